Source: an optimization exercise on an open RTL-to-GDS flow (aim: small area). Production flows keep margins and buffers that such runs may drop. Where RTL was checked, it was by simulation tests only, not by an equivalence proof against the original. Runs are listed by start time; runs that overlapped did not see each other's results, and the first one shown may already differ from the original design. Some runs may be left out. An edit can pass the tests and still lose a function that they never use. No functional check of the RTL was part of runs 2, 3, 8, 11, 12 and 14. The clock cells of runs 6 to 18 come from the design's own scripts or RTL, not from TritonCTS. No driver is modelled on the clock port, so clock power and skew are understated where the tree is cut down; a real chip needs a root buffer or a tree. Power is estimated from default activity; no workload was simulated.

==> design/flow/constraint.sdc <==
create_clock -name core_clock -period 8.0 [get_ports {clk}]
set_input_delay 1.6000 -clock core_clock [delete_from_list [all_inputs] [get_ports {clk}]]
set_output_delay 1.6000 -clock core_clock [all_outputs]
set_load 0.01 [all_outputs]
==> design/flow/config.mk <==
export PLATFORM = sky130hd
export DESIGN_NAME = mac_row
export DESIGN_NICKNAME = mac_row
export VERILOG_FILES = /design/flow/design.v
export SDC_FILE = /design/flow/constraint.sdc
export NUM_CORES = 4
export LEC_CHECK = 0
export CAP_MARGIN = 20
export CORE_MARGIN = 2
export CORE_UTILIZATION = 40
export SLEW_MARGIN = 20
==> design/flow/design.v <==
module mac_tile_wrapper (
    clk,
    reset,
    execute,
    a_select,
    in_activation_flat,
    in_weight_flat,
    a_index_flat,
    w_index_flat,
    out_psum,
    w_index_out
);
    parameter bw = 4;
    parameter psum_bw = 16;
    parameter depth = 4;
    input clk;
    input reset;
    input execute;
    input a_select;
    input [2*bw-1:0] in_activation_flat;    
    input [depth*bw-1:0] in_weight_flat;    
    input [2*2-1:0] a_index_flat;            
    input [depth*2-1:0] w_index_flat;        
    output reg [psum_bw-1:0] out_psum;
    output [1:0] w_index_out;
    reg [bw-1:0] in_activation [0:1];
    reg [bw-1:0] in_weight [0:depth-1];
    reg [1:0] a_index [0:1];
    reg [1:0] w_index [0:depth-1];
    reg [bw-1:0] act_select, act_select_q;
    reg [1:0] act_select_index, act_select_index_q;
    reg [bw-1:0] select_w, select_w_q;
    reg [1:0] select_w_index, select_w_index_q;
    reg [1:0] out_w_index;
    wire [psum_bw-1:0] product;
    integer i;
    always @(*) begin
        for (i = 0; i < 2; i = i + 1) begin
            in_activation[i] = in_activation_flat[bw*i +: bw];
            a_index[i] = a_index_flat[2*i +: 2];
        end
        for (i = 0; i < depth; i = i + 1) begin
            in_weight[i] = in_weight_flat[bw*i +: bw];
            w_index[i] = w_index_flat[2*i +: 2];
        end
    end
    always @(*) begin
        if (a_select) begin
            act_select = in_activation[1];
            act_select_index = a_index[1];
        end else begin
            act_select = in_activation[0];
            act_select_index = a_index[0];
        end
        select_w = in_weight[act_select_index];
        select_w_index = w_index[act_select_index];
    end
    assign product = act_select_q * select_w_q;
    assign w_index_out = out_w_index;
    always @(posedge clk) begin
        if (reset) begin
            out_psum <= 0;
            out_w_index <= 0;
            act_select_q <= 0;
            act_select_index_q <= 0;
            select_w_q <= 0;
            select_w_index_q <= 0;
        end else begin
            act_select_q <= act_select;
            act_select_index_q <= act_select_index;
            select_w_q <= select_w;
            select_w_index_q <= select_w_index;
            if (execute) begin
                out_psum <= product;
                out_w_index <= select_w_index_q;
            end
        end
    end
endmodule
module mac_row (
    clk, reset, execute, load, a_select,
    nzero_weights_flat, w_indexes_flat,
    in_activation_flat, in_psum_flat, act_index_flat,
    final_psum_flat, load_out
);
    parameter nz = 8;
    parameter bw = 4;
    parameter psum_bw = 20;
    parameter ncol = 2;
    parameter col = 4;
    input clk, reset, execute, load, a_select;
    input [nz*bw-1:0] nzero_weights_flat;    
    input [nz*2-1:0] w_indexes_flat;         
    input [2*bw-1:0] in_activation_flat;     
    input [col*psum_bw-1:0] in_psum_flat;    
    input [2*2-1:0] act_index_flat;          
    output [col*psum_bw-1:0] final_psum_flat;
    output load_out;
    reg [psum_bw-1:0] int_psum [0:col-1];
    reg [psum_bw-1:0] final_psum [0:col-1];
    reg [psum_bw-1:0] temp_psum [0:col-1];
    wire [psum_bw-1:0] in_psum [0:col-1];
    wire [psum_bw-1:0] out_psum_wire [0:ncol-1];
    wire [1:0]         w_index_out_wire [0:ncol-1];
    reg load_q, execute_q;
    assign load_out = load_q;
    integer i;
    generate
        genvar idx;
        for (idx = 0; idx < col; idx = idx + 1) begin : UNPACK_PSUM
            assign in_psum[idx] = in_psum_flat[psum_bw*idx +: psum_bw];
            assign final_psum_flat[psum_bw*idx +: psum_bw] = final_psum[idx];
        end
    endgenerate
    always @(*) begin
        for (i = 0; i < col; i = i + 1)
            temp_psum[i] = int_psum[i];
        for (i = 0; i < ncol; i = i + 1)
            temp_psum[w_index_out_wire[i]] = temp_psum[w_index_out_wire[i]] + out_psum_wire[i];
    end       
  always @(*) begin
    for (i = 0; i < col; i = i + 1)
        final_psum[i] = int_psum[i];
    end
    always @(posedge clk) begin
        execute_q <= execute;
        load_q <= load;
        if (reset) begin
            for (i = 0; i < col; i = i + 1) begin
                int_psum[i] <= 0;
            end
        end else if (execute_q) begin
            if (load_q) begin
                for (i = 0; i < col; i = i + 1)
                    int_psum[i] <= in_psum[i];
            end else begin
                for (i = 0; i < col; i = i + 1)
                    int_psum[i] <= temp_psum[i];
            end
        end
    end                 
    generate
        genvar tile;
        for (tile = 0; tile < ncol; tile = tile + 1) begin : col_num
            localparam integer slice_start = tile * col;
            wire [bw*col-1:0] in_weight_slice;
            wire [2*col-1:0]  w_index_slice;
            assign in_weight_slice = nzero_weights_flat[(slice_start*bw) +: (col*bw)];
            assign w_index_slice   = w_indexes_flat[(slice_start*2) +: (col*2)];
            mac_tile_wrapper #(
                .bw(bw),
                .psum_bw(psum_bw),
                .depth(col)
            ) mac_tile_instance (
                .clk(clk),
                .reset(reset),
                .execute(execute_q),
                .a_select(a_select),
                .in_activation_flat(in_activation_flat),
                .in_weight_flat(in_weight_slice),
                .a_index_flat(act_index_flat),
                .w_index_flat(w_index_slice),
                .out_psum(out_psum_wire[tile]),         
                .w_index_out(w_index_out_wire[tile])    
            );
        end
    endgenerate
endmodule
==> design/flow/run.sh <==
#!/bin/bash
# synth_recipe.tcl (not shown) runs the flow's synth.tcl, then flattens the netlist and writes it again
# the make line also repeats each setting of config.mk as NAME=value (left out here)
make -C /OpenROAD-flow-scripts/flow DESIGN_CONFIG=/design/flow/config.mk WORK_HOME=/design/flow/orfs CLKGATE_MAP_FILE= SYNTH_SCRIPT=/design/flow/synth_recipe.tcl finish
==> results of run 1 <==
-- state kept, by name, indices dropped and copies added, names as in the netlist --
register                                    flops
col_num.mac_tile_instance.select_w_q            8
col_num.mac_tile_instance.out_psum             16
col_num.mac_tile_instance.select_w_index_q      4
execute_q                                       1
col_num.mac_tile_instance.out_w_index           4
col_num.mac_tile_instance.act_select_q          4
int_psum                                       80
load_q                                          1
-- stage by stage --
| stage | instance area, µm² | util | setup WS, ns |
|---|---|---|---|
| after floorplan | 9960 | - | 2.65 |
| after global placement | 12400 | 0.509 | 2.35 |
| after detailed placement | 12400 | 0.509 | 2.27 |
| after CTS | 13000 | 0.534 | 2.21 |
| after global routing | 13000 | 0.534 | 1.61 |
| final | 13000 | 0.534 | 2.16 |
-- layout by cell type, fill, tap and decap left out, types with 26 or more instances in the layout --
| cell type | instances |
|---|---|
| nor2_1 | 189 |
| and2_1 | 26 |
| nor2b_1 | 34 |
| clkdlybuf4s50_1 | 224 |
| xor2_1 | 27 |
| a21oi_1 | 68 |
| mux4_2 | 35 |
| o21ai_0 | 72 |
| ha_1 | 41 |
| nand2_1 | 113 |
| xnor2_1 | 41 |
| mux2i_1 | 46 |
| a211oi_1 | 38 |
| o211ai_1 | 34 |
| dfxtp_1 | 115 |
-- cells in the mapped netlist, types with 22 or more instances --
cell      number
a21oi_1       68
nor3_1        22
nor2b_1       34
xor2_1        27
nand2_1      113
xnor2_1       41
o21ai_0       72
dfxtp_1      118
nor2_1       189
mux4_2        35
o211ai_1      34
ha_1          41
mux2i_1       47
a211oi_1      38
and2_1        26
clkbuf_1      73
-- cell families (layout without fill, tap and decap cells) --
family	count (synthesis)	in the layout	synth area share
AOI/OAI and AO/OA	347	347	0.236
muxes	84	84	0.129
buffers and inverters	119	301	0.0476
and+or+nand+nor	461	461	0.219
xor gates and xnor gates	68	68	0.0598
DFF	118	118	0.237
adders and majority gates	51	51	0.0716
-- layout make-up --
class                      count  area share
timing repair buffer         249       0.187
clock buffer                  18      0.0330
clock inverter                14      0.0136
tap                          324      0.0311
inverter                      20     0.00577
sequential                   118       0.182
multi-input combinational   1011       0.548
-- where the power goes --
group | switching, µW | total [µW] | internal [µW]
registers | 69.6 | 699 | 630
clock network | 315 | 809 | 494
logic | 313 | 605 | 292
total | 697 | 2110 | 1420
-- how the worst max path moves through the flow --
stage / startpoint / end / slack (ns)
after detailed placement: col_num[0].mac_tile_instance.out_w_index[1]$_SDFFE_PP0P_ / int_psum[3][10]$_SDFFE_PP0P_ / 2.27
after global routing: col_num[0].mac_tile_instance.out_w_index[1]$_SDFFE_PP0P_ / int_psum[2][15]$_SDFFE_PP0P_ / 1.61
final: col_num[0].mac_tile_instance.out_w_index[1]$_SDFFE_PP0P_ / int_psum[3][10]$_SDFFE_PP0P_ / 2.16
after floorplan: col_num[0].mac_tile_instance.out_w_index[1]$_SDFFE_PP0P_ / int_psum[2][16]$_SDFFE_PP0P_ / 2.65
after CTS: col_num[0].mac_tile_instance.out_w_index[1]$_SDFFE_PP0P_ / int_psum[3][10]$_SDFFE_PP0P_ / 2.21
after global placement: col_num[0].mac_tile_instance.out_w_index[1]$_SDFFE_PP0P_ / int_psum[3][10]$_SDFFE_PP0P_ / 2.35
-- layer usage --
layer  vias to the layer above  track usage  wire length [µm]
met2                       475        0.441             16300
li1                       4873            -                 -
met4                         0       0.0949              1090
met3                        70       0.0488              2900
met1                      4804        0.388             16400
met5                         -            0                 0
-- worst min-delay path, stage by stage (launching register included) --
cell and delay [ns]:
dfxtp_1 0.30, mux2i_1 0.06, nor2_1 0.08
==> results.cfg, run 1 <==
[outcome]
status = no timing/DRC/antenna violations

[grt]
grt_max_degree = 81
antenna_found_initial = 0
grt_overflow = 0
track_usage = 0.280
grt_pass1_wl_mm = 57.4
grt_pass1_vias = 9945

[synthesis]
synth_top_area_share = 0.237
synth_edf_count = 0
synthDistinctLibCells = 76
synth_area_leader_cell = dfxtp_1
synthCells = 1248
synth.avg_cell_area_um2 = 7.98
synth_top_flop_cell = dfxtp_1
synth_area_um2 = 9960
ys.warnings.count = 12
ys_ff_latch = 118
seq_area_frac_synth = 0.237
synthArstFlopShare = 0
ys_top_cells_by_area = dfxtp_1 (24%), mux4_2 (7.9%), nor2_1 (7.1%), ha_1 (5.1%), mux2i_1 (4.7%)
synth_nets = 1444

[worst_setup_path]
timing.rr.end = int_psum[3][10]$_SDFFE_PP0P_
cp_common_cell = nor2_1
cpPeakStageDelay_ns = 0.68
required_ns = 8.33
worstSetupPathDepth = 20
r2r-start = col_num[0].mac_tile_instance.out_w_index[1]$_SDFFE_PP0P_
ff2ff_path_depth = 20
arrival_ns = 6.18
crit_family = compound AO/OA/AOI/OAI gates
critPathCaptureType = flop
start_kind = flop
crit_buf_inv = 2
crit_chain = buf_4 -> mux4_2 -> ha_1 -> inv_1 -> fa_1 -> xor2_1 -> o21ai_0 -> mux4_2 -> ha_1 -> a21oi_1 -> nor2_1 -> nor2_1 -> o21bai_1 -> a21o_1 -> a31oi_1 -> nor2_1 -> xnor2_1 -> nor2_1 -> o311a_1 -> nor3_1
reg2reg_slack_ns = 2.16
cp_max_fo = 19
worst_path_max_delay_cell = dfxtp_2
path_class = flop to flop

[timing]
tightest_slew_ns = 1.11
period_share = 0.731
finalCriticalPeriod_ns = 5.84
setup_viol = 0
slew_headroom = 0.258
tns_ns = 0
slew_viol_final = 0
holdWs_ns = 0.468
skew_ns = 0.0137
rsz0062_at_grt = false
max_freq_mhz = 171
hold_viol_final = 0

[pwr]
ir_drop_mv = 0.127
leakage_uw = 0.00493
power.density_nw_per_um2 = 162
total_power_uw = 2110

[floorplanning]
num_rows = 57
initial_core_util = 0.408
fp.dieH_um = 162
ioPinCount = 226
dieWidth_um = 162
core_area_um2 = 24400
die_area_um2 = 26200

[routing]
dr_total_vias = 10200
routed_wl_mm = 36.7
wire_per_inst_um = 20.9
drt_first_pass_iters = 5
via_per_inst = 5.83
drcViolationCount = 0
postRouteAntennaNets = 0
drt_iter0_drc = 956

[worst_hold_path]
hold_depth = 2
hold_path_end = col_num[1].mac_tile_instance.out_w_index[1]$_SDFFE_PP0P_
hp-start = col_num[1].mac_tile_instance.select_w_index_q[1]$_SDFF_PP0_
hp-class = flop to flop

[cts]
clockRootBuffer = clkbuf_16
htreeDepth = 4
cts_tree = built
clkTransAtPathRegs_ns = 0.06
cts.sinks = 118
cts_buffers = 17
clk-insertion-delay-late_ns = 0.43
cts_setup_buffers = 0
cts_max_path_buffers = 2
cts-resized-gates = 0
postCtsHoldBufs = 0

[final_layout]
nets = 1613
diodes = 0
seqCellArea_um2 = 2370
fin_cells = 1754
multi_input_area_um2 = 7130
fillers = 2297
syn2layout_area_growth_pct = 30.7
final_layout_size_suffix_gt1_frac = 0.0804

[placement]
dp.cells = 1722
hpwl_mm = 27.1
routabilityCongestion = 0.966
portBuffers = 225

[flow_run]
drv_cap = 0
==> inputs of run 2 (changes only) <==
==> design/flow/design.v (replaced) <==
module mac_tile_wrapper (
    clk, en, index, in_weight_flat, w_index_flat, weight_out, w_index_out
);
    input clk;
    input en;                    
    input [1:0] index;           
    input [15:0] in_weight_flat;
    input [7:0] w_index_flat;
    output reg [3:0] weight_out;
    output reg [1:0] w_index_out;
    reg [3:0] w1;
    reg [1:0] c1;
    always @(posedge clk) begin
        w1 <= in_weight_flat[4*index +: 4];
        c1 <= w_index_flat[2*index +: 2];
        if (en) begin
            weight_out <= w1;
            w_index_out <= c1;
        end
    end
endmodule
module mac_row (
    clk, reset, execute, load, a_select,
    nzero_weights_flat, w_indexes_flat,
    in_activation_flat, in_psum_flat, act_index_flat,
    final_psum_flat, load_out
);
    input clk, reset, execute, load, a_select;
    input [31:0] nzero_weights_flat;
    input [15:0] w_indexes_flat;
    input [7:0] in_activation_flat;
    input [79:0] in_psum_flat;
    input [3:0] act_index_flat;
    output [79:0] final_psum_flat;
    output load_out;
    reg load_q, execute_q;
    reg [3:0] a1, a2;
    reg [19:0] psum [0:3];
    wire [1:0] idx = a_select ? act_index_flat[3:2] : act_index_flat[1:0];
    wire [3:0] act = a_select ? in_activation_flat[7:4] : in_activation_flat[3:0];
    wire [3:0] w0, w1;
    wire [1:0] c0, c1;
    mac_tile_wrapper t0 (.clk(clk), .en(execute_q), .index(idx),
        .in_weight_flat(nzero_weights_flat[15:0]), .w_index_flat(w_indexes_flat[7:0]),
        .weight_out(w0), .w_index_out(c0));
    mac_tile_wrapper t1 (.clk(clk), .en(execute_q), .index(idx),
        .in_weight_flat(nzero_weights_flat[31:16]), .w_index_flat(w_indexes_flat[15:8]),
        .weight_out(w1), .w_index_out(c1));
    always @(posedge clk) begin
        execute_q <= execute;
        load_q <= load;
        a1 <= reset ? 4'd0 : act;
        if (reset) a2 <= 4'd0;
        else if (execute_q) a2 <= a1;
    end
    wire [7:0] p0, p1;
    mul4x4 m0 (.a(a2), .b(w0), .p(p0));
    mul4x4 m1 (.a(a2), .b(w1), .p(p1));
    wire [8:0] p01;
    wire [8:0] pc;
    assign pc[0] = 1'b0;
    genvar j;
    generate
        for (j = 0; j < 8; j = j + 1) begin : P01
            assign p01[j] = p0[j] ^ p1[j] ^ pc[j];
            assign pc[j+1] = (p0[j] & p1[j]) | (pc[j] & (p0[j] ^ p1[j]));
        end
    endgenerate
    assign p01[8] = pc[8];
    assign load_out = load_q;
    genvar c;
    generate
        for (c = 0; c < 4; c = c + 1) begin : COL
            wire s0 = execute_q && (c0 == c);
            wire s1 = execute_q && (c1 == c);
            wire [8:0] addend = (s0 && s1) ? p01 : s0 ? {1'b0, p0} : s1 ? {1'b0, p1} : 9'd0;
            wire [19:0] b = {11'd0, addend};
            wire [19:0] sum;
            wire [20:0] cy;
            assign cy[0] = 1'b0;
            for (j = 0; j < 9; j = j + 1) begin : ADD
                assign sum[j] = psum[c][j] ^ b[j] ^ cy[j];
                assign cy[j+1] = (psum[c][j] & b[j]) | (cy[j] & (psum[c][j] ^ b[j]));
            end
            for (j = 9; j < 20; j = j + 1) begin : INC
                wire ci = (j == 15) ? (cy[9] & (&psum[c][14:9])) : cy[j];
                assign sum[j] = psum[c][j] ^ ci;
                assign cy[j+1] = psum[c][j] & ci;
            end
            always @(posedge clk) begin
                if (reset) psum[c] <= 20'd0;
                else if (execute_q && load_q) psum[c] <= in_psum_flat[20*c +: 20];
                else psum[c] <= sum;
            end
            assign final_psum_flat[20*c +: 20] = psum[c];
        end
    endgenerate
endmodule
module mul4x4 (a, b, p);
    input [3:0] a, b;
    output [7:0] p;
    wire [3:0] pp0 = a & {4{b[0]}};
    wire [3:0] pp1 = a & {4{b[1]}};
    wire [3:0] pp2 = a & {4{b[2]}};
    wire [3:0] pp3 = a & {4{b[3]}};
    wire [4:0] r1; wire [4:0] k1;
    assign k1[0] = 1'b0;
    genvar i;
    generate
        for (i = 0; i < 4; i = i + 1) begin : R1
            wire x = (i < 3) ? pp0[i+1] : 1'b0;
            assign r1[i] = x ^ pp1[i] ^ k1[i];
            assign k1[i+1] = (x & pp1[i]) | (k1[i] & (x ^ pp1[i]));
        end
    endgenerate
    assign r1[4] = k1[4];
    wire [4:0] r2; wire [4:0] k2;
    assign k2[0] = 1'b0;
    generate
        for (i = 0; i < 4; i = i + 1) begin : R2
            assign r2[i] = r1[i+1] ^ pp2[i] ^ k2[i];
            assign k2[i+1] = (r1[i+1] & pp2[i]) | (k2[i] & (r1[i+1] ^ pp2[i]));
        end
    endgenerate
    assign r2[4] = k2[4];
    wire [4:0] r3; wire [4:0] k3;
    assign k3[0] = 1'b0;
    generate
        for (i = 0; i < 4; i = i + 1) begin : R3
            assign r3[i] = r2[i+1] ^ pp3[i] ^ k3[i];
            assign k3[i+1] = (r2[i+1] & pp3[i]) | (k3[i] & (r2[i+1] ^ pp3[i]));
        end
    endgenerate
    assign r3[4] = k3[4];
    assign p = {r3, r2[0], r1[0], pp0[0]};
endmodule
--- a/design/flow/config.mk
+++ b/design/flow/config.mk
@@ -7,5 +7,7 @@
 export LEC_CHECK = 0
 export CAP_MARGIN = 20
 export CORE_MARGIN = 2
-export CORE_UTILIZATION = 40
+export CORE_UTILIZATION = 60
+export CTS_BUF_LIST = sky130_fd_sc_hd__clkbuf_4 sky130_fd_sc_hd__clkbuf_8
+export CTS_CLUSTER_SIZE = 30
 export SLEW_MARGIN = 20
==> results.cfg, run 2 <==
[outcome]
status = no timing/DRC/antenna violations

[routing]
postRouteAntennaNets = 0
via_per_inst = 5.63
drt_first_pass_iters = 6
dr_total_vias = 5985
drt_iter0_drc = 482
wire_per_inst_um = 19.1
drcViolationCount = 0
routed_wl_mm = 20.3

[timing]
tns_ns = 0
rsz0062_at_grt = false
max_freq_mhz = 130
slew_headroom = 0.361
setup_viol = 0
skew_ns = 0.0165
slew_viol_final = 0
period_share = 0.958
hold_viol_final = 0
finalCriticalPeriod_ns = 7.67
tightest_slew_ns = 0.959

[grt]
grt_max_degree = 121
grt_pass1_wl_mm = 32.1
antenna_found_initial = 0
track_usage = 0.330
grt_pass1_vias = 6405
grt_overflow = 0

[synthesis]
ys.warnings.count = 3
synthArstFlopShare = 0
synth.avg_cell_area_um2 = 10.1
yosys-top-cells-count = dfxtp_1 (102), nand2_1 (96), inv_1 (71)
seq_area_frac_synth = 0.341
synth_edf_count = 12
synthCells = 701
synth_top_flop_cell = dfxtp_1
ys_ff_latch = 114
yosysMostFrequentCell = dfxtp_1
synth_nets = 950
synth_top_area_share = 0.290
synth_area_leader_cell = dfxtp_1
ys_top_cells_by_area = dfxtp_1 (29%), fa_1 (16%), ha_1 (8.7%), edfxtp_1 (5.1%), nand2_1 (5.1%)
synth_area_um2 = 7050
synthDistinctLibCells = 38

[final_layout]
nets = 1157
top_register = psum
fin_util = 0.848
final_cell_mix = clkdlybuf4s50_1 (224), dfxtp_1 (100), nand2_1 (95)
syn2layout_area_growth_pct = 37.9
layout_commonest_cell = clkdlybuf4s50_1
largest_reg_flops = 80
diodes = 0
final_layout_size_suffix_gt1_frac = 0.0858

[worst_hold_path]
hp-class = flop to flop

[pwr]
power.density_nw_per_um2 = 158
ir_drop_mv = 0.154
leakage_uw = 0.00390

[cts]
clk-insertion-delay-late_ns = 0.46
cts_tree = built
cts_setup_buffers = 0
cts_max_path_buffers = 2
postCtsHoldBufs = 0
clkTransAtPathRegs_ns = 0.08
cts_buffers = 17
htreeDepth = 4
clockRootBuffer = clkbuf_8
cts.sinks = 114

[placement]
routabilityCongestion = 0.882
portBuffers = 225
hpwl_mm = 15.4

[worst_setup_path]
arrival_ns = 7.97
required_ns = 8.30
critPathCaptureType = flop
path_class = flop to flop
cp_max_fo = 5
start_kind = flop

[floorplanning]
ioPinCount = 226
dieWidth_um = 112
die_area_um2 = 12600
core_area_um2 = 11500
fp.dieH_um = 112
initial_core_util = 0.615
num_rows = 39

[flow_run]
drv_cap = 0
-- run 2: cell types whose count changed in the layout (fill, tap and decap cells not counted), moves of 27 or more --
cell,before,now
fa_1,10,52
o21ai_0,72,0
nor2b_1,34,0
nor2_1,189,51
a21oi_1,68,40
inv_1,19,71
xnor2_1,41,8
xor2_1,27,0
o211ai_1,34,0
-- run 2: area by class of cell --
cell class | count | area (µm²)
repair buffers | 230 | 2280
multi-input cells | 474 | 4190
well taps | 143 | 179
clock inverters | 9 | 106
fillers | 597 | 1740
flip-flops and latches | 114 | 2400
clock buffers | 23 | 298
inverters | 71 | 267
-- run 2: kinds of logic after synthesis --
kind of cell,count (synthesis),synth area share
and+or+nand+nor,196,0.125
muxes,54,0.104
buffers and inverters,113,0.0699
adders and majority gates,104,0.243
xor gates and xnor gates,8,0.00993
AOI/OAI and AO/OA,112,0.108
DFF,114,0.341
-- run 2: through the flow --
| step | hold WS [ns] | std cells | power, µW | area [µm²] | worst slack (ns) |
|---|---|---|---|---|---|
| after floorplan | 0.386 | 701 | 827 | 7050 | 1.02 |
| after global placement | 0.387 | 1032 | 979 | 9300 | 0.670 |
| after detailed placement | 0.389 | 1032 | 994 | 9300 | 0.252 |
| after CTS | 0.390 | 1064 | 1540 | 9700 | 0.153 |
| after global routing | 0.399 | 1064 | 1600 | 9730 | 0.00978 |
| final | 0.389 | 1064 | 1540 | 9730 | 0.334 |
-- run 2: path summary, 6_finish.rpt --
kind	start	end	slack (ns)	cells past startpoint
setup / recovery	t1.weight_out[1]$_DFFE_PP_	psum[0][19]$_SDFF_PP0_	0.33	25
hold / removal	t1.w1[1]$_DFF_P_	t1.weight_out[1]$_DFFE_PP_	0.39	0
hold reg to reg	t1.w1[1]$_DFF_P_	t1.weight_out[1]$_DFFE_PP_	0.39	0
setup reg to reg	t1.weight_out[1]$_DFFE_PP_	psum[0][19]$_SDFF_PP0_	0.33	25
-- run 2: metal layers --
layer	wire (µm)	track usage
met1	7650	0.381
met2	10600	0.595
met3	1340	0.0670
met4	704	0.141
met5	0	0
-- run 2: worst max-delay path: stages, from the launching register on --
cell	delay (ns)
edfxtp_1	0.42
and2_1	0.19
ha_1	0.22
fa_1	0.48
ha_1	0.21
fa_1	0.46
fa_1	0.59
fa_2	0.49
fa_1	0.44
fa_1	0.47
fa_1	0.47
fa_1	0.54
inv_1	0.06
mux2i_1	0.14
a22oi_1	0.12
fa_2	0.41
fa_1	0.40
inv_1	0.10
nand4_1	0.10
nor2_1	0.16
ha_1	0.17
ha_1	0.14
ha_1	0.17
ha_1	0.23
xnor2_1	0.21
a211oi_2	0.12
-- run 2: timing repair --
action | in CTS | in global routing
setup endpoints to repair | 0 | 2
hold endpoints to repair | 0 | 0
gates resized for setup | 0 | 7
-- run 2: report_power, final --
| part | internal [µW] | switching, µW |
|---|---|---|
| clock | 311 | 242 |
| sequential | 625 | 32.8 |
| combinational | 182 | 148 |
==> inputs of run 3 (changes only) <==
==> design/flow/config.mk (replaced) <==
export PLATFORM = sky130hd
export DESIGN_NAME = mac_row
export DESIGN_NICKNAME = mac_row
export VERILOG_FILES = /design/flow/design.v
export SDC_FILE = /design/flow/constraint.sdc
export NUM_CORES = 4
export LEC_CHECK = 0
export CAP_MARGIN = 20
export CORE_MARGIN = 2
export CORE_UTILIZATION = 40
export SLEW_MARGIN = 20
==> results.cfg, run 3 <==
[outcome]
status = no timing/DRC/antenna violations

[flow_run]
drv_cap = 0

[grt]
grt_pass1_vias = 5911
antenna_found_initial = 0
track_usage = 0.210
grt_overflow = 0
grt_max_degree = 121
grt_pass1_wl_mm = 30.1

[synthesis]
synth_area_leader_cell = dfxtp_1
seq_area_frac_synth = 0.341
synth_edf_count = 12
synth_area_um2 = 7050
yosysMostFrequentCell = dfxtp_1
ys_top_cells_by_area = dfxtp_1 (29%), fa_1 (16%), ha_1 (8.7%), edfxtp_1 (5.1%), nand2_1 (5.1%)
yosys-top-cells-count = dfxtp_1 (102), nand2_1 (96), inv_1 (71)
synth_top_area_share = 0.290
ys_ff_latch = 114
synth_nets = 950
synth.avg_cell_area_um2 = 10.1
synthCells = 701
ys.warnings.count = 3
synth_top_flop_cell = dfxtp_1
synthDistinctLibCells = 38
synthArstFlopShare = 0

[worst_setup_path]
cp_max_fo = 5
arrival_ns = 7.87
start_kind = flop
worstSetupPathDepth = 27
crit_family = adder cells
ff2ff_path_depth = 27
critPathCaptureType = flop
cpPeakStageDelay_ns = 0.57
path_class = flop to flop
worst_path_max_delay_cell = fa_1
crit_buf_inv = 5
required_ns = 8.32
cp_common_cell = fa_1

[timing]
hold_viol_final = 0
holdWs_ns = 0.398
max_freq_mhz = 132
period_share = 0.944
rsz0062_at_grt = false
tns_ns = 0
finalCriticalPeriod_ns = 7.55
slew_viol_final = 0
skew_ns = 0.0104
tightest_slew_ns = 0.975
setup_viol = 0
slew_headroom = 0.337

[pwr]
leakage_uw = 0.00400
ir_drop_mv = 0.136
power.density_nw_per_um2 = 178

[cts]
cts_setup_buffers = 0
clockRootBuffer = clkbuf_16
clkTransAtPathRegs_ns = 0.06
clk-insertion-delay-late_ns = 0.42
cts_buffers = 17
cts_max_path_buffers = 2
htreeDepth = 4
cts-resized-gates = 0
cts.sinks = 114
cts_tree = built
postCtsHoldBufs = 0

[routing]
routed_wl_mm = 19.0
postRouteAntennaNets = 0
wire_per_inst_um = 16.6
drt_first_pass_iters = 4
dr_total_vias = 5706
drt_iter0_drc = 232
via_per_inst = 4.98
drcViolationCount = 0

[floorplanning]
initial_core_util = 0.408
die_area_um2 = 18700
core_area_um2 = 17300
num_rows = 48
dieWidth_um = 137
fp.dieH_um = 137
ioPinCount = 226

[final_layout]
final_cell_mix = clkdlybuf4s50_1 (224), dfxtp_1 (100), nand2_1 (95)
layout_commonest_cell = clkdlybuf4s50_1
largest_reg_flops = 80
top_register = psum
final_layout_size_suffix_gt1_frac = 0.0803
nets = 1157
diodes = 0
syn2layout_area_growth_pct = 42.4

[placement]
portBuffers = 225
routabilityCongestion = 0.879
hpwl_mm = 14.6

[worst_hold_path]
hp-class = flop to flop
hold_depth = 0
run 3: cell count changes in the layout (fill, tap and decap cells not counted), sizes merged:
cell,before,now
bufinv,2,3
inv,71,75
clkbuf,23,19
clkinv,7,4
clkinvlp,0,2
run 3: cells by family (layout without fill, tap and decap cells):
| logic type | after synthesis | count (layout) | share of synthesized area |
|---|---|---|---|
| AND/OR/NAND/NOR | 196 | 196 | 0.125 |
| flip-flops | 114 | 114 | 0.341 |
| buffers and inverters | 113 | 333 | 0.0699 |
| AO/OA/AOI/OAI | 112 | 112 | 0.108 |
| adder cells (fa/ha/maj) | 104 | 104 | 0.243 |
| multiplexers | 54 | 54 | 0.104 |
| XOR/XNOR | 8 | 8 | 0.00993 |
run 3: per-layer routing:
metal | vias to the layer above | global-route usage | share of wire
met5 | - | 0 | 0
met2 | 188 | 0.338 | 0.47
met4 | 0 | 0.0727 | 0.022
met3 | 25 | 0.0574 | 0.068
li1 | 2786 | - | -
met1 | 2707 | 0.274 | 0.44
run 3: area by class of cell:
cell class	instances	area, µm²
timing repair buffer	230	2280
sequential	114	2400
tap	225	282
inverter	71	267
multi-input combinational	474	4170
clock inverter	13	170
clock buffer	19	464
fill	1497	7250
run 3: path summary, 6_finish.rpt:
path	startpoint	end	slack, ns
worst min register to register	t1.w1[0]$_DFF_P_	t1.weight_out[0]$_DFFE_PP_	0.40
worst max-delay path	t0.weight_out[1]$_DFFE_PP_	psum[2][19]$_SDFF_PP0_	0.45
worst min-delay path	t1.w1[0]$_DFF_P_	t1.weight_out[0]$_DFFE_PP_	0.40
worst max register to register	t0.weight_out[1]$_DFFE_PP_	psum[2][19]$_SDFF_PP0_	0.45
run 3: report_power, final:
part / internal, µW / switching, µW
clock: 520 / 284
combinational: 181 / 144
sequential: 625 / 31.6
total: 1330 / 460
run 3: per-stage QoR:
stage	setup WS, ns	total power [µW]	util	std cells	cell area (µm²)
after CTS	0.401	1810	0.581	1146	10000
after detailed placement	0.421	995	0.544	1114	9410
final	0.451	1790	0.581	1146	10000
after floorplan	1.02	827	-	701	7050
after global placement	0.576	988	0.543	1114	9400
after global routing	0.00540	1870	0.581	1146	10000
==> inputs of run 4 (changes only) <==
==> design/flow/design.v (replaced) <==
module mac_fa (a, b, c, s, co);
    input a, b, c;
    output s, co;
    assign s = a ^ b ^ c;
    assign co = (a & b) | (c & (a ^ b));
endmodule
module mac_ha (a, b, s, co);
    input a, b;
    output s, co;
    assign s = a ^ b;
    assign co = a & b;
endmodule
module mac_sel (ld, ad, d, s, q);
    input ld, ad, d, s;
    output q;
    assign q = (ld & d) | (ad & s);
endmodule
module mac_mul4 (a, b, p);
    input [3:0] a, b;
    output [7:0] p;
    wire [3:0] pp0 = a & {4{b[0]}};
    wire [3:0] pp1 = a & {4{b[1]}};
    wire [3:0] pp2 = a & {4{b[2]}};
    wire [3:0] pp3 = a & {4{b[3]}};
    wire s3a, c3a, s4a, c4a;
    mac_ha h3 (.a(pp0[3]), .b(pp1[2]), .s(s3a), .co(c3a));
    mac_ha h4 (.a(pp1[3]), .b(pp2[2]), .s(s4a), .co(c4a));
    wire s2b, c2b, s3b, c3b, s4b, c4b, s5b, c5b;
    mac_fa f2 (.a(pp0[2]), .b(pp1[1]), .c(pp2[0]), .s(s2b), .co(c2b));
    mac_fa f3 (.a(s3a), .b(pp2[1]), .c(pp3[0]), .s(s3b), .co(c3b));
    mac_fa f4 (.a(s4a), .b(pp3[1]), .c(c3a), .s(s4b), .co(c4b));
    mac_fa f5 (.a(pp2[3]), .b(pp3[2]), .c(c4a), .s(s5b), .co(c5b));
    wire k2, k3, k4, k5, k6;
    assign p[0] = pp0[0];
    mac_ha r1 (.a(pp0[1]), .b(pp1[0]), .s(p[1]), .co(k2));
    mac_ha r2 (.a(s2b), .b(k2), .s(p[2]), .co(k3));
    mac_fa r3 (.a(s3b), .b(c2b), .c(k3), .s(p[3]), .co(k4));
    mac_fa r4 (.a(s4b), .b(c3b), .c(k4), .s(p[4]), .co(k5));
    mac_fa r5 (.a(s5b), .b(c4b), .c(k5), .s(p[5]), .co(k6));
    mac_fa r6 (.a(pp3[3]), .b(c5b), .c(k6), .s(p[6]), .co(p[7]));
endmodule
module mac_row (
    clk, reset, execute, load, a_select,
    nzero_weights_flat, w_indexes_flat,
    in_activation_flat, in_psum_flat, act_index_flat,
    final_psum_flat, load_out
);
    input clk, reset, execute, load, a_select;
    input [31:0] nzero_weights_flat;
    input [15:0] w_indexes_flat;
    input [7:0] in_activation_flat;
    input [79:0] in_psum_flat;
    input [3:0] act_index_flat;
    output [79:0] final_psum_flat;
    output load_out;
    reg execute_q, load_q;
    reg [3:0] a1, a2, w1_0, w1_1, w2_0, w2_1;
    reg [1:0] c1_0, c1_1, c2_0, c2_1;
    reg [19:0] psum0, psum1, psum2, psum3;
    wire [1:0] idx = a_select ? act_index_flat[3:2] : act_index_flat[1:0];
    wire [3:0] act = a_select ? in_activation_flat[7:4] : in_activation_flat[3:0];
    always @(posedge clk) begin
        execute_q <= execute;
        load_q <= load;
        a1 <= reset ? 4'd0 : act;
        w1_0 <= nzero_weights_flat[4*idx +: 4];
        w1_1 <= nzero_weights_flat[16 + 4*idx +: 4];
        c1_0 <= w_indexes_flat[2*idx +: 2];
        c1_1 <= w_indexes_flat[8 + 2*idx +: 2];
        if (reset) a2 <= 4'd0;
        else if (execute_q) a2 <= a1;
        if (execute_q) begin
            w2_0 <= w1_0;
            w2_1 <= w1_1;
            c2_0 <= c1_0;
            c2_1 <= c1_1;
        end
    end
    assign load_out = load_q;
    wire [7:0] p0, p1;
    mac_mul4 m0 (.a(a2), .b(w2_0), .p(p0));
    mac_mul4 m1 (.a(a2), .b(w2_1), .p(p1));
    wire eq = (c2_0 == c2_1);
    wire [7:0] p1e = p1 & {8{eq}};
    wire [8:0] q0;
    wire [8:0] qk;
    assign q0[0] = p0[0] ^ p1e[0];
    assign qk[1] = p0[0] & p1e[0];
    genvar j;
    generate
        for (j = 1; j < 8; j = j + 1) begin : Q0
            mac_fa u (.a(p0[j]), .b(p1e[j]), .c(qk[j]), .s(q0[j]), .co(qk[j+1]));
        end
    endgenerate
    assign q0[8] = qk[8];
    wire ld = execute_q & load_q;
    wire ldv = ld & ~reset;           
    wire adv = ~ld & ~reset;          
    wire e0 = execute_q;
    wire e1 = execute_q & ~eq;
    wire g0_0 = e0 & (c2_0 == 2'd0);
    wire g1_0 = e1 & (c2_1 == 2'd0);
    wire [8:0] ad0 = ({9{g0_0}} & q0) | ({9{g1_0}} & {1'b0, p1});
    wire [19:0] sum0;
    wire [20:0] cy0;
    mac_ha a0_0 (.a(psum0[0]), .b(ad0[0]), .s(sum0[0]), .co(cy0[1]));
    generate
        for (j = 1; j < 9; j = j + 1) begin : ADD0
            mac_fa u (.a(psum0[j]), .b(ad0[j]), .c(cy0[j]), .s(sum0[j]), .co(cy0[j+1]));
        end
    endgenerate
    assign cy0[15] = cy0[9] & (&psum0[14:9]);
    generate
        for (j = 9; j < 19; j = j + 1) begin : INC0
            if (j != 14) begin : h
                mac_ha u (.a(psum0[j]), .b(cy0[j]), .s(sum0[j]), .co(cy0[j+1]));
            end else begin : x
                assign sum0[j] = psum0[j] ^ cy0[j];
            end
        end
    endgenerate
    assign sum0[19] = psum0[19] ^ cy0[19];
    wire [19:0] nx0;
    generate
        for (j = 0; j < 20; j = j + 1) begin : SEL0
            mac_sel u (.ld(ldv), .ad(adv), .d(in_psum_flat[20*0 + j]), .s(sum0[j]), .q(nx0[j]));
        end
    endgenerate
    always @(posedge clk) psum0 <= nx0;
    assign final_psum_flat[20*0 +: 20] = psum0;
    wire g0_1 = e0 & (c2_0 == 2'd1);
    wire g1_1 = e1 & (c2_1 == 2'd1);
    wire [8:0] ad1 = ({9{g0_1}} & q0) | ({9{g1_1}} & {1'b0, p1});
    wire [19:0] sum1;
    wire [20:0] cy1;
    mac_ha a1_0 (.a(psum1[0]), .b(ad1[0]), .s(sum1[0]), .co(cy1[1]));
    generate
        for (j = 1; j < 9; j = j + 1) begin : ADD1
            mac_fa u (.a(psum1[j]), .b(ad1[j]), .c(cy1[j]), .s(sum1[j]), .co(cy1[j+1]));
        end
    endgenerate
    assign cy1[15] = cy1[9] & (&psum1[14:9]);
    generate
        for (j = 9; j < 19; j = j + 1) begin : INC1
            if (j != 14) begin : h
                mac_ha u (.a(psum1[j]), .b(cy1[j]), .s(sum1[j]), .co(cy1[j+1]));
            end else begin : x
                assign sum1[j] = psum1[j] ^ cy1[j];
            end
        end
    endgenerate
    assign sum1[19] = psum1[19] ^ cy1[19];
    wire [19:0] nx1;
    generate
        for (j = 0; j < 20; j = j + 1) begin : SEL1
            mac_sel u (.ld(ldv), .ad(adv), .d(in_psum_flat[20*1 + j]), .s(sum1[j]), .q(nx1[j]));
        end
    endgenerate
    always @(posedge clk) psum1 <= nx1;
    assign final_psum_flat[20*1 +: 20] = psum1;
    wire g0_2 = e0 & (c2_0 == 2'd2);
    wire g1_2 = e1 & (c2_1 == 2'd2);
    wire [8:0] ad2 = ({9{g0_2}} & q0) | ({9{g1_2}} & {1'b0, p1});
    wire [19:0] sum2;
    wire [20:0] cy2;
    mac_ha a2_0 (.a(psum2[0]), .b(ad2[0]), .s(sum2[0]), .co(cy2[1]));
    generate
        for (j = 1; j < 9; j = j + 1) begin : ADD2
            mac_fa u (.a(psum2[j]), .b(ad2[j]), .c(cy2[j]), .s(sum2[j]), .co(cy2[j+1]));
        end
    endgenerate
    assign cy2[15] = cy2[9] & (&psum2[14:9]);
    generate
        for (j = 9; j < 19; j = j + 1) begin : INC2
            if (j != 14) begin : h
                mac_ha u (.a(psum2[j]), .b(cy2[j]), .s(sum2[j]), .co(cy2[j+1]));
            end else begin : x
                assign sum2[j] = psum2[j] ^ cy2[j];
            end
        end
    endgenerate
    assign sum2[19] = psum2[19] ^ cy2[19];
    wire [19:0] nx2;
    generate
        for (j = 0; j < 20; j = j + 1) begin : SEL2
            mac_sel u (.ld(ldv), .ad(adv), .d(in_psum_flat[20*2 + j]), .s(sum2[j]), .q(nx2[j]));
        end
    endgenerate
    always @(posedge clk) psum2 <= nx2;
    assign final_psum_flat[20*2 +: 20] = psum2;
    wire g0_3 = e0 & (c2_0 == 2'd3);
    wire g1_3 = e1 & (c2_1 == 2'd3);
    wire [8:0] ad3 = ({9{g0_3}} & q0) | ({9{g1_3}} & {1'b0, p1});
    wire [19:0] sum3;
    wire [20:0] cy3;
    mac_ha a3_0 (.a(psum3[0]), .b(ad3[0]), .s(sum3[0]), .co(cy3[1]));
    generate
        for (j = 1; j < 9; j = j + 1) begin : ADD3
            mac_fa u (.a(psum3[j]), .b(ad3[j]), .c(cy3[j]), .s(sum3[j]), .co(cy3[j+1]));
        end
    endgenerate
    assign cy3[15] = cy3[9] & (&psum3[14:9]);
    generate
        for (j = 9; j < 19; j = j + 1) begin : INC3
            if (j != 14) begin : h
                mac_ha u (.a(psum3[j]), .b(cy3[j]), .s(sum3[j]), .co(cy3[j+1]));
            end else begin : x
                assign sum3[j] = psum3[j] ^ cy3[j];
            end
        end
    endgenerate
    assign sum3[19] = psum3[19] ^ cy3[19];
    wire [19:0] nx3;
    generate
        for (j = 0; j < 20; j = j + 1) begin : SEL3
            mac_sel u (.ld(ldv), .ad(adv), .d(in_psum_flat[20*3 + j]), .s(sum3[j]), .q(nx3[j]));
        end
    endgenerate
    always @(posedge clk) psum3 <= nx3;
    assign final_psum_flat[20*3 +: 20] = psum3;
endmodule
==> design/flow/flow/run.sh (new file) <==
#!/bin/bash
# Layout flow: the standard flow, with port buffers of the smallest buffer.
cd "$(dirname "$0")/.."
export BUFFER_PORTS_ARGS="-buffer_cell sky130_fd_sc_hd__buf_1"
bash standard.sh > standard.log 2>&1
==> design/flow/standard.sh (new file) <==
#!/bin/bash
# synth_recipe.tcl (not shown) runs the flow's synth.tcl, then flattens the netlist and writes it again
# the make line also repeats each setting of config.mk as NAME=value (left out here)
make -C /OpenROAD-flow-scripts/flow DESIGN_CONFIG=/design/flow/config.mk WORK_HOME=/design/flow/orfs CLKGATE_MAP_FILE= SYNTH_SCRIPT=/design/flow/synth_recipe.tcl "${@:-finish}"
--- a/design/flow/config.mk
+++ b/design/flow/config.mk
@@ -9,3 +9,4 @@
 export CORE_MARGIN = 2
 export CORE_UTILIZATION = 40
 export SLEW_MARGIN = 20
+export SYNTH_HIERARCHICAL = 1
removed: design/flow/run.sh
==> results.cfg, run 4 <==
[cts]
cts-resized-gates = 0
cts_tree = built
cts_setup_buffers = 0
cts.sinks = 114
clkTransAtPathRegs_ns = 0.06
cts_max_path_buffers = 2
clk-insertion-delay-late_ns = 0.42
postCtsHoldBufs = 0
htreeDepth = 4
clockRootBuffer = clkbuf_16
cts_buffers = 17

[floorplanning]
ioPinCount = 226
core_area_um2 = 15100
dieWidth_um = 128
fp.dieH_um = 128
die_area_um2 = 16400
initial_core_util = 0.407
num_rows = 45

[synthesis]
synth_nets = 721
synth_top_family_by_area = adder cells
synthAdderAreaFrac = 0.278
synth-compound-area-share = 0.160
synth.avg_cell_area_um2 = 13.1
synthMuxAreaShare = 0.0640
synthXorXnorAreaFrac = 0.0142
synth_area_leader_cell = dfxtp_1
seq_area_frac_synth = 0.390
yosysMostFrequentCell = dfxtp_1
synthArstFlopShare = 0
synth_area_um2 = 6160
yosys-top-cells-count = dfxtp_1 (102), a22o_1 (80), fa_1 (55)
ys_ff_latch = 114
ys_top_cells_by_area = dfxtp_1 (33%), fa_1 (18%), a22o_1 (11%), ha_1 (10%), edfxtp_1 (5.9%)
yosys.area_share.simple = 0.0703
synthCells = 472
synth_top_flop_cell = dfxtp_1
synth_top_area_share = 0.332
synth_edf_count = 12
ys.warnings.count = 7
synthDistinctLibCells = 28

[final_layout]
layout_commonest_cell = buf_1
syn2layout_area_growth_pct = 26.0
final_cell_mix = buf_1 (225), dfxtp_1 (102), a22o_1 (80)
final_layout_size_suffix_gt1_frac = 0.0641
diodes = 0
nets = 954
fin_cells = 906

[routing]
postRouteAntennaNets = 0
drt_iter0_drc = 261
routed_wl_mm = 15.4
wire_per_inst_um = 17.0
dr_total_vias = 4832
drcViolationCount = 0
via_per_inst = 5.33
drt_first_pass_iters = 4

[worst_hold_path]
hp-start = c1_1[0]$_DFF_P_
hold_depth = 0
hp-class = flop to flop
hold_path_end = c2_1[0]$_DFFE_PP_

[placement]
routabilityCongestion = 0.854
dp.cells = 874
hpwl_mm = 11.9
portBuffers = 225

[grt]
grt_pass1_wl_mm = 24.9
grt_overflow = 0
antenna_found_initial = 0
grt_pass1_vias = 5083
grt_max_degree = 81
track_usage = 0.197

[pwr]
ir_drop_mv = 0.142
p_seq_frac = 0.420
p_comb_frac = 0.129
internal_power_uw = 1150
power.density_nw_per_um2 = 202
p_sw_uw = 421
leakage_uw = 0.00337
power_frac_clock = 0.452
swShare = 0.269

[worst_setup_path]
timing.rr.end = psum3[14]$_DFF_P_
critPathCaptureType = flop
crit_path_start = w2_1[0]$_DFFE_PP_
start_kind = flop
cp_max_fo = 5
arrival_ns = 7.23
path_class = flop to flop
required_ns = 8.31
r2r-start = w2_1[0]$_DFFE_PP_
reg2reg_slack_ns = 1.08
ff2ff_path_depth = 22

[timing]
rsz0062_at_grt = false
slew_headroom = 0.415
tightest_slew_ns = 0.877
max_freq_mhz = 144
setup_viol = 0
period_share = 0.866
finalCriticalPeriod_ns = 6.92
slew_viol_final = 0
hold_viol_final = 0
tns_ns = 0
skew_ns = 0.0124

[outcome]
status = no timing/DRC/antenna violations

[flow_run]
drv_cap = 0
-- run 4: cell count changes after synthesis, sizes merged, moves of 36 or more --
cell    previous run  this run
a211oi            40         0
a22o               1        80
nor2              54        18
inv               71        17
nand2             96         1
a21oi             40         1
-- run 4: layout make-up --
class / instances / area [µm²]
Clock inverter: 11 / 106
Tap cell: 188 / 235
Inverter: 17 / 63.8
Multi-Input combinational cell: 327 / 3640
Clock buffer: 21 / 450
Sequential cell: 114 / 2400
Timing Repair Buffer: 228 / 867
Fill cell: 1400 / 7380
-- run 4: modules after synthesis (local to each module, per instance) --
module | area (µm²) | cells | flip-flops and latches | times used
mac_row | 3540 | 255 | 114 | 1
mac_sel | 8.76 | 1 | 0 | 80
mac_fa | 20.0 | 1 | 0 | 55
mac_mul4 | 108 | 17 | 0 | 2
mac_ha | 12.5 | 1 | 0 | 48
-- run 4: worst max path at each step --
stage	endpoint	slack (ns)	depth (start not counted)
global route	psum3[19]$_DFF_P_	0.76	23
finish	psum3[14]$_DFF_P_	1.08	22
global placement	psum3[14]$_DFF_P_	1.19	22
CTS	psum3[14]$_DFF_P_	1.04	22
floorplan	psum1[14]$_DFF_P_	1.56	22
detailed placement	psum3[14]$_DFF_P_	1.08	22
-- run 4: kinds of logic after synthesis --
| family | after synthesis |
|---|---|
| xor gates and xnor gates | 10 |
| DFF | 114 |
| adders and majority gates | 104 |
| and+or+nand+nor | 78 |
| buffers and inverters | 31 |
| AOI/OAI and AO/OA | 113 |
| muxes | 22 |
-- run 4: power by group through the flow --
stage	Sequential [µW]	Clock, µW	Combinational, µW
final	658	708	202
after floorplan	670	0	117
after global placement	668	0	196
after global routing	664	755	226
after CTS	658	728	204
after detailed placement	670	0	202
-- run 4: worst max-delay path: stages (launching register included) --
cell,delay [ns]
edfxtp_1,0.44
and2_1,0.17
ha_1,0.31
fa_1,0.51
fa_1,0.55
inv_1,0.09
nor3_1,0.29
fa_1,0.47
inv_1,0.13
o32ai_1,0.13
fa_1,0.44
fa_1,0.39
fa_1,0.45
fa_1,0.40
fa_1,0.39
fa_1,0.40
ha_1,0.20
ha_1,0.18
ha_1,0.18
ha_1,0.19
ha_1,0.19
xor2_1,0.14
a22o_1,0.17
-- run 4: metal layers --
metal	vias to the layer above	GRT usage	part of all wire
met5	-	0	0
met2	184	0.319	0.48
met3	23	0.0672	0.074
met4	0	0.0814	0.023
li1	2268	-	-
met1	2357	0.240	0.42
-- run 4: stage by stage --
| stage | setup WS, ns | cell area (µm²) | power, µW | utilization | hold WS, ns |
|---|---|---|---|---|---|
| 3_5_place_dp | 1.08 | 7200 | 872 | 0.476 | 0.392 |
| 4_1_cts | 1.04 | 7760 | 1590 | 0.512 | 0.405 |
| 2_1_floorplan | 1.56 | 6160 | 787 | - | 0.386 |
| 5_1_grt | 0.757 | 7760 | 1650 | 0.513 | 0.416 |
| 6_report | 1.08 | 7760 | 1570 | 0.513 | 0.405 |
| 3_3_place_gp | 1.19 | 7200 | 864 | 0.476 | 0.389 |
==> inputs of run 5 (changes only) <==
==> design/flow/flow/run.sh (replaced) <==
#!/bin/bash
# Layout flow: the standard ORFS flow (standard.sh) with two changes:
#  - port buffers use the smallest buffer cell (buffer_ports -buffer_cell)
#  - the clock tree is built by flow/cts_tree.tcl instead of TritonCTS
set -euo pipefail
cd "$(dirname "$0")/.."
export BUFFER_PORTS_ARGS="-buffer_cell sky130_fd_sc_hd__buf_1"
export PRE_CTS_TCL="$PWD/flow/cts_tree.tcl"
export CLK_LEAVES=${CLK_LEAVES:-8}
export CLK_BUF=${CLK_BUF:-sky130_fd_sc_hd__clkbuf_8}
export CLK_ROOT_BUF=${CLK_ROOT_BUF:-sky130_fd_sc_hd__clkbuf_8}
bash standard.sh > standard.log 2>&1
==> design/flow/flow/cts_tree.tcl (new file) <==
# Hook sourced by ORFS's cts.tcl before clock_tree_synthesis (PRE_CTS_TCL).
# It replaces TritonCTS with a small balanced tree built by hand: the clock
# port drives one root buffer (CLK_ROOT_BUF), which drives CLK_LEAVES leaf
# buffers (CLK_BUF). The registers are split into CLK_LEAVES groups of equal
# size by recursive bisection of their placement, and each leaf buffer sits at
# the centre of its group.
proc mk_clock_tree {args} {
  set db [ord::get_db]
  set block [ord::get_db_block]
  set k $::env(CLK_LEAVES)
  set master [$db findMaster $::env(CLK_BUF)]
  set bt [$block findBTerm clk]
  set net [$bt getNet]
  set sinks [list]
  set xs [list]
  set ys [list]
  foreach it [$net getITerms] {
    set bb [[$it getInst] getBBox]
    lappend sinks $it
    lappend xs [expr {([$bb xMin] + [$bb xMax]) / 2}]
    lappend ys [expr {([$bb yMin] + [$bb yMax]) / 2}]
  }
  set n [llength $sinks]
  # split the registers into k groups of equal size by recursive bisection
  # along the longer side of each group's bounding box
  set groups [list [list 0 $k [lsearch -all -integer -not $xs -999999999]]]
  set asg [lrepeat $n 0]
  while {[llength $groups] > 0} {
    set g [lindex $groups 0]
    set groups [lrange $groups 1 end]
    lassign $g c0 kk idx
    if {$kk == 1} {
      foreach i $idx { lset asg $i $c0 }
      continue
    }
    set minx 1e18; set maxx -1e18; set miny 1e18; set maxy -1e18
    foreach i $idx {
      set x [lindex $xs $i]; set y [lindex $ys $i]
      if {$x < $minx} {set minx $x}; if {$x > $maxx} {set maxx $x}
      if {$y < $miny} {set miny $y}; if {$y > $maxy} {set maxy $y}
    }
    set keys [list]
    foreach i $idx {
      if {$maxx - $minx >= $maxy - $miny} { lappend keys [list $i [lindex $xs $i]] } else { lappend keys [list $i [lindex $ys $i]] }
    }
    set keys [lsort -real -index 1 $keys]
    set k1 [expr {$kk / 2}]
    set n1 [expr {int(round(double([llength $idx]) * $k1 / $kk))}]
    set a [list]; set b [list]
    set j 0
    foreach e $keys { if {$j < $n1} { lappend a [lindex $e 0] } else { lappend b [lindex $e 0] }; incr j }
    lappend groups [list $c0 $k1 $a] [list [expr {$c0 + $k1}] [expr {$kk - $k1}] $b]
  }
  for {set c 0} {$c < $k} {incr c} { set sx($c) 0; set sy($c) 0; set cnt($c) 0 }
  for {set i 0} {$i < $n} {incr i} {
    set c [lindex $asg $i]
    set sx($c) [expr {$sx($c) + [lindex $xs $i]}]
    set sy($c) [expr {$sy($c) + [lindex $ys $i]}]
    incr cnt($c)
  }
  set cx [list]; set cy [list]
  for {set c 0} {$c < $k} {incr c} {
    lappend cx [expr {$sx($c) / max(1, $cnt($c))}]; lappend cy [expr {$sy($c) / max(1, $cnt($c))}]
  }
  # optional root buffer between the port and the leaf buffers
  set src $net
  if {[info exists ::env(CLK_ROOT_BUF)] && $::env(CLK_ROOT_BUF) ne ""} {
    set r [odb::dbInst_create $block [$db findMaster $::env(CLK_ROOT_BUF)] "clkbuf_root"]
    set rn [odb::dbNet_create $block "clknet_root"]
    $rn setSigType CLOCK
    set mx 0; set my 0
    for {set c 0} {$c < $k} {incr c} { set mx [expr {$mx + [lindex $cx $c] / $k}]; set my [expr {$my + [lindex $cy $c] / $k}] }
    [$r findITerm A] connect $net
    [$r findITerm X] connect $rn
    $r setLocation [expr {int($mx)}] [expr {int($my)}]
    $r setPlacementStatus PLACED
    set src $rn
  }
  for {set c 0} {$c < $k} {incr c} {
    set b [odb::dbInst_create $block $master "clkbuf_leaf_$c"]
    set ln [odb::dbNet_create $block "clknet_leaf_$c"]
    $ln setSigType CLOCK
    [$b findITerm A] connect $src
    [$b findITerm X] connect $ln
    $b setLocation [expr {int([lindex $cx $c])}] [expr {int([lindex $cy $c])}]
    $b setPlacementStatus PLACED
    set leafnet($c) $ln
    puts "clock leaf $c: $cnt($c) registers"
  }
  for {set i 0} {$i < $n} {incr i} {
    set it [lindex $sinks $i]
    $it disconnect
    $it connect $leafnet([lindex $asg $i])
  }
  global_connect
}

rename clock_tree_synthesis triton_clock_tree_synthesis
proc clock_tree_synthesis {args} {
  puts "manual clock tree instead of: clock_tree_synthesis $args"
  mk_clock_tree
}
--- a/design/flow/config.mk
+++ b/design/flow/config.mk
@@ -7,6 +7,6 @@
 export LEC_CHECK = 0
 export CAP_MARGIN = 20
 export CORE_MARGIN = 2
-export CORE_UTILIZATION = 40
+export CORE_UTILIZATION = 80
 export SLEW_MARGIN = 20
 export SYNTH_HIERARCHICAL = 1
==> results.cfg, run 5 <==
[outcome]
status = stopped before the end
stop_stage = clock tree synthesis (4_1_cts)
firstError = [ERROR DPL-0033] detailed placement checks failed during check placement.

[placement]
portBuffers = 225
routabilityCongestion = 0.931
hpwl_mm = 16.2

[floorplanning]
fp.dieH_um = 91.7
dieWidth_um = 91.7
initial_core_util = 0.836
ioPinCount = 226
num_rows = 31

[synthesis]
seq_area_frac_synth = 0.390
synth_top_area_share = 0.332
yosys-top-cells-count = dfxtp_1 (102), a22o_1 (80), fa_1 (55)
ys.warnings.count = 7
synth_top_flop_cell = dfxtp_1
yosysMostFrequentCell = dfxtp_1
synth_nets = 721
synthArstFlopShare = 0
synthDistinctLibCells = 28
ys_top_cells_by_area = dfxtp_1 (33%), fa_1 (18%), a22o_1 (11%), ha_1 (10%), edfxtp_1 (5.9%)
synth_area_leader_cell = dfxtp_1
synthCells = 472
synth_area_um2 = 6160
synth.avg_cell_area_um2 = 13.1
ys_ff_latch = 114
synth_edf_count = 12

[cts]
cts_setup_buffers = 0
cts-resized-gates = 0
postCtsHoldBufs = 0
[run 5: cell counts after synthesis]
Identical to the previous run, type by type.
[run 5: cell families after synthesis]
logic type / after synthesis / share of synthesized area
muxes: 22 / 0.0640
adders and majority gates: 104 / 0.278
buffers and inverters: 31 / 0.0232
xor gates and xnor gates: 10 / 0.0142
and+or+nand+nor: 78 / 0.0703
AOI/OAI and AO/OA: 113 / 0.160
DFF: 114 / 0.390
[run 5: power by group through the flow]
stage / registers (µW) / clock network [µW] / logic (µW)
detailed placement: 674 / 0 / 212
global placement: 667 / 0 / 188
floorplan: 670 / 0 / 117
[run 5: how the worst min path moves through the flow]
stage,from,depth (start not counted),endpoint
after floorplan,c1_0[0]$_DFF_P_,0,c2_0[0]$_DFFE_PP_
after global placement,w1_0[2]$_DFF_P_,0,w2_0[2]$_DFFE_PP_
after detailed placement,w1_1[0]$_DFF_P_,0,w2_1[0]$_DFFE_PP_
[run 5: per-module statistics from Yosys, one instance, submodules excluded]
module / flip-flops and latches / cells inside / area [µm²]
mac_ha: 0 / 1 / 12.5
mac_sel: 0 / 1 / 8.76
mac_row: 114 / 255 / 3540
mac_mul4: 0 / 17 / 108
mac_fa: 0 / 1 / 20.0
[run 5: through the flow]
stage                     setup slack, ns  instances  hold slack (ns)  total power, µW  area, µm²
after detailed placement            0.879        785            0.389              886       7090
after floorplan                      1.56        472            0.386              787       6160
after global placement               1.28        785            0.388              855       7090
==> inputs of run 6 (changes only) <==
--- a/design/flow/config.mk
+++ b/design/flow/config.mk
@@ -7,6 +7,6 @@
 export LEC_CHECK = 0
 export CAP_MARGIN = 20
 export CORE_MARGIN = 2
-export CORE_UTILIZATION = 80
+export CORE_UTILIZATION = 60
 export SLEW_MARGIN = 20
 export SYNTH_HIERARCHICAL = 1
==> results.cfg, run 6 <==
[grt]
antenna_found_initial = 0
grt_pass1_vias = 4948
grt_max_degree = 81
track_usage = 0.255
grt_pass1_wl_mm = 23.1
grt_overflow = 0

[floorplanning]
core_area_um2 = 9860
initial_core_util = 0.624
die_area_um2 = 11100
dieWidth_um = 105
num_rows = 36
ioPinCount = 226
fp.dieH_um = 105

[worst_setup_path]
worst_path_max_delay_cell = fa_1
cpPeakStageDelay_ns = 0.54
cp_max_fo = 5
arrival_ns = 7.20
path_class = flop to flop
cp_common_cell = fa_1
start_kind = flop
crit_family = adder cells
crit_buf_inv = 2
crit_chain = and2_1 -> ha_1 -> fa_1 -> fa_1 -> inv_1 -> nor3_1 -> fa_1 -> inv_1 -> o32ai_1 -> fa_1 -> fa_1 -> fa_1 -> fa_1 -> fa_1 -> fa_1 -> ha_1 -> ha_1 -> ha_1 -> ha_1 -> ha_1 -> xor2_1 -> a22o_1
required_ns = 8.29
critPathCaptureType = flop

[final_layout]
nets = 946
final_cell_mix = buf_1 (225), dfxtp_1 (101), a22o_1 (80)
final_layout_size_suffix_gt1_frac = 0.0374
final_cell_area_um2 = 7260
syn2layout_area_growth_pct = 17.8
layout_commonest_cell = buf_1
fin_util = 0.736
diodes = 0

[synthesis]
yosys-top-cells-count = dfxtp_1 (102), a22o_1 (80), fa_1 (55)
synthArstFlopShare = 0
synthDistinctLibCells = 28
ys_ff_latch = 114
ys.warnings.count = 7
synth_area_um2 = 6160
seq_area_frac_synth = 0.390
synth_area_leader_cell = dfxtp_1
yosysMostFrequentCell = dfxtp_1
synth_top_area_share = 0.332
synth_nets = 721
synth.avg_cell_area_um2 = 13.1
synth_top_flop_cell = dfxtp_1
synth_edf_count = 12
ys_top_cells_by_area = dfxtp_1 (33%), fa_1 (18%), a22o_1 (11%), ha_1 (10%), edfxtp_1 (5.9%)
synthCells = 472

[timing]
setup_viol = 0
skew_ns = 0.0174
hold_viol_final = 0
slew_headroom = 0.434
holdWs_ns = 0.409
period_share = 0.864
max_freq_mhz = 145
finalCriticalPeriod_ns = 6.91
tns_ns = 0
tightest_slew_ns = 0.849
slew_viol_final = 0
rsz0062_at_grt = false

[routing]
drcViolationCount = 0
drt_iter0_drc = 262
postRouteAntennaNets = 0
via_per_inst = 5.80
dr_total_vias = 4805
wire_per_inst_um = 17.6
drt_first_pass_iters = 5
routed_wl_mm = 14.5

[pwr]
total_power_uw = 1130
power.density_nw_per_um2 = 156
ir_drop_mv = 0.133
leakage_uw = 0.00317

[cts]
postCtsHoldBufs = 0
cts-resized-gates = 0
clkTransAtPathRegs_ns = 0.10
clk-insertion-delay-late_ns = 0.39
cts_setup_buffers = 0

[outcome]
status = no timing/DRC/antenna violations

[placement]
hpwl_mm = 11.7
place_area_um2 = 7130
routabilityCongestion = 0.861
portBuffers = 225

[flow_run]
drv_cap = 0

[worst_hold_path]
hp-class = flop to flop
-- run 6: worst paths after layout --
check                         start                end  slack, ns  cells after the start
hold reg to reg     c1_0[1]$_DFF_P_  c2_0[1]$_DFFE_PP_       0.41                      0
hold / removal      c1_0[1]$_DFF_P_  c2_0[1]$_DFFE_PP_       0.41                      0
setup / recovery  w2_1[1]$_DFFE_PP_  psum3[14]$_DFF_P_       1.09                     22
setup reg to reg  w2_1[1]$_DFFE_PP_  psum3[14]$_DFF_P_       1.09                     22
-- run 6: routing by layer --
layer	part of all wire	routed length, µm	global-route usage	vias up
met5	0	0	0	-
met4	0.029	415	0.0657	0
met3	0.086	1250	0.0507	34
met2	0.51	7420	0.460	212
met1	0.37	5450	0.310	2319
li1	-	-	-	2240
-- run 6: worst register-to-register path, delay by kind of cell (launching register included) --
family,cells,cell delay [ns]
fa+ha+maj,15,5.24
simple gates,2,0.48
flops,1,0.45
compound gates,2,0.29
buf+inv,2,0.21
xor+xnor,1,0.14
-- run 6: metrics by stage --
step / std cells / worst slack (ns)
floorplan: 472 / 1.56
global placement: 819 / 1.22
detailed placement: 819 / 1.05
CTS: 828 / 1.07
global route: 828 / 0.783
finish: 828 / 1.09
-- run 6: per-module statistics from Yosys (local to each module, per instance) --
module	cell area, µm²	cells	copies in the design	flip-flops and latches
mac_fa	20.0	1	55	0
mac_ha	12.5	1	48	0
mac_mul4	108	17	2	0
mac_row	3540	255	1	114
mac_sel	8.76	1	80	0
-- run 6: report_power, final --
| part | internal [µW] | switching [µW] |
|---|---|---|
| Sequential | 622 | 35.6 |
| Clock | 101 | 172 |
| Combinational | 87.3 | 112 |
-- run 6: layout make-up --
type	instances	area (µm²)
well taps	133	166
flip-flops and latches	114	2400
repair buffers	228	867
multi-input cells	327	3630
plain buffers	9	124
inverters	17	63.8
fillers	746	2610
-- run 6: logic make-up (layout without fill, tap and decap cells) --
group,Yosys count,after routing,synth area share
DFF,114,114,0.390
AOI/OAI and AO/OA,113,113,0.160
adders and majority gates,104,104,0.278
and+or+nand+nor,78,78,0.0703
buffers and inverters,31,254,0.0232
muxes,22,22,0.0640
xor gates and xnor gates,10,10,0.0142
==> inputs of run 7 (changes only) <==
--- a/design/flow/design.v
+++ b/design/flow/design.v
@@ -9,6 +9,11 @@
     output s, co;
     assign s = a ^ b;
     assign co = a & b;
+endmodule
+module mac_pick (s, d, y);
+    input [3:0] s, d;
+    output y;
+    assign y = |(s & d);
 endmodule
 module mac_sel (ld, ad, d, s, q);
     input ld, ad, d, s;
@@ -59,14 +64,28 @@
     reg [19:0] psum0, psum1, psum2, psum3;
     wire [1:0] idx = a_select ? act_index_flat[3:2] : act_index_flat[1:0];
     wire [3:0] act = a_select ? in_activation_flat[7:4] : in_activation_flat[3:0];
+    wire [3:0] oh = {idx == 2'd3, idx == 2'd2, idx == 2'd1, idx == 2'd0};
+    wire [3:0] sw0, sw1;
+    wire [1:0] sc0, sc1;
+    genvar b;
+    generate
+        for (b = 0; b < 4; b = b + 1) begin : PW
+            mac_pick u0 (.s(oh), .d({nzero_weights_flat[12+b], nzero_weights_flat[8+b], nzero_weights_flat[4+b], nzero_weights_flat[b]}), .y(sw0[b]));
+            mac_pick u1 (.s(oh), .d({nzero_weights_flat[28+b], nzero_weights_flat[24+b], nzero_weights_flat[20+b], nzero_weights_flat[16+b]}), .y(sw1[b]));
+        end
+        for (b = 0; b < 2; b = b + 1) begin : PC
+            mac_pick u0 (.s(oh), .d({w_indexes_flat[6+b], w_indexes_flat[4+b], w_indexes_flat[2+b], w_indexes_flat[b]}), .y(sc0[b]));
+            mac_pick u1 (.s(oh), .d({w_indexes_flat[14+b], w_indexes_flat[12+b], w_indexes_flat[10+b], w_indexes_flat[8+b]}), .y(sc1[b]));
+        end
+    endgenerate
     always @(posedge clk) begin
         execute_q <= execute;
         load_q <= load;
         a1 <= reset ? 4'd0 : act;
-        w1_0 <= nzero_weights_flat[4*idx +: 4];
-        w1_1 <= nzero_weights_flat[16 + 4*idx +: 4];
-        c1_0 <= w_indexes_flat[2*idx +: 2];
-        c1_1 <= w_indexes_flat[8 + 2*idx +: 2];
+        w1_0 <= sw0;
+        w1_1 <= sw1;
+        c1_0 <= sc0;
+        c1_1 <= sc1;
         if (reset) a2 <= 4'd0;
         else if (execute_q) a2 <= a1;
         if (execute_q) begin
@@ -100,7 +119,13 @@
     wire e1 = execute_q & ~eq;
     wire g0_0 = e0 & (c2_0 == 2'd0);
     wire g1_0 = e1 & (c2_1 == 2'd0);
-    wire [8:0] ad0 = ({9{g0_0}} & q0) | ({9{g1_0}} & {1'b0, p1});
+    wire [8:0] ad0;
+    generate
+        for (j = 0; j < 8; j = j + 1) begin : AD0
+            mac_sel u (.ld(g0_0), .ad(g1_0), .d(q0[j]), .s(p1[j]), .q(ad0[j]));
+        end
+    endgenerate
+    assign ad0[8] = g0_0 & q0[8];
     wire [19:0] sum0;
     wire [20:0] cy0;
     mac_ha a0_0 (.a(psum0[0]), .b(ad0[0]), .s(sum0[0]), .co(cy0[1]));
@@ -130,7 +155,13 @@
     assign final_psum_flat[20*0 +: 20] = psum0;
     wire g0_1 = e0 & (c2_0 == 2'd1);
     wire g1_1 = e1 & (c2_1 == 2'd1);
-    wire [8:0] ad1 = ({9{g0_1}} & q0) | ({9{g1_1}} & {1'b0, p1});
+    wire [8:0] ad1;
+    generate
+        for (j = 0; j < 8; j = j + 1) begin : AD1
+            mac_sel u (.ld(g0_1), .ad(g1_1), .d(q0[j]), .s(p1[j]), .q(ad1[j]));
+        end
+    endgenerate
+    assign ad1[8] = g0_1 & q0[8];
     wire [19:0] sum1;
     wire [20:0] cy1;
     mac_ha a1_0 (.a(psum1[0]), .b(ad1[0]), .s(sum1[0]), .co(cy1[1]));
@@ -160,7 +191,13 @@
     assign final_psum_flat[20*1 +: 20] = psum1;
     wire g0_2 = e0 & (c2_0 == 2'd2);
     wire g1_2 = e1 & (c2_1 == 2'd2);
-    wire [8:0] ad2 = ({9{g0_2}} & q0) | ({9{g1_2}} & {1'b0, p1});
+    wire [8:0] ad2;
+    generate
+        for (j = 0; j < 8; j = j + 1) begin : AD2
+            mac_sel u (.ld(g0_2), .ad(g1_2), .d(q0[j]), .s(p1[j]), .q(ad2[j]));
+        end
+    endgenerate
+    assign ad2[8] = g0_2 & q0[8];
     wire [19:0] sum2;
     wire [20:0] cy2;
     mac_ha a2_0 (.a(psum2[0]), .b(ad2[0]), .s(sum2[0]), .co(cy2[1]));
@@ -190,7 +227,13 @@
     assign final_psum_flat[20*2 +: 20] = psum2;
     wire g0_3 = e0 & (c2_0 == 2'd3);
     wire g1_3 = e1 & (c2_1 == 2'd3);
-    wire [8:0] ad3 = ({9{g0_3}} & q0) | ({9{g1_3}} & {1'b0, p1});
+    wire [8:0] ad3;
+    generate
+        for (j = 0; j < 8; j = j + 1) begin : AD3
+            mac_sel u (.ld(g0_3), .ad(g1_3), .d(q0[j]), .s(p1[j]), .q(ad3[j]));
+        end
+    endgenerate
+    assign ad3[8] = g0_3 & q0[8];
     wire [19:0] sum3;
     wire [20:0] cy3;
     mac_ha a3_0 (.a(psum3[0]), .b(ad3[0]), .s(sum3[0]), .co(cy3[1]));
--- a/design/flow/flow/run.sh
+++ b/design/flow/flow/run.sh
@@ -6,7 +6,7 @@
 cd "$(dirname "$0")/.."
 export BUFFER_PORTS_ARGS="-buffer_cell sky130_fd_sc_hd__buf_1"
 export PRE_CTS_TCL="$PWD/flow/cts_tree.tcl"
-export CLK_LEAVES=${CLK_LEAVES:-8}
+export CLK_LEAVES=${CLK_LEAVES:-7}
 export CLK_BUF=${CLK_BUF:-sky130_fd_sc_hd__clkbuf_8}
 export CLK_ROOT_BUF=${CLK_ROOT_BUF:-sky130_fd_sc_hd__clkbuf_8}
 bash standard.sh > standard.log 2>&1
--- a/design/flow/config.mk
+++ b/design/flow/config.mk
@@ -7,6 +7,6 @@
 export LEC_CHECK = 0
 export CAP_MARGIN = 20
 export CORE_MARGIN = 2
-export CORE_UTILIZATION = 60
+export CORE_UTILIZATION = 70
 export SLEW_MARGIN = 20
 export SYNTH_HIERARCHICAL = 1
==> results.cfg, run 7 <==
[outcome]
status = no timing/DRC/antenna violations

[routing]
dr_total_vias = 4895
postRouteAntennaNets = 0
drt_first_pass_iters = 4
via_per_inst = 5.95
drcViolationCount = 0
drt_iter0_drc = 220
routed_wl_mm = 14.2
wire_per_inst_um = 17.3

[worst_setup_path]
start_kind = flop
required_ns = 8.29
arrival_ns = 7.32
critPathCaptureType = flop
cp_common_cell = fa_1
crit_chain = and2_1 -> ha_1 -> fa_1 -> fa_1 -> fa_1 -> nor3b_1 -> fa_1 -> a22o_1 -> fa_1 -> fa_1 -> fa_1 -> fa_1 -> fa_1 -> ha_1 -> ha_1 -> ha_1 -> ha_1 -> ha_1 -> xor2_1 -> a22o_1
cp_max_fo = 9
crit_family = adder cells
path_class = flop to flop
worst_path_max_delay_cell = fa_1
cpPeakStageDelay_ns = 0.58
crit_buf_inv = 0

[timing]
tns_ns = 0
hold_viol_final = 0
slew_headroom = 0.338
tightest_slew_ns = 0.991
slew_viol_final = 0
skew_ns = 0.0152
period_share = 0.878
rsz0062_at_grt = false
setup_viol = 0
max_freq_mhz = 142
finalCriticalPeriod_ns = 7.03

[floorplanning]
num_rows = 34
fp.dieH_um = 97.2
core_area_um2 = 8550
ioPinCount = 226
die_area_um2 = 9450
initial_core_util = 0.711
dieWidth_um = 97.2

[grt]
grt_pass1_vias = 4956
antenna_found_initial = 0
grt_pass1_wl_mm = 23.0
track_usage = 0.292
grt_overflow = 0
grt_max_degree = 81

[synthesis]
synth_edf_count = 12
synthCells = 481
synthDistinctLibCells = 27
ys_top_cells_by_area = dfxtp_1 (34%), fa_1 (18%), a22o_1 (16%), ha_1 (10%), edfxtp_1 (5.9%)
seq_area_frac_synth = 0.395
yosysMostFrequentCell = a22o_1
yosys-top-cells-count = a22o_1 (112), dfxtp_1 (102), fa_1 (55)
synth_top_flop_cell = dfxtp_1
synth_area_leader_cell = dfxtp_1
ys_ff_latch = 114
synthArstFlopShare = 0
synth.avg_cell_area_um2 = 12.6
synth_nets = 730
ys.warnings.count = 7
synth_area_um2 = 6080
synth_top_area_share = 0.336

[cts]
clkTransAtPathRegs_ns = 0.11
clk-insertion-delay-late_ns = 0.39
cts-resized-gates = 0
cts_setup_buffers = 0
postCtsHoldBufs = 0

[pwr]
p_comb_frac = 0.178
p_sw_uw = 314
ir_drop_mv = 0.121
power_frac_clock = 0.233
p_seq_frac = 0.590
swShare = 0.282
internal_power_uw = 798
power.density_nw_per_um2 = 154
leakage_uw = 0.00329

[final_layout]
final_layout_size_suffix_gt1_frac = 0.0280
diodes = 0
syn2layout_area_growth_pct = 18.4
layout_commonest_cell = buf_1
nets = 965
fin_util = 0.842
final_cell_mix = buf_1 (225), a22o_1 (112), dfxtp_1 (102)

[placement]
routabilityCongestion = 0.870
portBuffers = 225
hpwl_mm = 11.1

[worst_hold_path]
hp-class = flop to flop

[flow_run]
drv_cap = 0
==> run 7: changes by cell type in the layout (fill, tap and decap cells not counted), moves of 4 or more <==
| cell | change |
|---|---|
| a22o_1 | +32 |
| a22oi_1 | +24 |
| inv_1 | -12 |
| mux4_2 | -9 |
| nand2_1 | +15 |
| nand2b_1 | +4 |
| nand3b_1 | -4 |
| nor3_1 | -8 |
| nor3b_1 | +8 |
| o32ai_1 | -30 |
==> run 7: worst reg2reg max path, cell delays in order (launching register included) <==
cell	delay, ns
dfxtp_1	0.48
and2_1	0.18
ha_1	0.25
fa_1	0.51
fa_1	0.45
fa_1	0.58
nor3b_1	0.31
fa_1	0.53
a22o_1	0.27
fa_1	0.43
fa_1	0.41
fa_1	0.41
fa_1	0.41
fa_1	0.43
ha_1	0.22
ha_1	0.18
ha_1	0.19
ha_1	0.19
ha_1	0.19
xor2_1	0.14
a22o_1	0.19
==> run 7: cell families after synthesis <==
kind of cell	share of synthesized area
AO/OA/AOI/OAI	0.207
flip-flops	0.395
adder cells (fa/ha/maj)	0.282
buffers and inverters	0.00843
multiplexers	0.0132
XOR/XNOR	0.0169
AND/OR/NAND/NOR	0.0772
==> run 7: per-module statistics from Yosys (local to each module, per instance) <==
module	cells inside	copies in the design	cell area, µm²	flops+latches
mac_ha	1	48	12.5	0
mac_row	196	1	2960	114
mac_sel	1	112	8.76	0
mac_mul4	17	2	108	0
mac_pick	3	12	18.8	0
mac_fa	1	55	20.0	0
==> run 7: per-stage QoR <==
stage	hold slack [ns]	area, µm²	setup slack [ns]	cells	total power, µW
2_1_floorplan	0.386	6080	1.45	481	781
3_3_place_gp	0.387	7090	1.18	814	853
3_5_place_dp	0.389	7090	0.994	814	865
4_1_cts	0.389	7200	0.984	822	1060
5_1_grt	0.421	7200	0.699	822	1160
6_report	0.414	7200	0.973	822	1110
==> run 7: routing by layer <==
layer,routed length [µm],vias to the layer above,track usage,share of wire
met5,0,-,0,0
met4,499,0,0.0910,0.035
met3,944,39,0.0345,0.066
met2,7110,227,0.513,0.50
li1,-,2290,-,-
met1,5670,2339,0.381,0.40
==> run 7: layout make-up <==
class	instances	area (µm²)
tap	108	135
timing repair buffer	230	882
inverter	6	22.5
sequential	114	2400
buffer	8	110
multi-input combinational	356	3650
fill	521	1350
==> run 7: power by group through the flow <==
stage	Sequential (µW)	Clock [µW]	Combinational (µW)
after floorplan	673	0	108
after detailed placement	669	0	196
after CTS	669	189	198
final	655	259	198
after global placement	666	0	187
after global routing	661	279	220
==> run 7: worst paths after layout <==
| kind | depth (start not counted) | start | slack (ns) | to |
|---|---|---|---|---|
| setup reg to reg | 20 | a2[3]$_SDFFE_PP0P_ | 0.97 | psum2[14]$_DFF_P_ |
| hold / removal | 0 | w1_0[1]$_DFF_P_ | 0.41 | w2_0[1]$_DFFE_PP_ |
| hold reg to reg | 0 | w1_0[1]$_DFF_P_ | 0.41 | w2_0[1]$_DFFE_PP_ |
| setup / recovery | 20 | a2[3]$_SDFFE_PP0P_ | 0.97 | psum2[14]$_DFF_P_ |
==> inputs of run 8 (changes only) <==
--- a/design/flow/design.v
+++ b/design/flow/design.v
@@ -9,6 +9,17 @@
     output s, co;
     assign s = a ^ b;
     assign co = a & b;
+endmodule
+module mac_dec (i, o);
+    input [1:0] i;
+    output [3:0] o;
+    assign o = {i == 2'd3, i == 2'd2, i == 2'd1, i == 2'd0};
+endmodule
+module mac_ctl (e, l, r, ldv, adv);
+    input e, l, r;
+    output ldv, adv;
+    assign ldv = e & l & ~r;
+    assign adv = ~(e & l) & ~r;
 endmodule
 module mac_pick (s, d, y);
     input [3:0] s, d;
@@ -64,18 +75,20 @@
     reg [19:0] psum0, psum1, psum2, psum3;
     wire [1:0] idx = a_select ? act_index_flat[3:2] : act_index_flat[1:0];
     wire [3:0] act = a_select ? in_activation_flat[7:4] : in_activation_flat[3:0];
-    wire [3:0] oh = {idx == 2'd3, idx == 2'd2, idx == 2'd1, idx == 2'd0};
+    wire [3:0] oh, oh1;
+    mac_dec d0 (.i(idx), .o(oh));
+    mac_dec d1 (.i(idx), .o(oh1));
     wire [3:0] sw0, sw1;
     wire [1:0] sc0, sc1;
     genvar b;
     generate
         for (b = 0; b < 4; b = b + 1) begin : PW
             mac_pick u0 (.s(oh), .d({nzero_weights_flat[12+b], nzero_weights_flat[8+b], nzero_weights_flat[4+b], nzero_weights_flat[b]}), .y(sw0[b]));
-            mac_pick u1 (.s(oh), .d({nzero_weights_flat[28+b], nzero_weights_flat[24+b], nzero_weights_flat[20+b], nzero_weights_flat[16+b]}), .y(sw1[b]));
+            mac_pick u1 (.s(oh1), .d({nzero_weights_flat[28+b], nzero_weights_flat[24+b], nzero_weights_flat[20+b], nzero_weights_flat[16+b]}), .y(sw1[b]));
         end
         for (b = 0; b < 2; b = b + 1) begin : PC
             mac_pick u0 (.s(oh), .d({w_indexes_flat[6+b], w_indexes_flat[4+b], w_indexes_flat[2+b], w_indexes_flat[b]}), .y(sc0[b]));
-            mac_pick u1 (.s(oh), .d({w_indexes_flat[14+b], w_indexes_flat[12+b], w_indexes_flat[10+b], w_indexes_flat[8+b]}), .y(sc1[b]));
+            mac_pick u1 (.s(oh1), .d({w_indexes_flat[14+b], w_indexes_flat[12+b], w_indexes_flat[10+b], w_indexes_flat[8+b]}), .y(sc1[b]));
         end
     endgenerate
     always @(posedge clk) begin
@@ -112,9 +125,6 @@
         end
     endgenerate
     assign q0[8] = qk[8];
-    wire ld = execute_q & load_q;
-    wire ldv = ld & ~reset;           
-    wire adv = ~ld & ~reset;          
     wire e0 = execute_q;
     wire e1 = execute_q & ~eq;
     wire g0_0 = e0 & (c2_0 == 2'd0);
@@ -145,10 +155,12 @@
         end
     endgenerate
     assign sum0[19] = psum0[19] ^ cy0[19];
+    wire ldv_0, adv_0;
+    mac_ctl k0 (.e(execute_q), .l(load_q), .r(reset), .ldv(ldv_0), .adv(adv_0));
     wire [19:0] nx0;
     generate
         for (j = 0; j < 20; j = j + 1) begin : SEL0
-            mac_sel u (.ld(ldv), .ad(adv), .d(in_psum_flat[20*0 + j]), .s(sum0[j]), .q(nx0[j]));
+            mac_sel u (.ld(ldv_0), .ad(adv_0), .d(in_psum_flat[20*0 + j]), .s(sum0[j]), .q(nx0[j]));
         end
     endgenerate
     always @(posedge clk) psum0 <= nx0;
@@ -181,10 +193,12 @@
         end
     endgenerate
     assign sum1[19] = psum1[19] ^ cy1[19];
+    wire ldv_1, adv_1;
+    mac_ctl k1 (.e(execute_q), .l(load_q), .r(reset), .ldv(ldv_1), .adv(adv_1));
     wire [19:0] nx1;
     generate
         for (j = 0; j < 20; j = j + 1) begin : SEL1
-            mac_sel u (.ld(ldv), .ad(adv), .d(in_psum_flat[20*1 + j]), .s(sum1[j]), .q(nx1[j]));
+            mac_sel u (.ld(ldv_1), .ad(adv_1), .d(in_psum_flat[20*1 + j]), .s(sum1[j]), .q(nx1[j]));
         end
     endgenerate
     always @(posedge clk) psum1 <= nx1;
@@ -217,10 +231,12 @@
         end
     endgenerate
     assign sum2[19] = psum2[19] ^ cy2[19];
+    wire ldv_2, adv_2;
+    mac_ctl k2 (.e(execute_q), .l(load_q), .r(reset), .ldv(ldv_2), .adv(adv_2));
     wire [19:0] nx2;
     generate
         for (j = 0; j < 20; j = j + 1) begin : SEL2
-            mac_sel u (.ld(ldv), .ad(adv), .d(in_psum_flat[20*2 + j]), .s(sum2[j]), .q(nx2[j]));
+            mac_sel u (.ld(ldv_2), .ad(adv_2), .d(in_psum_flat[20*2 + j]), .s(sum2[j]), .q(nx2[j]));
         end
     endgenerate
     always @(posedge clk) psum2 <= nx2;
@@ -253,10 +269,12 @@
         end
     endgenerate
     assign sum3[19] = psum3[19] ^ cy3[19];
+    wire ldv_3, adv_3;
+    mac_ctl k3 (.e(execute_q), .l(load_q), .r(reset), .ldv(ldv_3), .adv(adv_3));
     wire [19:0] nx3;
     generate
         for (j = 0; j < 20; j = j + 1) begin : SEL3
-            mac_sel u (.ld(ldv), .ad(adv), .d(in_psum_flat[20*3 + j]), .s(sum3[j]), .q(nx3[j]));
+            mac_sel u (.ld(ldv_3), .ad(adv_3), .d(in_psum_flat[20*3 + j]), .s(sum3[j]), .q(nx3[j]));
         end
     endgenerate
     always @(posedge clk) psum3 <= nx3;
--- a/design/flow/flow/run.sh
+++ b/design/flow/flow/run.sh
@@ -8,5 +8,5 @@
 export PRE_CTS_TCL="$PWD/flow/cts_tree.tcl"
 export CLK_LEAVES=${CLK_LEAVES:-7}
 export CLK_BUF=${CLK_BUF:-sky130_fd_sc_hd__clkbuf_8}
-export CLK_ROOT_BUF=${CLK_ROOT_BUF:-sky130_fd_sc_hd__clkbuf_8}
+export CLK_ROOT_BUF=${CLK_ROOT_BUF:-sky130_fd_sc_hd__clkbuf_4}
 bash standard.sh > standard.log 2>&1
==> results.cfg, run 8 <==
[synthesis]
synth_top_flop_cell = dfxtp_1
ys_top_cells_by_area = dfxtp_1 (33%), fa_1 (18%), a22o_1 (16%), ha_1 (10%), edfxtp_1 (5.9%)
synth_top_area_share = 0.332
synth_area_um2 = 6140
ys_ff_latch = 114
synth_nets = 736
synthArstFlopShare = 0
yosys-top-cells-count = a22o_1 (112), dfxtp_1 (102), fa_1 (55)
seq_area_frac_synth = 0.391
synth_area_leader_cell = dfxtp_1
synth.avg_cell_area_um2 = 12.6
synthCells = 487
ys.warnings.count = 7
synthDistinctLibCells = 31
synth_edf_count = 12
yosysMostFrequentCell = a22o_1

[pwr]
power_frac_clock = 0.225
p_comb_frac = 0.187
ir_drop_mv = 0.143
leakage_uw = 0.00332
power.density_nw_per_um2 = 154
swShare = 0.287
p_seq_frac = 0.588
p_sw_uw = 321
internal_power_uw = 797

[worst_setup_path]
path_class = flop to flop
cp_max_fo = 5
critPathCaptureType = flop
crit_path_start = w2_1[0]$_DFFE_PP_
r2r-start = w2_1[0]$_DFFE_PP_
crit_family = adder cells
crit_chain = and2_1 -> ha_1 -> fa_1 -> fa_1 -> nor3b_1 -> fa_1 -> a22o_1 -> fa_1 -> fa_1 -> fa_1 -> fa_1 -> fa_1 -> fa_1 -> nand4_1 -> nor2_1 -> ha_1 -> ha_1 -> ha_1 -> ha_1 -> xor2_1 -> a22o_1
worst_path_max_delay_cell = fa_1
required_ns = 8.35
crit_buf_inv = 0
start_kind = flop
cp_common_cell = fa_1
arrival_ns = 7.44
cpPeakStageDelay_ns = 0.70

[placement]
routabilityCongestion = 0.877
portBuffers = 225
dp_slack_ns = 0.933
hpwl_mm = 11.9

[final_layout]
syn2layout_area_growth_pct = 17.9
diodes = 0
fillers = 483
nets = 972
final_cell_mix = buf_1 (225), a22o_1 (112), dfxtp_1 (102)
final_layout_size_suffix_gt1_frac = 0.0347
layout_commonest_cell = buf_1

[timing]
finalCriticalPeriod_ns = 7.09
tightest_slew_ns = 0.775
period_share = 0.886
rsz0062_at_grt = false
holdWs_ns = 0.413
hold_viol_final = 0
setup_viol = 0
max_freq_mhz = 141
slew_headroom = 0.483
slew_viol_final = 0
skew_ns = 0.0160
tns_ns = 0
final.setup.worst_slack_ns = 0.913

[cts]
clk-insertion-delay-late_ns = 0.46
cts-resized-gates = 0
clkTransAtPathRegs_ns = 0.10
cts_setup_buffers = 0
postCtsHoldBufs = 0

[floorplanning]
initial_core_util = 0.712
core_area_um2 = 8640
die_area_um2 = 9540
fp.dieH_um = 97.7
ioPinCount = 226
num_rows = 34
dieWidth_um = 97.7

[routing]
drcViolationCount = 0
drt_first_pass_iters = 5
wire_per_inst_um = 18.2
postRouteAntennaNets = 0
via_per_inst = 6.03
drt_iter0_drc = 216
dr_total_vias = 4998
routed_wl_mm = 15.1

[outcome]
status = no timing/DRC/antenna violations

[flow_run]
drv_cap = 0

[grt]
antenna_found_initial = 0
grt_max_degree = 30
grt_pass1_wl_mm = 24.1
track_usage = 0.309
grt_pass1_vias = 5077
grt_overflow = 0

[worst_hold_path]
hp-start = w1_0[1]$_DFF_P_
hp-class = flop to flop
## run 8: power groups by stage
stage	combinational, µW	sequential (µW)	clock (µW)
detailed placement	207	671	0
global placement	196	667	0
floorplan	113	675	0
global route	231	663	270
finish	209	658	251
CTS	209	671	184
## run 8: logic make-up after synthesis
| family | Yosys count | synth area share |
|---|---|---|
| multiplexers | 10 | 0.0167 |
| adder cells (fa/ha/maj) | 104 | 0.279 |
| AND/OR/NAND/NOR | 96 | 0.0867 |
| buffers and inverters | 9 | 0.00712 |
| flip-flops | 114 | 0.391 |
| AO/OA/AOI/OAI | 144 | 0.203 |
| XOR/XNOR | 10 | 0.0167 |
## run 8: area by class of cell
| cell class | count | area, µm² | area share |
|---|---|---|---|
| Buffer | 8 | 104 | 0.0143 |
| Inverter | 4 | 15.0 | 0.00207 |
| Multi-Input combinational cell | 364 | 3700 | 0.511 |
| Sequential cell | 114 | 2400 | 0.332 |
| Tap cell | 108 | 135 | 0.0187 |
| Timing Repair Buffer | 231 | 890 | 0.123 |
## run 8: per-layer routing
metal / vias to the layer above / routed length (µm) / GRT usage
met1: 2413 / 5760 / 0.375
met2: 241 / 8010 / 0.595
li1: 2317 / - / -
met4: 0 / 310 / 0.0652
met5: - / 0 / 0
met3: 27 / 976 / 0.0281
## run 8: per-module statistics from Yosys, one instance, submodules excluded, excerpt
| module | copies in the design | flops+latches | cell area, µm² |
|---|---|---|---|
| mac_sel | 112 | 0 | 8.76 |
| mac_fa | 55 | 0 | 20.0 |
| mac_ctl | 4 | 0 | 13.8 |
| mac_dec | 2 | 0 | 26.3 |
| mac_pick | 12 | 0 | 18.8 |
| mac_ha | 48 | 0 | 12.5 |
## run 8: stage by stage
stage          total power [µW]  instances  instance area, µm²  utilization
3_3_place_gp                864        821                7140        0.827
2_1_floorplan               787        487                6140            -
5_1_grt                    1160        829                7240        0.839
6_report                   1120        829                7240        0.839
3_5_place_dp                878        821                7140        0.827
4_1_cts                    1060        829                7240        0.839
## run 8: worst paths after layout
path | endpoint | slack, ns | cells past startpoint
max | psum2[19]$_DFF_P_ | 0.91 | 21
min | w2_0[1]$_DFFE_PP_ | 0.41 | 0
max reg2reg | psum2[19]$_DFF_P_ | 0.91 | 21
min reg2reg | w2_0[1]$_DFFE_PP_ | 0.41 | 0
==> inputs of run 9 (changes only) <==
==> design/flow/design.v: back to that of run 7 <==
==> results.cfg, run 9 <==
[grt]
grt_pass1_wl_mm = 22.9
grt_max_degree = 81
grt_pass1_vias = 4959
track_usage = 0.291
antenna_found_initial = 0
grt_overflow = 0

[worst_setup_path]
path_class = flop to flop
ff2ff_path_depth = 20
critPathCaptureType = flop
crit_buf_inv = 0
cpPeakStageDelay_ns = 0.58
worst_path_max_delay_cell = fa_1
start_kind = flop
crit_family = adder cells
cp_max_fo = 9
worstSetupPathDepth = 20
required_ns = 8.37
arrival_ns = 7.39
crit_chain = and2_1 -> ha_1 -> fa_1 -> fa_1 -> fa_1 -> nor3b_1 -> fa_1 -> a22o_1 -> fa_1 -> fa_1 -> fa_1 -> fa_1 -> fa_1 -> ha_1 -> ha_1 -> ha_1 -> ha_1 -> ha_1 -> xor2_1 -> a22o_1
cp_common_cell = fa_1

[floorplanning]
dieWidth_um = 97.2
num_rows = 34
fp.dieH_um = 97.2
ioPinCount = 226
die_area_um2 = 9450
core_area_um2 = 8550
initial_core_util = 0.711

[synthesis]
ys.warnings.count = 7
synth_top_flop_cell = dfxtp_1
synthCells = 481
synth_area_leader_cell = dfxtp_1
synth.avg_cell_area_um2 = 12.6
synth_edf_count = 12
synth_nets = 730
ys_top_cells_by_area = dfxtp_1 (34%), fa_1 (18%), a22o_1 (16%), ha_1 (10%), edfxtp_1 (5.9%)
synthArstFlopShare = 0
yosysMostFrequentCell = a22o_1
yosys-top-cells-count = a22o_1 (112), dfxtp_1 (102), fa_1 (55)
seq_area_frac_synth = 0.395
synthDistinctLibCells = 27
synth_top_area_share = 0.336
synth_area_um2 = 6080
ys_ff_latch = 114

[routing]
wl_met2_mm = 7.06
dr_total_vias = 4887
drt_first_pass_iters = 4
via_per_inst = 5.95
wl_met1_mm = 5.64
wire_per_inst_um = 17.2
top_layer = met4
routed_wl_mm = 14.2
drcViolationCount = 0
drt_iter0_drc = 248
postRouteAntennaNets = 0
dr_wl_met3_um = 973

[outcome]
status = no timing/DRC/antenna violations

[placement]
hpwl_mm = 11.1
place_area_um2 = 7090
dp_slack_ns = 0.994
routabilityCongestion = 0.870
portBuffers = 225

[final_layout]
final_cell_area_um2 = 7190
final_cell_mix = buf_1 (225), a22o_1 (112), dfxtp_1 (102)
multi_input_area_um2 = 3650
layout_commonest_cell = buf_1
seqCellArea_um2 = 2400
diodes = 0
fillers = 522
final_layout_size_suffix_gt1_frac = 0.0280
nets = 965
syn2layout_area_growth_pct = 18.3

[worst_hold_path]
hold_depth = 0
hp-class = flop to flop

[pwr]
power.density_nw_per_um2 = 153
ir_drop_mv = 0.120
leakage_uw = 0.00328

[timing]
holdWs_ns = 0.414
max_freq_mhz = 142
tns_ns = 0
slew_headroom = 0.347
hold_viol_final = 0
setup_viol = 0
rsz0062_at_grt = false
slew_viol_final = 0
finalCriticalPeriod_ns = 7.02
tightest_slew_ns = 0.978
skew_ns = 0.0147
period_share = 0.878
final.setup.worst_slack_ns = 0.979

[cts]
clk-insertion-delay-late_ns = 0.47
clkTransAtPathRegs_ns = 0.11
postCtsHoldBufs = 0
cts_setup_buffers = 0
cts-resized-gates = 0

[flow_run]
drv_cap = 0
==> run 9: cell count changes after synthesis, sizes merged, moves of 2 or more <==
cell | before | now
o22ai | 0 | 2
nand2b | 2 | 4
inv | 3 | 6
a21oi | 4 | 1
and3b | 4 | 0
and2b | 2 | 0
o32ai | 0 | 2
and2 | 34 | 32
nor2b | 2 | 0
mux2 | 2 | 0
nand2 | 14 | 16
==> run 9: worst reg2reg max path: stages, from the launching register on <==
cell and delay, ns:
dfxtp_1 0.40, and2_1 0.19, ha_1 0.31, fa_1 0.51, fa_1 0.45, fa_1 0.58, nor3b_1 0.31, fa_1 0.53
a22o_1 0.27, fa_1 0.43, fa_1 0.41, fa_1 0.40, fa_1 0.41, fa_1 0.43, ha_1 0.22, ha_1 0.18
ha_1 0.19, ha_1 0.19, ha_1 0.19, xor2_1 0.14, a22o_1 0.19
==> run 9: per-module statistics from Yosys (local to each module, per instance) <==
module    flops+latches  times used  cell area (µm²)  cells
mac_fa                0          55             20.0      1
mac_ha                0          48             12.5      1
mac_mul4              0           2              108     17
mac_pick              0          12             18.8      3
mac_row             114           1             2960    196
mac_sel               0         112             8.76      1
==> run 9: power breakdown <==
part           switching [µW]  internal, µW
clock                     167          84.0
combinational             112          85.6
sequential               33.6           621
total                     313           791
==> run 9: layer usage <==
layer | global-route usage | vias up
li1 | - | 2293
met1 | 0.381 | 2317
met2 | 0.513 | 236
met3 | 0.0309 | 41
met4 | 0.0921 | 0
met5 | 0 | -
==> run 9: final cells by class <==
type	instances	area share
Buffer	8	0.0144
Inverter	6	0.00313
Timing Repair Buffer	230	0.123
Tap cell	108	0.0188
Sequential cell	114	0.334
Multi-Input combinational cell	356	0.507
==> run 9: worst paths after layout <==
path	from	end	slack, ns
setup reg to reg	a2[3]$_SDFFE_PP0P_	psum2[14]$_DFF_P_	0.98
hold reg to reg	w1_1[2]$_DFF_P_	w2_1[2]$_DFFE_PP_	0.41
hold / removal	w1_1[2]$_DFF_P_	w2_1[2]$_DFFE_PP_	0.41
setup / recovery	a2[3]$_SDFFE_PP0P_	psum2[14]$_DFF_P_	0.98
==> run 9: per-stage QoR <==
step	utilization	power [µW]	instances
finish	0.841	1100	822
global placement	0.829	853	814
CTS	0.841	1050	822
global route	0.841	1150	822
detailed placement	0.829	865	814
floorplan	-	781	481
==> run 9: logic make-up after synthesis <==
group / after synthesis / share of synthesized area
adder cells (fa/ha/maj): 104 / 0.282
AO/OA/AOI/OAI: 145 / 0.207
XOR/XNOR: 10 / 0.0169
flip-flops: 114 / 0.395
AND/OR/NAND/NOR: 89 / 0.0772
multiplexers: 8 / 0.0132
buffers and inverters: 11 / 0.00843
==> inputs of run 10 (changes only) <==
--- a/design/flow/design.v
+++ b/design/flow/design.v
@@ -43,6 +43,58 @@
     mac_fa r4 (.a(s4b), .b(c3b), .c(k4), .s(p[4]), .co(k5));
     mac_fa r5 (.a(s5b), .b(c4b), .c(k5), .s(p[5]), .co(k6));
     mac_fa r6 (.a(pp3[3]), .b(c5b), .c(k6), .s(p[6]), .co(p[7]));
+endmodule
+module mac_x3 (a, t);
+    input [3:0] a;
+    output [5:0] t;
+    wire k2, k3, k4;
+    assign t[0] = a[0];
+    mac_ha h1 (.a(a[1]), .b(a[0]), .s(t[1]), .co(k2));
+    mac_fa f2 (.a(a[2]), .b(a[1]), .c(k2), .s(t[2]), .co(k3));
+    mac_fa f3 (.a(a[3]), .b(a[2]), .c(k3), .s(t[3]), .co(k4));
+    mac_ha h4 (.a(a[3]), .b(k4), .s(t[4]), .co(t[5]));
+endmodule
+module mac_dig (a, t, d, y);
+    input [3:0] a;
+    input [5:0] t;
+    input [1:0] d;
+    output [5:0] y;
+    wire one, two, thr;
+    mac_dsel s (.d(d), .one(one), .two(two), .thr(thr));
+    assign y[0] = d[0] & a[0];
+    mac_ao3 b1 (.a(one), .b(a[1]), .c(two), .d(a[0]), .e(thr), .f(t[1]), .y(y[1]));
+    mac_ao3 b2 (.a(one), .b(a[2]), .c(two), .d(a[1]), .e(thr), .f(t[2]), .y(y[2]));
+    mac_ao3 b3 (.a(one), .b(a[3]), .c(two), .d(a[2]), .e(thr), .f(t[3]), .y(y[3]));
+    assign y[4] = (two & a[3]) | (thr & t[4]);
+    assign y[5] = thr & t[5];
+endmodule
+module mac_dsel (d, one, two, thr);
+    input [1:0] d;
+    output one, two, thr;
+    assign one = d[0] & ~d[1];
+    assign two = d[1] & ~d[0];
+    assign thr = d[1] & d[0];
+endmodule
+module mac_ao3 (a, b, c, d, e, f, y);
+    input a, b, c, d, e, f;
+    output y;
+    assign y = (a & b) | (c & d) | (e & f);
+endmodule
+module mac_mul4r (a, t, b, p);
+    input [3:0] a, b;
+    input [5:0] t;
+    output [7:0] p;
+    wire [5:0] d0, d1;
+    mac_dig g0 (.a(a), .t(t), .d(b[1:0]), .y(d0));
+    mac_dig g1 (.a(a), .t(t), .d(b[3:2]), .y(d1));
+    wire k3, k4, k5, k6, k7;
+    assign p[1:0] = d0[1:0];
+    mac_ha r2 (.a(d0[2]), .b(d1[0]), .s(p[2]), .co(k3));
+    mac_fa r3 (.a(d0[3]), .b(d1[1]), .c(k3), .s(p[3]), .co(k4));
+    mac_fa r4 (.a(d0[4]), .b(d1[2]), .c(k4), .s(p[4]), .co(k5));
+    mac_fa r5 (.a(d0[5]), .b(d1[3]), .c(k5), .s(p[5]), .co(k6));
+    mac_ha r6 (.a(d1[4]), .b(k6), .s(p[6]), .co(k7));
+    assign p[7] = d1[5] ^ k7;
 endmodule
 module mac_row (
     clk, reset, execute, load, a_select,
@@ -97,8 +149,10 @@
     end
     assign load_out = load_q;
     wire [7:0] p0, p1;
-    mac_mul4 m0 (.a(a2), .b(w2_0), .p(p0));
-    mac_mul4 m1 (.a(a2), .b(w2_1), .p(p1));
+    wire [5:0] a2x3;
+    mac_x3 x3 (.a(a2), .t(a2x3));
+    mac_mul4r m0 (.a(a2), .t(a2x3), .b(w2_0), .p(p0));
+    mac_mul4r m1 (.a(a2), .t(a2x3), .b(w2_1), .p(p1));
     wire eq = (c2_0 == c2_1);
     wire [7:0] p1e = p1 & {8{eq}};
     wire [8:0] q0;
==> results.cfg, run 10 <==
[final_layout]
diodes = 0
fillers = 409
final_cell_mix = buf_1 (225), a22o_1 (116), dfxtp_1 (102)
final_layout_size_suffix_gt1_frac = 0.0401
final_cell_area_um2 = 7170
nets = 964
layout_commonest_cell = buf_1
fin_util = 0.864
syn2layout_area_growth_pct = 18.7

[placement]
routabilityCongestion = 0.854
portBuffers = 225
place_area_um2 = 7060
hpwl_mm = 12.3

[grt]
grt_pass1_vias = 5375
globalRouteMet2Util = 0.575
antenna_found_initial = 0
grt.met3_usage = 0.0607
grt_overflow = 0
use_met1 = 0.389
grt_max_degree = 81
track_usage = 0.325
grt_pass1_wl_mm = 25.5
top_usage_layer = met2

[timing]
tightest_slew_ns = 0.904
slew_viol_final = 0
slew_headroom = 0.398
skew_ns = 0.0208
hold_viol_final = 0
rsz0062_at_grt = false
period_share = 0.964
max_freq_mhz = 130
finalCriticalPeriod_ns = 7.71
tns_ns = 0
setup_viol = 0

[worst_hold_path]
hp-start = c1_0[0]$_DFF_P_
hp-class = flop to flop

[synthesis]
synthCells = 487
ys.warnings.count = 7
synth_area_um2 = 6040
synth.avg_cell_area_um2 = 12.4
synth_nets = 726

[worst_setup_path]
critPathCaptureType = flop
r2r-start = a2[1]$_SDFFE_PP0P_
start_kind = flop
cp_common_cell = fa_1
arrival_ns = 8.08
required_ns = 8.37
crit_chain = ha_1 -> fa_1 -> fa_1 -> a222oi_1 -> inv_1 -> fa_1 -> nor3b_1 -> fa_1 -> a22o_1 -> fa_1 -> fa_1 -> fa_1 -> fa_1 -> fa_1 -> fa_1 -> ha_1 -> ha_1 -> ha_1 -> ha_1 -> ha_1 -> xor2_1 -> a22o_1
crit_path_start = a2[1]$_SDFFE_PP0P_
worst_path_max_delay_cell = fa_1
path_class = flop to flop
cp_max_fo = 11
cpPeakStageDelay_ns = 0.67

[routing]
drt_iter0_drc = 316
drt_first_pass_iters = 12
routed_wl_mm = 16.0
drcViolationCount = 0
dr_total_vias = 5223
wire_per_inst_um = 19.3
postRouteAntennaNets = 0
via_per_inst = 6.31

[pwr]
total_power_uw = 1130
power.density_nw_per_um2 = 158
internal_power_uw = 800
ir_drop_mv = 0.104
swShare = 0.295
p_comb_frac = 0.196
p_sw_uw = 334
power_frac_clock = 0.225
p_seq_frac = 0.579
leakage_uw = 0.00330

[floorplanning]
initial_core_util = 0.728
ioPinCount = 226
num_rows = 33
fp.dieH_um = 96.9
core_area_um2 = 8300
die_area_um2 = 9380
dieWidth_um = 96.9

[cts]
cts-resized-gates = 0
postCtsHoldBufs = 0
cts_setup_buffers = 0
clkTransAtPathRegs_ns = 0.11
clk-insertion-delay-late_ns = 0.47

[outcome]
status = no timing/DRC/antenna violations

[flow_run]
drv_cap = 0
## run 10: cell count changes in the layout (fill, tap and decap cells not counted)
| cell | delta |
|---|---|
| and2_1 | -24 |
| nor2b_1 | +4 |
| xor2_1 | +2 |
| buf_4 | +1 |
| and2b_2 | +4 |
| a22o_1 | +4 |
| inv_1 | +12 |
| ha_1 | -2 |
| fa_1 | -8 |
| a222oi_1 | +12 |
| and2_2 | +4 |
## run 10: path summary, 6_finish.rpt
kind | end | slack, ns | cells past startpoint
worst max-delay path | psum0[14]$_DFF_P_ | 0.29 | 22
worst max register to register | psum0[14]$_DFF_P_ | 0.29 | 22
worst min-delay path | c2_0[0]$_DFFE_PP_ | 0.41 | 0
worst min register to register | c2_0[0]$_DFFE_PP_ | 0.41 | 0
## run 10: cell type report
| class | instances | area, µm² | share of cell area |
|---|---|---|---|
| multi-input combinational | 352 | 3570 | 0.499 |
| buffer | 8 | 104 | 0.0145 |
| inverter | 18 | 67.6 | 0.00943 |
| tap | 105 | 131 | 0.0183 |
| timing repair buffer | 231 | 890 | 0.124 |
| sequential | 114 | 2400 | 0.335 |
## run 10: stage by stage
step | instances | worst slack, ns | hold WS [ns]
2_1_floorplan | 487 | 0.952 | 0.386
3_3_place_gp | 820 | 0.645 | 0.386
3_5_place_dp | 820 | 0.422 | 0.389
4_1_cts | 828 | 0.337 | 0.389
5_1_grt | 828 | 0.0227 | 0.421
6_report | 828 | 0.286 | 0.409
## run 10: metal layers
layer	share of wire	vias to the layer above	wire length, µm
met5	0	-	0
met4	0.042	0	678
met3	0.091	69	1450
met2	0.51	356	8100
met1	0.36	2440	5730
li1	-	2358	-
## run 10: power by group through the flow
stage	sequential, µW	clock [µW]	combinational, µW
2_1_floorplan	675	0	122
3_3_place_gp	666	0	204
3_5_place_dp	670	0	217
4_1_cts	670	184	220
5_1_grt	663	275	241
6_report	657	255	223
## run 10: critical path, delay by kind of cell (launching register included)
family,cells,cell delay (ns)
adders and majority gates,16,5.86
and+or+nand+nor,1,0.32
buffers and inverters,1,0.11
xor gates and xnor gates,1,0.14
AOI/OAI and AO/OA,3,0.76
DFF,1,0.43
==> inputs of run 11 (changes only) <==
--- a/design/flow/design.v
+++ b/design/flow/design.v
@@ -10,10 +10,11 @@
     assign s = a ^ b;
     assign co = a & b;
 endmodule
-module mac_pick (s, d, y);
+module mac_pick (s, d, h, q, y);
     input [3:0] s, d;
+    input h, q;
     output y;
-    assign y = |(s & d);
+    assign y = |(s & d) | (h & q);
 endmodule
 module mac_sel (ld, ad, d, s, q);
     input ld, ad, d, s;
@@ -116,36 +117,35 @@
     reg [19:0] psum0, psum1, psum2, psum3;
     wire [1:0] idx = a_select ? act_index_flat[3:2] : act_index_flat[1:0];
     wire [3:0] act = a_select ? in_activation_flat[7:4] : in_activation_flat[3:0];
-    wire [3:0] oh = {idx == 2'd3, idx == 2'd2, idx == 2'd1, idx == 2'd0};
+    wire [3:0] oh = {4{execute}} & {idx == 2'd3, idx == 2'd2, idx == 2'd1, idx == 2'd0};
+    wire hold = ~execute;
     wire [3:0] sw0, sw1;
     wire [1:0] sc0, sc1;
     genvar b;
     generate
         for (b = 0; b < 4; b = b + 1) begin : PW
-            mac_pick u0 (.s(oh), .d({nzero_weights_flat[12+b], nzero_weights_flat[8+b], nzero_weights_flat[4+b], nzero_weights_flat[b]}), .y(sw0[b]));
-            mac_pick u1 (.s(oh), .d({nzero_weights_flat[28+b], nzero_weights_flat[24+b], nzero_weights_flat[20+b], nzero_weights_flat[16+b]}), .y(sw1[b]));
+            mac_pick u0 (.s(oh), .d({nzero_weights_flat[12+b], nzero_weights_flat[8+b], nzero_weights_flat[4+b], nzero_weights_flat[b]}), .h(hold), .q(w1_0[b]), .y(sw0[b]));
+            mac_pick u1 (.s(oh), .d({nzero_weights_flat[28+b], nzero_weights_flat[24+b], nzero_weights_flat[20+b], nzero_weights_flat[16+b]}), .h(hold), .q(w1_1[b]), .y(sw1[b]));
         end
         for (b = 0; b < 2; b = b + 1) begin : PC
-            mac_pick u0 (.s(oh), .d({w_indexes_flat[6+b], w_indexes_flat[4+b], w_indexes_flat[2+b], w_indexes_flat[b]}), .y(sc0[b]));
-            mac_pick u1 (.s(oh), .d({w_indexes_flat[14+b], w_indexes_flat[12+b], w_indexes_flat[10+b], w_indexes_flat[8+b]}), .y(sc1[b]));
+            mac_pick u0 (.s(oh), .d({w_indexes_flat[6+b], w_indexes_flat[4+b], w_indexes_flat[2+b], w_indexes_flat[b]}), .h(hold), .q(c1_0[b]), .y(sc0[b]));
+            mac_pick u1 (.s(oh), .d({w_indexes_flat[14+b], w_indexes_flat[12+b], w_indexes_flat[10+b], w_indexes_flat[8+b]}), .h(hold), .q(c1_1[b]), .y(sc1[b]));
         end
     endgenerate
     always @(posedge clk) begin
         execute_q <= execute;
         load_q <= load;
-        a1 <= reset ? 4'd0 : act;
+        if (reset) a1 <= 4'd0;
+        else if (execute) a1 <= act;
         w1_0 <= sw0;
         w1_1 <= sw1;
         c1_0 <= sc0;
         c1_1 <= sc1;
-        if (reset) a2 <= 4'd0;
-        else if (execute_q) a2 <= a1;
-        if (execute_q) begin
-            w2_0 <= w1_0;
-            w2_1 <= w1_1;
-            c2_0 <= c1_0;
-            c2_1 <= c1_1;
-        end
+        a2 <= reset ? 4'd0 : a1;
+        w2_0 <= w1_0;
+        w2_1 <= w1_1;
+        c2_0 <= c1_0;
+        c2_1 <= c1_1;
     end
     assign load_out = load_q;
     wire [7:0] p0, p1;
==> results.cfg, run 11 <==
[floorplanning]
fp.dieH_um = 96.4
die_area_um2 = 9290
initial_core_util = 0.723
core_area_um2 = 8260
num_rows = 33
ioPinCount = 226
dieWidth_um = 96.4

[pwr]
ir_drop_mv = 0.114
leakage_uw = 0.00326
power.density_nw_per_um2 = 163

[worst_setup_path]
cp_common_cell = fa_1
crit_path_start = a2[1]$_SDFF_PP0_
cp_max_fo = 10
cpPeakStageDelay_ns = 0.59
critPathCaptureType = flop
required_ns = 8.36
crit_family = adder cells
worst_path_max_delay_cell = fa_1
arrival_ns = 8.17
path_class = flop to flop
start_kind = flop
crit_buf_inv = 1
crit_chain = ha_1 -> fa_1 -> fa_1 -> a222oi_1 -> inv_1 -> fa_1 -> fa_1 -> nor3b_2 -> fa_1 -> a22o_1 -> fa_1 -> fa_1 -> fa_1 -> fa_1 -> fa_1 -> nand4_1 -> nor2_1 -> ha_1 -> ha_1 -> ha_1 -> ha_1 -> xor2_1 -> a22o_1
r2r-start = a2[1]$_SDFF_PP0_

[timing]
finalCriticalPeriod_ns = 7.80
hold_viol_final = 0
setup_viol = 0
max_freq_mhz = 128
holdWs_ns = 0.358
slew_headroom = 0.330
final.setup.worst_slack_ns = 0.196
rsz0062_at_grt = false
skew_ns = 0.0108
tns_ns = 0
period_share = 0.976
slew_viol_final = 0
tightest_slew_ns = 1.00

[routing]
wire_per_inst_um = 19.1
dr_total_vias = 5382
routed_wl_mm = 15.8
via_per_inst = 6.50
drcViolationCount = 0
drt_iter0_drc = 462
postRouteAntennaNets = 0
drt_first_pass_iters = 6

[grt]
grt_max_degree = 81
grt_overflow = 0
grt_pass1_wl_mm = 24.0
grt_pass1_vias = 5101
antenna_found_initial = 0
track_usage = 0.326

[synthesis]
synth_area_um2 = 5970
synth_nets = 730
synth.avg_cell_area_um2 = 12.2
synthCells = 491
ys.warnings.count = 7

[final_layout]
final_layout_size_suffix_gt1_frac = 0.0387
layout_commonest_cell = buf_1
final_cell_mix = buf_1 (225), a22o_1 (116), dfxtp_1 (114)
diodes = 0
fillers = 408
syn2layout_area_growth_pct = 18.6
nets = 964

[outcome]
status = no timing/DRC/antenna violations

[placement]
routabilityCongestion = 0.876
dp_slack_ns = 0.327
portBuffers = 225
hpwl_mm = 12.1

[worst_hold_path]
hp-start = w1_1[2]$_DFF_P_
hp-class = flop to flop

[cts]
clkTransAtPathRegs_ns = 0.10
clk-insertion-delay-late_ns = 0.47

[flow_run]
drv_cap = 0
==> run 11: report_power, final <==
group          internal [µW]  switching [µW]  total (µW)
clock network           84.1             168         252
logic                    102             141         243
registers                615            42.9         658
total                    800             352        1150
==> run 11: layout make-up <==
type	instances	area, µm²	area share
Multi-Input combinational cell	357	3640	0.514
Sequential cell	114	2280	0.322
Timing Repair Buffer	227	860	0.121
Tap cell	105	131	0.0186
Buffer	8	104	0.0147
Inverter	17	63.8	0.00901
==> run 11: what timing repair did <==
item,4_1_cts,5_1_grt
endpoints found under the setup margin,0,8
setup buffers,0,0
gates resized for setup,0,3
hold buffers,0,0
hold endpoints to repair,0,0
==> run 11: final timing paths <==
| kind | endpoint | slack [ns] | depth (start not counted) |
|---|---|---|---|
| max reg2reg | psum0[19]$_DFF_P_ | 0.20 | 23 |
| max | psum0[19]$_DFF_P_ | 0.20 | 23 |
| min | w2_1[2]$_DFF_P_ | 0.36 | 0 |
| min reg2reg | w2_1[2]$_DFF_P_ | 0.36 | 0 |
==> run 11: per-stage QoR <==
stage / cells / area (µm²) / util / power (µW)
floorplan: 491 / 5970 / - / 808
global placement: 820 / 6960 / 0.843 / 884
detailed placement: 820 / 6960 / 0.843 / 903
CTS: 828 / 7070 / 0.856 / 1090
global route: 828 / 7080 / 0.857 / 1200
finish: 828 / 7080 / 0.857 / 1150
==> run 11: layer usage <==
metal / vias up / routed length, µm / global-route usage
li1: 2386 / - / -
met1: 2563 / 5700 / 0.385
met2: 357 / 7860 / 0.588
met3: 76 / 1440 / 0.0352
met4: 0 / 811 / 0.156
met5: - / 0 / 0
==> inputs of run 12 (changes only) <==
--- a/design/flow/config.mk
+++ b/design/flow/config.mk
@@ -8,5 +8,6 @@
 export CAP_MARGIN = 20
 export CORE_MARGIN = 2
 export CORE_UTILIZATION = 70
+export SETUP_SLACK_MARGIN = 0.3
 export SLEW_MARGIN = 20
 export SYNTH_HIERARCHICAL = 1
==> results.cfg, run 12 <==
[grt]
use_met1 = 0.388
grt_pass1_wl_mm = 23.9
grt_max_degree = 81
globalRouteMet2Util = 0.583
top_usage_layer = met2
grt_pass1_vias = 5117
track_usage = 0.326
grt_overflow = 0
antenna_found_initial = 0
grt.met3_usage = 0.0352

[timing]
slew_viol_final = 0
rsz0062_at_grt = false
hold_viol_final = 0
max_freq_mhz = 133
setup_viol = 0
tightest_slew_ns = 0.994
skew_ns = 0.00908
period_share = 0.943
finalCriticalPeriod_ns = 7.54
slew_headroom = 0.336
final.setup.worst_slack_ns = 0.457
tns_ns = 0

[routing]
drt_iter0_drc = 440
via_per_inst = 6.42
routed_wl_mm = 15.7
drcViolationCount = 0
dr_total_vias = 5313
drt_first_pass_iters = 8
postRouteAntennaNets = 0
wire_per_inst_um = 18.9

[cts]
postCtsHoldBufs = 0
clkTransAtPathRegs_ns = 0.10
cts_setup_buffers = 0
clk-insertion-delay-late_ns = 0.47

[worst_setup_path]
crit_buf_inv = 1
critPathCaptureType = flop
crit_chain = ha_1 -> fa_1 -> fa_1 -> a222oi_1 -> inv_1 -> fa_2 -> nor3b_2 -> fa_1 -> a22o_1 -> fa_1 -> fa_1 -> fa_1 -> fa_1 -> fa_1 -> fa_2 -> nand4_1 -> nor2_1 -> ha_1 -> ha_1 -> ha_1 -> ha_1 -> xor2_1 -> a22o_1
crit_family = adder cells
worst_path_max_delay_cell = fa_2
cpPeakStageDelay_ns = 0.60
path_class = flop to flop
cp_max_fo = 10
cp_common_cell = fa_1
start_kind = flop
required_ns = 8.37
arrival_ns = 7.91

[final_layout]
nets = 964
multi_input_area_um2 = 3660
final_cell_mix = buf_1 (225), a22o_1 (116), dfxtp_1 (112)
seqCellArea_um2 = 2280
syn2layout_area_growth_pct = 18.9
diodes = 0
fillers = 402
layout_commonest_cell = buf_1
final_layout_size_suffix_gt1_frac = 0.0470

[floorplanning]
fp.dieH_um = 96.4
die_area_um2 = 9290
ioPinCount = 226
core_area_um2 = 8260
initial_core_util = 0.723
num_rows = 33
dieWidth_um = 96.4

[placement]
portBuffers = 225
routabilityCongestion = 0.876
hpwl_mm = 12.1
dp_slack_ns = 0.327

[pwr]
ir_drop_mv = 0.114
power.density_nw_per_um2 = 162
leakage_uw = 0.00326

[synthesis]
synth_area_um2 = 5970
ys.warnings.count = 7
synth_nets = 730
synthCells = 491
synth.avg_cell_area_um2 = 12.2

[worst_hold_path]
hp-class = flop to flop

[outcome]
status = no timing/DRC/antenna violations

[flow_run]
drv_cap = 0
-- run 12: final timing paths --
| check | from | to | slack, ns | depth (start not counted) |
|---|---|---|---|---|
| max | a2[1]$_SDFF_PP0_ | psum0[19]$_DFF_P_ | 0.46 | 23 |
| max reg2reg | a2[1]$_SDFF_PP0_ | psum0[19]$_DFF_P_ | 0.46 | 23 |
| min reg2reg | w1_1[2]$_DFF_P_ | w2_1[2]$_DFF_P_ | 0.36 | 0 |
| min | w1_1[2]$_DFF_P_ | w2_1[2]$_DFF_P_ | 0.36 | 0 |
-- run 12: where the power goes --
group,internal (µW),total [µW],switching (µW)
registers,615,657,42.6
clock network,84.1,252,168
logic,102,244,142
total,801,1150,352
-- run 12: per-stage QoR --
step	power (µW)	hold WS, ns	cell area [µm²]	cells	util
after floorplan	808	0.331	5970	491	-
after global placement	884	0.342	6960	820	0.843
after detailed placement	903	0.343	6960	820	0.843
after CTS	1090	0.346	7080	828	0.857
after global routing	1200	0.371	7100	828	0.860
final	1150	0.358	7100	828	0.860
-- run 12: repair_timing --
item,in CTS,in global routing
pin swaps,1,4
resized for setup,3,7
gates cloned,0,0
endpoints found under the setup margin,2,19
-- run 12: final cells by class --
class                      instances  share of cell area
multi-input combinational        357               0.515
sequential                       114               0.322
timing repair buffer             227               0.121
tap                              105              0.0185
buffer                             8              0.0146
inverter                          17             0.00899
-- run 12: worst register-to-register path, stage by stage (launching register included) --
cell	delay (ns)
dfxtp_2	0.39
ha_1	0.23
fa_1	0.38
fa_1	0.50
a222oi_1	0.40
inv_1	0.14
fa_2	0.60
nor3b_2	0.21
fa_1	0.50
a22o_1	0.26
fa_1	0.42
fa_1	0.43
fa_1	0.43
fa_1	0.43
fa_1	0.42
fa_2	0.39
nand4_1	0.15
nor2_1	0.09
ha_1	0.19
ha_1	0.18
ha_1	0.18
ha_1	0.19
xor2_1	0.16
a22o_1	0.17
-- run 12: routing by layer --
layer	wire (µm)	up-vias	share of wire
li1	-	2387	-
met1	5670	2507	0.36
met2	7960	352	0.51
met3	1330	67	0.085
met4	707	0	0.045
met5	0	-	0
==> inputs of run 13 (changes only) <==
--- a/design/flow/design.v
+++ b/design/flow/design.v
@@ -44,58 +44,6 @@
     mac_fa r4 (.a(s4b), .b(c3b), .c(k4), .s(p[4]), .co(k5));
     mac_fa r5 (.a(s5b), .b(c4b), .c(k5), .s(p[5]), .co(k6));
     mac_fa r6 (.a(pp3[3]), .b(c5b), .c(k6), .s(p[6]), .co(p[7]));
-endmodule
-module mac_x3 (a, t);
-    input [3:0] a;
-    output [5:0] t;
-    wire k2, k3, k4;
-    assign t[0] = a[0];
-    mac_ha h1 (.a(a[1]), .b(a[0]), .s(t[1]), .co(k2));
-    mac_fa f2 (.a(a[2]), .b(a[1]), .c(k2), .s(t[2]), .co(k3));
-    mac_fa f3 (.a(a[3]), .b(a[2]), .c(k3), .s(t[3]), .co(k4));
-    mac_ha h4 (.a(a[3]), .b(k4), .s(t[4]), .co(t[5]));
-endmodule
-module mac_dig (a, t, d, y);
-    input [3:0] a;
-    input [5:0] t;
-    input [1:0] d;
-    output [5:0] y;
-    wire one, two, thr;
-    mac_dsel s (.d(d), .one(one), .two(two), .thr(thr));
-    assign y[0] = d[0] & a[0];
-    mac_ao3 b1 (.a(one), .b(a[1]), .c(two), .d(a[0]), .e(thr), .f(t[1]), .y(y[1]));
-    mac_ao3 b2 (.a(one), .b(a[2]), .c(two), .d(a[1]), .e(thr), .f(t[2]), .y(y[2]));
-    mac_ao3 b3 (.a(one), .b(a[3]), .c(two), .d(a[2]), .e(thr), .f(t[3]), .y(y[3]));
-    assign y[4] = (two & a[3]) | (thr & t[4]);
-    assign y[5] = thr & t[5];
-endmodule
-module mac_dsel (d, one, two, thr);
-    input [1:0] d;
-    output one, two, thr;
-    assign one = d[0] & ~d[1];
-    assign two = d[1] & ~d[0];
-    assign thr = d[1] & d[0];
-endmodule
-module mac_ao3 (a, b, c, d, e, f, y);
-    input a, b, c, d, e, f;
-    output y;
-    assign y = (a & b) | (c & d) | (e & f);
-endmodule
-module mac_mul4r (a, t, b, p);
-    input [3:0] a, b;
-    input [5:0] t;
-    output [7:0] p;
-    wire [5:0] d0, d1;
-    mac_dig g0 (.a(a), .t(t), .d(b[1:0]), .y(d0));
-    mac_dig g1 (.a(a), .t(t), .d(b[3:2]), .y(d1));
-    wire k3, k4, k5, k6, k7;
-    assign p[1:0] = d0[1:0];
-    mac_ha r2 (.a(d0[2]), .b(d1[0]), .s(p[2]), .co(k3));
-    mac_fa r3 (.a(d0[3]), .b(d1[1]), .c(k3), .s(p[3]), .co(k4));
-    mac_fa r4 (.a(d0[4]), .b(d1[2]), .c(k4), .s(p[4]), .co(k5));
-    mac_fa r5 (.a(d0[5]), .b(d1[3]), .c(k5), .s(p[5]), .co(k6));
-    mac_ha r6 (.a(d1[4]), .b(k6), .s(p[6]), .co(k7));
-    assign p[7] = d1[5] ^ k7;
 endmodule
 module mac_row (
     clk, reset, execute, load, a_select,
@@ -149,10 +97,8 @@
     end
     assign load_out = load_q;
     wire [7:0] p0, p1;
-    wire [5:0] a2x3;
-    mac_x3 x3 (.a(a2), .t(a2x3));
-    mac_mul4r m0 (.a(a2), .t(a2x3), .b(w2_0), .p(p0));
-    mac_mul4r m1 (.a(a2), .t(a2x3), .b(w2_1), .p(p1));
+    mac_mul4 m0 (.a(a2), .b(w2_0), .p(p0));
+    mac_mul4 m1 (.a(a2), .b(w2_1), .p(p1));
     wire eq = (c2_0 == c2_1);
     wire [7:0] p1e = p1 & {8{eq}};
     wire [8:0] q0;
--- a/design/flow/config.mk
+++ b/design/flow/config.mk
@@ -8,6 +8,5 @@
 export CAP_MARGIN = 20
 export CORE_MARGIN = 2
 export CORE_UTILIZATION = 70
-export SETUP_SLACK_MARGIN = 0.3
 export SLEW_MARGIN = 20
 export SYNTH_HIERARCHICAL = 1
==> results.cfg, run 13 <==
[outcome]
status = no timing/DRC/antenna violations

[flow_run]
drv_cap = 0

[final_layout]
final_layout_size_suffix_gt1_frac = 0.0238
nets = 966
diodes = 0
final_cell_area_um2 = 7090
final_cell_mix = buf_1 (225), dfxtp_1 (114), a22o_1 (112)
syn2layout_area_growth_pct = 17.9
layout_commonest_cell = buf_1

[routing]
drcViolationCount = 0
dr_total_vias = 5024
drt_iter0_drc = 286
wire_per_inst_um = 17.9
via_per_inst = 6.13
postRouteAntennaNets = 0
routed_wl_mm = 14.7
drt_first_pass_iters = 8

[synthesis]
ys.warnings.count = 7
ys_top_cells_by_area = dfxtp_1 (38%), fa_1 (18%), a22o_1 (16%), ha_1 (10%), and2_1 (3.3%)
yosys-top-cells-count = dfxtp_1 (114), a22o_1 (112), fa_1 (55)
synthDistinctLibCells = 30
synth_edf_count = 0
yosysMostFrequentCell = dfxtp_1
synthCells = 485
synth_nets = 734
ys_ff_latch = 114
synth.avg_cell_area_um2 = 12.4
synth_area_leader_cell = dfxtp_1
synth_area_um2 = 6010
synth_top_area_share = 0.379
seq_area_frac_synth = 0.379
synthArstFlopShare = 0
synth_top_flop_cell = dfxtp_1

[worst_setup_path]
start_kind = flop
crit_path_start = a2[3]$_SDFF_PP0_
r2r-start = a2[3]$_SDFF_PP0_
cp_common_cell = fa_1
cpPeakStageDelay_ns = 0.64
critPathCaptureType = flop
worst_path_max_delay_cell = fa_1
cp_max_fo = 8
required_ns = 8.36
path_class = flop to flop
crit_chain = and2_1 -> ha_1 -> fa_1 -> fa_1 -> nor3b_1 -> fa_1 -> a22o_1 -> fa_1 -> fa_1 -> fa_1 -> fa_1 -> fa_1 -> fa_1 -> ha_1 -> ha_1 -> ha_1 -> ha_1 -> ha_1 -> xor2_1 -> a22o_1
arrival_ns = 7.26

[grt]
track_usage = 0.305
antenna_found_initial = 0
grt_pass1_wl_mm = 24.1
grt_overflow = 0
grt_max_degree = 81
grt_pass1_vias = 5132

[pwr]
leakage_uw = 0.00324
total_power_uw = 1110
ir_drop_mv = 0.121
power.density_nw_per_um2 = 157

[floorplanning]
ioPinCount = 226
fp.dieH_um = 96.7
dieWidth_um = 96.7
core_area_um2 = 8260
die_area_um2 = 9350
num_rows = 33
initial_core_util = 0.728

[timing]
slew_headroom = 0.383
tns_ns = 0
finalCriticalPeriod_ns = 6.89
setup_viol = 0
hold_viol_final = 0
max_freq_mhz = 145
holdWs_ns = 0.359
slew_viol_final = 0
tightest_slew_ns = 0.924
skew_ns = 0.0154
period_share = 0.862
rsz0062_at_grt = false

[placement]
routabilityCongestion = 0.915
portBuffers = 225
hpwl_mm = 11.4
place_area_um2 = 6990

[cts]
clk-insertion-delay-late_ns = 0.47
postCtsHoldBufs = 0
clkTransAtPathRegs_ns = 0.09
cts-resized-gates = 0
cts_setup_buffers = 0

[worst_hold_path]
hp-class = flop to flop
hp-start = w1_0[0]$_DFF_P_
[run 13: cell type report]
cell class,instances,area (µm²)
Tap cell,105,131
Fill cell,473,1160
Inverter,5,18.8
Multi-Input combinational cell,361,3700
Buffer,8,104
Timing Repair Buffer,227,860
Sequential cell,114,2280
[run 13: where the power goes]
part	total [µW]	leakage, µW	internal [µW]	switching [µW]
Clock	249	0.0000549	84.0	165
Sequential	656	0.000939	614	41.9
Combinational	210	0.00225	90.7	119
[run 13: Yosys stat by module, one instance, submodules excluded]
module | cells | times used | flip-flops and latches
mac_row | 200 | 1 | 114
mac_mul4 | 17 | 2 | 0
mac_pick | 3 | 12 | 0
mac_fa | 1 | 55 | 0
mac_ha | 1 | 48 | 0
mac_sel | 1 | 112 | 0
[run 13: final timing paths]
check                       to  slack, ns  depth (start not counted)
max          psum3[14]$_DFF_P_       1.11                         20
min            w2_0[0]$_DFF_P_       0.36                          0
min reg2reg    w2_0[0]$_DFF_P_       0.36                          0
max reg2reg  psum3[14]$_DFF_P_       1.11                         20
[run 13: cells by family after synthesis]
family,count (synthesis),share of synthesized area
adder cells (fa/ha/maj),104,0.285
buffers and inverters,10,0.00894
AND/OR/NAND/NOR,94,0.0870
XOR/XNOR,10,0.0171
multiplexers,4,0.00666
flip-flops,114,0.379
AO/OA/AOI/OAI,149,0.216
[run 13: critical path: cells and delay by family (launching register included)]
| kind | cells | cell delay [ns] |
|---|---|---|
| adders and majority gates | 15 | 5.40 |
| and+or+nand+nor | 2 | 0.46 |
| AOI/OAI and AO/OA | 2 | 0.43 |
| DFF | 1 | 0.36 |
| xor gates and xnor gates | 1 | 0.14 |
[run 13: stage by stage]
stage / std cells / setup WS (ns) / utilization
2_1_floorplan: 485 / 1.50 / -
3_3_place_gp: 812 / 1.23 / 0.846
3_5_place_dp: 812 / 1.12 / 0.846
4_1_cts: 820 / 1.09 / 0.859
5_1_grt: 820 / 0.825 / 0.859
6_report: 820 / 1.11 / 0.859
[run 13: metal layers]
metal	up-vias	wire length [µm]	track usage
met5	-	0	0
met4	0	363	0.0748
met3	27	1030	0.0311
met2	255	7500	0.550
met1	2418	5770	0.396
li1	2324	-	-
==> inputs of run 14 (changes only) <==
--- a/design/flow/design.v
+++ b/design/flow/design.v
@@ -134,14 +134,9 @@
             mac_fa u (.a(psum0[j]), .b(ad0[j]), .c(cy0[j]), .s(sum0[j]), .co(cy0[j+1]));
         end
     endgenerate
-    assign cy0[15] = cy0[9] & (&psum0[14:9]);
     generate
         for (j = 9; j < 19; j = j + 1) begin : INC0
-            if (j != 14) begin : h
-                mac_ha u (.a(psum0[j]), .b(cy0[j]), .s(sum0[j]), .co(cy0[j+1]));
-            end else begin : x
-                assign sum0[j] = psum0[j] ^ cy0[j];
-            end
+            mac_ha u (.a(psum0[j]), .b(cy0[j]), .s(sum0[j]), .co(cy0[j+1]));
         end
     endgenerate
     assign sum0[19] = psum0[19] ^ cy0[19];
@@ -170,14 +165,9 @@
             mac_fa u (.a(psum1[j]), .b(ad1[j]), .c(cy1[j]), .s(sum1[j]), .co(cy1[j+1]));
         end
     endgenerate
-    assign cy1[15] = cy1[9] & (&psum1[14:9]);
     generate
         for (j = 9; j < 19; j = j + 1) begin : INC1
-            if (j != 14) begin : h
-                mac_ha u (.a(psum1[j]), .b(cy1[j]), .s(sum1[j]), .co(cy1[j+1]));
-            end else begin : x
-                assign sum1[j] = psum1[j] ^ cy1[j];
-            end
+            mac_ha u (.a(psum1[j]), .b(cy1[j]), .s(sum1[j]), .co(cy1[j+1]));
         end
     endgenerate
     assign sum1[19] = psum1[19] ^ cy1[19];
@@ -206,14 +196,9 @@
             mac_fa u (.a(psum2[j]), .b(ad2[j]), .c(cy2[j]), .s(sum2[j]), .co(cy2[j+1]));
         end
     endgenerate
-    assign cy2[15] = cy2[9] & (&psum2[14:9]);
     generate
         for (j = 9; j < 19; j = j + 1) begin : INC2
-            if (j != 14) begin : h
-                mac_ha u (.a(psum2[j]), .b(cy2[j]), .s(sum2[j]), .co(cy2[j+1]));
-            end else begin : x
-                assign sum2[j] = psum2[j] ^ cy2[j];
-            end
+            mac_ha u (.a(psum2[j]), .b(cy2[j]), .s(sum2[j]), .co(cy2[j+1]));
         end
     endgenerate
     assign sum2[19] = psum2[19] ^ cy2[19];
@@ -242,14 +227,9 @@
             mac_fa u (.a(psum3[j]), .b(ad3[j]), .c(cy3[j]), .s(sum3[j]), .co(cy3[j+1]));
         end
     endgenerate
-    assign cy3[15] = cy3[9] & (&psum3[14:9]);
     generate
         for (j = 9; j < 19; j = j + 1) begin : INC3
-            if (j != 14) begin : h
-                mac_ha u (.a(psum3[j]), .b(cy3[j]), .s(sum3[j]), .co(cy3[j+1]));
-            end else begin : x
-                assign sum3[j] = psum3[j] ^ cy3[j];
-            end
+            mac_ha u (.a(psum3[j]), .b(cy3[j]), .s(sum3[j]), .co(cy3[j+1]));
         end
     endgenerate
     assign sum3[19] = psum3[19] ^ cy3[19];
==> results.cfg, run 14 <==
[timing]
finalCriticalPeriod_ns = 7.70
tightest_slew_ns = 0.899
slew_headroom = 0.401
hold_viol_final = 0
setup_viol = 0
holdWs_ns = 0.359
skew_ns = 0.0140
tns_ns = 0
period_share = 0.963
max_freq_mhz = 130
slew_viol_final = 0

[floorplanning]
ioPinCount = 226
initial_core_util = 0.725
dieWidth_um = 96.3
die_area_um2 = 9270
core_area_um2 = 8220
fp.dieH_um = 96.3
num_rows = 33

[cts]
cts_setup_buffers = 0
clkTransAtPathRegs_ns = 0.10
cts-resized-gates = 0
clk-insertion-delay-late_ns = 0.47
postCtsHoldBufs = 0

[synthesis]
ys.warnings.count = 7
synthArstFlopShare = 0
synthCells = 476
ys_ff_latch = 114
synth_top_flop_cell = dfxtp_1
yosysMostFrequentCell = dfxtp_1
synth_area_leader_cell = dfxtp_1
synth_area_um2 = 5960
synth_top_area_share = 0.383
synth_edf_count = 0
synth_nets = 729
synth.avg_cell_area_um2 = 12.5
ys_top_cells_by_area = dfxtp_1 (38%), fa_1 (18%), a22o_1 (16%), ha_1 (11%), and2_1 (3.4%)
synthDistinctLibCells = 28
seq_area_frac_synth = 0.383
yosys-top-cells-count = dfxtp_1 (114), a22o_1 (112), fa_1 (55)

[outcome]
status = no timing/DRC/antenna violations

[pwr]
power.density_nw_per_um2 = 158
p_seq_frac = 0.583
ir_drop_mv = 0.148
leakage_uw = 0.00327
swShare = 0.293
p_comb_frac = 0.194
internal_power_uw = 794
power_frac_clock = 0.223
p_sw_uw = 328

[placement]
place_area_um2 = 6950
routabilityCongestion = 0.892
hpwl_mm = 11.1
portBuffers = 225

[grt]
grt_max_degree = 81
use_met1 = 0.356
grt_pass1_vias = 4665
top_usage_layer = met2
grt.met3_usage = 0.0415
grt_pass1_wl_mm = 21.4
grt_overflow = 0
antenna_found_initial = 0
track_usage = 0.290
globalRouteMet2Util = 0.527

[routing]
via_per_inst = 6.05
routed_wl_mm = 14.0
drt_first_pass_iters = 5
wire_per_inst_um = 17.2
dr_total_vias = 4918
drt_iter0_drc = 230
postRouteAntennaNets = 0
drcViolationCount = 0

[worst_setup_path]
arrival_ns = 8.07
cp-endpoint = psum3[19]$_DFF_P_
path_class = flop to flop
timing.rr.end = psum3[19]$_DFF_P_
required_ns = 8.37
r2r-start = a2[3]$_SDFF_PP0_
start_kind = flop
ff2ff_path_depth = 25
reg2reg_slack_ns = 0.30
crit_path_start = a2[3]$_SDFF_PP0_
cp_max_fo = 8
critPathCaptureType = flop

[final_layout]
diodes = 0
final_cell_mix = buf_1 (225), a22o_1 (112), dfxtp_1 (112)
final_layout_size_suffix_gt1_frac = 0.0367
final_cell_area_um2 = 7110
nets = 963
layout_commonest_cell = buf_1
syn2layout_area_growth_pct = 19.2

[worst_hold_path]
hp-class = flop to flop

[flow_run]
drv_cap = 0
==> run 14: stage by stage <==
| step | setup slack, ns | cells | util | total power (µW) |
|---|---|---|---|---|
| 2_1_floorplan | 0.646 | 476 | - | 786 |
| 3_3_place_gp | 0.380 | 805 | 0.846 | 862 |
| 3_5_place_dp | 0.193 | 805 | 0.846 | 876 |
| 4_1_cts | 0.191 | 813 | 0.859 | 1060 |
| 5_1_grt | -0.0190 | 813 | 0.865 | 1180 |
| 6_report | 0.297 | 813 | 0.865 | 1120 |
==> run 14: layer usage <==
metal	up-vias	routed length [µm]
met3	41	1200
met4	0	452
met2	264	6960
li1	2292	-
met1	2321	5390
met5	-	0
==> run 14: worst min path at each step <==
stage	startpoint	to	slack, ns	cells after the start
after floorplan	c1_0[0]$_DFF_P_	c2_0[0]$_DFF_P_	0.33	0
after global placement	c1_1[0]$_DFF_P_	c2_1[0]$_DFF_P_	0.34	0
after detailed placement	c1_1[0]$_DFF_P_	c2_1[0]$_DFF_P_	0.34	0
after CTS	c1_1[0]$_DFF_P_	c2_1[0]$_DFF_P_	0.34	0
after global routing	c1_1[0]$_DFF_P_	c2_1[0]$_DFF_P_	0.36	0
final	w1_0[2]$_DFF_P_	w2_0[2]$_DFF_P_	0.36	0
==> run 14: final cells by class <==
class	count	area (µm²)
Inverter	2	7.51
Multi-Input combinational cell	354	3700
Fill cell	442	1110
Buffer	8	104
Tap cell	105	131
Sequential cell	114	2280
Timing Repair Buffer	230	882
==> run 14: critical path, stage by stage (launching register included) <==
cell	delay [ns]
dfxtp_2	0.36
and2_1	0.16
ha_1	0.31
fa_1	0.51
fa_1	0.45
fa_2	0.61
nor3b_4	0.25
fa_2	0.51
a22o_1	0.24
fa_1	0.41
fa_1	0.40
fa_1	0.39
fa_1	0.39
fa_1	0.40
ha_1	0.20
ha_1	0.19
ha_1	0.20
ha_1	0.19
ha_1	0.19
ha_1	0.19
ha_1	0.19
ha_1	0.19
ha_1	0.18
ha_1	0.18
xor2_1	0.16
a22o_1	0.17
==> run 14: cell families after synthesis <==
group / count (synthesis) / synth area share
buffers and inverters: 8 / 0.00798
adder cells (fa/ha/maj): 108 / 0.296
multiplexers: 4 / 0.00672
AND/OR/NAND/NOR: 89 / 0.0844
flip-flops: 114 / 0.383
AO/OA/AOI/OAI: 147 / 0.211
XOR/XNOR: 6 / 0.0113
==> run 14: power by group through the flow <==
stage	Clock [µW]	Sequential, µW	Combinational [µW]
finish	250	654	218
global route	276	662	242
CTS	184	667	211
detailed placement	0	666	210
global placement	0	664	198
floorplan	0	667	120
==> run 14: modules after synthesis (local to each module, per instance) <==
| module | area, µm² | copies in the design | cells inside | flops+latches |
|---|---|---|---|---|
| mac_ha | 12.5 | 52 | 1 | 0 |
| mac_mul4 | 108 | 2 | 17 | 0 |
| mac_sel | 8.76 | 112 | 1 | 0 |
| mac_pick | 21.3 | 12 | 3 | 0 |
| mac_row | 2760 | 1 | 187 | 114 |
| mac_fa | 20.0 | 55 | 1 | 0 |
==> inputs of run 15 (changes only) <==
--- a/design/flow/design.v
+++ b/design/flow/design.v
@@ -45,6 +45,48 @@
     mac_fa r5 (.a(s5b), .b(c4b), .c(k5), .s(p[5]), .co(k6));
     mac_fa r6 (.a(pp3[3]), .b(c5b), .c(k6), .s(p[6]), .co(p[7]));
 endmodule
+module mac_mul45 (a, b, p);
+    input [3:0] a;
+    input [4:0] b;
+    output [8:0] p;
+    wire [3:0] pp0 = a & {4{b[0]}};
+    wire [3:0] pp1 = a & {4{b[1]}};
+    wire [3:0] pp2 = a & {4{b[2]}};
+    wire [3:0] pp3 = a & {4{b[3]}};
+    wire [3:0] pp4 = a & {4{b[4]}};
+    wire h1_s, h1_c;
+    mac_ha h1 (.a(pp0[3]), .b(pp1[2]), .s(h1_s), .co(h1_c));
+    wire f2_s, f2_c;
+    mac_fa f2 (.a(pp1[3]), .b(pp2[2]), .c(pp3[1]), .s(f2_s), .co(f2_c));
+    wire h3_s, h3_c;
+    mac_ha h3 (.a(pp2[3]), .b(pp3[2]), .s(h3_s), .co(h3_c));
+    wire h4_s, h4_c;
+    mac_ha h4 (.a(pp0[2]), .b(pp1[1]), .s(h4_s), .co(h4_c));
+    wire f5_s, f5_c;
+    mac_fa f5 (.a(pp2[1]), .b(pp3[0]), .c(h1_s), .s(f5_s), .co(f5_c));
+    wire f6_s, f6_c;
+    mac_fa f6 (.a(pp4[0]), .b(h1_c), .c(f2_s), .s(f6_s), .co(f6_c));
+    wire f7_s, f7_c;
+    mac_fa f7 (.a(pp4[1]), .b(f2_c), .c(h3_s), .s(f7_s), .co(f7_c));
+    wire f8_s, f8_c;
+    mac_fa f8 (.a(pp3[3]), .b(pp4[2]), .c(h3_c), .s(f8_s), .co(f8_c));
+    assign p[0] = pp0[0];
+    wire h9_c;
+    mac_ha h9 (.a(pp0[1]), .b(pp1[0]), .s(p[1]), .co(h9_c));
+    wire f10_c;
+    mac_fa f10 (.a(pp2[0]), .b(h4_s), .c(h9_c), .s(p[2]), .co(f10_c));
+    wire f11_c;
+    mac_fa f11 (.a(h4_c), .b(f5_s), .c(f10_c), .s(p[3]), .co(f11_c));
+    wire f12_c;
+    mac_fa f12 (.a(f5_c), .b(f6_s), .c(f11_c), .s(p[4]), .co(f12_c));
+    wire f13_c;
+    mac_fa f13 (.a(f6_c), .b(f7_s), .c(f12_c), .s(p[5]), .co(f13_c));
+    wire f14_c;
+    mac_fa f14 (.a(f7_c), .b(f8_s), .c(f13_c), .s(p[6]), .co(f14_c));
+    wire f15_c;
+    mac_fa f15 (.a(pp4[3]), .b(f8_c), .c(f14_c), .s(p[7]), .co(f15_c));
+    assign p[8] = f15_c;
+endmodule
 module mac_row (
     clk, reset, execute, load, a_select,
     nzero_weights_flat, w_indexes_flat,
@@ -60,7 +102,8 @@
     output [79:0] final_psum_flat;
     output load_out;
     reg execute_q, load_q;
-    reg [3:0] a1, a2, w1_0, w1_1, w2_0, w2_1;
+    reg [3:0] a1, a2, w1_0, w1_1, w2_1;
+    reg [4:0] w2_0;
     reg [1:0] c1_0, c1_1, c2_0, c2_1;
     reg [19:0] psum0, psum1, psum2, psum3;
     wire [1:0] idx = a_select ? act_index_flat[3:2] : act_index_flat[1:0];
@@ -80,6 +123,18 @@
             mac_pick u1 (.s(oh), .d({w_indexes_flat[14+b], w_indexes_flat[12+b], w_indexes_flat[10+b], w_indexes_flat[8+b]}), .h(hold), .q(c1_1[b]), .y(sc1[b]));
         end
     endgenerate
+    wire eq1 = (c1_0 == c1_1);
+    wire [3:0] w1e = w1_1 & {4{eq1}};
+    wire [4:0] ws;
+    wire [4:0] wk;
+    mac_ha s0 (.a(w1_0[0]), .b(w1e[0]), .s(ws[0]), .co(wk[1]));
+    genvar i;
+    generate
+        for (i = 1; i < 4; i = i + 1) begin : WSUM
+            mac_fa u (.a(w1_0[i]), .b(w1e[i]), .c(wk[i]), .s(ws[i]), .co(wk[i+1]));
+        end
+    endgenerate
+    assign ws[4] = wk[4];
     always @(posedge clk) begin
         execute_q <= execute;
         load_q <= load;
@@ -90,28 +145,19 @@
         c1_0 <= sc0;
         c1_1 <= sc1;
         a2 <= reset ? 4'd0 : a1;
-        w2_0 <= w1_0;
-        w2_1 <= w1_1;
+        w2_0 <= ws;
+        w2_1 <= w1_1 & {4{~eq1}};
         c2_0 <= c1_0;
         c2_1 <= c1_1;
     end
     assign load_out = load_q;
-    wire [7:0] p0, p1;
-    mac_mul4 m0 (.a(a2), .b(w2_0), .p(p0));
+    wire [8:0] p0;
+    wire [7:0] p1;
+    mac_mul45 m0 (.a(a2), .b(w2_0), .p(p0));
     mac_mul4 m1 (.a(a2), .b(w2_1), .p(p1));
-    wire eq = (c2_0 == c2_1);
-    wire [7:0] p1e = p1 & {8{eq}};
-    wire [8:0] q0;
-    wire [8:0] qk;
-    assign q0[0] = p0[0] ^ p1e[0];
-    assign qk[1] = p0[0] & p1e[0];
+    wire [8:0] q0 = p0;
+    wire eq = 1'b0;
     genvar j;
-    generate
-        for (j = 1; j < 8; j = j + 1) begin : Q0
-            mac_fa u (.a(p0[j]), .b(p1e[j]), .c(qk[j]), .s(q0[j]), .co(qk[j+1]));
-        end
-    endgenerate
-    assign q0[8] = qk[8];
     wire ld = execute_q & load_q;
     wire ldv = ld & ~reset;           
     wire adv = ~ld & ~reset;          
==> results.cfg, run 15 <==
[synthesis]
synthMuxAreaShare = 0.00673
synth.avg_cell_area_um2 = 12.5
synthCells = 476
synth_top_family_by_area = adder cells
synthXorXnorAreaFrac = 0.00883
yosys-top-cells-count = dfxtp_1 (115), a22o_1 (112), fa_1 (54)
yosysMostFrequentCell = dfxtp_1
synth_top_flop_cell = dfxtp_1
synthAdderAreaFrac = 0.293
synth_area_leader_cell = dfxtp_1
seq_area_frac_synth = 0.387
synth_nets = 728
synth_area_um2 = 5950
synth_edf_count = 0
synth_top_area_share = 0.387
yosys.area_share.simple = 0.0812
synth-compound-area-share = 0.215
synthDistinctLibCells = 29
ys_top_cells_by_area = dfxtp_1 (39%), fa_1 (18%), a22o_1 (16%), ha_1 (11%), and2_1 (3.8%)
ys.warnings.count = 7
ys_ff_latch = 115
synthArstFlopShare = 0

[timing]
holdWs_ns = 0.393
slew_headroom = 0.362
finalCriticalPeriod_ns = 6.94
slew_viol_final = 0
hold_viol_final = 0
max_freq_mhz = 144
final.setup.worst_slack_ns = 1.06
skew_ns = 0.0152
setup_viol = 0
tns_ns = 0
rsz0062_at_grt = false
period_share = 0.867
tightest_slew_ns = 0.957

[final_layout]
nets = 960
layout_commonest_cell = buf_1
final_cell_mix = buf_1 (225), dfxtp_1 (115), a22o_1 (112)
final_layout_size_suffix_gt1_frac = 0.0184
syn2layout_area_growth_pct = 18.1
diodes = 0
fillers = 483
final_cell_area_um2 = 7030

[cts]
clkTransAtPathRegs_ns = 0.11
cts-resized-gates = 0
clk-insertion-delay-late_ns = 0.48
postCtsHoldBufs = 0
cts_setup_buffers = 0

[worst_setup_path]
crit_family = adder cells
cp_max_fo = 9
crit_buf_inv = 0
path_class = flop to flop
crit_chain = and2_1 -> ha_1 -> fa_1 -> fa_1 -> a22o_1 -> fa_1 -> fa_1 -> fa_1 -> fa_1 -> fa_1 -> fa_1 -> ha_1 -> ha_1 -> ha_1 -> ha_1 -> ha_1 -> ha_1 -> ha_1 -> ha_1 -> ha_1 -> ha_1 -> xor2_1 -> a22o_1
start_kind = flop
required_ns = 8.37
arrival_ns = 7.31
cp_common_cell = ha_1
cpPeakStageDelay_ns = 0.56
worst_path_max_delay_cell = fa_1
critPathCaptureType = flop

[routing]
drt_iter0_drc = 299
drt_first_pass_iters = 7
via_per_inst = 6.14
routed_wl_mm = 14.9
wire_per_inst_um = 18.4
dr_total_vias = 4981
postRouteAntennaNets = 0
drcViolationCount = 0

[floorplanning]
num_rows = 33
initial_core_util = 0.724
core_area_um2 = 8220
ioPinCount = 226
dieWidth_um = 96.2
die_area_um2 = 9250
fp.dieH_um = 96.2

[worst_hold_path]
hp-class = flop to flop

[outcome]
status = no timing/DRC/antenna violations

[placement]
hpwl_mm = 11.8
portBuffers = 225
routabilityCongestion = 0.865
dp_slack_ns = 1.07
place_area_um2 = 6920

[pwr]
ir_drop_mv = 0.135
power.density_nw_per_um2 = 164
total_power_uw = 1150
leakage_uw = 0.00327

[grt]
track_usage = 0.316
grt_pass1_wl_mm = 22.9
grt_overflow = 0
grt_max_degree = 68
grt_pass1_vias = 4825
antenna_found_initial = 0

[flow_run]
drv_cap = 0
run 15: final cells by class:
class,count,area (µm²),share of cell area
Buffer,8,104,0.0148
Inverter,2,7.51,0.00107
Multi-Input combinational cell,353,3610,0.514
Sequential cell,115,2300,0.328
Tap cell,105,131,0.0187
Timing Repair Buffer,228,867,0.123
run 15: through the flow:
stage	instances	util
finish	811	0.855
global route	811	0.855
CTS	811	0.855
detailed placement	803	0.843
global placement	803	0.843
floorplan	476	-
run 15: kinds of logic (layout without fill, tap and decap cells):
family,Yosys count,count (layout)
AOI/OAI and AO/OA,149,149
xor gates and xnor gates,6,6
adders and majority gates,107,107
buffers and inverters,8,238
DFF,115,115
muxes,4,4
and+or+nand+nor,87,87
run 15: per-module statistics from Yosys, one instance, submodules excluded:
module / flip-flops and latches / cell area [µm²]
mac_mul45: 0 / 140
mac_pick: 0 / 21.3
mac_row: 115 / 2720
mac_mul4: 0 / 108
mac_fa: 0 / 20.0
mac_ha: 0 / 12.5
mac_sel: 0 / 8.76
run 15: final timing paths:
kind	startpoint	end	slack (ns)	cells after the start
min	c1_1[1]$_DFF_P_	c2_1[1]$_DFF_P_	0.39	0
max reg2reg	a2[3]$_SDFF_PP0_	psum3[19]$_DFF_P_	1.06	23
max	a2[3]$_SDFF_PP0_	psum3[19]$_DFF_P_	1.06	23
min reg2reg	c1_1[1]$_DFF_P_	c2_1[1]$_DFF_P_	0.39	0
run 15: power breakdown:
| group | internal [µW] | switching (µW) | total [µW] |
|---|---|---|---|
| registers | 627 | 47.8 | 675 |
| logic | 98.2 | 125 | 223 |
| clock network | 84.1 | 172 | 256 |
| total | 809 | 344 | 1150 |
run 15: layer usage:
layer  GRT usage  routed length (µm)  vias to the layer above
li1            -                   -                     2278
met1       0.372                5430                     2369
met2       0.586                7740                      284
met3      0.0478                1200                       50
met4       0.100                 544                        0
met5           0                   0                        -
==> inputs of run 16 (changes only) <==
--- a/design/flow/design.v
+++ b/design/flow/design.v
@@ -144,7 +144,7 @@
         w1_1 <= sw1;
         c1_0 <= sc0;
         c1_1 <= sc1;
-        a2 <= reset ? 4'd0 : a1;
+        a2 <= (execute & ~reset) ? a1 : 4'd0;
         w2_0 <= ws;
         w2_1 <= w1_1 & {4{~eq1}};
         c2_0 <= c1_0;
@@ -161,8 +161,8 @@
     wire ld = execute_q & load_q;
     wire ldv = ld & ~reset;           
     wire adv = ~ld & ~reset;          
-    wire e0 = execute_q;
-    wire e1 = execute_q & ~eq;
+    wire e0 = 1'b1;
+    wire e1 = ~eq;
     wire g0_0 = e0 & (c2_0 == 2'd0);
     wire g1_0 = e1 & (c2_1 == 2'd0);
     wire [8:0] ad0;
==> results.cfg, run 16 <==
[outcome]
status = no timing/DRC/antenna violations

[routing]
drt_first_pass_iters = 5
routed_wl_mm = 14.4
wire_per_inst_um = 17.8
postRouteAntennaNets = 0
drcViolationCount = 0
via_per_inst = 6.08
dr_total_vias = 4901
drt_iter0_drc = 255

[synthesis]
synthArstFlopShare = 0
synth_top_flop_cell = dfxtp_1
yosysMostFrequentCell = dfxtp_1
synth_edf_count = 0
ys_ff_latch = 115
ys_top_cells_by_area = dfxtp_1 (39%), fa_1 (18%), a22o_1 (17%), ha_1 (11%), and2_1 (4.4%)
synth_area_um2 = 5940
synth_top_area_share = 0.387
synthDistinctLibCells = 27
synth_nets = 723
synth_area_leader_cell = dfxtp_1
ys.warnings.count = 7
yosys-top-cells-count = dfxtp_1 (115), a22o_1 (112), fa_1 (54)
synth.avg_cell_area_um2 = 12.6
synthCells = 471
seq_area_frac_synth = 0.387

[placement]
hpwl_mm = 11.3
portBuffers = 225
routabilityCongestion = 0.863

[cts]
clkTransAtPathRegs_ns = 0.10
cts_setup_buffers = 0
postCtsHoldBufs = 0
cts-resized-gates = 0
clk-insertion-delay-late_ns = 0.47

[final_layout]
diodes = 0
final_cell_mix = buf_1 (225), dfxtp_1 (115), a22o_1 (112)
layout_commonest_cell = buf_1
final_layout_size_suffix_gt1_frac = 0.0171
nets = 955
syn2layout_area_growth_pct = 18.1

[grt]
track_usage = 0.302
grt_pass1_vias = 4845
antenna_found_initial = 0
grt_overflow = 0
grt_max_degree = 81
grt_pass1_wl_mm = 22.4

[floorplanning]
dieWidth_um = 96.1
die_area_um2 = 9240
num_rows = 33
initial_core_util = 0.723
ioPinCount = 226
core_area_um2 = 8220
fp.dieH_um = 96.1

[worst_hold_path]
hold_depth = 0
hp-start = c1_1[1]$_DFF_P_
hp-class = flop to flop
hold_path_end = c2_1[1]$_DFF_P_

[pwr]
leakage_uw = 0.00327
ir_drop_mv = 0.118
power.density_nw_per_um2 = 162

[timing]
holdWs_ns = 0.391
skew_ns = 0.0131
setup_viol = 0
period_share = 0.866
slew_headroom = 0.394
rsz0062_at_grt = false
finalCriticalPeriod_ns = 6.93
tns_ns = 0
hold_viol_final = 0
slew_viol_final = 0
max_freq_mhz = 144
tightest_slew_ns = 0.909

[worst_setup_path]
start_kind = flop
cp_max_fo = 9
arrival_ns = 7.29
r2r-start = a2[2]$_SDFF_PN0_
critPathCaptureType = flop
path_class = flop to flop
required_ns = 8.36
ff2ff_path_depth = 23
timing.rr.end = psum3[19]$_DFF_P_
reg2reg_slack_ns = 1.07

[flow_run]
drv_cap = 0
run 16: cell count changes after synthesis, sizes merged:
cell / previous run / this run
inv: 2 / 1
nor2: 14 / 8
nor2b: 4 / 5
clkbuf: 1 / 0
and2: 36 / 42
nand2b: 2 / 0
nand2: 16 / 14
run 16: worst max path at each step:
stage	startpoint	end	cells past startpoint
after detailed placement	a2[2]$_SDFF_PN0_	psum2[19]$_DFF_P_	23
after CTS	a2[2]$_SDFF_PN0_	psum3[19]$_DFF_P_	23
final	a2[2]$_SDFF_PN0_	psum3[19]$_DFF_P_	23
after floorplan	a2[3]$_SDFF_PN0_	psum0[19]$_DFF_P_	23
after global placement	a2[2]$_SDFF_PN0_	psum2[19]$_DFF_P_	23
after global routing	a2[3]$_SDFF_PN0_	psum2[19]$_DFF_P_	23
run 16: metal layers:
metal | part of all wire | global-route usage
met1 | 0.38 | 0.365
met2 | 0.52 | 0.560
met3 | 0.080 | 0.0415
met4 | 0.028 | 0.0857
met5 | 0 | 0
run 16: layout make-up:
class                           count  area (µm²)
Timing Repair Buffer              227         860
Inverter                            1        3.75
Multi-Input combinational cell    350        3620
Buffer                              8         104
Fill cell                         449        1200
Sequential cell                   115        2300
Tap cell                          105         131
run 16: report_power, final:
group          switching [µW]  internal [µW]  total, µW
combinational             117           89.6        206
clock                     169           84.1        253
sequential               47.3            627        674
total                     334            800       1130
run 16: Yosys stat by module (local to each module, per instance):
module | area [µm²] | flops+latches
mac_row | 2710 | 115
mac_ha | 12.5 | 0
mac_pick | 21.3 | 0
mac_mul45 | 140 | 0
mac_sel | 8.76 | 0
mac_fa | 20.0 | 0
mac_mul4 | 108 | 0
run 16: per-stage QoR:
stage           util  total power [µW]  cell area (µm²)  setup WS (ns)  instances
2_1_floorplan      -               798             5940           1.50        471
3_3_place_gp   0.841               876             6910           1.25        798
3_5_place_dp   0.841               891             6910           1.10        798
4_1_cts        0.854              1080             7020           1.10        806
5_1_grt        0.854              1190             7020          0.819        806
6_report       0.854              1130             7020           1.07        806
run 16: critical path, stage by stage, from the launching register on:
cell and delay (ns):
dfxtp_1 0.47, and2_1 0.18, ha_1 0.23, fa_1 0.46
fa_1 0.44, fa_1 0.41, fa_1 0.54, a22o_1 0.27
fa_1 0.41, fa_1 0.39, fa_1 0.40, fa_1 0.37
ha_1 0.19, ha_1 0.18, ha_1 0.19, ha_1 0.21
ha_1 0.20, ha_1 0.20, ha_1 0.20, ha_1 0.18
ha_1 0.18, ha_1 0.18, xor2_1 0.16, a22o_1 0.17
run 16: cell families after synthesis:
group / after synthesis / synth area share
and+or+nand+nor: 84 / 0.0815
xor gates and xnor gates: 6 / 0.00884
muxes: 4 / 0.00674
adders and majority gates: 107 / 0.294
buffers and inverters: 6 / 0.00716
DFF: 115 / 0.387
AOI/OAI and AO/OA: 149 / 0.215
==> inputs of run 17 (changes only) <==
--- a/design/flow/flow/run.sh
+++ b/design/flow/flow/run.sh
@@ -6,7 +6,7 @@
 cd "$(dirname "$0")/.."
 export BUFFER_PORTS_ARGS="-buffer_cell sky130_fd_sc_hd__buf_1"
 export PRE_CTS_TCL="$PWD/flow/cts_tree.tcl"
-export CLK_LEAVES=${CLK_LEAVES:-7}
+export CLK_LEAVES=${CLK_LEAVES:-6}
 export CLK_BUF=${CLK_BUF:-sky130_fd_sc_hd__clkbuf_8}
 export CLK_ROOT_BUF=${CLK_ROOT_BUF:-sky130_fd_sc_hd__clkbuf_4}
 bash standard.sh > standard.log 2>&1
==> results.cfg, run 17 <==
[outcome]
status = no timing/DRC/antenna violations

[worst_setup_path]
cp_max_fo = 9
crit_chain = and2_1 -> ha_1 -> fa_1 -> fa_1 -> fa_1 -> fa_1 -> a22o_1 -> fa_1 -> fa_1 -> fa_1 -> fa_1 -> ha_1 -> ha_1 -> ha_1 -> ha_1 -> ha_1 -> ha_1 -> ha_1 -> ha_1 -> ha_1 -> ha_1 -> xor2_1 -> a22o_1
required_ns = 8.35
crit_buf_inv = 0
start_kind = flop
cpPeakStageDelay_ns = 0.54
arrival_ns = 7.27
path_class = flop to flop
cp_common_cell = ha_1
worst_path_max_delay_cell = fa_1
crit_family = adder cells
critPathCaptureType = flop

[cts]
clk-insertion-delay-late_ns = 0.45
clkTransAtPathRegs_ns = 0.12
postCtsHoldBufs = 0
cts-resized-gates = 0
cts_setup_buffers = 0

[floorplanning]
core_area_um2 = 8220
initial_core_util = 0.723
dieWidth_um = 96.1
num_rows = 33
die_area_um2 = 9240
ioPinCount = 226
fp.dieH_um = 96.1

[synthesis]
synth_top_flop_cell = dfxtp_1
ys.warnings.count = 7
yosysMostFrequentCell = dfxtp_1
ys_ff_latch = 115
seq_area_frac_synth = 0.387
synthDistinctLibCells = 27
synth_edf_count = 0
ys_top_cells_by_area = dfxtp_1 (39%), fa_1 (18%), a22o_1 (17%), ha_1 (11%), and2_1 (4.4%)
synth.avg_cell_area_um2 = 12.6
synth_area_leader_cell = dfxtp_1
yosys-top-cells-count = dfxtp_1 (115), a22o_1 (112), fa_1 (54)
synth_top_area_share = 0.387
synthCells = 471
synthArstFlopShare = 0
synth_area_um2 = 5940
synth_nets = 723

[placement]
hpwl_mm = 11.3
dp_slack_ns = 1.10
portBuffers = 225
routabilityCongestion = 0.863

[routing]
wire_per_inst_um = 17.6
drt_iter0_drc = 228
drcViolationCount = 0
dr_total_vias = 4872
via_per_inst = 6.05
drt_first_pass_iters = 5
routed_wl_mm = 14.2
postRouteAntennaNets = 0

[pwr]
leakage_uw = 0.00326
total_power_uw = 1110
ir_drop_mv = 0.125
power.density_nw_per_um2 = 159

[timing]
final.setup.worst_slack_ns = 1.07
tightest_slew_ns = 0.918
max_freq_mhz = 144
period_share = 0.866
slew_viol_final = 0
finalCriticalPeriod_ns = 6.93
tns_ns = 0
hold_viol_final = 0
slew_headroom = 0.388
setup_viol = 0
skew_ns = 0.0125
rsz0062_at_grt = false

[grt]
grt_max_degree = 81
track_usage = 0.302
grt_pass1_vias = 4820
grt_pass1_wl_mm = 22.3
grt_overflow = 0
antenna_found_initial = 0

[flow_run]
drv_cap = 0

[final_layout]
diodes = 0
final_layout_size_suffix_gt1_frac = 0.0157
syn2layout_area_growth_pct = 17.9
layout_commonest_cell = buf_1
nets = 954
final_cell_mix = buf_1 (225), dfxtp_1 (115), a22o_1 (112)
multi_input_area_um2 = 3620
seqCellArea_um2 = 2300
fillers = 455
fin_util = 0.852

[worst_hold_path]
hp-class = flop to flop
## run 17: cell count changes in the layout (fill, tap and decap cells not counted), sizes merged
cell    before  now
clkbuf       8    7
## run 17: metal layers
metal,vias to the layer above,share of wire,global-route usage,wire [µm]
met2,248,0.52,0.563,7400
met1,2327,0.37,0.370,5300
li1,2266,-,-,-
met4,0,0.026,0.0762,369
met5,-,0,0,0
met3,31,0.078,0.0345,1100
## run 17: kinds of logic after synthesis
group	synth area share
multiplexers	0.00674
AND/OR/NAND/NOR	0.0815
buffers and inverters	0.00716
AO/OA/AOI/OAI	0.215
flip-flops	0.387
XOR/XNOR	0.00884
adder cells (fa/ha/maj)	0.294
## run 17: path summary, 6_finish.rpt
| path | slack, ns | cells past startpoint | endpoint | startpoint |
|---|---|---|---|---|
| worst max register to register | 1.07 | 23 | psum3[19]$_DFF_P_ | a2[2]$_SDFF_PN0_ |
| worst min register to register | 0.38 | 0 | c2_1[0]$_DFF_P_ | c1_1[0]$_DFF_P_ |
| worst min-delay path | 0.38 | 0 | c2_1[0]$_DFF_P_ | c1_1[0]$_DFF_P_ |
| worst max-delay path | 1.07 | 23 | psum3[19]$_DFF_P_ | a2[2]$_SDFF_PN0_ |
## run 17: power breakdown
part	internal (µW)	switching, µW	total (µW)	leakage (µW)
Sequential	627	46.9	674	0.000947
Clock	73.6	161	234	0.0000477
Combinational	89.4	117	206	0.00227
## run 17: area by class of cell
cell class	count	share of cell area
Sequential cell	115	0.329
Multi-Input combinational cell	350	0.516
Tap cell	105	0.0188
Buffer	7	0.0129
Inverter	1	0.000536
Timing Repair Buffer	227	0.123
## run 17: stage by stage
| step | cells | cell area (µm²) | hold WS [ns] |
|---|---|---|---|
| after detailed placement | 798 | 6910 | 0.379 |
| final | 805 | 7000 | 0.383 |
| after global placement | 798 | 6910 | 0.374 |
| after floorplan | 471 | 5940 | 0.363 |
| after global routing | 805 | 7000 | 0.393 |
| after CTS | 805 | 7000 | 0.379 |
## run 17: per-module statistics from Yosys (local to each module, per instance)
| module | flip-flops and latches | copies in the design | cell area (µm²) |
|---|---|---|---|
| mac_ha | 0 | 53 | 12.5 |
| mac_fa | 0 | 54 | 20.0 |
| mac_mul4 | 0 | 1 | 108 |
| mac_mul45 | 0 | 1 | 140 |
| mac_pick | 0 | 12 | 21.3 |
| mac_row | 115 | 1 | 2710 |
| mac_sel | 0 | 112 | 8.76 |
==> inputs of run 18 (changes only) <==
--- a/design/flow/config.mk
+++ b/design/flow/config.mk
@@ -7,6 +7,6 @@
 export LEC_CHECK = 0
 export CAP_MARGIN = 20
 export CORE_MARGIN = 2
-export CORE_UTILIZATION = 70
+export CORE_UTILIZATION = 75
 export SLEW_MARGIN = 20
 export SYNTH_HIERARCHICAL = 1
==> results.cfg, run 18 <==
[placement]
portBuffers = 225
place_area_um2 = 6910
hpwl_mm = 12.5
dp_slack_ns = 1.05
routabilityCongestion = 0.835

[worst_setup_path]
r2r-start = a2[3]$_SDFF_PN0_
cpPeakStageDelay_ns = 0.55
path_class = flop to flop
start_kind = flop
crit_chain = and2_1 -> ha_1 -> fa_1 -> fa_1 -> fa_1 -> a22o_1 -> fa_1 -> fa_1 -> fa_1 -> fa_1 -> fa_1 -> ha_1 -> ha_1 -> ha_1 -> ha_1 -> ha_1 -> ha_1 -> ha_1 -> ha_1 -> ha_1 -> ha_1 -> xor2_1 -> a22o_1
cp_max_fo = 9
critPathCaptureType = flop
crit_path_start = a2[3]$_SDFF_PN0_
cp_common_cell = ha_1
required_ns = 8.35
worst_path_max_delay_cell = fa_1
arrival_ns = 7.43

[final_layout]
nets = 954
layout_commonest_cell = buf_1
diodes = 0
fillers = 313
final_layout_size_suffix_gt1_frac = 0.0157
syn2layout_area_growth_pct = 17.8
final_cell_mix = buf_1 (225), dfxtp_1 (115), a22o_1 (112)
fin_util = 0.910
final_cell_area_um2 = 7000

[timing]
slew_headroom = 0.350
tns_ns = 0
tightest_slew_ns = 0.976
rsz0062_at_grt = false
finalCriticalPeriod_ns = 7.08
hold_viol_final = 0
period_share = 0.884
setup_viol = 0
final.setup.worst_slack_ns = 0.925
max_freq_mhz = 141
slew_viol_final = 0
skew_ns = 0.0130

[routing]
dr_wl_met3_mm = 1.44
routed_wl_mm = 16.5
drt_first_pass_iters = 6
wl_met1_mm = 5.67
drt_iter0_drc = 326
postRouteAntennaNets = 0
top_layer = met4
dr_total_vias = 5187
wire_per_inst_um = 20.6
drcViolationCount = 0
via_per_inst = 6.47
wl_met2_mm = 8.43

[synthesis]
synth_top_flop_cell = dfxtp_1
ys.warnings.count = 7
synthAdderAreaFrac = 0.294
synth_area_leader_cell = dfxtp_1
synthXorXnorAreaFrac = 0.00884
yosys-top-cells-count = dfxtp_1 (115), a22o_1 (112), fa_1 (54)
yosys.area_share.simple = 0.0815
ys_ff_latch = 115
yosysMostFrequentCell = dfxtp_1
synth-compound-area-share = 0.215
synth_top_family_by_area = adder cells
ys_top_cells_by_area = dfxtp_1 (39%), fa_1 (18%), a22o_1 (17%), ha_1 (11%), and2_1 (4.4%)
synth_nets = 723
synth_top_area_share = 0.387
synth.avg_cell_area_um2 = 12.6
seq_area_frac_synth = 0.387
synth_edf_count = 0
synth_area_um2 = 5940
synthCells = 471
synthMuxAreaShare = 0.00674
synthDistinctLibCells = 27
synthArstFlopShare = 0

[pwr]
power.density_nw_per_um2 = 162
ir_drop_mv = 0.140
leakage_uw = 0.00326
total_power_uw = 1140

[grt]
grt_pass1_wl_mm = 26.2
grt_max_degree = 81
track_usage = 0.381
grt_overflow = 0
grt_pass1_vias = 5372
antenna_found_initial = 0

[floorplanning]
dieWidth_um = 93.0
core_area_um2 = 7690
die_area_um2 = 8650
fp.dieH_um = 93.0
initial_core_util = 0.773
num_rows = 32
ioPinCount = 226

[cts]
clkTransAtPathRegs_ns = 0.12
cts-resized-gates = 0
clk-insertion-delay-late_ns = 0.45
postCtsHoldBufs = 0
cts_setup_buffers = 0

[flow_run]
drv_cap = 0

[worst_hold_path]
hp-start = c1_0[0]$_DFF_P_
hp-class = flop to flop

[outcome]
status = no timing/DRC/antenna violations
==> run 18: cell counts after synthesis <==
Identical to the previous run, type by type.
==> run 18: worst paths after layout <==
kind,to,slack (ns),depth (start not counted)
hold / removal,c2_0[0]$_DFF_P_,0.40,0
setup / recovery,psum1[19]$_DFF_P_,0.92,23
setup reg to reg,psum1[19]$_DFF_P_,0.92,23
hold reg to reg,c2_0[0]$_DFF_P_,0.40,0
==> run 18: power breakdown <==
part | total [µW] | internal (µW) | switching [µW] | leakage [µW]
Clock | 241 | 73.8 | 168 | 0.0000477
Combinational | 218 | 91.5 | 127 | 0.00227
Sequential | 677 | 627 | 50.4 | 0.000947
Total | 1140 | 792 | 345 | 0.00326
==> run 18: per-module statistics from Yosys (local to each module, per instance) <==
module / times used / cell area [µm²]
mac_fa: 54 / 20.0
mac_ha: 53 / 12.5
mac_mul4: 1 / 108
mac_mul45: 1 / 140
mac_pick: 12 / 21.3
mac_row: 1 / 2710
mac_sel: 112 / 8.76
==> run 18: worst max-delay path, delay by kind of cell (launching register included) <==
family,cells,cell delay [ns]
adders and majority gates,19,5.76
DFF,1,0.39
AOI/OAI and AO/OA,2,0.46
xor gates and xnor gates,1,0.16
and+or+nand+nor,1,0.19
==> run 18: cell type report <==
| class | count | area [µm²] | area share |
|---|---|---|---|
| Inverter | 1 | 3.75 | 0.000536 |
| Sequential cell | 115 | 2300 | 0.329 |
| Buffer | 7 | 90.1 | 0.0129 |
| Timing Repair Buffer | 227 | 860 | 0.123 |
| Tap cell | 102 | 128 | 0.0182 |
| Multi-Input combinational cell | 350 | 3620 | 0.517 |
==> run 18: layer usage <==
metal / track usage / up-vias
li1: - / 2273
met1: 0.432 / 2456
met2: 0.704 / 369
met3: 0.0508 / 89
met4: 0.190 / 0
met5: 0 / -
==> run 18: per-stage QoR <==
| step | std cells | hold slack (ns) |
|---|---|---|
| after floorplan | 471 | 0.363 |
| after global placement | 795 | 0.379 |
| after detailed placement | 795 | 0.379 |
| after CTS | 802 | 0.382 |
| after global routing | 802 | 0.406 |
| final | 802 | 0.399 |
==> run 18: cells by family after synthesis <==
group,after synthesis
mux,4
fa+ha+maj,107
xor+xnor,6
simple gates,84
compound gates,149
buf+inv,6
flops,115

==> afterwards: timing with drivers on the ports <==
No port has a modelled driver above. Below, the same layouts with a new extraction and two added sets of constraints. Step 1 assumes that a clkbuf_16 drives the clock port and a buf_2 every other input. Step 2, shift: input delay + t, output delay - t, t = (earliest + latest rising clock arrival at the registers) / 2. This alone moves slack from input paths to output paths. a / b / c = no drivers / after step 1 / after step 2; a / b = the first two.
| run | t (ns) | slack for setup (ns) | clock arrival spread, ns | pins driven straight from the clock port |
|---|---|---|---|---|
| run 1 | 0.469 | 2.156 / 2.156 / 2.156 | 0.014 / 0.013 | 1 |
| run 2 | 0.492 | 0.334 / 0.334 / 0.334 | 0.017 / 0.016 | 1 |
| run 3 | 0.455 | 0.451 / 0.451 / 0.451 | 0.010 / 0.011 | 1 |
| run 4 | 0.456 | 1.076 / 1.076 / 1.076 | 0.012 / 0.012 | 1 |
| run 6 | 0.420 | 1.090 / 1.090 / 1.090 | 0.018 / 0.017 | 1 |
| run 7 | 0.417 | 0.973 / 0.973 / 0.973 | 0.015 / 0.015 | 1 |
| run 8 | 0.487 | 0.913 / 0.913 / 0.913 | 0.016 / 0.016 | 1 |
| run 9 | 0.494 | 0.979 / 0.979 / 0.979 | 0.015 / 0.015 | 1 |
| run 10 | 0.495 | 0.286 / 0.286 / 0.286 | 0.021 / 0.021 | 1 |
| run 11 | 0.498 | 0.196 / 0.196 / 0.196 | 0.012 / 0.011 | 1 |
| run 12 | 0.496 | 0.457 / 0.457 / 0.457 | 0.009 / 0.009 | 1 |
| run 13 | 0.494 | 1.105 / 1.105 / 1.105 | 0.015 / 0.016 | 1 |
| run 14 | 0.500 | 0.297 / 0.297 / 0.297 | 0.014 / 0.014 | 1 |
| run 15 | 0.504 | 1.061 / 1.061 / 1.061 | 0.016 / 0.015 | 1 |
| run 16 | 0.494 | 1.069 / 1.069 / 1.069 | 0.013 / 0.013 | 1 |
| run 17 | 0.477 | 1.074 / 1.074 / 1.074 | 0.012 / 0.013 | 1 |
| run 18 | 0.482 | 0.925 / 0.925 / 0.925 | 0.013 / 0.013 | 1 |
After both steps every run listed still meets setup and hold.
